This design comes from an exercise in tuning for small area, a short achievable clock period and few clock cycles on the open sky130 flow, not from production work.
Where RTL was checked, it was by simulation tests only, not by an equivalence proof against the original.
Order is by start time. A run may have started before the one above it ended, and the first run may already hold edits.
Some runs may be left out. An edit can pass the tests and still lose a function that they never use.
For runs 3 to 8, 10, 13, 14, 17, 28, 29, 31 and 32, only the layout was checked, not whether the RTL still works.

<file path="design.v">
module SME(clk,reset,chardata,isstring,ispattern,valid,match,match_index);
  input clk;
  input reset;
  input [7:0] chardata;
  input isstring;
  input ispattern;
  output match;
  output [4:0] match_index;
  output valid;
  reg match;
  reg [4:0] match_index;
  reg valid;
  reg [7:0] string_data [31:0];
  reg [5:0] string_length;
  reg [7:0] pattern_data [7:0];
  reg [3:0] pattern_length;
  reg [1:0] state;
  reg [5:0] string_counter;
  reg [3:0] pattern_counter;
  reg fresh;             
  reg [5:0] head;        
  reg star_seen;         
  reg [3:0] star_pattern;  
  reg [5:0] star_string;   
  parameter DATA_READ   = 0;
  parameter FIND_HEAD   = 1;
  parameter CHECK_DATA  = 2;
  parameter DATA_OUT    = 3;
  always@(*) valid <= (state == DATA_OUT);
  wire anchored = (pattern_data[0] == "^");
  wire [7:0] pchar = pattern_data[pattern_counter[2:0]];
  wire [7:0] schar = string_data[string_counter[4:0]];
  wire [7:0] prev_char = string_data[head[4:0] - 5'd1];
  wire at_end = (string_counter >= string_length);
  always @(posedge clk or posedge reset) begin
    if(reset)begin
      state <= DATA_READ;
      string_length <= 0;
      pattern_length <= 0;
      match_index <= 0;
      match <= 0;
      fresh <= 1;
      head <= 0;
      star_seen <= 0;
    end
    else begin
      case(state)
        DATA_READ:begin
          if(isstring)begin
            if(fresh)begin
              string_length <= 1;
              string_data[0] <= chardata;
            end
            else begin
              string_length <= string_length + 1;
              string_data[string_length[4:0]] <= chardata;
            end
            pattern_length <= 0;
            fresh <= 0;
          end
          else if(ispattern)begin
            pattern_length <= pattern_length + 1;
            pattern_data[pattern_length[2:0]] <= chardata;
            fresh <= 0;
          end
          else if(pattern_length != 0)begin
            state <= FIND_HEAD;
            head <= 0;
          end
        end
        FIND_HEAD:begin
          if(head >= string_length)begin
            state <= DATA_OUT;
            match <= 0;
            match_index <= 0;
          end
          else if(anchored && head != 0 && prev_char != " ")begin
            head <= head + 1;
          end
          else begin
            state <= CHECK_DATA;
            string_counter <= head;
            pattern_counter <= anchored ? 4'd1 : 4'd0;
            star_seen <= 0;
          end
        end
        CHECK_DATA:begin
          if(pattern_counter >= pattern_length)begin  
            state <= DATA_OUT;
            match <= 1;
            match_index <= head[4:0];
          end
          else if(pchar == "*")begin
            star_seen <= 1;
            star_pattern <= pattern_counter + 1;
            star_string <= string_counter;
            pattern_counter <= pattern_counter + 1;
          end
          else if(pchar == "$" && at_end)begin
            pattern_counter <= pattern_counter + 1;
          end
          else if(!at_end && ( schar == pchar || pchar == "."
                              || (pchar == "$" && schar == " ") ))begin
            string_counter <= string_counter + 1;
            pattern_counter <= pattern_counter + 1;
          end
          else if(star_seen && star_string < string_length)begin
            star_string <= star_string + 1;
            string_counter <= star_string + 1;
            pattern_counter <= star_pattern;
          end
          else begin
            state <= FIND_HEAD;
            head <= head + 1;
          end
        end
        DATA_OUT:begin
          match <= 0;
          match_index <= 0;
          fresh <= 1;
          pattern_length <= 0;
          state <= DATA_READ;
          if(isstring)begin
            string_length <= 1;
            string_data[0] <= chardata;
            fresh <= 0;
          end
          else if(ispattern)begin
            pattern_length <= 1;
            pattern_data[0] <= chardata;
            fresh <= 0;
          end
        end
        default begin
          state <= DATA_READ;
        end
      endcase
    end
  end
endmodule
</file>
<file path="constraint.sdc">
create_clock -name core_clock -period 6.2 [get_ports {clk}]
set_input_delay 1.2400 -clock core_clock [delete_from_list [all_inputs] [get_ports {clk}]]
set_output_delay 1.2400 -clock core_clock [all_outputs]
set_load 0.01 [all_outputs]
</file>
<file path="config.mk">
export PLATFORM = sky130hd
export DESIGN_NAME = SME
export DESIGN_NICKNAME = SME
export VERILOG_FILES = /design/flow/design.v
export SDC_FILE = /design/flow/constraint.sdc
export NUM_CORES = 4
export LEC_CHECK = 0
export CAP_MARGIN = 20
export CORE_MARGIN = 2
export CORE_UTILIZATION = 40
export SLEW_MARGIN = 20
</file>
<file path="run.sh">
#!/bin/bash
# synth_recipe.tcl (not shown) runs the flow's synth.tcl, then flattens the netlist and writes it again
# the make line also repeats each setting of config.mk as NAME=value (left out here)
make -C /OpenROAD-flow-scripts/flow DESIGN_CONFIG=/design/flow/config.mk WORK_HOME=/design/flow/orfs CLKGATE_MAP_FILE= SYNTH_SCRIPT=/design/flow/synth_recipe.tcl finish
</file>
==> results.toml, run 1 <==
[detailed_routing]
drcViolationCount = 0
via_count = 14500
wl_per_cell_um = 35.7
ant_nets = 0
first_pass_iters = 8
routed.top_layer = "met4"
met3WireLength_mm = 6.40
vias_per_cell = 6.69
wirelength_mm = 77.1
m1WireLength_mm = 30.4
drt_iter0_drc = 2053
dr_wl_met2_mm = 34.3

[sta]
finalSetupViolCount = 0
rsz0062_at_grt = "no"
clock_skew_ns = 0.0156
timing.fmax_mhz = 180
min_period_over_period_pct = 89.6
period_needed_ns = 5.55
hold_violations = 0
worst_pin_slew_ns = 1.17
setup_ws_ns = 0.647
maxSlewViolCount = 0
tns_ns = 0
relSlewSlack_pct = 22.0

[synthesis]
syn_inst = 1499
netlist_area_sq_um = 18700
yosysSeqAreaShare_pct = 58.1
ys_seq_elements = 366
ys_types = 100
yosys.area_share.simple_pct = 13.9
synthTopCellsByArea = "edfxtp_1 (55%), ha_1 (3.8%), dfrtp_1 (3.3%), mux2i_1 (2.5%), nand3_1 (2.0%)"
yosys.area.top_type_share_pct = 54.6
synth_nets = 1568
synth_ff_type = "edfxtp_1"
syn_avg_cell_area_sq_um = 12.5
yosysWarnings = 3
synthAdderAreaFrac_pct = 3.81
async_flop_share_pct = 7.10
synth_compound_area_share_pct = 14.9
yosysTopAreaCell = "edfxtp_1"
synth_xor_area_share_pct = 0.883
post_synth_mux_area_share_pct = 4.91
synth_top_family_by_area = "compound AO/OA/AOI/OAI gates"
synth_edf_count = 340

[critical_path]
critical_path.max_fanout = 13
reg2reg_depth = 13
slowest_stage = "a22oi_1"
crit_required_ns = 6.43
crit_top_cell = "o21ai_1"
r2r_start = "string_counter[3]"
critPathKind = "flop to flop"
worstPathArrival_ns = 5.78
crit_path_start_kind = "flop"
slowest_delay_ns = 0.84
crit_chain = "and3_1 -> ha_1 -> a22oi_1 -> nand3_1 -> or4_1 -> o21ai_1 -> xor2_1 -> or4b_1 -> o21ai_1 -> o21ai_2 -> nor2b_1 -> o21a_1 -> nor2_1"
cp-end-kind = "flop"
endpoint = "string_counter[0]"
timing.rr.end = "string_counter[0]"
crit_path_start = "string_counter[3]"
r2r_slack_ns = 0.65

[floorplan]
start_util_pct = 40.3
dieArea_sq_um = 48500
core_area_sq_um = 46400
die_y_um = 220
ios = 19
die_w_um = 220
std_cell_rows = 79

[cts]
max-clock-path-buffers = 3
htree_levels = 2
cts_tree = "built"
post-cts-setup-buffers = 0
numCtsBuffers = 42
numClockSinks = 366
path_clk_slew_ns = 0.06
post_cts_resized = 0
clock-root-buffer = "clkbuf_16"
clock_latency_ns = 0.60
hold_buffers = 0

[placement]
hpwl_mm = 55.6
port-buffer-count = 18
place.gp.congestion = 1.04
place_ws_ns = 0.921
placedCellCount = 2083
dpl_cell_area_sq_um = 19500

[global_routing]
gr-total-overflow = 0
grt_max_degree = 85
grt_pass1_wl_mm = 108
grt_pass1_vias = 14000
antenna_found_initial = 0
grt.total_usage_pct = 32.0

[run]
drv_cap = 0

[cells_and_area]
area.growth.synth_to_final_pct = 11.7
nets = 1589
instances_no_fill = 2159
drive_gt1_share_pct = 12.2
n_fill_cell = 4148
final_area_sq_um = 20900
num_antenna_cells = 0

[outcome]
status = "complete, no violations"

[hold_path]
hold_class = "flop to flop"
[state kept, by name, indices dropped and copies added (netlist names)]
signal	count
fresh	1
star_pattern	4
star_string	6
string_data	256
string_length	6
string_counter	6
pattern_counter	4
match_index	5
match	1
pattern_data	64
state	2
head	6
star_seen	1
pattern_length	4
[how the worst min path moves through the flow]
| stage | slack (ns) | start | to | cells after the start |
|---|---|---|---|---|
| after global placement | 0.46 | match | match | 1 |
| after global routing | 0.52 | match | match | 1 |
| final | 0.48 | string_length[5] | string_length[5] | 1 |
| after floorplan | 0.45 | string_length[5] | string_length[5] | 1 |
| after detailed placement | 0.47 | match | match | 1 |
| after CTS | 0.48 | string_length[5] | string_length[5] | 1 |
[layer usage]
metal  global-route usage (%)  vias up
met5                        0        -
met3                     5.26      281
met1                     41.5     7198
li1                         -     6017
met2                     50.1      958
met4                     20.2        0
[synth_stat cells, types with 16 or more instances]
cell type,n
a21o_1,16
a21oi_1,33
a221oi_1,18
a22o_1,30
a22oi_1,40
a31oi_1,31
and2_1,18
and3_1,27
buf_2,28
clkbuf_1,33
dfrtp_1,25
edfxtp_1,340
ha_1,57
inv_1,35
mux2_2,30
mux2i_1,47
nand2_1,100
nand3_1,76
nand3b_1,17
nor2_1,67
nor3_1,35
nor4_1,19
o21ai_0,55
o22ai_1,20
[stage by stage]
stage               hold slack (ns)  util, %
floorplan                     0.448        -
global placement              0.463     42.1
detailed placement            0.471     42.1
CTS                           0.482     45.0
global route                  0.515     45.0
finish                        0.481     45.0
[cell families (layout without fill, tap and decap cells)]
group	count (synthesis)	count (layout)
mux	83	83
simple gates	475	475
xor+xnor	18	18
fa+ha+maj	57	57
buf+inv	125	178
compound gates	375	375
flops	366	366
[area by class of cell]
cell class              instances  area, sq um  share of cell area [%]
clock inverters                28          284                    1.36
repair buffers                 67          551                    2.64
flip-flops and latches        366        10900                    52.0
inverters                      35          131                   0.629
clock buffers                  48         1070                    5.14
multi-input cells            1008         7210                    34.6
well taps                     607          759                    3.64
[placed cells by master (no fill, tap or decap), types with 33 or more instances in the layout]
cell type and instances:
a21oi_1 33, a22oi_1 40, buf_4 46, clkbuf_16 42
edfxtp_1 340, ha_1 57, inv_1 34, mux2i_1 47
nand2_1 100, nand3_1 76, nor2_1 67, nor3_1 34
o21ai_0 55
[worst max-delay path: cells and delay by family (launching register included)]
family,cells,cell delay [ns]
xor gates and xnor gates,1,0.09
adders and majority gates,1,0.40
DFF,1,0.69
and+or+nand+nor,6,2.41
AOI/OAI and AO/OA,5,1.59
Testbench counts, summed over its fixed seeds: cycles 68,754.
Power of run 1 is not shown: the default activity estimate is doubtful for this run.
==> run 2: changes to the inputs <==
==> design.v (replaced) <==
module SME(clk,reset,chardata,isstring,ispattern,valid,match,match_index);
  input clk;
  input reset;
  input [7:0] chardata;
  input isstring;
  input ispattern;
  output match;
  output [4:0] match_index;
  output valid;
  reg match;
  reg [4:0] match_index;
  reg valid;
  reg [7:0] s [0:31];        
  reg [5:0] len;             
  reg       prev_str;        
  reg [31:0] eq_r;
  reg        v_r;            
  reg        first_r;        
  reg        lit_r, dot_r, dol_r, star_r, car_r;
  reg [32:0] D;              
  reg [4:0]  off;            
  reg        star_seen;
  reg [4:0]  start0;         
  integer k;
  wire newstr = isstring & ~prev_str;
  always @(posedge clk) begin
    if (isstring) begin
      for (k = 0; k < 31; k = k + 1) s[k] <= s[k+1];
      s[31] <= chardata;
      len <= newstr ? 6'd1 : len + 6'd1;
    end
  end
  always @(posedge clk) begin
    for (k = 0; k < 32; k = k + 1) eq_r[k] <= (s[k] == chardata);
    dot_r  <= (chardata == ".");
    dol_r  <= (chardata == "$");
    star_r <= (chardata == "*");
    car_r  <= (chardata == "^");
    lit_r  <= (chardata != ".") & (chardata != "$") & (chardata != "*") & (chardata != "^");
  end
  always @(posedge clk or posedge reset) begin
    if (reset) begin
      prev_str <= 1'b0;
      v_r <= 1'b0;
      first_r <= 1'b0;
      valid <= 1'b0;
    end else begin
      prev_str <= isstring;
      v_r <= ispattern;
      first_r <= ispattern & ~v_r;
      valid <= v_r & ~ispattern;
    end
  end
  reg [31:0] occ, sp;
  always @(*) begin
    for (k = 0; k < 32; k = k + 1) begin
      occ[k] = ({1'b0, k[5:0]} + {1'b0, len}) >= 7'd32;
      sp[k]  = (s[k] == 8'h20);
    end
  end
  wire [32:0] Dcur   = first_r ? {1'b0, occ} : D;
  wire [4:0]  offcur = first_r ? len[4:0] : off;
  reg [32:0] X, Dn, pre;
  reg [31:0] anch;
  always @(*) begin
    X = Dcur;
    if (lit_r)  X = {1'b0, Dcur[31:0] & eq_r};
    if (dot_r)  X = {1'b0, Dcur[31:0]};
    if (dol_r)  X = {Dcur[32], Dcur[31:0] & sp};
    pre[0] = X[0];
    for (k = 1; k < 33; k = k + 1) pre[k] = pre[k-1] | X[k];
    anch[0] = occ[0];
    for (k = 1; k < 32; k = k + 1) anch[k] = occ[k] & (~occ[k-1] | sp[k-1]);
    Dn = {X[31:0], 1'b0};
    if (dol_r)  Dn = X;
    if (star_r) Dn = pre;
    if (car_r)  Dn = {1'b0, anch};
  end
  reg [4:0] lo;
  always @(*) begin
    lo = 5'd0;
    for (k = 31; k >= 0; k = k - 1) if (X[k]) lo = k[4:0];
  end
  wire [4:0] idx_now = lo + offcur;
  always @(posedge clk) begin
    if (v_r) begin
      D <= Dn;
      off <= offcur - {4'd0, lit_r | dot_r};
      star_seen <= (star_seen & ~first_r) | star_r;
      if (star_r) start0 <= idx_now;
    end
    match <= |X;
    match_index <= (star_seen & ~first_r) ? start0 : idx_now;
  end
endmodule
==> results.toml, run 2 <==
[floorplan]
die_w_um = 215
die_y_um = 215
dieArea_sq_um = 46200
std_cell_rows = 77
ios = 19
start_util_pct = 40.4
core_area_sq_um = 44000

[placement]
hpwl_mm = 29.0
place.gp.congestion = 0.958
dpl_cell_area_sq_um = 18500
port-buffer-count = 18

[synthesis]
yosysMostFrequentCell = "edfxtp_1"
synthTopCellsByArea = "edfxtp_1 (52%), xnor2_1 (13%), dfxtp_1 (4.8%), nand4_1 (2.3%), nor2_1 (2.2%)"
yosysTopAreaCell = "edfxtp_1"
synth_ff_type = "edfxtp_1"
ys_types = 99
syn_inst = 1466
netlist_area_sq_um = 17800
ys_seq_elements = 353
yosysSeqAreaShare_pct = 57.0
synth_nets = 1488
yosys.area.top_type_share_pct = 51.6
yosysWarnings = 2
async_flop_share_pct = 1.13
synth_edf_count = 306
synthTopCellsByCount = "edfxtp_1 (306), xnor2_1 (262), nor2_1 (105)"
syn_avg_cell_area_sq_um = 12.1

[sta]
hold_violations = 0
rsz0062_at_grt = "no"
tns_ns = 0
finalSetupViolCount = 0
relSlewSlack_pct = 33.6
min_period_over_period_pct = 87.7
period_needed_ns = 5.44
worst_pin_slew_ns = 0.996
timing.fmax_mhz = 184
maxSlewViolCount = 0
clock_skew_ns = 0.0138

[cts]
max-clock-path-buffers = 3
numCtsBuffers = 38
cts_tree = "built"
post-cts-setup-buffers = 0
post_cts_resized = 0
htree_levels = 2
hold_buffers = 0
numClockSinks = 353
clock-root-buffer = "clkbuf_16"
clock_latency_ns = 0.54
path_clk_slew_ns = 0.06

[global_routing]
antenna_found_initial = 0
gr-total-overflow = 0
grt_max_degree = 149
grt.total_usage_pct = 19.0
grt_pass1_wl_mm = 70.0
grt_pass1_vias = 12200

[cells_and_area]
most-common-layout-cells = "edfxtp_1 (306), xnor2_1 (262), nor2_1 (105)"
drive_gt1_share_pct = 9.74
largest-register = "s"
final_area_sq_um = 19800
area.growth.synth_to_final_pct = 11.1
top_regs = "s: 256 flops, D: 33 flops, eq_r: 32 flops"
seq_area_sq_um = 10200
n_fill_cell = 4003
nets = 1491
multi_input_area_sq_um = 7120
num_antenna_cells = 0
largest_reg_flops = 256
final_common_cell = "edfxtp_1"

[hold_path]
hold_class = "flop to flop"
hp-start = "start0[3]"

[critical_path]
r2r_start = "len[5]"
slowest_delay_ns = 1.01
crit_path_start_kind = "flop"
worstPathArrival_ns = 5.73
critPathKind = "flop to flop"
cp-end-kind = "flop"
slowest_stage = "edfxtp_1"
critical_path.max_fanout = 30
crit_chain = "a211o_1 -> o311ai_1 -> a211oi_1 -> a21oi_1 -> a2111oi_0 -> a21oi_1 -> a211oi_1 -> ha_1 -> inv_1 -> fa_1 -> inv_1 -> a21o_1 -> a21oi_1 -> xnor2_1 -> or4_1 -> and2_1"
crit_path_start = "len[5]"
crit_required_ns = 6.50
crit_top_cell = "a21oi_1"

[detailed_routing]
drt_iter0_drc = 1135
wl_per_cell_um = 21.3
ant_nets = 0
first_pass_iters = 8
via_count = 12100
drcViolationCount = 0
vias_per_cell = 5.79
wirelength_mm = 44.6

[run]
drv_cap = 0

[outcome]
status = "complete, no violations"
==> run 2: critical path: cells and delay by family (launching register included) <==
| kind | cells | cell delay [ns] |
|---|---|---|
| adder cells (fa/ha/maj) | 2 | 0.63 |
| AND/OR/NAND/NOR | 2 | 0.66 |
| XOR/XNOR | 1 | 0.13 |
| buffers and inverters | 2 | 0.12 |
| AO/OA/AOI/OAI | 9 | 2.64 |
| flip-flops | 1 | 1.01 |
==> run 2: final timing paths <==
check,to,slack [ns],cells past startpoint
min in group asynchronous,valid,0.89,2
max,start0[4],0.76,16
max in group asynchronous,v_r,5.14,2
min,match_index[3],0.48,1
min reg2reg,match_index[3],0.48,1
max reg2reg,start0[4],0.76,16
==> run 2: logic make-up (layout without fill, tap and decap cells) <==
kind of cell               count (synthesis)  count (layout)  share of synthesized area (%)
adders and majority gates                 10              10                          0.745
DFF                                      353             353                           57.0
and+or+nand+nor                          430             430                           13.8
muxes                                     19              19                           1.13
xor gates and xnor gates                 264             264                           13.0
AOI/OAI and AO/OA                        277             277                           11.3
buffers and inverters                    113             146                           3.02
==> run 2: final cells by class <==
cell class / count / area share, %
timing repair buffer: 49 / 1.97
sequential: 353 / 51.3
clock buffer: 62 / 6.00
clock inverter: 8 / 0.449
inverter: 27 / 0.512
multi-input combinational: 1000 / 36.0
tap: 592 / 3.75
==> run 2: through the flow <==
stage	hold slack, ns	instances	worst slack [ns]	utilization [%]
after floorplan	0.449	1466	1.89	-
after global placement	0.458	2021	1.07	42.0
after detailed placement	0.459	2021	0.868	42.0
after CTS	0.479	2091	0.838	44.9
after global routing	0.490	2091	0.495	44.9
final	0.477	2091	0.765	44.9
==> run 2: metal layers <==
metal	share of wire, %	GRT usage, %	vias up
li1	-	-	5570
met1	45	26.0	6090
met2	47	31.4	362
met3	5.3	2.94	86
met4	2.4	5.39	0
met5	0	0	-
Testbench counts for the RTL of run 2, summed over its fixed seeds: cycles 16,721.
Power of run 2 is not shown: the default activity estimate is doubtful for this run.
==> run 3: changes to the inputs <==
==> design.v (replaced) <==
module SME(clk,reset,chardata,isstring,ispattern,valid,match,match_index);
  input clk;
  input reset;
  input [7:0] chardata;
  input isstring;
  input ispattern;
  output match;
  output [4:0] match_index;
  output valid;
  reg match;
  reg [4:0] match_index;
  reg valid;
  reg [7:0] s [0:31];        
  reg [5:0] len;             
  reg       prev_str;        
  reg [31:0] eq_r;
  reg        v_r;            
  reg        lit_r, dol_r, star_r, shift_r;
  reg [32:0] D;              
  reg [4:0]  off;            
  reg        star_seen;
  reg [4:0]  start0;         
  integer k, j;
  wire newstr = isstring & ~prev_str;
  always @(posedge clk) begin
    if (isstring) begin
      for (k = 0; k < 31; k = k + 1) s[k] <= s[k+1];
      s[31] <= chardata;
      len <= newstr ? 6'd1 : len + 6'd1;
    end
  end
  reg [31:0] occ, sp;
  always @(*)
    for (k = 0; k < 32; k = k + 1) begin
      occ[k] = ({1'b0, k[5:0]} + {1'b0, len}) >= 7'd32;
      sp[k]  = (s[k] == 8'h20);
    end
  reg [31:0] anch;
  always @(*) begin
    anch[0] = occ[0];
    for (k = 1; k < 32; k = k + 1) anch[k] = occ[k] & (~occ[k-1] | sp[k-1]);
  end
  wire is_dot  = (chardata == ".");
  wire is_dol  = (chardata == "$");
  wire is_star = (chardata == "*");
  wire is_car  = (chardata == "^");
  wire first = ispattern & ~v_r;    
  always @(posedge clk) begin
    for (k = 0; k < 32; k = k + 1) eq_r[k] <= (s[k] == chardata);
    dol_r   <= is_dol;
    star_r  <= is_star;
    lit_r   <= ~(is_dot | is_dol | is_star | is_car);
    shift_r <= ~(is_dol | is_star | is_car);
  end
  always @(posedge clk or posedge reset) begin
    if (reset) begin
      prev_str <= 1'b0;
      v_r <= 1'b0;
      valid <= 1'b0;
    end else begin
      prev_str <= isstring;
      v_r <= ispattern;
      valid <= v_r & ~ispattern;
    end
  end
  reg [32:0] X, Dn;
  reg [32:0] pre [0:6];
  always @(*) begin
    X[31:0] = D[31:0] & (eq_r | {32{~lit_r}}) & (sp | {32{~dol_r}});
    X[32]   = D[32] & ~shift_r;
    pre[0] = X;
    for (j = 0; j < 6; j = j + 1)
      for (k = 0; k < 33; k = k + 1)
        pre[j+1][k] = ((k >> j) & 1) ? (pre[j][k] | pre[j][((k >> j) << j) - 1]) : pre[j][k];
    Dn = X;
    if (shift_r) Dn = {X[31:0], 1'b0};
    if (star_r)  Dn = pre[6];
  end
  reg [31:0] a1; reg [15:0] a2; reg [7:0] a4; reg [3:0] a8; reg [1:0] a16;
  reg [0:0] i1 [0:15]; reg [1:0] i2 [0:7]; reg [2:0] i3 [0:3]; reg [3:0] i4 [0:1];
  reg [4:0] lo;
  always @(*) begin
    for (k = 0; k < 16; k = k + 1) begin
      a2[k] = X[2*k] | X[2*k+1];
      i1[k] = ~X[2*k];
    end
    for (k = 0; k < 8; k = k + 1) begin
      a4[k] = a2[2*k] | a2[2*k+1];
      i2[k] = a2[2*k] ? {1'b0, i1[2*k]} : {1'b1, i1[2*k+1]};
    end
    for (k = 0; k < 4; k = k + 1) begin
      a8[k] = a4[2*k] | a4[2*k+1];
      i3[k] = a4[2*k] ? {1'b0, i2[2*k]} : {1'b1, i2[2*k+1]};
    end
    for (k = 0; k < 2; k = k + 1) begin
      a16[k] = a8[2*k] | a8[2*k+1];
      i4[k] = a8[2*k] ? {1'b0, i3[2*k]} : {1'b1, i3[2*k+1]};
    end
    lo = a16[0] ? {1'b0, i4[0]} : (a16[1] ? {1'b1, i4[1]} : 5'd0);
  end
  wire [4:0] idx_now = lo + off;
  always @(posedge clk) begin
    D <= first ? {1'b0, is_car ? anch : occ} : Dn;
    off <= first ? len[4:0] : off - {4'd0, lit_r | (shift_r & ~lit_r)};
    star_seen <= ~first & (star_seen | star_r);
    if (star_r) start0 <= idx_now;
    match <= |X;
    match_index <= star_seen ? start0 : idx_now;
  end
endmodule
--- a/config.mk
+++ b/config.mk
@@ -7,2 +7,3 @@
 export LEC_CHECK = 0
+export ABC_CLOCK_PERIOD_IN_PS = 2800
 export CAP_MARGIN = 20
@@ -10,2 +11,3 @@
 export CORE_UTILIZATION = 40
+export SETUP_SLACK_MARGIN = 3.4
 export SLEW_MARGIN = 20
==> results.toml, run 3 <==
[sta]
finalSetupViolCount = 0
maxSlewViolCount = 0
hold_violations = 0
relSlewSlack_pct = 36.6
worst_pin_slew_ns = 0.951
period_needed_ns = 3.56
tns_ns = 0
clock_skew_ns = 0.0229
timing.fmax_mhz = 281
rsz0062_at_grt = "yes"
min_period_over_period_pct = 57.5

[synthesis]
synth_ff_type = "edfxtp_1"
async_flop_share_pct = 0.855
syn_avg_cell_area_sq_um = 11.7
yosysTopAreaCell = "edfxtp_1"
ys_seq_elements = 351
synth_nets = 1421
synth_edf_count = 267
synthTopCellsByCount = "edfxtp_1 (267), xnor2_1 (263), nor2_1 (112)"
yosysMostFrequentCell = "edfxtp_1"
netlist_area_sq_um = 16400
yosys.area.top_type_share_pct = 48.9
yosysSeqAreaShare_pct = 59.3
ys_types = 64
synthTopCellsByArea = "edfxtp_1 (49%), xnor2_1 (14%), dfxtp_1 (9.9%), nor2_1 (2.6%), nand4_1 (2.6%)"
syn_inst = 1399
yosysWarnings = 7

[cells_and_area]
top_regs = "s: 256 flops, D: 32 flops, eq_r: 32 flops"
num_antenna_cells = 0
finish.utilization_pct = 47.0
final_common_cell = "edfxtp_1"
largest_reg_flops = 256
largest-register = "s"
area.growth.synth_to_final_pct = 16.5
nets = 1446
most-common-layout-cells = "edfxtp_1 (267), xnor2_1 (263), nor2_1 (111)"
drive_gt1_share_pct = 15.6

[placement]
place.gp.congestion = 0.893
port-buffer-count = 18
hpwl_mm = 24.8

[global_routing]
grt_pass1_vias = 11000
grt_max_degree = 134
gr-total-overflow = 0
antenna_found_initial = 0
grt_pass1_wl_mm = 62.2
grt.total_usage_pct = 18.8

[hold_path]
hold_end = "match_index[1]"
hold_class = "flop to flop"
hp-start = "start0[1]"
min_path_cells = 2

[floorplan]
std_cell_rows = 74
core_area_sq_um = 40600
die_y_um = 206
die_w_um = 206
start_util_pct = 40.3
dieArea_sq_um = 42600
ios = 19

[critical_path]
critical_path.max_fanout = 3
cp-end-kind = "flop"
crit_required_ns = 6.61
critPathKind = "flop to flop"
reg2reg_depth = 16
r2r_start = "s[28][4]"
r2r_slack_ns = 2.64
timing.rr.end = "match_index[4]"
crit_path_start_kind = "flop"
worstPathArrival_ns = 3.97

[cts]
clock-root-buffer = "clkbuf_16"
max-clock-path-buffers = 3
hold_buffers = 0
numClockSinks = 351
cts_tree = "built"
path_clk_slew_ns = 0.06
clock_latency_ns = 0.53
htree_levels = 2
numCtsBuffers = 39

[detailed_routing]
wirelength_mm = 39.5
drt_iter0_drc = 855
via_count = 11000
vias_per_cell = 5.56
first_pass_iters = 5
wl_per_cell_um = 19.9
ant_nets = 0
drcViolationCount = 0

[run]
drv_cap = 0

[outcome]
status = "complete, no violations"
==> run 3: critical path, cell delays in order, from the launching register on <==
cell and delay [ns]:
edfxtp_1 0.45, nor4b_2 0.38, a21oi_1 0.17, o22a_1 0.28
and2_1 0.21, a211oi_2 0.21, o21ai_1 0.13, a211oi_2 0.27
ha_2 0.22, inv_2 0.04, fa_2 0.33, inv_1 0.06
a21o_1 0.12, a21oi_2 0.06, xnor2_1 0.13, xnor2_1 0.13
mux2_2 0.26
==> run 3: area by class of cell <==
| type | instances | area (sq um) |
|---|---|---|
| fillers | 3588 | 21600 |
| multi-input cells | 958 | 6950 |
| repair buffers | 59 | 498 |
| clock inverters | 12 | 87.6 |
| clock buffers | 57 | 1100 |
| well taps | 532 | 666 |
| flip-flops and latches | 351 | 9720 |
| inverters | 15 | 63.8 |
==> run 3: worst max path at each step <==
stage,startpoint,end,slack (ns)
after floorplan,s[18][5],match_index[4],2.95
after global placement,s[22][0],match_index[4],2.34
after detailed placement,s[22][0],match_index[4],2.33
after CTS,s[21][0],match_index[4],2.67
after global routing,s[21][3],match_index[4],2.45
final,s[28][4],match_index[4],2.64
==> run 3: metal layers <==
layer | global-route usage [%] | part of all wire, %
met1 | 26.4 | 45
met2 | 29.7 | 47
met3 | 3.19 | 5.6
met4 | 5.69 | 2.4
met5 | 0 | 0
==> run 3: cell families (layout without fill, tap and decap cells) <==
kind of cell,count (synthesis),in the layout,share of synthesized area [%]
adders and majority gates,10,10,0.809
buffers and inverters,91,143,2.21
and+or+nand+nor,408,409,13.1
xor gates and xnor gates,267,267,14.3
AOI/OAI and AO/OA,266,266,9.93
muxes,6,6,0.405
DFF,351,351,59.3
==> run 3: stage by stage <==
stage,instance area [sq um],instances,setup WS [ns],hold slack (ns)
final,19100,1984,2.64,0.466
after global routing,19100,1984,2.45,0.491
after floorplan,16700,1399,2.95,0.422
after global placement,17300,1891,2.34,0.448
after CTS,19000,1982,2.67,0.473
after detailed placement,17300,1891,2.33,0.453
==> run 3: what timing repair did <==
item                       CTS  global route
buffers inserted            21             2
resized for setup           52            13
cloned                       1             0
setup endpoints to repair   41            35
pin swaps                   11             3
Power of run 3 is not shown: the default activity estimate is doubtful for this run.
==> run 4: changes to the inputs <==
--- a/config.mk
+++ b/config.mk
@@ -7,3 +7,2 @@
 export LEC_CHECK = 0
-export ABC_CLOCK_PERIOD_IN_PS = 2800
 export CAP_MARGIN = 20
@@ -11,3 +10,2 @@
 export CORE_UTILIZATION = 40
-export SETUP_SLACK_MARGIN = 3.4
 export SLEW_MARGIN = 20
==> results.toml, run 4 <==
[synthesis]
netlist_area_sq_um = 16400
yosysTopAreaCell = "edfxtp_1"
async_flop_share_pct = 0.855
syn_avg_cell_area_sq_um = 11.7
synthTopCellsByCount = "edfxtp_1 (267), xnor2_1 (263), nor2_1 (112)"
ys_seq_elements = 351
synth_edf_count = 267
synth_nets = 1421
synth_ff_type = "edfxtp_1"
yosysWarnings = 7
syn_inst = 1399
ys_types = 64
yosys.area.top_type_share_pct = 48.9
synthTopCellsByArea = "edfxtp_1 (49%), xnor2_1 (14%), dfxtp_1 (9.9%), nor2_1 (2.6%), nand4_1 (2.6%)"
yosysMostFrequentCell = "edfxtp_1"
yosysSeqAreaShare_pct = 59.3

[critical_path]
critPathKind = "flop to flop"
worstPathArrival_ns = 4.57
slowest_stage = "o22ai_1"
critPathBufInv = 2
slowest_delay_ns = 0.61
crit_required_ns = 6.61
cpLargestDelayFamily = "compound AO/OA/AOI/OAI gates"
cp-end-kind = "flop"
critical_path.max_fanout = 14
crit_path_start_kind = "flop"
crit_chain = "nor4_1 -> a21oi_1 -> o22ai_1 -> nor4_4 -> nand2_2 -> nor2_1 -> a211oi_1 -> ha_1 -> inv_1 -> fa_1 -> inv_1 -> a21o_1 -> a21oi_1 -> xnor2_1 -> xnor2_1 -> mux2_2"

[cells_and_area]
largest_reg_flops = 256
seq_area_sq_um = 9710
instances_no_fill = 1953
largest-register = "s"
n_fill_cell = 3674
num_antenna_cells = 0
top_regs = "s: 256 flops, D: 32 flops, eq_r: 32 flops"
final_common_cell = "edfxtp_1"
area.growth.synth_to_final_pct = 10.9
most-common-layout-cells = "edfxtp_1 (267), xnor2_1 (263), nor2_1 (111)"
nets = 1416
multi_input_area_sq_um = 6320
drive_gt1_share_pct = 7.60

[floorplan]
die_y_um = 206
die_w_um = 206
ios = 19
std_cell_rows = 74
start_util_pct = 40.3
core_area_sq_um = 40600
dieArea_sq_um = 42600

[outcome]
status = "complete, no violations"

[global_routing]
gr-total-overflow = 0
antenna_found_initial = 0
grt_pass1_wl_mm = 60.2
grt_max_degree = 145
grt.total_usage_pct = 18.0
grt_pass1_vias = 10800

[sta]
clock_skew_ns = 0.0145
maxSlewViolCount = 0
min_period_over_period_pct = 67.0
relSlewSlack_pct = 36.0
finalSetupViolCount = 0
tns_ns = 0
hold_violations = 0
rsz0062_at_grt = "no"
worst_pin_slew_ns = 0.959
period_needed_ns = 4.16
timing.fmax_mhz = 241

[cts]
clock-root-buffer = "clkbuf_16"
post-cts-setup-buffers = 0
numClockSinks = 351
max-clock-path-buffers = 3
hold_buffers = 0
clock_latency_ns = 0.53
numCtsBuffers = 37
post_cts_resized = 0
path_clk_slew_ns = 0.06
cts_tree = "built"
htree_levels = 2

[detailed_routing]
via_count = 10900
first_pass_iters = 5
wirelength_mm = 37.9
vias_per_cell = 5.56
drcViolationCount = 0
wl_per_cell_um = 19.4
ant_nets = 0
drt_iter0_drc = 891

[placement]
place.gp.congestion = 0.884
port-buffer-count = 18
placedCellCount = 1887
hpwl_mm = 24.2

[hold_path]
hold_class = "flop to flop"

[run]
drv_cap = 0
run 4: kinds of logic (layout without fill, tap and decap cells):
| group | after synthesis | in the layout | share of synthesized area (%) |
|---|---|---|---|
| mux | 6 | 6 | 0.405 |
| flops | 351 | 351 | 59.3 |
| xor+xnor | 267 | 267 | 14.3 |
| compound gates | 266 | 266 | 9.93 |
| buf+inv | 91 | 113 | 2.21 |
| fa+ha+maj | 10 | 10 | 0.809 |
| simple gates | 408 | 408 | 13.1 |
run 4: through the flow:
step / setup slack (ns) / hold WS [ns] / area, sq um / util (%)
after CTS: 2.03 / 0.480 / 18200 / 44.7
final: 2.04 / 0.474 / 18200 / 44.7
after floorplan: 2.73 / 0.422 / 16400 / -
after detailed placement: 2.03 / 0.466 / 17000 / 41.9
after global routing: 1.62 / 0.493 / 18200 / 44.7
after global placement: 2.08 / 0.450 / 17000 / 41.9
run 4: final cells by class:
cell class | instances | area share (%)
Multi-Input combinational cell | 957 | 34.8
Timing Repair Buffer | 32 | 1.45
Sequential cell | 351 | 53.4
Clock buffer | 58 | 6.09
Inverter | 15 | 0.310
Clock inverter | 8 | 0.275
Tap cell | 532 | 3.66
run 4: tightest hold or removal path: cells and delay by family, from the launching register on:
kind            cells  cell delay (ns)
simple gates        1             0.05
compound gates      1             0.07
flops               1             0.33
run 4: worst paths after layout:
path / slack, ns / cells after the start / start / end
min: 0.47 / 2 / start0[1] / match_index[1]
min in group asynchronous: 0.88 / 2 / reset / prev_str
max reg2reg: 2.04 / 16 / s[0][0] / match_index[4]
max: 2.04 / 16 / s[0][0] / match_index[4]
min reg2reg: 0.47 / 2 / start0[1] / match_index[1]
max in group asynchronous: 5.19 / 2 / reset / valid
run 4: metal layers:
| metal | track usage (%) | vias up | routed length [um] |
|---|---|---|---|
| li1 | - | 5146 | - |
| met1 | 25.0 | 5380 | 17400 |
| met4 | 4.26 | 0 | 690 |
| met3 | 3.12 | 58 | 2120 |
| met5 | 0 | - | 0 |
| met2 | 29.2 | 272 | 17600 |
Power of run 4 is not shown: the default activity estimate is doubtful for this run.
==> run 5: changes to the inputs <==
--- a/design.v
+++ b/design.v
@@ -17,3 +17,3 @@
   reg        v_r;            
-  reg        lit_r, dol_r, star_r, shift_r;
+  reg        need_r, dol_r, star_r, shift_r, car_r;
   reg [32:0] D;              
@@ -31,13 +31,6 @@
   end
-  reg [31:0] occ, sp;
+  reg [31:0] occ;
   always @(*)
-    for (k = 0; k < 32; k = k + 1) begin
+    for (k = 0; k < 32; k = k + 1)
       occ[k] = ({1'b0, k[5:0]} + {1'b0, len}) >= 7'd32;
-      sp[k]  = (s[k] == 8'h20);
-    end
-  reg [31:0] anch;
-  always @(*) begin
-    anch[0] = occ[0];
-    for (k = 1; k < 32; k = k + 1) anch[k] = occ[k] & (~occ[k-1] | sp[k-1]);
-  end
   wire is_dot  = (chardata == ".");
@@ -47,7 +40,11 @@
   wire first = ispattern & ~v_r;    
+  wire [7:0] cmp = {chardata[7], chardata[6] & ~is_car, chardata[5] | is_car,
+                    chardata[4:3] & {2{~is_car}}, chardata[2] & ~(is_car | is_dol),
+                    chardata[1] & ~is_car, chardata[0]};
   always @(posedge clk) begin
-    for (k = 0; k < 32; k = k + 1) eq_r[k] <= (s[k] == chardata);
+    for (k = 0; k < 32; k = k + 1) eq_r[k] <= (s[k] == cmp);
     dol_r   <= is_dol;
     star_r  <= is_star;
-    lit_r   <= ~(is_dot | is_dol | is_star | is_car);
+    need_r  <= ~(is_dot | is_star | is_car);
+    car_r   <= is_car;
     shift_r <= ~(is_dol | is_star | is_car);
@@ -68,3 +65,3 @@
   always @(*) begin
-    X[31:0] = D[31:0] & (eq_r | {32{~lit_r}}) & (sp | {32{~dol_r}});
+    X[31:0] = D[31:0] & (eq_r | {32{~need_r}});
     X[32]   = D[32] & ~shift_r;
@@ -77,2 +74,4 @@
     if (star_r)  Dn = pre[6];
+    if (car_r)
+      for (k = 1; k < 33; k = k + 1) Dn[k] = X[k] & (~X[k-1] | eq_r[k-1]);
   end
@@ -100,6 +99,11 @@
   end
-  wire [4:0] idx_now = lo + off;
+  wire [4:0] g = lo & off, p = lo ^ off;
+  wire c1 = g[0];
+  wire c2 = g[1] | (p[1] & g[0]);
+  wire c3 = g[2] | (p[2] & g[1]) | (p[2] & p[1] & g[0]);
+  wire c4 = g[3] | (p[3] & g[2]) | (p[3] & p[2] & g[1]) | (p[3] & p[2] & p[1] & g[0]);
+  wire [4:0] idx_now = p ^ {c4, c3, c2, c1, 1'b0};
   always @(posedge clk) begin
-    D <= first ? {1'b0, is_car ? anch : occ} : Dn;
-    off <= first ? len[4:0] : off - {4'd0, lit_r | (shift_r & ~lit_r)};
+    D <= first ? {1'b0, occ} : Dn;
+    off <= first ? len[4:0] : off - {4'd0, shift_r};
     star_seen <= ~first & (star_seen | star_r);
--- a/config.mk
+++ b/config.mk
@@ -7,2 +7,3 @@
 export LEC_CHECK = 0
+export ABC_CLOCK_PERIOD_IN_PS = 2000
 export CAP_MARGIN = 20
@@ -10,2 +11,3 @@
 export CORE_UTILIZATION = 40
+export SETUP_SLACK_MARGIN = 3.6
 export SLEW_MARGIN = 20
==> results.toml, run 5 <==
[outcome]
status = "complete, no violations"

[detailed_routing]
wirelength_mm = 41.0
ant_nets = 0
drcViolationCount = 0
drt_iter0_drc = 1132
first_pass_iters = 7
vias_per_cell = 5.61
via_count = 10600
wl_per_cell_um = 21.7

[cts]
numClockSinks = 351
hold_buffers = 0
cts_tree = "built"
path_clk_slew_ns = 0.06
max-clock-path-buffers = 3
clock-root-buffer = "clkbuf_16"
clock_latency_ns = 0.55
htree_levels = 2
numCtsBuffers = 39

[sta]
setup_ws_ns = 3.02
holdWs_ns = 0.465
worst_pin_slew_ns = 1.04
timing.fmax_mhz = 314
period_needed_ns = 3.18
tns_ns = 0
maxSlewViolCount = 0
relSlewSlack_pct = 30.1
finalSetupViolCount = 0
rsz0062_at_grt = "yes"
min_period_over_period_pct = 51.3
clock_skew_ns = 0.0116
hold_violations = 0

[synthesis]
yosys.area.top_type_share_pct = 50.7
syn_avg_cell_area_sq_um = 12.6
synth_top_family_by_area = "XOR/XNOR gates"
async_flop_share_pct = 0.855
synthTopCellsByCount = "edfxtp_1 (267), xnor2_1 (196), dfxtp_1 (81)"
yosysWarnings = 7
yosysMostFrequentCell = "edfxtp_1"
synthTopCellsByArea = "edfxtp_1 (51%), xnor2_1 (11%), dfxtp_1 (10%), xor2_1 (3.9%), o21ai_0 (1.9%)"
synth_edf_count = 267
synth_xor_area_share_pct = 14.8
synthAdderAreaFrac_pct = 0.839
ys_seq_elements = 351
synth_ff_type = "edfxtp_1"
yosysTopAreaCell = "edfxtp_1"
synth_nets = 1278
syn_inst = 1256
netlist_area_sq_um = 15800
synth_compound_area_share_pct = 10.4
yosys.area_share.simple_pct = 9.19
yosysSeqAreaShare_pct = 61.4
ys_types = 79
post_synth_mux_area_share_pct = 0.483

[placement]
hpwl_mm = 23.0
place.gp.congestion = 0.908
dpl_cell_area_sq_um = 16700
place_ws_ns = 1.71
port-buffer-count = 18

[global_routing]
grt.total_usage_pct = 19.3
antenna_found_initial = 1
grt_pass1_wl_mm = 60.3
grt_max_degree = 116
gr-total-overflow = 0
grt_pass1_vias = 10100

[critical_path]
crit_path_start_kind = "flop"
critical_path.max_fanout = 5
crit_required_ns = 6.65
r2r_start = "need_r"
worstPathArrival_ns = 3.63
cp-end-kind = "flop"
critPathKind = "flop to flop"
crit_path_start = "need_r"

[hold_path]
hp-start = "s[17][4]"
hold_class = "flop to flop"

[cells_and_area]
area.growth.synth_to_final_pct = 21.6
num_antenna_cells = 0
largest-register = "s"
nets = 1360
largest_reg_flops = 256
most-common-layout-cells = "edfxtp_1 (267), xnor2_1 (169), dfxtp_1 (78)"
drive_gt1_share_pct = 19.6
final_area_sq_um = 19200
final_common_cell = "edfxtp_1"
top_regs = "s: 256 flops, D: 32 flops, eq_r: 32 flops"

[run]
drv_cap = 0

[floorplan]
die_w_um = 203
die_y_um = 203
std_cell_rows = 72
start_util_pct = 40.7
dieArea_sq_um = 41100
ios = 19
core_area_sq_um = 38800
==> run 5: cell types whose count changed after synthesis, sizes merged, moves of 18 or more <==
| cell | change |
|---|---|
| a21oi | -21 |
| a22oi | +21 |
| clkbuf | -21 |
| nand2 | -41 |
| nand3 | +27 |
| nand4 | -32 |
| nor2 | -60 |
| nor3 | +26 |
| nor4 | -34 |
| nor4b | -28 |
| o21ai | -31 |
| o22ai | -18 |
| xnor2 | -67 |
| xor2 | +67 |
==> run 5: worst max-delay path, cell delays in order (launching register included) <==
cell and delay (ns):
dfxtp_4 0.41, buf_12 0.15, o21bai_4 0.12, nand4_1 0.17, or2_4 0.28, or4_4 0.41, a22oi_2 0.25, ha_1 0.28
a21o_1 0.17, a21o_1 0.17, a21oi_2 0.12, xor2_1 0.17, xnor2_1 0.10, mux2_2 0.26
==> run 5: metal layers <==
metal / up-vias / wire length (um) / GRT usage [%]
met1: 5213 / 17600 / 26.6
met3: 98 / 2960 / 3.27
li1: 4794 / - / -
met4: 0 / 1300 / 7.85
met5: - / 0 / 0
met2: 468 / 19100 / 30.4
==> run 5: kinds of logic (layout without fill, tap and decap cells) <==
kind of cell,count (synthesis),in the layout
AO/OA/AOI/OAI,249,249
XOR/XNOR,267,267
adder cells (fa/ha/maj),10,10
buffers and inverters,95,199
flip-flops,351,351
multiplexers,7,7
AND/OR/NAND/NOR,277,284
==> run 5: area by class of cell <==
| cell class | instances | area [sq um] |
|---|---|---|
| clock inverters | 16 | 209 |
| clock buffers | 54 | 1100 |
| inverters | 26 | 101 |
| repair inverters | 1 | 7.51 |
| well taps | 518 | 648 |
| flip-flops and latches | 351 | 9720 |
| repair buffers | 102 | 1150 |
| multi-input cells | 817 | 6300 |
| fillers | 3331 | 19600 |
==> run 5: worst paths after layout <==
path | to | slack [ns] | cells past startpoint
hold reg to reg | s[16][4] | 0.47 | 0
max in group asynchronous | valid | 5.22 | 2
setup / recovery | match_index[4] | 3.02 | 13
hold / removal | s[16][4] | 0.47 | 0
min in group asynchronous | v_r | 0.85 | 2
setup reg to reg | match_index[4] | 3.02 | 13
==> run 5: through the flow <==
step,cells,utilization [%]
floorplan,1256,-
global placement,1737,42.8
detailed placement,1738,42.9
CTS,1858,48.4
global route,1885,49.5
finish,1885,49.5
==> run 5: timing repair <==
action | CTS | global route
gates cloned | 11 | 4
pin swaps | 26 | 22
setup buffers | 39 | 23
resized for setup | 119 | 45
hold endpoints to repair | 0 | 0
endpoints found under the setup margin | 68 | 43
Power of run 5 is not shown: the default activity estimate is doubtful for this run.
==> run 6: changes to the inputs <==
--- a/config.mk
+++ b/config.mk
@@ -7,3 +7,3 @@
 export LEC_CHECK = 0
-export ABC_CLOCK_PERIOD_IN_PS = 2000
+export ABC_CLOCK_PERIOD_IN_PS = 2800
 export CAP_MARGIN = 20
@@ -11,3 +11,3 @@
 export CORE_UTILIZATION = 40
-export SETUP_SLACK_MARGIN = 3.6
+export SETUP_SLACK_MARGIN = 3.4
 export SLEW_MARGIN = 20
==> results.toml, run 6 <==
[floorplan]
start_util_pct = 40.7
ios = 19
std_cell_rows = 72
core_area_sq_um = 38800
die_y_um = 203
dieArea_sq_um = 41100
die_w_um = 203

[detailed_routing]
vias_per_cell = 5.55
drt_iter0_drc = 1185
via_count = 10300
wl_per_cell_um = 20.9
ant_nets = 0
drcViolationCount = 0
wirelength_mm = 38.7
first_pass_iters = 6

[sta]
min_period_over_period_pct = 51.5
relSlewSlack_pct = 26.1
holdWs_ns = 0.464
hold_violations = 0
finalSetupViolCount = 0
rsz0062_at_grt = "yes"
tns_ns = 0
timing.fmax_mhz = 313
worst_pin_slew_ns = 1.10
maxSlewViolCount = 0
period_needed_ns = 3.19
clock_skew_ns = 0.0188

[synthesis]
syn_avg_cell_area_sq_um = 12.6
synth_nets = 1278
ys_types = 79
yosysWarnings = 7
yosys.area.top_type_share_pct = 50.7
synth_ff_type = "edfxtp_1"
synth_edf_count = 267
ys_seq_elements = 351
netlist_area_sq_um = 15800
synthTopCellsByArea = "edfxtp_1 (51%), xnor2_1 (11%), dfxtp_1 (10%), xor2_1 (3.9%), o21ai_0 (1.9%)"
yosysSeqAreaShare_pct = 61.4
synthTopCellsByCount = "edfxtp_1 (267), xnor2_1 (196), dfxtp_1 (81)"
yosysMostFrequentCell = "edfxtp_1"
syn_inst = 1256
async_flop_share_pct = 0.855
yosysTopAreaCell = "edfxtp_1"

[cts]
path_clk_slew_ns = 0.06
numClockSinks = 351
numCtsBuffers = 39
htree_levels = 2
cts_tree = "built"
max-clock-path-buffers = 3
clock-root-buffer = "clkbuf_16"
clock_latency_ns = 0.56

[cells_and_area]
num_antenna_cells = 0
largest-register = "s"
final_area_sq_um = 18500
final_common_cell = "edfxtp_1"
drive_gt1_share_pct = 16.6
nets = 1325
area.growth.synth_to_final_pct = 17.1
top_regs = "s: 256 flops, D: 32 flops, eq_r: 32 flops"
largest_reg_flops = 256
instances_no_fill = 1851
most-common-layout-cells = "edfxtp_1 (267), xnor2_1 (169), dfxtp_1 (72)"

[global_routing]
grt_pass1_vias = 10200
gr-total-overflow = 0
grt_max_degree = 150
grt.total_usage_pct = 18.4
use_met1_pct = 25.8
antenna_found_initial = 2
grt_pass1_wl_mm = 58.2
grt.busiest_layer = "met2"
grtUsageMet2_pct = 28.9
grt_use_met3_pct = 3.40

[outcome]
status = "complete, no violations"

[hold_path]
hold_class = "flop to flop"

[critical_path]
critPathKind = "flop to flop"
crit_required_ns = 6.63
worstPathArrival_ns = 3.63
crit_path_start_kind = "flop"
cp-end-kind = "flop"
critical_path.max_fanout = 3

[placement]
hpwl_mm = 23.0
dpl_cell_area_sq_um = 16700
placedCellCount = 1740
place.gp.congestion = 0.938
port-buffer-count = 18

[run]
drv_cap = 0
[run 6: worst paths after layout]
kind	slack (ns)	depth (start not counted)	start	end
worst max-delay path	3.01	12	D[2]	match_index[4]
worst min-delay path	0.46	0	s[27][5]	s[26][5]
worst max register to register	3.01	12	D[2]	match_index[4]
worst min register to register	0.46	0	s[27][5]	s[26][5]
max in group asynchronous	5.18	2	reset	valid
min in group asynchronous	0.89	2	reset	v_r
[run 6: cell families (layout without fill, tap and decap cells)]
kind of cell / Yosys count / in the layout / synth area share [%]
flops: 351 / 351 / 61.4
buf+inv: 95 / 166 / 2.92
compound gates: 249 / 249 / 10.4
simple gates: 277 / 283 / 9.19
xor+xnor: 267 / 267 / 14.8
fa+ha+maj: 10 / 10 / 0.839
mux: 7 / 7 / 0.483
[run 6: critical path: stages (launching register included)]
cell and delay, ns:
dfxtp_2 0.34, nor4_2 0.28, o211ai_1 0.22, or2_4 0.32
or4_4 0.43, a22oi_2 0.21, ha_1 0.26, a21o_1 0.17
a21o_1 0.17, a21oi_2 0.13, xor2_1 0.19, xnor2_1 0.09
mux2_2 0.26
[run 6: what timing repair did]
item / in CTS / in global routing
gates resized for setup: 64 / 45
buffers inserted: 21 / 12
endpoints found under the setup margin: 42 / 42
endpoints found under the hold margin: 0 / 0
gates cloned: 4 / 3
pin swaps: 20 / 13
hold buffers: 0 / 0
[run 6: layout make-up]
| cell class | instances | area [sq um] |
|---|---|---|
| clock inverters | 13 | 120 |
| fillers | 3383 | 20300 |
| multi-input cells | 816 | 6170 |
| flip-flops and latches | 351 | 9730 |
| well taps | 518 | 648 |
| repair buffers | 69 | 662 |
| inverters | 26 | 97.6 |
| clock buffers | 58 | 1100 |
[run 6: metrics by stage]
step	util (%)	setup slack (ns)
after floorplan	-	3.09
after global placement	42.9	1.88
after detailed placement	42.9	1.82
after CTS	47.0	3.04
after global routing	47.7	2.89
final	47.7	3.01
[run 6: metal layers]
metal	up-vias	wire [um]
li1	4719	-
met1	5057	17400
met2	391	17700
met5	-	0
met3	97	2540
met4	0	1040
Power of run 6 is not shown: the default activity estimate is doubtful for this run.
==> run 7: changes to the inputs <==
--- a/design.v
+++ b/design.v
@@ -77,30 +77,22 @@
   end
-  reg [31:0] a1; reg [15:0] a2; reg [7:0] a4; reg [3:0] a8; reg [1:0] a16;
-  reg [0:0] i1 [0:15]; reg [1:0] i2 [0:7]; reg [2:0] i3 [0:3]; reg [3:0] i4 [0:1];
-  reg [4:0] lo;
+  reg [3:0] any;
+  reg [2:0] loc [0:3];
+  reg [3:0] sum3 [0:3];
+  reg [1:0] hi [0:3];
+  reg [4:0] idxb [0:3];
+  reg [7:0] xb;
   always @(*) begin
-    for (k = 0; k < 16; k = k + 1) begin
-      a2[k] = X[2*k] | X[2*k+1];
-      i1[k] = ~X[2*k];
+    for (j = 0; j < 4; j = j + 1) begin
+      xb = X[8*j +: 8];
+      any[j] = |xb;
+      loc[j][2] = ~(|xb[3:0]);
+      loc[j][1] = loc[j][2] ? ~(|xb[5:4]) : ~(|xb[1:0]);
+      loc[j][0] = loc[j][2] ? (loc[j][1] ? ~xb[6] : ~xb[4]) : (loc[j][1] ? ~xb[2] : ~xb[0]);
+      sum3[j] = {1'b0, loc[j]} + {1'b0, off[2:0]};
+      hi[j] = off[4:3] + j[1:0] + {1'b0, sum3[j][3]};
+      idxb[j] = {hi[j], sum3[j][2:0]};
     end
-    for (k = 0; k < 8; k = k + 1) begin
-      a4[k] = a2[2*k] | a2[2*k+1];
-      i2[k] = a2[2*k] ? {1'b0, i1[2*k]} : {1'b1, i1[2*k+1]};
-    end
-    for (k = 0; k < 4; k = k + 1) begin
-      a8[k] = a4[2*k] | a4[2*k+1];
-      i3[k] = a4[2*k] ? {1'b0, i2[2*k]} : {1'b1, i2[2*k+1]};
-    end
-    for (k = 0; k < 2; k = k + 1) begin
-      a16[k] = a8[2*k] | a8[2*k+1];
-      i4[k] = a8[2*k] ? {1'b0, i3[2*k]} : {1'b1, i3[2*k+1]};
-    end
-    lo = a16[0] ? {1'b0, i4[0]} : (a16[1] ? {1'b1, i4[1]} : 5'd0);
   end
-  wire [4:0] g = lo & off, p = lo ^ off;
-  wire c1 = g[0];
-  wire c2 = g[1] | (p[1] & g[0]);
-  wire c3 = g[2] | (p[2] & g[1]) | (p[2] & p[1] & g[0]);
-  wire c4 = g[3] | (p[3] & g[2]) | (p[3] & p[2] & g[1]) | (p[3] & p[2] & p[1] & g[0]);
-  wire [4:0] idx_now = p ^ {c4, c3, c2, c1, 1'b0};
+  wire [4:0] idx_now = any[0] ? idxb[0] : any[1] ? idxb[1] : any[2] ? idxb[2] :
+                       any[3] ? idxb[3] : off;
   always @(posedge clk) begin
==> results.toml, run 7 <==
[detailed_routing]
drt_iter0_drc = 1002
first_pass_iters = 6
ant_nets = 0
vias_per_cell = 5.57
m1WireLength_mm = 18.5
wl_per_cell_um = 20.8
via_count = 11100
wirelength_mm = 41.5
drcViolationCount = 0
routed.top_layer = "met4"
met3WireLength_mm = 2.46
dr_wl_met2_mm = 19.2

[global_routing]
grt.total_usage_pct = 18.9
grt_pass1_vias = 11000
grt_pass1_wl_mm = 63.8
antenna_found_initial = 0
gr-total-overflow = 0
grt_max_degree = 125

[sta]
maxSlewViolCount = 0
hold_violations = 0
holdWs_ns = 0.460
worst_pin_slew_ns = 0.976
tns_ns = 0
setup_ws_ns = 3.18
relSlewSlack_pct = 34.9
timing.fmax_mhz = 331
finalSetupViolCount = 0
min_period_over_period_pct = 48.7
period_needed_ns = 3.02
clock_skew_ns = 0.0248
rsz0062_at_grt = "yes"

[cells_and_area]
finish.utilization_pct = 47.9
nets = 1470
area.growth.synth_to_final_pct = 18.2
largest_reg_flops = 256
num_antenna_cells = 0
most-common-layout-cells = "edfxtp_1 (267), xor2_1 (175), nor2_1 (86)"
final_common_cell = "edfxtp_1"
largest-register = "s"
drive_gt1_share_pct = 15.8
top_regs = "s: 256 flops, D: 32 flops, eq_r: 32 flops"

[cts]
cts_tree = "built"
htree_levels = 2
path_clk_slew_ns = 0.07
clock_latency_ns = 0.55
numClockSinks = 351
max-clock-path-buffers = 3
numCtsBuffers = 37
clock-root-buffer = "clkbuf_16"

[synthesis]
synth_nets = 1410
synthTopCellsByArea = "edfxtp_1 (49%), dfxtp_1 (9.8%), xor2_1 (9.3%), xnor2_1 (4.2%), o21ai_0 (2.3%)"
yosysTopAreaCell = "edfxtp_1"
async_flop_share_pct = 0.855
syn_avg_cell_area_sq_um = 12.0
yosysMostFrequentCell = "edfxtp_1"
syn_inst = 1373
yosys.area.top_type_share_pct = 48.6
synth_edf_count = 267
netlist_area_sq_um = 16500
ys_seq_elements = 351
yosysSeqAreaShare_pct = 58.9
ys_types = 71
synthTopCellsByCount = "edfxtp_1 (267), xor2_1 (175), nor2_1 (87)"
synth_ff_type = "edfxtp_1"
yosysWarnings = 7

[floorplan]
start_util_pct = 40.5
core_area_sq_um = 40700
dieArea_sq_um = 42900
die_w_um = 207
die_y_um = 207
ios = 19
std_cell_rows = 74

[hold_path]
hold_class = "flop to flop"
min_path_cells = 2

[critical_path]
critical_path.max_fanout = 7
crit_required_ns = 6.49
critPathKind = "flop to flop"
worstPathArrival_ns = 3.32
crit_path_start_kind = "flop"
reg2reg_depth = 14
cp-end-kind = "flop"

[run]
drv_cap = 0

[placement]
place_ws_ns = 1.88
port-buffer-count = 18
place.gp.congestion = 0.879
hpwl_mm = 25.4

[outcome]
status = "complete, no violations"
run 7: cell count changes in the layout (fill, tap and decap cells not counted), moves of 19 or more:
cell,before,now
xnor2_2,27,1
xnor2_1,169,78
buf_4,37,56
nand3_1,51,26
xor2_1,71,175
nor2_1,50,86
nor3_1,29,50
run 7: kinds of logic after synthesis:
family / after synthesis / synth area share (%)
compound gates: 306 / 12.5
xor+xnor: 254 / 13.5
fa+ha+maj: 25 / 2.08
buf+inv: 113 / 2.75
flops: 351 / 58.9
mux: 21 / 1.29
simple gates: 303 / 8.98
run 7: critical path: stages (launching register included):
cell	delay (ns)
dfxtp_4	0.36
buf_12	0.14
clkinvlp_4	0.17
buf_12	0.19
o21a_4	0.20
inv_2	0.05
o21ai_2	0.05
a221oi_2	0.31
ha_2	0.25
inv_2	0.04
fa_2	0.34
xnor2_2	0.14
mux2i_1	0.16
o21ai_2	0.11
a31o_2	0.25
run 7: metrics by stage:
stage	std cells	cell area (sq um)
finish	1994	19500
global route	1994	19500
global placement	1873	17300
CTS	1976	19100
detailed placement	1873	17300
floorplan	1373	16600
run 7: path summary, 6_finish.rpt:
kind / end / slack [ns] / from
worst max-delay path: start0[2] / 3.18 / need_r
min in group asynchronous: v_r / 0.88 / reset
max in group asynchronous: prev_str / 5.19 / reset
worst max register to register: start0[2] / 3.18 / need_r
worst min register to register: match_index[4] / 0.46 / start0[4]
worst min-delay path: match_index[4] / 0.46 / start0[4]
run 7: layout make-up:
cell class              instances  area, sq um
fillers                      3584        21200
flip-flops and latches        351         9720
multi-input cells             911         6770
clock buffers                  51         1030
repair buffers                 93         1000
well taps                     532          666
clock inverters                17          169
inverters                      39          150
run 7: routing by layer:
layer / vias to the layer above / global-route usage (%)
met5: - / 0
met4: 0 / 6.26
met3: 89 / 2.61
met2: 377 / 30.7
met1: 5460 / 26.0
li1: 5177 / -
run 7: what timing repair did:
action,4_1_cts,5_1_grt
gates resized for setup,95,59
setup endpoints to repair,52,48
pin swaps,23,14
setup buffers,29,16
cloned,6,2
hold buffers,0,0
endpoints found under the hold margin,0,0
Power of run 7 is not shown: the default activity estimate is doubtful for this run.
==> run 8: changes to the inputs <==
--- a/config.mk
+++ b/config.mk
@@ -7,3 +7,3 @@
 export LEC_CHECK = 0
-export ABC_CLOCK_PERIOD_IN_PS = 2800
+export ABC_CLOCK_PERIOD_IN_PS = 2400
 export CAP_MARGIN = 20
@@ -11,3 +11,3 @@
 export CORE_UTILIZATION = 40
-export SETUP_SLACK_MARGIN = 3.4
+export SETUP_SLACK_MARGIN = 3.8
 export SLEW_MARGIN = 20
==> results.toml, run 8 <==
[detailed_routing]
drcViolationCount = 0
via_count = 11500
vias_per_cell = 5.66
wl_per_cell_um = 21.9
drt_iter0_drc = 1240
wirelength_mm = 44.6
ant_nets = 0
first_pass_iters = 7

[cts]
max-clock-path-buffers = 3
cts_tree = "built"
hold_buffers = 0
clock_latency_ns = 0.56
path_clk_slew_ns = 0.06
numClockSinks = 351
htree_levels = 2
clock-root-buffer = "clkbuf_16"
numCtsBuffers = 38

[cells_and_area]
instances_no_fill = 2038
area.growth.synth_to_final_pct = 25.5
num_antenna_cells = 0
final_area_sq_um = 20700
n_fill_cell = 3456
final_common_cell = "edfxtp_1"
nets = 1514
largest_reg_flops = 256
top_regs = "s: 256 flops, D: 32 flops, eq_r: 32 flops"
largest-register = "s"
most-common-layout-cells = "edfxtp_1 (267), xor2_1 (146), nor2_1 (84)"
drive_gt1_share_pct = 23.3

[synthesis]
yosysWarnings = 7
synth_compound_area_share_pct = 12.5
ys_types = 71
ys_seq_elements = 351
synth_nets = 1410
async_flop_share_pct = 0.855
netlist_area_sq_um = 16500
synthTopCellsByCount = "edfxtp_1 (267), xor2_1 (175), nor2_1 (87)"
yosysMostFrequentCell = "edfxtp_1"
yosys.area_share.simple_pct = 8.98
synthAdderAreaFrac_pct = 2.08
synth_edf_count = 267
syn_avg_cell_area_sq_um = 12.0
post_synth_mux_area_share_pct = 1.29
yosysTopAreaCell = "edfxtp_1"
yosysSeqAreaShare_pct = 58.9
synth_ff_type = "edfxtp_1"
synth_top_family_by_area = "XOR/XNOR gates"
syn_inst = 1373
yosys.area.top_type_share_pct = 48.6
synth_xor_area_share_pct = 13.5
synthTopCellsByArea = "edfxtp_1 (49%), dfxtp_1 (9.8%), xor2_1 (9.3%), xnor2_1 (4.2%), o21ai_0 (2.3%)"

[sta]
tns_ns = 0
period_needed_ns = 3.01
finalSetupViolCount = 0
setup_ws_ns = 3.19
rsz0062_at_grt = "yes"
worst_pin_slew_ns = 0.899
hold_violations = 0
clock_skew_ns = 0.0209
relSlewSlack_pct = 39.8
maxSlewViolCount = 0
timing.fmax_mhz = 333
min_period_over_period_pct = 48.5

[floorplan]
start_util_pct = 40.5
std_cell_rows = 74
dieArea_sq_um = 42900
ios = 19
die_w_um = 207
core_area_sq_um = 40700
die_y_um = 207

[critical_path]
crit_chain = "buf_12 -> buf_4 -> o21ai_4 -> or2_2 -> inv_2 -> o211ai_1 -> o21ai_2 -> ha_2 -> inv_1 -> fa_1 -> xor2_1 -> nor2_1 -> a31o_2"
crit_cells = 13
reg2reg_depth = 13
critical_path.max_fanout = 16
critPathKind = "flop to flop"
r2r_slack_ns = 3.19
crit_path_start = "need_r"
endpoint = "start0[2]"
critPathBufInv = 4
crit_path_start_kind = "flop"
worstPathArrival_ns = 3.30
timing.rr.end = "start0[2]"
cp-end-kind = "flop"
crit_required_ns = 6.50
slowest_delay_ns = 0.39
slowest_stage = "dfxtp_4"
r2r_start = "need_r"
cpLargestDelayFamily = "adder cells"

[placement]
place.gp.congestion = 0.844
port-buffer-count = 18
placedCellCount = 1869
place_ws_ns = 1.89
hpwl_mm = 25.1
dpl_cell_area_sq_um = 17300

[global_routing]
gr-total-overflow = 0
grt_pass1_wl_mm = 67.0
grt_pass1_vias = 11300
antenna_found_initial = 0
grt.total_usage_pct = 20.2
grt_max_degree = 126

[outcome]
status = "complete, no violations"

[run]
drv_cap = 0

[hold_path]
hold_class = "flop to flop"
[run 8: cell counts after synthesis]
No cell type changed its count.
[run 8: layout make-up]
| type | count | area (sq um) | share of cell area, % |
|---|---|---|---|
| clock buffers | 52 | 1000 | 4.85 |
| clock inverters | 17 | 115 | 0.556 |
| inverters | 39 | 154 | 0.743 |
| multi-input cells | 918 | 7480 | 36.1 |
| flip-flops and latches | 351 | 9720 | 46.9 |
| well taps | 532 | 666 | 3.21 |
| repair buffers | 128 | 1570 | 7.58 |
| repair inverters | 1 | 5.00 | 0.0242 |
[run 8: logic make-up (layout without fill, tap and decap cells)]
kind of cell	count (synthesis)	count (layout)
AOI/OAI and AO/OA	306	306
xor gates and xnor gates	254	254
adders and majority gates	25	25
buffers and inverters	113	237
DFF	351	351
muxes	21	21
and+or+nand+nor	303	312
[run 8: stage by stage]
step	hold WS [ns]	util [%]
after floorplan	0.421	-
after global placement	0.440	42.4
after detailed placement	0.448	42.4
after CTS	0.463	49.2
after global routing	0.471	50.8
final	0.454	50.8
[run 8: worst min-delay path by stage]
| stage | endpoint | slack, ns | start | depth (start not counted) |
|---|---|---|---|---|
| 6_report | match_index[4] | 0.45 | start0[4] | 2 |
| 5_1_grt | s[11][0] | 0.47 | s[12][0] | 0 |
| 4_1_cts | match_index[4] | 0.46 | start0[4] | 2 |
| 3_5_place_dp | match_index[4] | 0.45 | start0[4] | 2 |
| 3_3_place_gp | match_index[4] | 0.44 | start0[4] | 2 |
| 2_1_floorplan | match_index[4] | 0.42 | start0[4] | 2 |
[run 8: what timing repair did]
action	in CTS	in global routing
gates resized for setup	197	98
setup endpoints to repair	75	64
pin swaps	60	63
gates cloned	18	1
setup buffers	65	16
[run 8: worst min-delay path: stages, from the launching register on]
cell	delay, ns
edfxtp_1	0.32
nand2_1	0.05
o31ai_1	0.05
[run 8: metal layers]
layer,global-route usage [%],up-vias,wire (um)
met5,0,-,0
met4,6.33,0,1470
met3,4.18,89,3040
met2,32.4,431,20900
met1,27.5,5750,19100
li1,-,5265,-
Power of run 8 is not shown: the default activity estimate is doubtful for this run.
==> run 9: changes to the inputs <==
--- a/design.v
+++ b/design.v
@@ -15,5 +15,5 @@
   reg       prev_str;        
-  reg [31:0] eq_r;
+  reg [31:0] eq_r;           
   reg        v_r;            
-  reg        need_r, dol_r, star_r, shift_r, car_r;
+  reg        dol_r, star_r, shift_r, car_r;
   reg [32:0] D;              
@@ -40,2 +40,3 @@
   wire first = ispattern & ~v_r;    
+  wire need = ~(is_dot | is_star);    
   wire [7:0] cmp = {chardata[7], chardata[6] & ~is_car, chardata[5] | is_car,
@@ -44,6 +45,5 @@
   always @(posedge clk) begin
-    for (k = 0; k < 32; k = k + 1) eq_r[k] <= (s[k] == cmp);
+    for (k = 0; k < 32; k = k + 1) eq_r[k] <= (s[k] == cmp) | ~need;
     dol_r   <= is_dol;
     star_r  <= is_star;
-    need_r  <= ~(is_dot | is_star | is_car);
     car_r   <= is_car;
@@ -65,3 +65,3 @@
   always @(*) begin
-    X[31:0] = D[31:0] & (eq_r | {32{~need_r}});
+    X[31:0] = D[31:0] & eq_r;
     X[32]   = D[32] & ~shift_r;
@@ -75,24 +75,32 @@
     if (car_r)
-      for (k = 1; k < 33; k = k + 1) Dn[k] = X[k] & (~X[k-1] | eq_r[k-1]);
+      begin Dn[0] = D[0]; for (k = 1; k < 33; k = k + 1) Dn[k] = D[k] & (~D[k-1] | eq_r[k-1]); end
   end
-  reg [3:0] any;
-  reg [2:0] loc [0:3];
-  reg [3:0] sum3 [0:3];
-  reg [1:0] hi [0:3];
-  reg [4:0] idxb [0:3];
-  reg [7:0] xb;
+  reg [31:0] a1; reg [15:0] a2; reg [7:0] a4; reg [3:0] a8; reg [1:0] a16;
+  reg [0:0] i1 [0:15]; reg [1:0] i2 [0:7]; reg [2:0] i3 [0:3]; reg [3:0] i4 [0:1];
+  reg [4:0] lo;
   always @(*) begin
-    for (j = 0; j < 4; j = j + 1) begin
-      xb = X[8*j +: 8];
-      any[j] = |xb;
-      loc[j][2] = ~(|xb[3:0]);
-      loc[j][1] = loc[j][2] ? ~(|xb[5:4]) : ~(|xb[1:0]);
-      loc[j][0] = loc[j][2] ? (loc[j][1] ? ~xb[6] : ~xb[4]) : (loc[j][1] ? ~xb[2] : ~xb[0]);
-      sum3[j] = {1'b0, loc[j]} + {1'b0, off[2:0]};
-      hi[j] = off[4:3] + j[1:0] + {1'b0, sum3[j][3]};
-      idxb[j] = {hi[j], sum3[j][2:0]};
+    for (k = 0; k < 16; k = k + 1) begin
+      a2[k] = X[2*k] | X[2*k+1];
+      i1[k] = ~X[2*k];
     end
+    for (k = 0; k < 8; k = k + 1) begin
+      a4[k] = a2[2*k] | a2[2*k+1];
+      i2[k] = a2[2*k] ? {1'b0, i1[2*k]} : {1'b1, i1[2*k+1]};
+    end
+    for (k = 0; k < 4; k = k + 1) begin
+      a8[k] = a4[2*k] | a4[2*k+1];
+      i3[k] = a4[2*k] ? {1'b0, i2[2*k]} : {1'b1, i2[2*k+1]};
+    end
+    for (k = 0; k < 2; k = k + 1) begin
+      a16[k] = a8[2*k] | a8[2*k+1];
+      i4[k] = a8[2*k] ? {1'b0, i3[2*k]} : {1'b1, i3[2*k+1]};
+    end
+    lo = a16[0] ? {1'b0, i4[0]} : (a16[1] ? {1'b1, i4[1]} : 5'd0);
   end
-  wire [4:0] idx_now = any[0] ? idxb[0] : any[1] ? idxb[1] : any[2] ? idxb[2] :
-                       any[3] ? idxb[3] : off;
+  wire [4:0] g = lo & off, p = lo ^ off;
+  wire c1 = g[0];
+  wire c2 = g[1] | (p[1] & g[0]);
+  wire c3 = g[2] | (p[2] & g[1]) | (p[2] & p[1] & g[0]);
+  wire c4 = g[3] | (p[3] & g[2]) | (p[3] & p[2] & g[1]) | (p[3] & p[2] & p[1] & g[0]);
+  wire [4:0] idx_now = p ^ {c4, c3, c2, c1, 1'b0};
   always @(posedge clk) begin
--- a/config.mk
+++ b/config.mk
@@ -7,3 +7,3 @@
 export LEC_CHECK = 0
-export ABC_CLOCK_PERIOD_IN_PS = 2400
+export ABC_CLOCK_PERIOD_IN_PS = 2800
 export CAP_MARGIN = 20
@@ -11,3 +11,3 @@
 export CORE_UTILIZATION = 40
-export SETUP_SLACK_MARGIN = 3.8
+export SETUP_SLACK_MARGIN = 3.4
 export SLEW_MARGIN = 20
==> results.toml, run 9 <==
[cells_and_area]
top_regs = "s: 256 flops, D: 32 flops, eq_r: 32 flops"
instances_no_fill = 1901
final_common_cell = "edfxtp_1"
most-common-layout-cells = "edfxtp_1 (268), xor2_1 (158), xnor2_1 (85)"
drive_gt1_share_pct = 15.9
largest-register = "s"
area.growth.synth_to_final_pct = 16.7
largest_reg_flops = 256
final_area_sq_um = 18800
n_fill_cell = 3606
num_antenna_cells = 0
nets = 1367

[floorplan]
die_w_um = 205
std_cell_rows = 73
ios = 19
start_util_pct = 40.5
core_area_sq_um = 39800
die_y_um = 205
dieArea_sq_um = 42000

[run]
drv_cap = 0

[synthesis]
synth_ff_type = "edfxtp_1"
yosysTopAreaCell = "edfxtp_1"
yosys.area.top_type_share_pct = 49.8
ys_seq_elements = 350
synth_edf_count = 268
yosysWarnings = 7
netlist_area_sq_um = 16100
ys_types = 69
syn_avg_cell_area_sq_um = 12.5
synthTopCellsByCount = "edfxtp_1 (268), xor2_1 (160), xnor2_1 (86)"
syn_inst = 1295
yosysMostFrequentCell = "edfxtp_1"
async_flop_share_pct = 0.857
yosysSeqAreaShare_pct = 60.1
synth_nets = 1317
synthTopCellsByArea = "edfxtp_1 (50%), dfxtp_1 (9.8%), xor2_1 (8.7%), xnor2_1 (4.7%), nand3_1 (2.4%)"

[critical_path]
critPathBufInv = 1
slowest_delay_ns = 0.41
cpLargestDelayFamily = "compound AO/OA/AOI/OAI gates"
crit_chain = "a22oi_2 -> nand4_1 -> buf_4 -> nor2_4 -> nand3_2 -> o31ai_4 -> ha_1 -> a21o_1 -> a21o_1 -> a21oi_2 -> xor2_1 -> xnor2_1 -> mux2_2"
slowest_stage = "dfxtp_1"
worstPathArrival_ns = 3.33
critical_path.max_fanout = 6
crit_path_start_kind = "flop"
critPathKind = "flop to flop"
crit_top_cell = "a21o_1"
cp-end-kind = "flop"
crit_required_ns = 6.63

[detailed_routing]
drcViolationCount = 0
via_count = 10700
ant_nets = 0
drt_iter0_drc = 1134
vias_per_cell = 5.61
wl_per_cell_um = 21.7
first_pass_iters = 5
wirelength_mm = 41.3

[cts]
path_clk_slew_ns = 0.06
htree_levels = 2
numCtsBuffers = 40
max-clock-path-buffers = 3
clock_latency_ns = 0.55
numClockSinks = 350
hold_buffers = 0
cts_tree = "built"
clock-root-buffer = "clkbuf_16"

[hold_path]
hold_class = "flop to flop"

[sta]
rsz0062_at_grt = "yes"
tns_ns = 0
period_needed_ns = 2.90
holdWs_ns = 0.459
min_period_over_period_pct = 46.8
finalSetupViolCount = 0
clock_skew_ns = 0.0179
worst_pin_slew_ns = 0.988
timing.fmax_mhz = 345
maxSlewViolCount = 0
hold_violations = 0
relSlewSlack_pct = 34.1

[global_routing]
grt_pass1_vias = 10300
antenna_found_initial = 0
grt_max_degree = 148
grt.total_usage_pct = 19.5
gr-total-overflow = 0
grt_pass1_wl_mm = 61.9

[outcome]
status = "complete, no violations"

[placement]
dpl_cell_area_sq_um = 16800
port-buffer-count = 18
place.gp.congestion = 0.882
hpwl_mm = 24.8
placedCellCount = 1778
==> run 9: cell count changes after synthesis, sizes merged, moves of 19 or more <==
cell,change
inv,-19
nand4,-33
o41ai,+23
nor2,-19
a21oi,+24
o21ai,-33
nor3,-44
nand2b,+23
nand3,+52
==> run 9: final timing paths <==
path                                  end  depth (start not counted)  slack (ns)  startpoint
max                        match_index[4]                         13        3.30     eq_r[6]
min                        match_index[1]                          1        0.46   start0[1]
max reg2reg                match_index[4]                         13        3.30     eq_r[6]
min reg2reg                match_index[1]                          1        0.46   start0[1]
max in group asynchronous        prev_str                          2        5.19       reset
min in group asynchronous           valid                          2        0.87       reset
==> run 9: kinds of logic after synthesis <==
| logic type | Yosys count | synth area share (%) |
|---|---|---|
| DFF | 350 | 60.1 |
| and+or+nand+nor | 304 | 9.46 |
| AOI/OAI and AO/OA | 283 | 12.9 |
| xor gates and xnor gates | 246 | 13.3 |
| buffers and inverters | 93 | 2.81 |
| adders and majority gates | 10 | 0.822 |
| muxes | 9 | 0.597 |
==> run 9: metrics by stage <==
step,worst slack [ns],util [%]
finish,3.30,47.3
CTS,3.28,46.8
global route,3.15,47.3
global placement,1.61,42.2
floorplan,3.16,-
detailed placement,1.49,42.2
==> run 9: cell type report <==
type,count,area [sq um],share of cell area [%]
flip-flops and latches,350,9720,51.6
clock buffers,60,1110,5.87
inverters,20,75.1,0.398
clock inverters,13,78.8,0.418
multi-input cells,860,6470,34.4
well taps,525,657,3.49
repair buffers,73,732,3.88
==> run 9: metal layers <==
metal | vias up | wire (um) | global-route usage [%]
met5 | - | 0 | 0
met4 | 0 | 1220 | 7.09
met1 | 5295 | 18500 | 27.2
met3 | 80 | 2640 | 3.66
met2 | 363 | 18900 | 30.5
li1 | 4920 | - | -
==> run 9: what timing repair did <==
action	4_1_cts	5_1_grt
setup buffers	31	8
gates cloned	9	2
setup endpoints to repair	50	33
pin swaps	27	15
resized for setup	86	25
==> run 9: worst register-to-register path: stages (launching register included) <==
cell and delay [ns]:
dfxtp_1 0.41, a22oi_2 0.31, nand4_1 0.12, buf_4 0.18, nor2_4 0.09, nand3_2 0.11, o31ai_4 0.26, ha_1 0.29
a21o_1 0.17, a21o_1 0.18, a21oi_2 0.14, xor2_1 0.17, xnor2_1 0.09, mux2_2 0.26
Testbench counts for the RTL of run 9, summed over its fixed seeds: cycles 16,721.
Power of run 9 is not shown: the default activity estimate is doubtful for this run.
==> run 10: changes to the inputs <==
==> design.v (replaced) <==
module SME(clk,reset,chardata,isstring,ispattern,valid,match,match_index);
  input clk;
  input reset;
  input [7:0] chardata;
  input isstring;
  input ispattern;
  output match;
  output [4:0] match_index;
  output valid;
  reg match;
  reg [4:0] match_index;
  reg valid;
  reg [7:0] s [0:31];        
  reg [5:0] len;             
  reg       prev_str;        
  reg [32:-1] X;             
  reg        v_r;            
  reg        sh_r, st_r;     
  reg [4:0]  off;            
  reg        star_seen;      
  reg [4:0]  start0;         
  integer k, j;
  wire newstr = isstring & ~prev_str;
  always @(posedge clk) begin
    if (isstring) begin
      for (k = 0; k < 31; k = k + 1) s[k] <= s[k+1];
      s[31] <= chardata;
      len <= newstr ? 6'd1 : len + 6'd1;
    end
  end
  reg [31:0] occ;
  always @(*)
    for (k = 0; k < 32; k = k + 1)
      occ[k] = ({1'b0, k[5:0]} + {1'b0, len}) >= 7'd32;
  always @(posedge clk or posedge reset) begin
    if (reset) begin
      prev_str <= 1'b0;
      v_r <= 1'b0;
      valid <= 1'b0;
    end else begin
      prev_str <= isstring;
      v_r <= ispattern;
      valid <= v_r & ~ispattern;
    end
  end
  wire first = ispattern & ~v_r;    
  wire is_dot  = (chardata == ".");
  wire is_dol  = (chardata == "$");
  wire is_star = (chardata == "*");
  wire is_car  = (chardata == "^");
  wire pass = is_dot | is_star;
  reg [32:0] Dp;
  reg [32:-1] D;
  reg [32:0] pre [0:6];
  always @(*) begin
    pre[0] = X[32:0];
    for (j = 0; j < 6; j = j + 1)
      for (k = 0; k < 33; k = k + 1)
        pre[j+1][k] = ((k >> j) & 1) ? (pre[j][k] | pre[j][((k >> j) << j) - 1]) : pre[j][k];
    Dp = X[32:0];
    if (sh_r) Dp = X[31:-1];
    if (st_r) Dp = pre[6];
    D = first ? (is_car ? {2'b0, occ} : {1'b0, occ, 1'b0}) : {Dp, 1'b0};
  end
  wire [7:0] cmp = {chardata[7], chardata[6] & ~is_car, chardata[5] | is_car,
                    chardata[4:3] & {2{~is_car}}, chardata[2] & ~(is_car | is_dol),
                    chardata[1] & ~is_car, chardata[0]};
  reg [31:0] eq;
  reg [32:-1] Xn;
  always @(*) begin
    for (k = 0; k < 32; k = k + 1) eq[k] = (s[k] == cmp);
    Xn[-1] = D[-1];
    for (k = 0; k < 32; k = k + 1)
      Xn[k] = D[k] & (eq[k] | pass | ~occ[k]);
    Xn[32] = D[32] & (is_dol | is_star);
  end
  reg [15:0] a2; reg [7:0] a4; reg [3:0] a8; reg [1:0] a16;
  reg [0:0] i1 [0:15]; reg [1:0] i2 [0:7]; reg [2:0] i3 [0:3]; reg [3:0] i4 [0:1];
  reg [4:0] lo;
  always @(*) begin
    for (k = 0; k < 16; k = k + 1) begin
      a2[k] = X[2*k] | X[2*k+1];
      i1[k] = ~X[2*k];
    end
    for (k = 0; k < 8; k = k + 1) begin
      a4[k] = a2[2*k] | a2[2*k+1];
      i2[k] = a2[2*k] ? {1'b0, i1[2*k]} : {1'b1, i1[2*k+1]};
    end
    for (k = 0; k < 4; k = k + 1) begin
      a8[k] = a4[2*k] | a4[2*k+1];
      i3[k] = a4[2*k] ? {1'b0, i2[2*k]} : {1'b1, i2[2*k+1]};
    end
    for (k = 0; k < 2; k = k + 1) begin
      a16[k] = a8[2*k] | a8[2*k+1];
      i4[k] = a8[2*k] ? {1'b0, i3[2*k]} : {1'b1, i3[2*k+1]};
    end
    lo = a16[0] ? {1'b0, i4[0]} : (a16[1] ? {1'b1, i4[1]} : 5'd0);
  end
  wire [4:0] idx_now = lo + off;
  always @(posedge clk) begin
    X <= Xn;
    sh_r <= ~(is_dol | is_star);
    st_r <= is_star;
    off <= first ? len[4:0] + {4'd0, is_car} : off - {4'd0, sh_r};
    star_seen <= ~first & (star_seen | (v_r & st_r));
    if (st_r) start0 <= idx_now;
    match <= |X[32:0];
    match_index <= star_seen ? start0 : idx_now;
  end
endmodule
==> results.toml, run 10 <==
[outcome]
status = "complete, no violations"

[synthesis]
yosysSeqAreaShare_pct = 54.5
synth_edf_count = 267
synth_compound_area_share_pct = 18.4
yosys.area.top_type_share_pct = 48.2
ys_seq_elements = 318
netlist_area_sq_um = 16600
synth_nets = 1523
synth_ff_type = "edfxtp_1"
post_synth_mux_area_share_pct = 1.21
synth_xor_area_share_pct = 8.17
syn_avg_cell_area_sq_um = 11.1
ys_types = 94
synthTopCellsByCount = "edfxtp_1 (267), nor2_1 (116), a21oi_1 (99)"
yosysMostFrequentCell = "edfxtp_1"
async_flop_share_pct = 0.943
syn_inst = 1499
synthTopCellsByArea = "edfxtp_1 (48%), dfxtp_1 (5.8%), xnor2_1 (4.6%), xor2_1 (3.5%), a21oi_1 (3.0%)"
synth_top_family_by_area = "compound AO/OA/AOI/OAI gates"
yosysTopAreaCell = "edfxtp_1"
yosys.area_share.simple_pct = 13.0
yosysWarnings = 7
synthAdderAreaFrac_pct = 0.949

[global_routing]
grt_pass1_wl_mm = 81.9
grt.total_usage_pct = 24.9
antenna_found_initial = 2
grt_pass1_vias = 12800
grt_max_degree = 136
gr-total-overflow = 0

[cts]
cts_tree = "built"
max-clock-path-buffers = 3
clock_latency_ns = 0.55
path_clk_slew_ns = 0.06
numCtsBuffers = 36
numClockSinks = 318
clock-root-buffer = "clkbuf_16"
htree_levels = 2

[detailed_routing]
routed.top_layer = "met5"
met3WireLength_mm = 7.04
ant_nets = 0
wl_per_cell_um = 26.4
dr_wl_met2_mm = 24.8
vias_per_cell = 6.48
wirelength_mm = 57.6
first_pass_iters = 6
m1WireLength_mm = 22.4
via_count = 14100
drt_iter0_drc = 2245
drcViolationCount = 0

[cells_and_area]
nets = 1650
largest-register = "s"
top_regs = "s: 256 flops, X: 33 flops, len: 6 flops"
drive_gt1_share_pct = 22.0
final_common_cell = "edfxtp_1"
largest_reg_flops = 256
n_fill_cell = 3509
area.growth.synth_to_final_pct = 24.3
finish.utilization_pct = 50.5
most-common-layout-cells = "edfxtp_1 (267), buf_4 (134), nor2_1 (112)"
final_area_sq_um = 20700

[critical_path]
critPathBufInv = 0
critical_path.max_fanout = 5
cp-end-kind = "flop"
crit_required_ns = 6.63
crit_chain = "or4_4 -> or2_4 -> a221oi_4 -> o31a_1 -> a21oi_2 -> ha_2 -> fa_2 -> a21o_1 -> a21oi_2 -> xnor2_1 -> xnor2_1 -> mux2_2"
critPathKind = "flop to flop"
worstPathArrival_ns = 3.56
crit_path_start_kind = "flop"
slowest_delay_ns = 0.54
slowest_stage = "or4_4"
cpLargestDelayFamily = "simple AND/OR/NAND/NOR gates"

[sta]
clock_skew_ns = 0.0193
relSlewSlack_pct = 34.0
maxSlewViolCount = 0
hold_violations = 0
rsz0062_at_grt = "yes"
period_needed_ns = 3.13
worst_pin_slew_ns = 0.990
tns_ns = 0
finalSetupViolCount = 0
min_period_over_period_pct = 50.5
timing.fmax_mhz = 319

[placement]
port-buffer-count = 18
hpwl_mm = 33.9
dpl_cell_area_sq_um = 17300
place.gp.congestion = 0.905

[floorplan]
core_area_sq_um = 40900
die_y_um = 208
start_util_pct = 40.6
die_w_um = 208
dieArea_sq_um = 43200
ios = 19
std_cell_rows = 74

[hold_path]
hold_class = "flop to flop"

[run]
drv_cap = 0
run 10: cell types whose count changed after synthesis, sizes merged, moves of 14 or more:
cell,change
nand3,-44
nor3,+40
a21oi,+30
o21ai,+34
nand2b,-24
o41ai,-26
o22ai,+17
buf,+18
nor2,+49
inv,+21
xor2,-93
o211ai,+14
dfxtp,-31
nor4,+17
run 10: final cells by class:
type | instances | area [sq um] | area share [%]
timing repair inverter | 1 | 16.3 | 0.0787
clock inverter | 12 | 158 | 0.763
timing repair buffer | 187 | 1980 | 9.60
tap | 532 | 666 | 3.22
antenna | 1 | 2.50 | 0.0121
clock buffer | 46 | 960 | 4.65
sequential | 318 | 9070 | 43.9
multi-input combinational | 1039 | 7590 | 36.8
inverter | 43 | 208 | 1.01
run 10: final timing paths:
check                        start        endpoint  slack, ns  cells past startpoint
setup reg to reg             X[21]  match_index[4]       3.07                     12
max in group asynchronous    reset           valid       5.11                      2
hold / removal             s[7][7]         s[6][7]       0.46                      0
min in group asynchronous    reset        prev_str       0.91                      2
hold reg to reg            s[7][7]         s[6][7]       0.46                      0
setup / recovery             X[21]  match_index[4]       3.07                     12
run 10: per-stage QoR:
step / setup WS [ns] / hold WS (ns) / instances
after global routing: 2.91 / 0.471 / 2178
after CTS: 2.99 / 0.459 / 2108
after detailed placement: 1.97 / 0.445 / 1971
final: 3.07 / 0.457 / 2179
after floorplan: 3.17 / 0.426 / 1499
after global placement: 2.04 / 0.445 / 1971
run 10: cells by family (layout without fill, tap and decap cells):
group,Yosys count,after routing
AOI/OAI and AO/OA,444,444
xor gates and xnor gates,155,155
adders and majority gates,12,12
buffers and inverters,144,289
DFF,318,318
muxes,19,19
other,0,1
and+or+nand+nor,407,409
run 10: repair_timing:
action                                  CTS  global route
endpoints found under the hold margin     0             0
pin swaps                                21            47
hold buffers                              0             0
cloned                                    8             5
buffers inserted                         71            65
endpoints found under the setup margin   49            38
gates resized for setup                 111            73
run 10: metal layers:
layer / vias up / track usage, %
met4: 2 / 11.6
met1: 6816 / 34.3
met3: 218 / 5.67
li1: 6020 / -
met2: 1054 / 37.4
met5: - / 0
Power of run 10 is not shown: the default activity estimate is doubtful for this run.
==> run 11: changes to the inputs <==
==> design.v: back to that of run 9 <==
--- a/config.mk
+++ b/config.mk
@@ -11,2 +11,5 @@
 export CORE_UTILIZATION = 40
+export CTS_BUF_LIST = sky130_fd_sc_hd__clkbuf_8
+export CTS_CLUSTER_DIAMETER = 60
+export CTS_CLUSTER_SIZE = 16
 export SETUP_SLACK_MARGIN = 3.4
==> results.toml, run 11 <==
[floorplan]
start_util_pct = 40.5
core_area_sq_um = 39800
std_cell_rows = 73
ios = 19
dieArea_sq_um = 42000
die_y_um = 205
die_w_um = 205

[global_routing]
gr-total-overflow = 0
grt_pass1_vias = 10200
grt_pass1_wl_mm = 61.4
grt.total_usage_pct = 19.1
grt_max_degree = 148
antenna_found_initial = 0

[sta]
min_period_over_period_pct = 47.5
period_needed_ns = 2.94
clock_skew_ns = 0.0509
worst_pin_slew_ns = 1.15
relSlewSlack_pct = 23.4
hold_violations = 0
maxSlewViolCount = 0
timing.fmax_mhz = 340
rsz0062_at_grt = "yes"
finalSetupViolCount = 0
tns_ns = 0

[run]
drv_cap = 0

[detailed_routing]
drt_iter0_drc = 1127
ant_nets = 0
drcViolationCount = 0
wirelength_mm = 40.8
first_pass_iters = 5
via_count = 10700
wl_per_cell_um = 21.6
vias_per_cell = 5.64

[cells_and_area]
multi_input_area_sq_um = 6440
final_common_cell = "edfxtp_1"
top_regs = "s: 256 flops, D: 32 flops, eq_r: 32 flops"
largest-register = "s"
nets = 1364
largest_reg_flops = 256
area.growth.synth_to_final_pct = 13.4
finish.utilization_pct = 46.0
num_antenna_cells = 0
n_fill_cell = 3677
seq_area_sq_um = 9750
drive_gt1_share_pct = 16.8
most-common-layout-cells = "edfxtp_1 (268), xor2_1 (160), xnor2_1 (85)"

[synthesis]
yosysTopAreaCell = "edfxtp_1"
synthTopCellsByCount = "edfxtp_1 (268), xor2_1 (160), xnor2_1 (86)"
yosys.area.top_type_share_pct = 49.8
yosysMostFrequentCell = "edfxtp_1"
async_flop_share_pct = 0.857
synth_ff_type = "edfxtp_1"
yosysWarnings = 7
syn_avg_cell_area_sq_um = 12.5
netlist_area_sq_um = 16100
ys_types = 69
yosysSeqAreaShare_pct = 60.1
synthTopCellsByArea = "edfxtp_1 (50%), dfxtp_1 (9.8%), xor2_1 (8.7%), xnor2_1 (4.7%), nand3_1 (2.4%)"
ys_seq_elements = 350
synth_nets = 1317
synth_edf_count = 268
syn_inst = 1295

[cts]
htree_levels = 1
cts_tree = "built"
max-clock-path-buffers = 3
clock-root-buffer = "clkbuf_8"
clock_latency_ns = 0.68
numClockSinks = 350
numCtsBuffers = 31
path_clk_slew_ns = 0.09

[hold_path]
hold_class = "flop to flop"

[critical_path]
cp-end-kind = "flop"
crit_path_start_kind = "flop"
worstPathArrival_ns = 3.48
critical_path.max_fanout = 4
critPathKind = "flop to flop"
crit_required_ns = 6.73

[placement]
port-buffer-count = 18
hpwl_mm = 24.8
place.gp.congestion = 0.882

[outcome]
status = "complete, no violations"
run 11: changes by cell type after synthesis, moves of 18 or more:
cell / before / now
nor2_1: 116 / 68
o21ai_0: 71 / 44
nand3_1: 32 / 78
buf_2: 30 / 10
nand2b_1: 8 / 32
dfxtp_1: 48 / 79
xor2_1: 67 / 160
a21oi_1: 99 / 70
o41ai_2: 0 / 22
inv_1: 38 / 20
nor3_1: 48 / 9
run 11: final timing paths:
check	startpoint	to	slack [ns]	cells after the start
worst max-delay path	D[0]	match_index[4]	3.26	13
worst min-delay path	s[11][7]	s[10][7]	0.46	0
worst max register to register	D[0]	match_index[4]	3.26	13
worst min register to register	s[11][7]	s[10][7]	0.46	0
max in group asynchronous	reset	prev_str	5.29	2
min in group asynchronous	reset	valid	0.77	2
run 11: kinds of logic after synthesis:
group | synth area share [%]
DFF | 60.1
and+or+nand+nor | 9.46
adders and majority gates | 0.822
buffers and inverters | 2.81
xor gates and xnor gates | 13.3
AOI/OAI and AO/OA | 12.9
muxes | 0.597
run 11: critical path: stages, from the launching register on:
cell	delay, ns
edfxtp_1	0.42
a22oi_2	0.29
nand4_1	0.14
buf_6	0.16
nor2_4	0.09
nand3_2	0.11
o31ai_4	0.32
ha_1	0.29
a21o_1	0.18
a21o_1	0.18
a21oi_2	0.13
xor2_1	0.18
xnor2_1	0.09
mux2_2	0.26
run 11: metrics by stage:
step	instances	setup WS [ns]	hold WS, ns	area (sq um)
2_1_floorplan	1295	3.16	0.442	16300
3_3_place_gp	1778	1.61	0.449	16800
3_5_place_dp	1778	1.49	0.456	16800
4_1_cts	1875	3.30	0.463	18100
5_1_grt	1890	3.11	0.469	18300
6_report	1890	3.26	0.464	18300
run 11: area by class of cell:
class / count / share of cell area (%)
multi-input cells: 859 / 35.2
inverters: 20 / 0.410
well taps: 525 / 3.59
clock inverters: 24 / 0.944
repair buffers: 80 / 4.18
clock buffers: 32 / 2.41
flip-flops and latches: 350 / 53.3
run 11: layer usage:
metal | track usage [%] | wire (um) | vias to the layer above
met3 | 2.72 | 2520 | 87
met2 | 30.3 | 18600 | 400
met1 | 27.6 | 18500 | 5277
met4 | 5.14 | 1110 | 0
met5 | 0 | 0 | -
li1 | - | - | 4901
run 11: what timing repair did:
| action | CTS | global route |
|---|---|---|
| pin swaps | 35 | 15 |
| resized for setup | 96 | 32 |
| cloned | 7 | 1 |
| endpoints found under the setup margin | 48 | 29 |
| hold buffers | 0 | 0 |
| setup buffers | 34 | 14 |
Testbench counts for the RTL of run 11, summed over its fixed seeds: cycles 16,721.
Power of run 11 is not shown: the default activity estimate is doubtful for this run.
==> run 12: changes to the inputs <==
--- a/config.mk
+++ b/config.mk
@@ -11,5 +11,5 @@
 export CORE_UTILIZATION = 40
-export CTS_BUF_LIST = sky130_fd_sc_hd__clkbuf_8
-export CTS_CLUSTER_DIAMETER = 60
-export CTS_CLUSTER_SIZE = 16
+export CTS_BUF_LIST = sky130_fd_sc_hd__clkbuf_16
+export CTS_CLUSTER_DIAMETER = 80
+export CTS_CLUSTER_SIZE = 25
 export SETUP_SLACK_MARGIN = 3.4
==> results.toml, run 12 <==
[detailed_routing]
vias_per_cell = 5.62
wirelength_mm = 40.2
first_pass_iters = 5
wl_per_cell_um = 21.5
drcViolationCount = 0
ant_nets = 0
via_count = 10500
drt_iter0_drc = 1134

[cells_and_area]
most-common-layout-cells = "edfxtp_1 (268), xor2_1 (160), xnor2_1 (85)"
nets = 1349
drive_gt1_share_pct = 15.2
top_regs = "s: 256 flops, D: 32 flops, eq_r: 32 flops"
instances_no_fill = 1871
largest_reg_flops = 256
num_antenna_cells = 0
final_common_cell = "edfxtp_1"
area.growth.synth_to_final_pct = 14.3
finish.utilization_pct = 46.3
largest-register = "s"

[global_routing]
grt_pass1_wl_mm = 61.0
grt_max_degree = 148
grt_pass1_vias = 10100
gr-total-overflow = 0
grt.total_usage_pct = 19.1
antenna_found_initial = 0

[sta]
relSlewSlack_pct = 35.9
tns_ns = 0
min_period_over_period_pct = 47.1
hold_violations = 0
maxSlewViolCount = 0
timing.fmax_mhz = 342
rsz0062_at_grt = "yes"
clock_skew_ns = 0.0341
finalSetupViolCount = 0
period_needed_ns = 2.92
worst_pin_slew_ns = 0.960

[synthesis]
synth_nets = 1317
netlist_area_sq_um = 16100
yosysWarnings = 7
synth_edf_count = 268
ys_seq_elements = 350
ys_types = 69
synth_ff_type = "edfxtp_1"
syn_inst = 1295
synthTopCellsByCount = "edfxtp_1 (268), xor2_1 (160), xnor2_1 (86)"
yosysMostFrequentCell = "edfxtp_1"
yosys.area.top_type_share_pct = 49.8
async_flop_share_pct = 0.857
syn_avg_cell_area_sq_um = 12.5
synthTopCellsByArea = "edfxtp_1 (50%), dfxtp_1 (9.8%), xor2_1 (8.7%), xnor2_1 (4.7%), nand3_1 (2.4%)"
yosysSeqAreaShare_pct = 60.1
yosysTopAreaCell = "edfxtp_1"

[hold_path]
hold_class = "flop to flop"

[floorplan]
ios = 19
die_y_um = 205
die_w_um = 205
dieArea_sq_um = 42000
core_area_sq_um = 39800
std_cell_rows = 73
start_util_pct = 40.5

[cts]
path_clk_slew_ns = 0.09
cts_tree = "built"
numClockSinks = 350
numCtsBuffers = 25
clock_latency_ns = 0.59
max-clock-path-buffers = 3
hold_buffers = 0
htree_levels = 1
clock-root-buffer = "clkbuf_16"

[placement]
placedCellCount = 1778
port-buffer-count = 18
place.gp.congestion = 0.882
hpwl_mm = 24.8

[critical_path]
crit_required_ns = 6.67
critPathKind = "flop to flop"
critical_path.max_fanout = 6
worstPathArrival_ns = 3.40
cp-end-kind = "flop"
crit_path_start_kind = "flop"

[run]
drv_cap = 0

[outcome]
status = "complete, no violations"
-- run 12: cell types whose count changed in the layout (fill, tap and decap cells not counted), moves of 3 or more --
| cell | previous run | this run |
|---|---|---|
| a22o_4 | 3 | 0 |
| buf_4 | 53 | 43 |
| clkbuf_16 | 0 | 25 |
| clkbuf_8 | 32 | 0 |
| clkinv_4 | 0 | 3 |
| dfxtp_1 | 57 | 67 |
| dfxtp_4 | 8 | 0 |
| inv_1 | 30 | 21 |
| inv_16 | 0 | 3 |
| nand2_4 | 5 | 1 |
| nand2_8 | 7 | 10 |
-- run 12: metrics by stage --
step                worst slack [ns]  cell area (sq um)  hold WS (ns)
CTS                             3.29              18300         0.465
detailed placement              1.49              16800         0.456
global route                    3.16              18500         0.476
finish                          3.28              18500         0.460
floorplan                       3.16              16300         0.442
global placement                1.61              16800         0.449
-- run 12: layout make-up --
| class | instances | area [sq um] |
|---|---|---|
| Tap cell | 525 | 657 |
| Clock buffer | 25 | 626 |
| Sequential cell | 350 | 9720 |
| Multi-Input combinational cell | 859 | 6400 |
| Inverter | 20 | 75.1 |
| Timing Repair Buffer | 71 | 693 |
| Fill cell | 3657 | 21400 |
| Clock inverter | 21 | 277 |
-- run 12: logic make-up after synthesis --
family | count (synthesis) | share of synthesized area, %
AND/OR/NAND/NOR | 304 | 9.46
adder cells (fa/ha/maj) | 10 | 0.822
XOR/XNOR | 246 | 13.3
buffers and inverters | 93 | 2.81
flip-flops | 350 | 60.1
multiplexers | 9 | 0.597
AO/OA/AOI/OAI | 283 | 12.9
-- run 12: worst paths after layout --
path	startpoint	endpoint	slack [ns]	depth (start not counted)
min reg2reg	start0[4]	match_index[4]	0.46	1
max in group asynchronous	reset	prev_str	5.23	2
min in group asynchronous	reset	valid	0.83	2
min	start0[4]	match_index[4]	0.46	1
max reg2reg	eq_r[12]	match_index[4]	3.28	13
max	eq_r[12]	match_index[4]	3.28	13
-- run 12: timing repair --
| action | 4_1_cts | 5_1_grt |
|---|---|---|
| setup endpoints to repair | 49 | 31 |
| gates resized for setup | 80 | 25 |
| pin swaps | 24 | 11 |
| gates cloned | 8 | 0 |
| setup buffers | 30 | 9 |
-- run 12: critical path, cell delays in order, from the launching register on --
cell and delay, ns:
dfxtp_1 0.41, a22oi_2 0.26, nand4_1 0.13, buf_4 0.19, nor2_4 0.12, nand3_2 0.11, o31ai_4 0.27, ha_1 0.29
a21o_1 0.17, a21o_1 0.18, a21oi_2 0.14, xor2_1 0.18, xnor2_1 0.09, mux2_2 0.26
-- run 12: routing by layer --
layer  global-route usage [%]  vias to the layer above  wire [um]
li1                         -                     4872          -
met5                        0                        -          0
met3                     2.75                       51       2300
met2                     30.6                      330      18700
met4                     4.96                        0        927
met1                     27.2                     5264      18300
Power of run 12 is not shown: the default activity estimate is doubtful for this run.
==> run 13: changes to the inputs <==
==> design.v (replaced) <==
module SME(clk,reset,chardata,isstring,ispattern,valid,match,match_index);
  input clk;
  input reset;
  input [7:0] chardata;
  input isstring;
  input ispattern;
  output match;
  output [4:0] match_index;
  output valid;
  reg match;
  reg [4:0] match_index;
  reg valid;
  reg [7:0] s [0:31];        
  reg [5:0] len;             
  reg       prev_str;        
  reg        v_r;            
  reg [32:-1] D;             
  reg [4:0]  off;            
  reg        star_seen;      
  reg [4:0]  start0;         
  integer k, j;
  wire newstr = isstring & ~prev_str;
  always @(posedge clk) begin
    if (isstring) begin
      for (k = 0; k < 31; k = k + 1) s[k] <= s[k+1];
      s[31] <= chardata;
      len <= newstr ? 6'd1 : len + 6'd1;
    end
  end
  reg [31:0] occ, spo;
  always @(*)
    for (k = 0; k < 32; k = k + 1) begin
      occ[k] = ({1'b0, k[5:0]} + {1'b0, len}) >= 7'd32;
      spo[k] = (s[k] == 8'h20) | ~occ[k];
    end
  always @(posedge clk or posedge reset) begin
    if (reset) begin
      prev_str <= 1'b0;
      v_r <= 1'b0;
      valid <= 1'b0;
    end else begin
      prev_str <= isstring;
      v_r <= ispattern;
      valid <= v_r & ~ispattern;
    end
  end
  reg [15:0] a2; reg [7:0] a4; reg [3:0] a8; reg [1:0] a16;
  reg [0:0] i1 [0:15]; reg [1:0] i2 [0:7]; reg [2:0] i3 [0:3]; reg [3:0] i4 [0:1];
  reg [4:0] lo;
  always @(*) begin
    for (k = 0; k < 16; k = k + 1) begin
      a2[k] = D[2*k] | D[2*k+1];
      i1[k] = ~D[2*k];
    end
    for (k = 0; k < 8; k = k + 1) begin
      a4[k] = a2[2*k] | a2[2*k+1];
      i2[k] = a2[2*k] ? {1'b0, i1[2*k]} : {1'b1, i1[2*k+1]};
    end
    for (k = 0; k < 4; k = k + 1) begin
      a8[k] = a4[2*k] | a4[2*k+1];
      i3[k] = a4[2*k] ? {1'b0, i2[2*k]} : {1'b1, i2[2*k+1]};
    end
    for (k = 0; k < 2; k = k + 1) begin
      a16[k] = a8[2*k] | a8[2*k+1];
      i4[k] = a8[2*k] ? {1'b0, i3[2*k]} : {1'b1, i3[2*k+1]};
    end
    lo = a16[0] ? {1'b0, i4[0]} : (a16[1] ? {1'b1, i4[1]} : 5'd0);
  end
  wire [4:0] idx_now = lo + off;    
  wire is_dot  = (chardata == ".");
  wire is_dol  = (chardata == "$");
  wire is_star = (chardata == "*");
  wire is_car  = (chardata == "^");
  wire lit   = ~(is_dot | is_dol | is_star | is_car);
  wire spc   = is_dol | is_car;           
  wire shift = ~(is_dol | is_star);       
  wire first = ispattern & ~v_r;          
  reg [32:-1] Dc, Dn;
  reg [32:0] pre [0:6];
  reg [31:0] eq, X;
  always @(*) begin
    if (first) Dc = is_car ? {2'b0, occ} : {1'b0, occ, 1'b0};
    else       Dc = D;
    for (k = 0; k < 32; k = k + 1) eq[k] = (s[k] == chardata);
    pre[0] = Dc[32:0];
    for (j = 0; j < 6; j = j + 1)
      for (k = 0; k < 33; k = k + 1)
        pre[j+1][k] = ((k >> j) & 1) ? (pre[j][k] | pre[j][((k >> j) << j) - 1]) : pre[j][k];
    for (k = 0; k < 32; k = k + 1)
      X[k] = Dc[k] & ((eq[k] & lit) | is_dot | (spc & spo[k]));
    if (is_star)    Dn = {pre[6], 1'b0};
    else if (shift) Dn = {X, Dc[-1], 1'b0};
    else            Dn = {Dc[32], X, 1'b0};
  end
  always @(posedge clk) begin
    D <= Dn;
    off <= (first ? len[4:0] + {4'd0, is_car} : off) - {4'd0, shift};
    star_seen <= (star_seen & ~first) | is_star;
    if (is_star) start0 <= first ? 5'd0 : idx_now;
    match <= |D[32:0];
    match_index <= star_seen ? start0 : idx_now;
  end
endmodule
==> results.toml, run 13 <==
[outcome]
status = "complete, no violations"

[sta]
maxSlewViolCount = 0
relSlewSlack_pct = 29.8
tns_ns = 0
rsz0062_at_grt = "yes"
clock_skew_ns = 0.0210
finalSetupViolCount = 0
period_needed_ns = 3.19
hold_violations = 0
worst_pin_slew_ns = 1.03
timing.fmax_mhz = 313
min_period_over_period_pct = 51.5

[synthesis]
synthTopCellsByCount = "edfxtp_1 (267), xnor2_1 (152), xor2_1 (118)"
syn_avg_cell_area_sq_um = 11.5
ys_seq_elements = 315
synth_edf_count = 267
yosysWarnings = 7
yosys.area.top_type_share_pct = 49.7
synthTopCellsByArea = "edfxtp_1 (50%), xnor2_1 (8.3%), xor2_1 (6.4%), dfxtp_1 (5.6%), nor4_1 (2.9%)"
yosysMostFrequentCell = "edfxtp_1"
synth_ff_type = "edfxtp_1"
yosysTopAreaCell = "edfxtp_1"
synth_nets = 1421
yosysSeqAreaShare_pct = 55.8
ys_types = 79
async_flop_share_pct = 0.952
syn_inst = 1398
netlist_area_sq_um = 16100

[global_routing]
grt_max_degree = 136
grt.total_usage_pct = 22.6
antenna_found_initial = 0
gr-total-overflow = 0
grt_pass1_wl_mm = 71.6
grt_pass1_vias = 11800

[floorplan]
start_util_pct = 40.6
std_cell_rows = 73
die_w_um = 205
dieArea_sq_um = 41900
die_y_um = 205
core_area_sq_um = 39700
ios = 19

[cts]
path_clk_slew_ns = 0.09
numClockSinks = 315
clock_latency_ns = 0.54
max-clock-path-buffers = 3
numCtsBuffers = 19
cts_tree = "built"
clock-root-buffer = "clkbuf_16"
hold_buffers = 0
htree_levels = 1

[hold_path]
min_path_cells = 2
hold_end = "match_index[3]"
hold_class = "flop to flop"
hp-start = "start0[3]"

[run]
drv_cap = 0

[cells_and_area]
area.growth.synth_to_final_pct = 19.8
n_fill_cell = 3446
largest_reg_flops = 256
top_regs = "s: 256 flops, D: 33 flops, len: 6 flops"
drive_gt1_share_pct = 18.0
instances_no_fill = 2004
nets = 1489
num_antenna_cells = 0
largest-register = "s"
final_common_cell = "edfxtp_1"
most-common-layout-cells = "edfxtp_1 (267), xnor2_1 (152), xor2_1 (118)"

[detailed_routing]
wirelength_mm = 48.7
drcViolationCount = 0
first_pass_iters = 8
via_count = 12200
vias_per_cell = 6.09
drt_iter0_drc = 1677
ant_nets = 0
wl_per_cell_um = 24.3

[placement]
port-buffer-count = 18
hpwl_mm = 26.2
place.gp.congestion = 0.888
placedCellCount = 1873

[critical_path]
crit_required_ns = 6.61
reg2reg_depth = 13
critical_path.max_fanout = 5
r2r_slack_ns = 3.04
critPathKind = "primary input to flop"
timing.rr.end = "D[19]"
crit_path_start_kind = "primary input"
cp-end-kind = "flop"
r2r_start = "len[1]"
worstPathArrival_ns = 3.61
run 13: cell families after synthesis:
logic type | Yosys count | synth area share (%)
simple gates | 413 | 14.4
mux | 13 | 0.854
xor+xnor | 270 | 14.7
flops | 315 | 55.8
fa+ha+maj | 11 | 0.900
compound gates | 269 | 10.7
buf+inv | 107 | 2.69
run 13: area by class of cell:
type | count | area (sq um) | share of cell area, %
Sequential cell | 315 | 9000 | 46.6
Multi-Input combinational cell | 980 | 7370 | 38.2
Clock inverter | 15 | 151 | 0.784
Inverter | 19 | 108 | 0.557
Timing Repair Buffer | 128 | 1510 | 7.83
Tap cell | 525 | 657 | 3.40
Timing Repair inverter | 3 | 41.3 | 0.214
Clock buffer | 19 | 475 | 2.46
run 13: worst max path at each step:
| stage | from | end | depth (start not counted) | slack [ns] |
|---|---|---|---|---|
| after global placement | ispattern | D[16] | 9 | 1.38 |
| final | chardata[1] | D[19] | 12 | 3.01 |
| after global routing | D[24] | match_index[4] | 14 | 2.89 |
| after CTS | chardata[5] | D[16] | 11 | 2.89 |
| after detailed placement | ispattern | D[21] | 9 | 1.38 |
| after floorplan | chardata[0] | D[16] | 9 | 2.78 |
run 13: repair_timing:
item,CTS,global route
gates resized for setup,108,71
endpoints found under the hold margin,0,0
gates cloned,12,3
buffers inserted,54,28
pin swaps,29,29
endpoints found under the setup margin,51,48
run 13: metal layers:
metal	part of all wire [%]	track usage, %	vias to the layer above
met5	0	0	-
met4	4.1	8.46	0
met3	9.7	5.11	127
met2	45	35.3	649
met1	42	30.6	6027
li1	-	-	5409
run 13: per-stage QoR:
step,area [sq um],hold WS (ns),util (%),worst slack (ns)
CTS,18700,0.479,47.2,2.89
detailed placement,16900,0.448,42.5,1.38
global placement,16900,0.437,42.5,1.38
finish,19300,0.476,48.6,3.01
floorplan,16400,0.415,-,2.78
global route,19300,0.500,48.6,2.89
run 13: worst max-delay path, cell delays in order:
cell and delay [ns]:
clkbuf_4 0.17, buf_12 0.14, nand4b_1 0.13, or4_4 0.53, a211oi_4 0.26, a2bb2o_4 0.25, nor4_4 0.14, buf_6 0.17
nand2_8 0.08, buf_12 0.13, a211oi_4 0.25, o22ai_1 0.11
Power of run 13 is not shown: the default activity estimate is doubtful for this run.
==> run 14: changes to the inputs <==
==> flow/run.sh (new file) <==
#!/bin/bash
# The standard layout (standard.sh, unchanged synthesis and steps), with the
# port buffers made of buf_4 cells instead of the slow delay buffers that
# buffer_ports picks on its own.
set -euo pipefail
echo 'export BUFFER_PORTS_ARGS = -buffer_cell sky130_fd_sc_hd__buf_4' >> config.mk
bash standard.sh > standard.log 2>&1
==> standard.sh (new file) <==
#!/bin/bash
# synth_recipe.tcl (not shown) runs the flow's synth.tcl, then flattens the netlist and writes it again
# the make line also repeats each setting of config.mk as NAME=value (left out here)
make -C /OpenROAD-flow-scripts/flow DESIGN_CONFIG=/design/flow/config.mk WORK_HOME=/design/flow/orfs CLKGATE_MAP_FILE= SYNTH_SCRIPT=/design/flow/synth_recipe.tcl "${@:-finish}"
--- a/config.mk
+++ b/config.mk
@@ -16 +16,2 @@
 export SLEW_MARGIN = 20
+export BUFFER_PORTS_ARGS = -buffer_cell sky130_fd_sc_hd__buf_4
removed: run.sh
==> results.toml, run 14 <==
[outcome]
status = "complete, no violations"

[detailed_routing]
drcViolationCount = 0
drt_iter0_drc = 1479
ant_nets = 0
via_count = 12300
vias_per_cell = 6.13
wl_per_cell_um = 24.2
first_pass_iters = 6
wirelength_mm = 48.4

[cts]
clock-root-buffer = "clkbuf_16"
clock_latency_ns = 0.52
htree_levels = 1
path_clk_slew_ns = 0.10
numClockSinks = 315
max-clock-path-buffers = 3
hold_buffers = 0
numCtsBuffers = 17
cts_tree = "built"

[sta]
hold_violations = 0
min_period_over_period_pct = 52.6
setup_ws_ns = 2.94
timing.fmax_mhz = 307
period_needed_ns = 3.26
finalSetupViolCount = 0
worst_pin_slew_ns = 1.14
clock_skew_ns = 0.0143
maxSlewViolCount = 0
relSlewSlack_pct = 23.7
tns_ns = 0
rsz0062_at_grt = "yes"

[synthesis]
syn_inst = 1398
synth_ff_type = "edfxtp_1"
ys_types = 79
async_flop_share_pct = 0.952
yosysTopAreaCell = "edfxtp_1"
synth_edf_count = 267
netlist_area_sq_um = 16100
synth_nets = 1421
yosysSeqAreaShare_pct = 55.8
yosysWarnings = 7
synthTopCellsByArea = "edfxtp_1 (50%), xnor2_1 (8.3%), xor2_1 (6.4%), dfxtp_1 (5.6%), nor4_1 (2.9%)"
ys_seq_elements = 315
syn_avg_cell_area_sq_um = 11.5
yosysMostFrequentCell = "edfxtp_1"
yosys.area.top_type_share_pct = 49.7
synthTopCellsByCount = "edfxtp_1 (267), xnor2_1 (152), xor2_1 (118)"

[critical_path]
cp-end-kind = "flop"
critical_path.max_fanout = 5
reg2reg_depth = 14
crit_required_ns = 6.59
crit_path_start_kind = "primary input"
timing.rr.end = "start0[4]"
slowest_delay_ns = 0.52
endpoint = "D[21]"
r2r_start = "D[24]"
crit_path_start = "chardata[5]"
critPathKind = "primary input to flop"
r2r_slack_ns = 3.00
slowest_stage = "or4_4"
worstPathArrival_ns = 3.65
crit_chain = "buf_16 -> buf_16 -> nand4bb_4 -> or4_4 -> a211oi_4 -> a2bb2o_4 -> nor4_4 -> nand2_2 -> buf_6 -> a211oi_4 -> o211ai_1"

[global_routing]
grt_max_degree = 119
antenna_found_initial = 0
grt_pass1_vias = 11500
grt.total_usage_pct = 22.3
grt_pass1_wl_mm = 71.1
gr-total-overflow = 0

[cells_and_area]
largest-register = "s"
finish.utilization_pct = 48.3
final_common_cell = "edfxtp_1"
nets = 1486
largest_reg_flops = 256
most-common-layout-cells = "edfxtp_1 (267), xnor2_1 (152), xor2_1 (118)"
n_fill_cell = 3477
drive_gt1_share_pct = 19.1
num_antenna_cells = 0
area.growth.synth_to_final_pct = 19.1
top_regs = "s: 256 flops, D: 33 flops, len: 6 flops"

[floorplan]
std_cell_rows = 73
die_w_um = 205
dieArea_sq_um = 41900
start_util_pct = 40.6
die_y_um = 205
core_area_sq_um = 39700
ios = 19

[hold_path]
hold_class = "flop to flop"
min_path_cells = 2

[run]
drv_cap = 0

[placement]
place.gp.congestion = 0.874
hpwl_mm = 27.1
place_ws_ns = 1.32
port-buffer-count = 18
[run 14: cell families (layout without fill, tap and decap cells)]
kind of cell,Yosys count,in the layout,synth area share (%)
simple gates,413,415,14.4
compound gates,269,269,10.7
xor+xnor,270,270,14.7
mux,13,13,0.854
buf+inv,107,180,2.69
fa+ha+maj,11,11,0.900
flops,315,315,55.8
[run 14: how the worst min path moves through the flow]
stage / slack [ns] / to / from
floorplan: 0.41 / match / D[32]
global placement: 0.43 / match_index[3] / start0[3]
detailed placement: 0.43 / match_index[3] / start0[3]
CTS: 0.46 / match_index[3] / start0[3]
global route: 0.50 / match_index[1] / start0[1]
finish: 0.46 / match_index[3] / start0[3]
[run 14: metrics by stage]
step	hold WS (ns)	area, sq um	cells
after global routing	0.497	19200	1998
final	0.463	19200	1998
after floorplan	0.415	16400	1398
after detailed placement	0.435	16800	1867
after CTS	0.458	18500	1961
after global placement	0.431	16800	1867
[run 14: cell type report]
class,count,area (sq um),area share [%]
clock buffer,17,425,2.22
clock inverter,12,63.8,0.332
inverter,19,104,0.541
multi-input combinational,978,7400,38.6
sequential,315,9000,46.9
tap,525,657,3.42
timing repair buffer,130,1520,7.91
timing repair inverter,2,25.0,0.130
[run 14: per-layer routing]
| layer | wire length, um | GRT usage (%) | up-vias |
|---|---|---|---|
| met5 | 36 | 0.714 | - |
| met4 | 1950 | 8.41 | 2 |
| met3 | 4130 | 3.34 | 101 |
| met2 | 21400 | 34.3 | 619 |
| met1 | 20900 | 31.8 | 6123 |
| li1 | - | - | 5412 |
[run 14: critical path, delay by kind of cell]
| family | cells | cell delay, ns |
|---|---|---|
| AND/OR/NAND/NOR | 4 | 1.11 |
| AO/OA/AOI/OAI | 4 | 0.88 |
| buffers and inverters | 3 | 0.41 |
[run 14: timing repair]
action                                  4_1_cts  5_1_grt
pin swaps                                    16       57
resized for setup                           102       80
cloned                                       10        3
setup buffers                                55       34
endpoints found under the setup margin       51       44
Power of run 14 is not shown: the default activity estimate is doubtful for this run.
==> run 15: changes to the inputs <==
==> design.v: back to that of run 9 <==
--- a/config.mk
+++ b/config.mk
@@ -14,3 +14,3 @@
 export CTS_CLUSTER_SIZE = 25
-export SETUP_SLACK_MARGIN = 3.4
+export SETUP_SLACK_MARGIN = 3.7
 export SLEW_MARGIN = 20
==> results.toml, run 15 <==
[floorplan]
die_w_um = 205
die_y_um = 205
core_area_sq_um = 39800
ios = 19
start_util_pct = 40.5
dieArea_sq_um = 42000
std_cell_rows = 73

[cts]
numCtsBuffers = 23
htree_levels = 1
cts_tree = "built"
max-clock-path-buffers = 3
path_clk_slew_ns = 0.10
clock-root-buffer = "clkbuf_16"
clock_latency_ns = 0.56
numClockSinks = 350

[synthesis]
synth_nets = 1317
synthTopCellsByCount = "edfxtp_1 (268), xor2_1 (160), xnor2_1 (86)"
post_synth_mux_area_share_pct = 0.597
syn_inst = 1295
yosys.area.top_type_share_pct = 49.8
syn_avg_cell_area_sq_um = 12.5
yosysWarnings = 7
yosysTopAreaCell = "edfxtp_1"
synthTopCellsByArea = "edfxtp_1 (50%), dfxtp_1 (9.8%), xor2_1 (8.7%), xnor2_1 (4.7%), nand3_1 (2.4%)"
yosysSeqAreaShare_pct = 60.1
yosys.area_share.simple_pct = 9.46
synth_compound_area_share_pct = 12.9
async_flop_share_pct = 0.857
synth_edf_count = 268
synth_xor_area_share_pct = 13.3
yosysMostFrequentCell = "edfxtp_1"
ys_seq_elements = 350
ys_types = 69
synth_top_family_by_area = "XOR/XNOR gates"
netlist_area_sq_um = 16100
synthAdderAreaFrac_pct = 0.822
synth_ff_type = "edfxtp_1"

[critical_path]
crit_cells = 11
critPathBufInv = 0
crit_path_start_kind = "flop"
critical_path.max_fanout = 5
crit_chain = "a22o_1 -> or2_2 -> nor2_2 -> o211ai_1 -> a31oi_2 -> ha_1 -> a21o_1 -> a21oi_2 -> xor2_1 -> xnor2_1 -> mux2_2"
reg2reg_depth = 11
crit_required_ns = 6.61
worstPathArrival_ns = 3.38
slowest_delay_ns = 0.40
slowest_stage = "dfxtp_1"
cpLargestDelayFamily = "compound AO/OA/AOI/OAI gates"
cp-end-kind = "flop"
critPathKind = "flop to flop"

[detailed_routing]
wirelength_mm = 42.3
drt_iter0_drc = 1032
first_pass_iters = 5
wl_per_cell_um = 22.0
vias_per_cell = 5.70
via_count = 11000
drcViolationCount = 0
ant_nets = 0

[sta]
maxSlewViolCount = 0
hold_violations = 0
worst_pin_slew_ns = 0.852
rsz0062_at_grt = "yes"
min_period_over_period_pct = 47.9
timing.fmax_mhz = 337
finalSetupViolCount = 0
tns_ns = 0
period_needed_ns = 2.97
clock_skew_ns = 0.0469
relSlewSlack_pct = 43.0

[global_routing]
grt_pass1_vias = 10700
grt_max_degree = 131
antenna_found_initial = 0
grt_pass1_wl_mm = 64.2
gr-total-overflow = 0
grt.total_usage_pct = 20.2

[cells_and_area]
drive_gt1_share_pct = 23.0
largest_reg_flops = 256
largest-register = "s"
num_antenna_cells = 0
top_regs = "s: 256 flops, D: 32 flops, eq_r: 32 flops"
nets = 1402
area.growth.synth_to_final_pct = 21.0
most-common-layout-cells = "edfxtp_1 (268), xor2_1 (135), xnor2_1 (77)"
final_common_cell = "edfxtp_1"

[hold_path]
hold_class = "flop to flop"
min_path_cells = 0

[run]
drv_cap = 0

[outcome]
status = "complete, no violations"

[placement]
port-buffer-count = 18
hpwl_mm = 24.3
place.gp.congestion = 0.872
-- run 15: kinds of logic (layout without fill, tap and decap cells) --
family                   after synthesis  in the layout
adder cells (fa/ha/maj)               10             10
flip-flops                           350            350
buffers and inverters                 93            179
multiplexers                           9              9
AO/OA/AOI/OAI                        283            286
XOR/XNOR                             246            246
AND/OR/NAND/NOR                      304            316
-- run 15: cell type report --
| type | count | area [sq um] |
|---|---|---|
| fillers | 3470 | 20300 |
| clock inverters | 17 | 149 |
| inverters | 20 | 78.8 |
| clock buffers | 24 | 601 |
| repair buffers | 118 | 1300 |
| flip-flops and latches | 350 | 9730 |
| well taps | 525 | 657 |
| multi-input cells | 867 | 7020 |
-- run 15: metrics by stage --
| step | util (%) | setup slack (ns) | hold WS [ns] | area [sq um] | instances |
|---|---|---|---|---|---|
| 6_report | 49.0 | 3.23 | 0.461 | 19500 | 1921 |
| 5_1_grt | 49.0 | 3.03 | 0.461 | 19500 | 1921 |
| 4_1_cts | 47.9 | 3.25 | 0.464 | 19100 | 1897 |
| 3_5_place_dp | 42.1 | 2.10 | 0.455 | 16700 | 1775 |
| 3_3_place_gp | 42.1 | 2.22 | 0.448 | 16700 | 1775 |
| 2_1_floorplan | - | 3.16 | 0.442 | 16300 | 1295 |
-- run 15: path summary, 6_finish.rpt --
path,startpoint,to,slack [ns]
worst max register to register,eq_r[18],match_index[4],3.23
worst min-delay path,s[21][2],s[20][2],0.46
max in group asynchronous,reset,prev_str,5.49
worst max-delay path,eq_r[18],match_index[4],3.23
min in group asynchronous,reset,valid,0.58
worst min register to register,s[21][2],s[20][2],0.46
-- run 15: metal layers --
metal	routed length (um)	up-vias	global-route usage [%]
li1	-	4963	-
met1	18400	5449	28.3
met2	19900	467	32.5
met3	2820	77	2.69
met4	1250	0	6.22
met5	0	-	0
-- run 15: timing repair --
item / CTS / global route
cloned: 17 / 0
pin swaps: 90 / 40
setup endpoints to repair: 45 / 40
hold buffers: 0 / 0
buffers inserted: 64 / 24
gates resized for setup: 140 / 44
Testbench counts for the RTL of run 15, summed over its fixed seeds: cycles 16,721.
Power of run 15 is not shown: the default activity estimate is doubtful for this run.
==> run 16: changes to the inputs <==
--- a/config.mk
+++ b/config.mk
@@ -14,3 +14,3 @@
 export CTS_CLUSTER_SIZE = 25
-export SETUP_SLACK_MARGIN = 3.7
+export SETUP_SLACK_MARGIN = 3.4
 export SLEW_MARGIN = 20
==> results.toml, run 16 <==
[outcome]
status = "complete, no violations"

[floorplan]
dieArea_sq_um = 42000
start_util_pct = 40.5
ios = 19
std_cell_rows = 73
core_area_sq_um = 39800
die_y_um = 205
die_w_um = 205

[detailed_routing]
ant_nets = 0
wl_per_cell_um = 21.6
wirelength_mm = 40.5
drcViolationCount = 0
first_pass_iters = 7
drt_iter0_drc = 1098
via_count = 10600
vias_per_cell = 5.64

[synthesis]
ys_types = 69
synth_edf_count = 268
yosys.area_share.simple_pct = 9.46
syn_avg_cell_area_sq_um = 12.5
yosysSeqAreaShare_pct = 60.1
yosys.area.top_type_share_pct = 49.8
yosysMostFrequentCell = "edfxtp_1"
post_synth_mux_area_share_pct = 0.597
synth_ff_type = "edfxtp_1"
synth_top_family_by_area = "XOR/XNOR gates"
async_flop_share_pct = 0.857
synthTopCellsByArea = "edfxtp_1 (50%), dfxtp_1 (9.8%), xor2_1 (8.7%), xnor2_1 (4.7%), nand3_1 (2.4%)"
synth_xor_area_share_pct = 13.3
ys_seq_elements = 350
netlist_area_sq_um = 16100
syn_inst = 1295
yosysTopAreaCell = "edfxtp_1"
synth_nets = 1317
yosysWarnings = 7
synthTopCellsByCount = "edfxtp_1 (268), xor2_1 (160), xnor2_1 (86)"
synthAdderAreaFrac_pct = 0.822
synth_compound_area_share_pct = 12.9

[run]
drv_cap = 0

[cts]
cts_tree = "built"
path_clk_slew_ns = 0.10
htree_levels = 1
numClockSinks = 350
clock_latency_ns = 0.56
numCtsBuffers = 21
clock-root-buffer = "clkbuf_16"
max-clock-path-buffers = 3
hold_buffers = 0

[placement]
hpwl_mm = 24.7
place.gp.congestion = 0.889
port-buffer-count = 18
dpl_cell_area_sq_um = 16700

[sta]
relSlewSlack_pct = 29.0
tns_ns = 0
period_needed_ns = 2.91
maxSlewViolCount = 0
clock_skew_ns = 0.0256
worst_pin_slew_ns = 1.06
hold_violations = 0
timing.fmax_mhz = 344
finalSetupViolCount = 0
min_period_over_period_pct = 46.9
rsz0062_at_grt = "yes"

[critical_path]
crit_top_cell = "a21o_1"
critical_path.max_fanout = 5
cp-end-kind = "flop"
slowest_stage = "edfxtp_1"
critPathKind = "flop to flop"
crit_chain = "a22oi_2 -> and4_4 -> nand3b_1 -> a31oi_4 -> a2111oi_4 -> ha_2 -> a21o_1 -> a21o_1 -> a21oi_2 -> xor2_1 -> xnor2_1 -> mux2_2"
crit_required_ns = 6.64
slowest_delay_ns = 0.44
crit_path_start_kind = "flop"
worstPathArrival_ns = 3.35

[global_routing]
antenna_found_initial = 0
grt_pass1_vias = 10300
grt_max_degree = 116
gr-total-overflow = 0
grt_pass1_wl_mm = 61.0
grt.total_usage_pct = 19.0

[cells_and_area]
largest_reg_flops = 256
top_regs = "s: 256 flops, D: 32 flops, eq_r: 32 flops"
largest-register = "s"
final_common_cell = "edfxtp_1"
most-common-layout-cells = "edfxtp_1 (268), xor2_1 (159), xnor2_1 (85)"
area.growth.synth_to_final_pct = 14.3
num_antenna_cells = 0
nets = 1360
drive_gt1_share_pct = 16.1
final_area_sq_um = 18500

[hold_path]
hold_class = "flop to flop"
## run 16: cell counts after synthesis
Identical to the previous run, type by type.
## run 16: layout make-up
class | instances | area (sq um)
fillers | 3585 | 21400
flip-flops and latches | 350 | 9720
multi-input cells | 859 | 6400
repair buffers | 86 | 850
well taps | 525 | 657
clock buffers | 21 | 526
clock inverters | 16 | 224
inverters | 20 | 75.1
## run 16: kinds of logic (layout without fill, tap and decap cells)
kind of cell,after synthesis,in the layout
DFF,350,350
and+or+nand+nor,304,311
AOI/OAI and AO/OA,283,283
xor gates and xnor gates,246,246
buffers and inverters,93,143
adders and majority gates,10,10
muxes,9,9
## run 16: repair_timing
action | in CTS | in global routing
pin swaps | 30 | 17
gates resized for setup | 53 | 26
setup endpoints to repair | 40 | 32
gates cloned | 6 | 2
setup buffers | 28 | 28
## run 16: final timing paths
kind | start | end | slack [ns] | depth (start not counted)
setup reg to reg | D[0] | match_index[4] | 3.29 | 12
setup / recovery | D[0] | match_index[4] | 3.29 | 12
min in group asynchronous | reset | valid | 0.56 | 2
max in group asynchronous | reset | prev_str | 5.50 | 2
hold / removal | s[25][4] | s[24][4] | 0.47 | 0
hold reg to reg | s[25][4] | s[24][4] | 0.47 | 0
## run 16: worst max-delay path: cells and delay by family, from the launching register on
kind / cells / cell delay (ns)
xor gates and xnor gates: 2 / 0.27
AOI/OAI and AO/OA: 6 / 1.12
muxes: 1 / 0.26
adders and majority gates: 1 / 0.22
and+or+nand+nor: 2 / 0.50
DFF: 1 / 0.44
## run 16: through the flow
stage	cells	worst slack, ns	utilization [%]	hold WS [ns]
after global placement	1776	2.21	42.1	0.451
after detailed placement	1776	2.09	42.1	0.455
after CTS	1847	3.33	45.3	0.477
after floorplan	1295	3.16	-	0.442
after global routing	1877	3.15	46.3	0.489
final	1877	3.29	46.3	0.472
## run 16: metal layers
| layer | vias to the layer above | GRT usage, % | share of wire, % |
|---|---|---|---|
| li1 | 4875 | - | - |
| met1 | 5295 | 27.0 | 46 |
| met2 | 351 | 30.1 | 46 |
| met3 | 60 | 3.04 | 5.3 |
| met4 | 0 | 5.24 | 2.6 |
| met5 | - | 0 | 0 |
Power of run 16 is not shown: the default activity estimate is doubtful for this run.
==> run 17: changes to the inputs <==
--- a/design.v
+++ b/design.v
@@ -67,3 +67,3 @@
     X[32]   = D[32] & ~shift_r;
-    pre[0] = X;
+    pre[0] = D;                   
     for (j = 0; j < 6; j = j + 1)
@@ -77,30 +77,46 @@
   end
-  reg [31:0] a1; reg [15:0] a2; reg [7:0] a4; reg [3:0] a8; reg [1:0] a16;
-  reg [0:0] i1 [0:15]; reg [1:0] i2 [0:7]; reg [2:0] i3 [0:3]; reg [3:0] i4 [0:1];
-  reg [4:0] lo;
+  function [3:0] vtab(input [2:0] p, input [2:0] o);
+    case (o)
+      3'd0: vtab = {1'b0, p};
+      3'd1: vtab = {1'b0, p} + 4'd1;
+      3'd2: vtab = {1'b0, p} + 4'd2;
+      3'd3: vtab = {1'b0, p} + 4'd3;
+      3'd4: vtab = {1'b0, p} + 4'd4;
+      3'd5: vtab = {1'b0, p} + 4'd5;
+      3'd6: vtab = {1'b0, p} + 4'd6;
+      default: vtab = {1'b0, p} + 4'd7;
+    endcase
+  endfunction
+  function [1:0] htab(input [1:0] p, input [1:0] o);
+    case (o)
+      2'd0: htab = p;
+      2'd1: htab = p + 2'd1;
+      2'd2: htab = p + 2'd2;
+      default: htab = p + 2'd3;
+    endcase
+  endfunction
+  reg [3:0] V [0:7];
+  reg [1:0] h0 [0:3], h1 [0:3];
+  reg [7:0] xb, H;
+  reg [3:0] any;
+  reg [3:0] sb;
+  reg [4:0] idxb [0:3];
   always @(*) begin
-    for (k = 0; k < 16; k = k + 1) begin
-      a2[k] = X[2*k] | X[2*k+1];
-      i1[k] = ~X[2*k];
+    for (k = 0; k < 8; k = k + 1) V[k] = vtab(k[2:0], off[2:0]);
+    for (j = 0; j < 4; j = j + 1) begin
+      h0[j] = htab(j[1:0], off[4:3]);
+      h1[j] = htab(j[1:0] + 2'd1, off[4:3]);
     end
-    for (k = 0; k < 8; k = k + 1) begin
-      a4[k] = a2[2*k] | a2[2*k+1];
-      i2[k] = a2[2*k] ? {1'b0, i1[2*k]} : {1'b1, i1[2*k+1]};
+    for (j = 0; j < 4; j = j + 1) begin
+      xb = X[8*j +: 8];
+      any[j] = |xb;
+      H = xb & ~{xb[6:0] | {xb[5:0], 1'b0} | {xb[4:0], 2'b0} | {xb[3:0], 3'b0} |
+                 {xb[2:0], 4'b0} | {xb[1:0], 5'b0} | {xb[0], 6'b0}, 1'b0};
+      sb = ({4{H[0]}} & V[0]) | ({4{H[1]}} & V[1]) | ({4{H[2]}} & V[2]) | ({4{H[3]}} & V[3]) |
+           ({4{H[4]}} & V[4]) | ({4{H[5]}} & V[5]) | ({4{H[6]}} & V[6]) | ({4{H[7]}} & V[7]);
+      idxb[j] = {sb[3] ? h1[j] : h0[j], sb[2:0]};
     end
-    for (k = 0; k < 4; k = k + 1) begin
-      a8[k] = a4[2*k] | a4[2*k+1];
-      i3[k] = a4[2*k] ? {1'b0, i2[2*k]} : {1'b1, i2[2*k+1]};
-    end
-    for (k = 0; k < 2; k = k + 1) begin
-      a16[k] = a8[2*k] | a8[2*k+1];
-      i4[k] = a8[2*k] ? {1'b0, i3[2*k]} : {1'b1, i3[2*k+1]};
-    end
-    lo = a16[0] ? {1'b0, i4[0]} : (a16[1] ? {1'b1, i4[1]} : 5'd0);
   end
-  wire [4:0] g = lo & off, p = lo ^ off;
-  wire c1 = g[0];
-  wire c2 = g[1] | (p[1] & g[0]);
-  wire c3 = g[2] | (p[2] & g[1]) | (p[2] & p[1] & g[0]);
-  wire c4 = g[3] | (p[3] & g[2]) | (p[3] & p[2] & g[1]) | (p[3] & p[2] & p[1] & g[0]);
-  wire [4:0] idx_now = p ^ {c4, c3, c2, c1, 1'b0};
+  wire [4:0] idx_now = any[0] ? idxb[0] : any[1] ? idxb[1] : any[2] ? idxb[2] :
+                       any[3] ? idxb[3] : off;
   always @(posedge clk) begin
--- a/config.mk
+++ b/config.mk
@@ -14,3 +14,3 @@
 export CTS_CLUSTER_SIZE = 25
-export SETUP_SLACK_MARGIN = 3.4
+export SETUP_SLACK_MARGIN = 3.8
 export SLEW_MARGIN = 20
==> results.toml, run 17 <==
[synthesis]
yosysWarnings = 7
yosysMostFrequentCell = "edfxtp_1"
synthTopCellsByArea = "edfxtp_1 (48%), dfxtp_1 (9.4%), xor2_1 (8.4%), xnor2_1 (5.4%), o21ai_0 (3.2%)"
yosysSeqAreaShare_pct = 57.4
synthTopCellsByCount = "edfxtp_1 (268), xor2_1 (163), o21ai_0 (109)"
syn_avg_cell_area_sq_um = 11.5
ys_seq_elements = 350
async_flop_share_pct = 0.857
synth_ff_type = "edfxtp_1"
yosys.area.top_type_share_pct = 47.6
synth_edf_count = 268
yosysTopAreaCell = "edfxtp_1"
netlist_area_sq_um = 16900
synth_nets = 1496
ys_types = 69
syn_inst = 1475

[placement]
port-buffer-count = 18
place.gp.congestion = 0.906
hpwl_mm = 28.7

[critical_path]
crit_path_start_kind = "flop"
r2r_slack_ns = 3.33
cp-end-kind = "flop"
critPathKind = "flop to flop"
crit_required_ns = 6.59
worstPathArrival_ns = 3.26
crit_chain = "or4_4 -> or3_4 -> or3_4 -> or4_4 -> o31a_1 -> nor3_4 -> a222oi_1"
slowest_stage = "or4_4"
slowest_delay_ns = 0.54
critical_path.max_fanout = 5

[global_routing]
grt.total_usage_pct = 21.1
use_met1_pct = 29.3
grt_pass1_wl_mm = 71.4
grt_max_degree = 105
grt_use_met3_pct = 2.50
gr-total-overflow = 0
grt_pass1_vias = 11700
antenna_found_initial = 0
grtUsageMet2_pct = 34.6
grt.busiest_layer = "met2"

[cells_and_area]
area.growth.synth_to_final_pct = 17.4
nets = 1521
top_regs = "s: 256 flops, D: 32 flops, eq_r: 32 flops"
largest-register = "s"
final_common_cell = "edfxtp_1"
largest_reg_flops = 256
drive_gt1_share_pct = 17.1
most-common-layout-cells = "edfxtp_1 (268), xor2_1 (160), a21oi_1 (81)"

[sta]
clock_skew_ns = 0.0328
worst_pin_slew_ns = 1.03
finalSetupViolCount = 0
rsz0062_at_grt = "yes"
tns_ns = 0
relSlewSlack_pct = 31.3
maxSlewViolCount = 0
hold_violations = 0
timing.fmax_mhz = 349
min_period_over_period_pct = 46.3
period_needed_ns = 2.87

[floorplan]
core_area_sq_um = 41900
ios = 19
die_y_um = 210
std_cell_rows = 75
start_util_pct = 40.4
die_w_um = 210
dieArea_sq_um = 43900

[cts]
hold_buffers = 0
numClockSinks = 350
max-clock-path-buffers = 3
cts_tree = "built"
path_clk_slew_ns = 0.08
clock-root-buffer = "clkbuf_16"
numCtsBuffers = 21
clock_latency_ns = 0.56
htree_levels = 1

[detailed_routing]
via_count = 12200
wirelength_mm = 47.2
ant_nets = 0
vias_per_cell = 5.92
first_pass_iters = 5
wl_per_cell_um = 23.0
drcViolationCount = 0
drt_iter0_drc = 1249

[outcome]
status = "complete, no violations"

[hold_path]
hold_class = "flop to flop"

[run]
drv_cap = 0
==> run 17: changes by cell type after synthesis, moves of 18 or more <==
cell	change
xnor2_1	+18
o41ai_2	-22
nand4_1	+74
clkbuf_1	+21
nand3_1	-49
o21ai_0	+65
nand2_1	+25
==> run 17: layer usage <==
metal / routed length (um) / part of all wire, %
met5: 0 / 0
met4: 1480 / 3.1
met3: 2670 / 5.7
met2: 22500 / 48
met1: 20500 / 43
==> run 17: area by class of cell <==
| class | count | area, sq um |
|---|---|---|
| fillers | 3744 | 22000 |
| flip-flops and latches | 350 | 9750 |
| multi-input cells | 1009 | 7490 |
| repair buffers | 87 | 1150 |
| well taps | 539 | 674 |
| clock buffers | 21 | 526 |
| clock inverters | 17 | 128 |
| inverters | 31 | 125 |
| diodes | 2 | 5.00 |
==> run 17: logic make-up after synthesis <==
family | synth area share [%]
buf+inv | 2.61
mux | 0.992
xor+xnor | 13.8
fa+ha+maj | 0.666
flops | 57.4
compound gates | 13.4
simple gates | 11.1
==> run 17: worst max-delay path: cells and delay by family, from the launching register on <==
kind	cells	cell delay (ns)
flip-flops	1	0.35
AND/OR/NAND/NOR	5	1.89
AO/OA/AOI/OAI	2	0.48
==> run 17: path summary, 6_finish.rpt <==
kind | depth (start not counted) | endpoint | from
min in group asynchronous | 2 | valid | reset
setup reg to reg | 7 | D[27] | D[17]
hold reg to reg | 2 | match_index[3] | start0[3]
hold / removal | 2 | match_index[3] | start0[3]
max in group asynchronous | 2 | prev_str | reset
setup / recovery | 7 | D[27] | D[17]
==> run 17: timing repair <==
| item | in CTS | in global routing |
|---|---|---|
| endpoints found under the setup margin | 64 | 64 |
| gates resized for setup | 92 | 79 |
| setup buffers | 31 | 10 |
| cloned | 11 | 2 |
| pin swaps | 21 | 41 |
==> run 17: through the flow <==
| stage | std cells | utilization, % | instance area [sq um] | hold WS [ns] | worst slack (ns) |
|---|---|---|---|---|---|
| 2_1_floorplan | 1475 | - | 17300 | 0.412 | 3.43 |
| 3_3_place_gp | 1961 | 42.6 | 17800 | 0.440 | 2.49 |
| 3_5_place_dp | 1962 | 42.6 | 17800 | 0.439 | 2.39 |
| 4_1_cts | 2042 | 46.4 | 19400 | 0.463 | 3.28 |
| 5_1_grt | 2054 | 47.4 | 19800 | 0.480 | 3.27 |
| 6_report | 2056 | 47.4 | 19900 | 0.465 | 3.33 |
Power of run 17 is not shown: the default activity estimate is doubtful for this run.
==> run 18: changes to the inputs <==
--- a/design.v
+++ b/design.v
@@ -67,3 +67,3 @@
     X[32]   = D[32] & ~shift_r;
-    pre[0] = D;                   
+    pre[0] = X;
     for (j = 0; j < 6; j = j + 1)
@@ -77,22 +77,2 @@
   end
-  function [3:0] vtab(input [2:0] p, input [2:0] o);
-    case (o)
-      3'd0: vtab = {1'b0, p};
-      3'd1: vtab = {1'b0, p} + 4'd1;
-      3'd2: vtab = {1'b0, p} + 4'd2;
-      3'd3: vtab = {1'b0, p} + 4'd3;
-      3'd4: vtab = {1'b0, p} + 4'd4;
-      3'd5: vtab = {1'b0, p} + 4'd5;
-      3'd6: vtab = {1'b0, p} + 4'd6;
-      default: vtab = {1'b0, p} + 4'd7;
-    endcase
-  endfunction
-  function [1:0] htab(input [1:0] p, input [1:0] o);
-    case (o)
-      2'd0: htab = p;
-      2'd1: htab = p + 2'd1;
-      2'd2: htab = p + 2'd2;
-      default: htab = p + 2'd3;
-    endcase
-  endfunction
   reg [3:0] V [0:7];
@@ -104,6 +84,6 @@
   always @(*) begin
-    for (k = 0; k < 8; k = k + 1) V[k] = vtab(k[2:0], off[2:0]);
+    for (k = 0; k < 8; k = k + 1) V[k] = k[3:0] + {1'b0, off[2:0]};
     for (j = 0; j < 4; j = j + 1) begin
-      h0[j] = htab(j[1:0], off[4:3]);
-      h1[j] = htab(j[1:0] + 2'd1, off[4:3]);
+      h0[j] = off[4:3] + j[1:0];
+      h1[j] = off[4:3] + j[1:0] + 2'd1;
     end
==> results.toml, run 18 <==
[cells_and_area]
n_fill_cell = 3608
area.growth.synth_to_final_pct = 18.3
final_common_cell = "edfxtp_1"
largest-register = "s"
top_regs = "s: 256 flops, D: 32 flops, eq_r: 32 flops"
largest_reg_flops = 256
nets = 1489
finish.utilization_pct = 48.3
most-common-layout-cells = "edfxtp_1 (268), xnor2_1 (108), xor2_1 (93)"
drive_gt1_share_pct = 19.1
num_antenna_cells = 0

[critical_path]
timing.rr.end = "match_index[4]"
worstPathArrival_ns = 2.94
critPathKind = "flop to flop"
r2r_slack_ns = 3.70
cp-end-kind = "flop"
reg2reg_depth = 10
crit_path_start_kind = "flop"
r2r_start = "D[20]"
critical_path.max_fanout = 8
crit_required_ns = 6.64

[floorplan]
ios = 19
die_w_um = 208
std_cell_rows = 74
die_y_um = 208
core_area_sq_um = 41000
start_util_pct = 40.8
dieArea_sq_um = 43500

[placement]
place.gp.congestion = 0.912
port-buffer-count = 18
hpwl_mm = 28.7

[synthesis]
synth_ff_type = "edfxtp_1"
synthTopCellsByArea = "edfxtp_1 (48%), dfxtp_1 (9.5%), xnor2_1 (8.7%), xor2_1 (5.3%), nand4_1 (2.8%)"
async_flop_share_pct = 0.857
yosys.area.top_type_share_pct = 48.1
ys_types = 73
synth_edf_count = 268
yosysSeqAreaShare_pct = 58.0
yosysTopAreaCell = "edfxtp_1"
syn_avg_cell_area_sq_um = 11.7
ys_seq_elements = 350
yosysMostFrequentCell = "edfxtp_1"
synthTopCellsByCount = "edfxtp_1 (268), xnor2_1 (167), xor2_1 (101)"
yosysWarnings = 7
netlist_area_sq_um = 16700
syn_inst = 1429
synth_nets = 1452

[detailed_routing]
drt_iter0_drc = 1593
routed.top_layer = "met4"
via_count = 11900
first_pass_iters = 7
wirelength_mm = 46.2
wl_per_cell_um = 22.9
vias_per_cell = 5.90
ant_nets = 0
m1WireLength_mm = 20.8
met3WireLength_mm = 3.69
drcViolationCount = 0
dr_wl_met2_mm = 20.0

[sta]
timing.fmax_mhz = 400
min_period_over_period_pct = 40.3
worst_pin_slew_ns = 0.890
holdWs_ns = 0.478
relSlewSlack_pct = 40.7
period_needed_ns = 2.50
tns_ns = 0
maxSlewViolCount = 0
hold_violations = 0
rsz0062_at_grt = "yes"
finalSetupViolCount = 0
clock_skew_ns = 0.0285

[global_routing]
antenna_found_initial = 0
grt.total_usage_pct = 20.4
gr-total-overflow = 0
grt_pass1_vias = 11300
grt_pass1_wl_mm = 68.9
grt_max_degree = 112

[outcome]
status = "complete, no violations"

[cts]
numClockSinks = 350
htree_levels = 1
max-clock-path-buffers = 3
numCtsBuffers = 20
clock_latency_ns = 0.56
clock-root-buffer = "clkbuf_16"
hold_buffers = 0
path_clk_slew_ns = 0.10
cts_tree = "built"

[run]
drv_cap = 0

[hold_path]
hp-start = "s[22][2]"
min_path_cells = 0
hold_end = "s[21][2]"
hold_class = "flop to flop"
run 18: changes by cell type after synthesis, moves of 11 or more:
cell / delta
xor2_1: -62
buf_2: +18
xnor2_1: +63
a311oi_1: +21
and2_1: +15
a21oi_1: -13
nand2_1: -22
buf_1: -11
a31oi_1: +12
o21ai_0: -31
run 18: repair_timing:
action | CTS | global route
endpoints found under the setup margin | 60 | 111
cloned | 9 | 4
gates resized for setup | 84 | 47
pin swaps | 32 | 31
buffers inserted | 43 | 18
endpoints found under the hold margin | 0 | 0
run 18: stage by stage:
| stage | setup WS, ns | instance area (sq um) | instances |
|---|---|---|---|
| final | 3.70 | 19800 | 2012 |
| after global routing | 3.65 | 19800 | 2012 |
| after CTS | 3.73 | 19300 | 1989 |
| after detailed placement | 2.47 | 17800 | 1901 |
| after global placement | 2.52 | 17800 | 1901 |
| after floorplan | 3.61 | 17400 | 1429 |
run 18: area by class of cell:
class,instances,area [sq um],area share [%]
multi-input cells,964,7390,37.3
clock buffers,21,526,2.65
well taps,532,666,3.36
flip-flops and latches,350,9730,49.2
clock inverters,15,131,0.664
inverters,27,123,0.619
repair buffers,103,1230,6.20
run 18: worst max-delay path by stage:
stage                 from              to  slack (ns)  cells after the start
2_1_floorplan  chardata[7]        eq_r[20]        3.61                     10
3_3_place_gp   chardata[0]        eq_r[12]        2.52                     10
3_5_place_dp   chardata[7]        eq_r[12]        2.47                     10
4_1_cts             off[0]       start0[2]        3.73                      8
5_1_grt             off[1]       start0[2]        3.65                     10
6_report             D[20]  match_index[4]        3.70                     10
run 18: logic make-up after synthesis:
kind of cell	after synthesis	share of synthesized area [%]
fa+ha+maj	11	0.823
flops	350	58.0
mux	10	0.673
xor+xnor	268	14.0
compound gates	332	13.1
buf+inv	120	2.86
simple gates	338	10.5
run 18: layer usage:
metal  vias to the layer above  GRT usage [%]
li1                       5406              -
met1                      5826           30.7
met2                       536           30.4
met3                        97           2.58
met4                         0           6.92
met5                         -              0
run 18: worst max-delay path, cell delays in order, from the launching register on:
cell and delay [ns]:
dfxtp_2 0.37, a222oi_1 0.41, buf_4 0.19, buf_4 0.12, and4_1 0.24, a32oi_1 0.09
a311oi_2 0.32, nor4_2 0.09, xor2_1 0.17, buf_4 0.16, mux2_4 0.25
Testbench counts for the RTL of run 18, summed over its fixed seeds: cycles 16,721.
Power of run 18 is not shown: the default activity estimate is doubtful for this run.
==> run 19: changes to the inputs <==
--- a/config.mk
+++ b/config.mk
@@ -14,3 +14,3 @@
 export CTS_CLUSTER_SIZE = 25
-export SETUP_SLACK_MARGIN = 3.8
+export SETUP_SLACK_MARGIN = 3.6
 export SLEW_MARGIN = 20
==> results.toml, run 19 <==
[synthesis]
ys_types = 73
netlist_area_sq_um = 16700
synthTopCellsByArea = "edfxtp_1 (48%), dfxtp_1 (9.5%), xnor2_1 (8.7%), xor2_1 (5.3%), nand4_1 (2.8%)"
synth_nets = 1452
synth_ff_type = "edfxtp_1"
async_flop_share_pct = 0.857
yosys.area.top_type_share_pct = 48.1
syn_avg_cell_area_sq_um = 11.7
yosysSeqAreaShare_pct = 58.0
yosysTopAreaCell = "edfxtp_1"
ys_seq_elements = 350
yosysMostFrequentCell = "edfxtp_1"
synthTopCellsByCount = "edfxtp_1 (268), xnor2_1 (167), xor2_1 (101)"
synth_edf_count = 268
syn_inst = 1429
yosysWarnings = 7

[placement]
port-buffer-count = 18
hpwl_mm = 30.2
place.gp.congestion = 0.904
dpl_cell_area_sq_um = 17300

[critical_path]
r2r_start = "eq_r[9]"
timing.rr.end = "start0[3]"
critPathKind = "primary input to flop"
crit_path_start_kind = "primary input"
cp-end-kind = "flop"
critical_path.max_fanout = 8
worstPathArrival_ns = 3.01
critPathBufInv = 3
slowest_delay_ns = 0.24
crit_required_ns = 6.68
cpLargestDelayFamily = "simple AND/OR/NAND/NOR gates"
crit_chain = "buf_4 -> and3b_1 -> and4_4 -> nand2_4 -> inv_2 -> nor2_4 -> clkbuf_16 -> xor2_1 -> nand4_1 -> o21ai_1"
slowest_stage = "clkbuf_16"
reg2reg_depth = 8
r2r_slack_ns = 3.69

[global_routing]
gr-total-overflow = 0
grt_pass1_vias = 10900
grt.total_usage_pct = 20.3
grt_pass1_wl_mm = 67.8
grt_max_degree = 144
antenna_found_initial = 0

[outcome]
status = "complete, no violations"

[cts]
htree_levels = 1
cts_tree = "built"
path_clk_slew_ns = 0.08
numCtsBuffers = 22
hold_buffers = 0
numClockSinks = 350
clock-root-buffer = "clkbuf_16"
max-clock-path-buffers = 3
clock_latency_ns = 0.56

[detailed_routing]
wirelength_mm = 45.7
via_count = 11500
wl_per_cell_um = 23.3
ant_nets = 0
first_pass_iters = 6
drt_iter0_drc = 1329
drcViolationCount = 0
vias_per_cell = 5.86

[sta]
hold_violations = 0
min_period_over_period_pct = 40.8
finalSetupViolCount = 0
relSlewSlack_pct = 19.8
rsz0062_at_grt = "no"
worst_pin_slew_ns = 1.20
maxSlewViolCount = 0
clock_skew_ns = 0.0179
timing.fmax_mhz = 395
period_needed_ns = 2.53
tns_ns = 0

[cells_and_area]
drive_gt1_share_pct = 10.4
most-common-layout-cells = "edfxtp_1 (268), xnor2_1 (167), xor2_1 (100)"
nets = 1442
num_antenna_cells = 0
area.growth.synth_to_final_pct = 11.0
top_regs = "s: 256 flops, D: 32 flops, eq_r: 32 flops"
final_common_cell = "edfxtp_1"
largest-register = "s"
final_area_sq_um = 18600
n_fill_cell = 3739
largest_reg_flops = 256

[hold_path]
hold_class = "flop to flop"
hp-start = "start0[2]"
min_path_cells = 2
hold_end = "match_index[2]"

[floorplan]
die_w_um = 208
ios = 19
start_util_pct = 40.8
std_cell_rows = 74
core_area_sq_um = 41000
die_y_um = 208
dieArea_sq_um = 43500

[run]
drv_cap = 0
-- run 19: changes by cell type in the layout (fill, tap and decap cells not counted), sizes merged --
cell | previous run | this run
and2 | 34 | 33
buf | 98 | 52
bufbuf | 2 | 0
clkbuf | 24 | 25
clkinv | 3 | 8
inv | 38 | 35
-- run 19: worst max-delay path by stage --
stage	to	startpoint	slack (ns)	depth (start not counted)
after floorplan	eq_r[10]	chardata[0]	3.59	10
after global placement	eq_r[0]	chardata[7]	2.39	8
after detailed placement	eq_r[6]	chardata[7]	2.36	8
after CTS	start0[3]	off[1]	3.61	9
after global routing	eq_r[30]	chardata[2]	3.60	11
final	eq_r[21]	chardata[2]	3.67	10
-- run 19: tightest hold or removal path: cells and delay by family, from the launching register on --
family / cells / cell delay [ns]
simple gates: 1 / 0.05
compound gates: 1 / 0.05
flops: 1 / 0.33
-- run 19: through the flow --
stage / hold slack (ns) / util [%] / cells / worst slack, ns
4_1_cts: 0.465 / 44.6 / 1949 / 3.61
3_3_place_gp: 0.441 / 42.2 / 1898 / 2.39
2_1_floorplan: 0.421 / - / 1429 / 3.59
5_1_grt: 0.481 / 45.2 / 1966 / 3.60
3_5_place_dp: 0.443 / 42.2 / 1898 / 2.36
6_report: 0.458 / 45.2 / 1966 / 3.67
-- run 19: what timing repair did --
item	in CTS	in global routing
resized for setup	37	28
setup endpoints to repair	69	43
pin swaps	8	8
gates cloned	4	4
buffers inserted	8	13
-- run 19: final cells by class --
cell class                      count  area [sq um]  area share (%)
Clock buffer                       22           551            2.97
Clock inverter                     17           183           0.984
Inverter                           27           113           0.607
Multi-Input combinational cell    963          6750            36.4
Sequential cell                   350          9720            52.4
Tap cell                          532           666            3.59
Timing Repair Buffer               55           576            3.10
-- run 19: cells by family after synthesis --
kind of cell / share of synthesized area (%)
flip-flops: 58.0
AO/OA/AOI/OAI: 13.1
multiplexers: 0.673
buffers and inverters: 2.86
XOR/XNOR: 14.0
AND/OR/NAND/NOR: 10.5
adder cells (fa/ha/maj): 0.823
-- run 19: per-layer routing --
layer / vias up / track usage [%] / part of all wire, %
met3: 87 / 2.28 / 4.7
li1: 5307 / - / -
met2: 367 / 34.7 / 48
met1: 5763 / 25.9 / 42
met4: 0 / 9.25 / 4.9
met5: - / 0 / 0
Power of run 19 is not shown: the default activity estimate is doubtful for this run.
==> run 20: changes to the inputs <==
==> run.sh (new file) <==
#!/bin/bash
# synth_recipe.tcl (not shown) runs the flow's synth.tcl, then flattens the netlist and writes it again
# the make line also repeats each setting of config.mk as NAME=value (left out here)
make -C /OpenROAD-flow-scripts/flow DESIGN_CONFIG=/design/flow/config.mk WORK_HOME=/design/flow/orfs CLKGATE_MAP_FILE= SYNTH_SCRIPT=/design/flow/synth_recipe.tcl finish
--- a/config.mk
+++ b/config.mk
@@ -7,3 +7,3 @@
 export LEC_CHECK = 0
-export ABC_CLOCK_PERIOD_IN_PS = 2800
+export ABC_CLOCK_PERIOD_IN_PS = 2000
 export CAP_MARGIN = 20
@@ -16,2 +16 @@
 export SLEW_MARGIN = 20
-export BUFFER_PORTS_ARGS = -buffer_cell sky130_fd_sc_hd__buf_4
removed: flow/run.sh
removed: standard.sh
==> results.toml, run 20 <==
[critical_path]
r2r_slack_ns = 3.69
crit_required_ns = 6.64
worstPathArrival_ns = 2.96
critical_path.max_fanout = 8
cp-end-kind = "flop"
crit_path_start_kind = "flop"
critPathKind = "flop to flop"

[cts]
clock_latency_ns = 0.58
htree_levels = 1
cts_tree = "built"
max-clock-path-buffers = 3
numClockSinks = 350
numCtsBuffers = 23
path_clk_slew_ns = 0.10
hold_buffers = 0
clock-root-buffer = "clkbuf_16"

[sta]
relSlewSlack_pct = 38.4
rsz0062_at_grt = "yes"
maxSlewViolCount = 0
clock_skew_ns = 0.0328
setup_ws_ns = 3.69
timing.fmax_mhz = 398
tns_ns = 0
period_needed_ns = 2.51
finalSetupViolCount = 0
worst_pin_slew_ns = 0.924
min_period_over_period_pct = 40.5
hold_violations = 0

[floorplan]
core_area_sq_um = 41000
std_cell_rows = 74
dieArea_sq_um = 43500
die_y_um = 208
ios = 19
die_w_um = 208
start_util_pct = 40.8

[synthesis]
synth_nets = 1452
yosys.area.top_type_share_pct = 48.1
async_flop_share_pct = 0.857
netlist_area_sq_um = 16700
synth_xor_area_share_pct = 14.0
synthTopCellsByCount = "edfxtp_1 (268), xnor2_1 (167), xor2_1 (101)"
synth_edf_count = 268
synth_ff_type = "edfxtp_1"
ys_types = 73
yosysTopAreaCell = "edfxtp_1"
yosys.area_share.simple_pct = 10.5
synthAdderAreaFrac_pct = 0.823
ys_seq_elements = 350
synth_compound_area_share_pct = 13.1
yosysSeqAreaShare_pct = 58.0
post_synth_mux_area_share_pct = 0.673
yosysMostFrequentCell = "edfxtp_1"
syn_inst = 1429
yosysWarnings = 7
syn_avg_cell_area_sq_um = 11.7
synthTopCellsByArea = "edfxtp_1 (48%), dfxtp_1 (9.5%), xnor2_1 (8.7%), xor2_1 (5.3%), nand4_1 (2.8%)"
synth_top_family_by_area = "XOR/XNOR gates"

[cells_and_area]
largest-register = "s"
area.growth.synth_to_final_pct = 11.6
most-common-layout-cells = "edfxtp_1 (268), xnor2_1 (167), xor2_1 (99)"
nets = 1451
instances_no_fill = 1977
num_antenna_cells = 0
n_fill_cell = 3750
largest_reg_flops = 256
finish.utilization_pct = 45.5
multi_input_area_sq_um = 6730
seq_area_sq_um = 9720
top_regs = "s: 256 flops, D: 32 flops, eq_r: 32 flops"
final_common_cell = "edfxtp_1"
drive_gt1_share_pct = 10.0

[detailed_routing]
met3WireLength_mm = 2.43
m1WireLength_mm = 19.6
wl_per_cell_um = 22.6
wirelength_mm = 44.6
ant_nets = 0
first_pass_iters = 6
drt_iter0_drc = 1220
vias_per_cell = 5.84
routed.top_layer = "met4"
via_count = 11500
dr_wl_met2_mm = 21.4
drcViolationCount = 0

[placement]
place_ws_ns = 2.17
port-buffer-count = 18
placedCellCount = 1904
place.gp.congestion = 0.921
hpwl_mm = 28.1

[global_routing]
gr-total-overflow = 0
grt_pass1_vias = 11100
grt_pass1_wl_mm = 67.3
grt_max_degree = 95
antenna_found_initial = 2
grt.total_usage_pct = 20.0

[run]
drv_cap = 0

[hold_path]
hold_class = "flop to flop"

[outcome]
status = "complete, no violations"
-- run 20: metal layers --
layer	GRT usage (%)	vias up
li1	-	5309
met5	0	-
met2	33.4	411
met4	5.48	0
met3	2.29	53
met1	27.5	5773
-- run 20: cells by family (layout without fill, tap and decap cells) --
family                     Yosys count  count (layout)
buffers and inverters              120             132
xor gates and xnor gates           268             268
and+or+nand+nor                    338             342
muxes                               10              10
AOI/OAI and AO/OA                  332             332
adders and majority gates           11              11
DFF                                350             350
-- run 20: worst max-delay path, stage by stage (launching register included) --
cell and delay (ns):
dfxtp_1 0.39, a222oi_1 0.42, buf_4 0.20, and4_2 0.37, nand2_2 0.14, a211oi_1 0.33, nor4_2 0.10, xor2_1 0.16
mux2_4 0.27
-- run 20: path summary, 6_finish.rpt --
path                           from             end  depth (start not counted)
max reg2reg                eq_r[12]  match_index[4]                          8
min in group asynchronous     reset           valid                          2
max in group asynchronous     reset        prev_str                          2
max                        eq_r[12]  match_index[4]                          8
min reg2reg                s[24][3]        s[23][3]                          0
min                        s[24][3]        s[23][3]                          0
-- run 20: cell type report --
type	instances	share of cell area (%)
Tap cell	532	3.57
Sequential cell	350	52.1
Inverter	27	0.603
Multi-Input combinational cell	963	36.1
Clock inverter	19	1.01
Timing Repair Buffer	63	3.57
Clock buffer	23	3.08
-- run 20: timing repair --
action                                  CTS  global route
pin swaps                                 9             6
gates cloned                              7             2
buffers inserted                          9            13
gates resized for setup                  65            23
endpoints found under the setup margin   77            38
-- run 20: per-stage QoR --
stage                     hold slack, ns  cell area, sq um
after floorplan                    0.421             17000
after global placement             0.434             17400
after detailed placement           0.443             17400
after CTS                          0.458             18500
after global routing               0.468             18700
final                              0.458             18700
Power of run 20 is not shown: the default activity estimate is doubtful for this run.
==> run 21: changes to the inputs <==
--- a/config.mk
+++ b/config.mk
@@ -7,3 +7,3 @@
 export LEC_CHECK = 0
-export ABC_CLOCK_PERIOD_IN_PS = 2000
+export ABC_CLOCK_PERIOD_IN_PS = 2800
 export CAP_MARGIN = 20
@@ -14,3 +14,3 @@
 export CTS_CLUSTER_SIZE = 25
-export SETUP_SLACK_MARGIN = 3.6
+export SETUP_SLACK_MARGIN = 3.5
 export SLEW_MARGIN = 20
==> results.toml, run 21 <==
[hold_path]
min_path_cells = 0
hold_end = "s[16][7]"
hold_class = "flop to flop"
hp-start = "s[17][7]"

[detailed_routing]
wl_per_cell_um = 22.2
vias_per_cell = 5.87
wirelength_mm = 43.9
via_count = 11600
ant_nets = 0
drcViolationCount = 0
drt_iter0_drc = 1357
first_pass_iters = 5

[cells_and_area]
drive_gt1_share_pct = 9.44
num_antenna_cells = 0
area.growth.synth_to_final_pct = 11.6
nets = 1448
top_regs = "s: 256 flops, D: 32 flops, eq_r: 32 flops"
most-common-layout-cells = "edfxtp_1 (268), xnor2_1 (167), xor2_1 (98)"
final_common_cell = "edfxtp_1"
largest_reg_flops = 256
largest-register = "s"
final_area_sq_um = 18700
n_fill_cell = 3744

[synthesis]
synth_nets = 1452
synth_ff_type = "edfxtp_1"
ys_types = 73
yosysWarnings = 7
synth_compound_area_share_pct = 13.1
synthAdderAreaFrac_pct = 0.823
yosys.area_share.simple_pct = 10.5
synth_xor_area_share_pct = 14.0
yosysSeqAreaShare_pct = 58.0
synthTopCellsByArea = "edfxtp_1 (48%), dfxtp_1 (9.5%), xnor2_1 (8.7%), xor2_1 (5.3%), nand4_1 (2.8%)"
synthTopCellsByCount = "edfxtp_1 (268), xnor2_1 (167), xor2_1 (101)"
netlist_area_sq_um = 16700
synth_edf_count = 268
ys_seq_elements = 350
syn_avg_cell_area_sq_um = 11.7
async_flop_share_pct = 0.857
yosysMostFrequentCell = "edfxtp_1"
yosys.area.top_type_share_pct = 48.1
syn_inst = 1429
post_synth_mux_area_share_pct = 0.673
synth_top_family_by_area = "XOR/XNOR gates"
yosysTopAreaCell = "edfxtp_1"

[cts]
htree_levels = 1
numClockSinks = 350
max-clock-path-buffers = 3
hold_buffers = 0
cts_tree = "built"
numCtsBuffers = 21
clock-root-buffer = "clkbuf_16"
clock_latency_ns = 0.55
path_clk_slew_ns = 0.10

[floorplan]
die_y_um = 208
std_cell_rows = 74
core_area_sq_um = 41000
start_util_pct = 40.8
die_w_um = 208
ios = 19
dieArea_sq_um = 43500

[sta]
period_needed_ns = 2.65
relSlewSlack_pct = 27.7
rsz0062_at_grt = "no"
tns_ns = 0
timing.fmax_mhz = 377
maxSlewViolCount = 0
finalSetupViolCount = 0
min_period_over_period_pct = 42.8
hold_violations = 0
worst_pin_slew_ns = 1.08
clock_skew_ns = 0.0201

[critical_path]
crit_path_start_kind = "primary input"
critPathKind = "primary input to flop"
reg2reg_depth = 9
r2r_slack_ns = 3.57
cp-end-kind = "flop"
timing.rr.end = "start0[2]"
critical_path.max_fanout = 5
crit_required_ns = 6.67
worstPathArrival_ns = 3.12
r2r_start = "off[2]"

[global_routing]
grt_max_degree = 117
antenna_found_initial = 1
gr-total-overflow = 0
grt_pass1_wl_mm = 66.7
grt_pass1_vias = 11000
grt.total_usage_pct = 19.6

[placement]
hpwl_mm = 26.8
dpl_cell_area_sq_um = 17400
place.gp.congestion = 0.920
port-buffer-count = 18

[run]
drv_cap = 0

[outcome]
status = "complete, no violations"
run 21: cell counts after synthesis:
No cell type changed its count.
run 21: how the worst max path moves through the flow:
stage,start,to
finish,chardata[4],eq_r[21]
global placement,chardata[7],eq_r[21]
detailed placement,chardata[7],eq_r[21]
CTS,chardata[5],eq_r[21]
floorplan,chardata[7],eq_r[0]
global route,off[2],start0[2]
run 21: layer usage:
layer	track usage, %	up-vias	part of all wire [%]
li1	-	5307	-
met1	28.1	5747	45
met2	31.0	457	46
met3	2.85	66	6.8
met4	5.58	0	2.5
met5	0	-	0
run 21: cells by family after synthesis:
family,after synthesis
mux,10
buf+inv,120
xor+xnor,268
fa+ha+maj,11
flops,350
compound gates,332
simple gates,338
run 21: critical path: stages:
cell             delay [ns]
clkdlybuf4s15_2        0.27
and3b_1                0.18
and4_4                 0.25
nand2_4                0.05
buf_4                  0.17
o311ai_4               0.09
buf_6                  0.17
buf_4                  0.14
xor2_1                 0.15
nand4_1                0.16
o21ai_2                0.24
run 21: layout make-up:
| cell class | instances | area, sq um | area share, % |
|---|---|---|---|
| Tap cell | 532 | 666 | 3.57 |
| Timing Repair Buffer | 60 | 741 | 3.97 |
| Inverter | 27 | 103 | 0.550 |
| Multi-Input combinational cell | 965 | 6760 | 36.2 |
| Clock buffer | 21 | 526 | 2.81 |
| Clock inverter | 17 | 161 | 0.864 |
| Sequential cell | 350 | 9720 | 52.0 |
run 21: through the flow:
| step | hold slack [ns] | util (%) | std cells | setup slack (ns) |
|---|---|---|---|---|
| final | 0.470 | 45.5 | 1972 | 3.55 |
| after global routing | 0.482 | 45.5 | 1972 | 3.49 |
| after CTS | 0.472 | 45.0 | 1961 | 3.42 |
| after detailed placement | 0.455 | 42.3 | 1902 | 2.02 |
| after global placement | 0.442 | 42.3 | 1902 | 1.78 |
| after floorplan | 0.421 | - | 1429 | 3.51 |
run 21: timing repair:
item,CTS,global route
setup endpoints to repair,55,46
gates cloned,6,3
pin swaps,4,5
resized for setup,55,25
setup buffers,15,7
Power of run 21 is not shown: the default activity estimate is doubtful for this run.
==> run 22: changes to the inputs <==
--- a/config.mk
+++ b/config.mk
@@ -10,3 +10,3 @@
 export CORE_MARGIN = 2
-export CORE_UTILIZATION = 40
+export CORE_UTILIZATION = 60
 export CTS_BUF_LIST = sky130_fd_sc_hd__clkbuf_16
@@ -14,3 +14,3 @@
 export CTS_CLUSTER_SIZE = 25
-export SETUP_SLACK_MARGIN = 3.5
+export SETUP_SLACK_MARGIN = 3.6
 export SLEW_MARGIN = 20
==> results.toml, run 22 <==
[cts]
path_clk_slew_ns = 0.10
cts_tree = "built"
clock_latency_ns = 0.54
numClockSinks = 350
max-clock-path-buffers = 3
numCtsBuffers = 19
clock-root-buffer = "clkbuf_16"
htree_levels = 1
hold_buffers = 0

[global_routing]
grt.total_usage_pct = 28.9
grt.busiest_layer = "met2"
grt_max_degree = 157
grt_use_met3_pct = 4.79
grt_pass1_wl_mm = 63.7
antenna_found_initial = 0
use_met1_pct = 39.2
grt_pass1_vias = 11000
grtUsageMet2_pct = 47.3
gr-total-overflow = 0

[critical_path]
slowest_delay_ns = 0.75
crit_cells = 4
crit_path_start_kind = "primary input"
reg2reg_depth = 8
crit_required_ns = 6.61
slowest_stage = "clkdlybuf4s50_1"
worstPathArrival_ns = 2.99
cp-end-kind = "flop"
critPathKind = "primary input to flop"
critical_path.max_fanout = 21
critPathBufInv = 1
cpLargestDelayFamily = "simple AND/OR/NAND/NOR gates"
crit_chain = "clkdlybuf4s50_1 -> nand2b_2 -> nor2_1 -> a31oi_1"

[floorplan]
die_w_um = 171
std_cell_rows = 61
die_y_um = 171
ios = 19
dieArea_sq_um = 29200
start_util_pct = 60.5
core_area_sq_um = 27600

[cells_and_area]
largest_reg_flops = 256
area.growth.synth_to_final_pct = 9.61
num_antenna_cells = 0
most-common-layout-cells = "edfxtp_1 (268), xnor2_1 (167), xor2_1 (99)"
final_common_cell = "edfxtp_1"
largest-register = "s"
drive_gt1_share_pct = 8.83
final_area_sq_um = 18300
top_regs = "s: 256 flops, D: 32 flops, eq_r: 32 flops"
nets = 1437

[synthesis]
yosysWarnings = 7
syn_inst = 1429
yosysTopAreaCell = "edfxtp_1"
synth_ff_type = "edfxtp_1"
syn_avg_cell_area_sq_um = 11.7
synth_edf_count = 268
yosysMostFrequentCell = "edfxtp_1"
synthTopCellsByCount = "edfxtp_1 (268), xnor2_1 (167), xor2_1 (101)"
ys_types = 73
synth_nets = 1452
netlist_area_sq_um = 16700
yosysSeqAreaShare_pct = 58.0
async_flop_share_pct = 0.857
ys_seq_elements = 350
synthTopCellsByArea = "edfxtp_1 (48%), dfxtp_1 (9.5%), xnor2_1 (8.7%), xor2_1 (5.3%), nand4_1 (2.8%)"
yosys.area.top_type_share_pct = 48.1

[run]
drv_cap = 0

[hold_path]
min_path_cells = 0
hold_class = "flop to flop"

[placement]
hpwl_mm = 25.9
dpl_cell_area_sq_um = 17200
port-buffer-count = 18
place.gp.congestion = 0.935

[detailed_routing]
wirelength_mm = 42.6
wl_per_cell_um = 23.6
vias_per_cell = 6.41
ant_nets = 0
first_pass_iters = 10
drt_iter0_drc = 1379
via_count = 11600
drcViolationCount = 0

[sta]
clock_skew_ns = 0.0200
finalSetupViolCount = 0
maxSlewViolCount = 0
hold_violations = 0
tns_ns = 0
worst_pin_slew_ns = 1.04
timing.fmax_mhz = 387
relSlewSlack_pct = 30.2
rsz0062_at_grt = "yes"
min_period_over_period_pct = 41.7
period_needed_ns = 2.59

[outcome]
status = "complete, no violations"
[run 22: cell types whose count changed in the layout (fill, tap and decap cells not counted), sizes merged, moves of 3 or more]
cell           change
clkdlybuf4s50      -6
clkinv             -3
buf                -9
dlygate4sd2        +6
inv                +3
[run 22: cell type report]
cell class | instances | area, sq um
clock buffer | 19 | 475
clock inverter | 15 | 134
fill | 2115 | 9290
inverter | 27 | 109
multi-input combinational | 964 | 6790
sequential | 350 | 9720
tap | 378 | 473
timing repair buffer | 52 | 632
[run 22: path summary, 6_finish.rpt]
path / startpoint / slack [ns] / end
worst max-delay path: ispattern / 3.61 / D[30]
worst min-delay path: s[16][6] / 0.47 / s[15][6]
worst max register to register: eq_r[20] / 3.63 / start0[3]
worst min register to register: s[16][6] / 0.47 / s[15][6]
max in group asynchronous: reset / 5.16 / valid
min in group asynchronous: reset / 0.90 / prev_str
[run 22: per-stage QoR]
| step | std cells | setup WS, ns | util [%] | hold WS [ns] |
|---|---|---|---|---|
| 5_1_grt | 1805 | 3.56 | 66.4 | 0.483 |
| 2_1_floorplan | 1429 | 3.59 | - | 0.421 |
| 3_3_place_gp | 1747 | 2.48 | 62.2 | 0.438 |
| 4_1_cts | 1799 | 3.61 | 65.7 | 0.471 |
| 3_5_place_dp | 1747 | 2.36 | 62.2 | 0.454 |
| 6_report | 1805 | 3.61 | 66.4 | 0.471 |
[run 22: worst reg2reg max path: stages, from the launching register on]
cell      delay (ns)
dfxtp_1         0.43
a222oi_1        0.40
buf_4           0.19
nand3_1         0.13
nor2_1          0.36
nand3_1         0.22
a311oi_4        0.38
nor3_1          0.10
xnor2_1         0.13
[run 22: timing repair]
action | 4_1_cts | 5_1_grt
gates resized for setup | 69 | 31
setup buffers | 11 | 3
gates cloned | 7 | 3
pin swaps | 7 | 7
endpoints found under the setup margin | 81 | 46
[run 22: cell families (layout without fill, tap and decap cells)]
| logic type | after synthesis | after routing | share of synthesized area, % |
|---|---|---|---|
| adder cells (fa/ha/maj) | 11 | 11 | 0.823 |
| XOR/XNOR | 268 | 268 | 14.0 |
| AO/OA/AOI/OAI | 332 | 332 | 13.1 |
| buffers and inverters | 120 | 113 | 2.86 |
| flip-flops | 350 | 350 | 58.0 |
| AND/OR/NAND/NOR | 338 | 343 | 10.5 |
| multiplexers | 10 | 10 | 0.673 |
[run 22: layer usage]
layer / share of wire (%) / vias up
li1: - / 5296
met2: 48 / 503
met3: 7.4 / 90
met4: 3.1 / 0
met1: 41 / 5685
met5: 0 / -
Power of run 22 is not shown: the default activity estimate is doubtful for this run.
==> run 23: changes to the inputs <==
--- a/config.mk
+++ b/config.mk
@@ -10,3 +10,3 @@
 export CORE_MARGIN = 2
-export CORE_UTILIZATION = 60
+export CORE_UTILIZATION = 40
 export CTS_BUF_LIST = sky130_fd_sc_hd__clkbuf_16
@@ -14,3 +14,3 @@
 export CTS_CLUSTER_SIZE = 25
-export SETUP_SLACK_MARGIN = 3.6
+export SETUP_SLACK_MARGIN = 3.7
 export SLEW_MARGIN = 20
==> results.toml, run 23 <==
[outcome]
status = "complete, no violations"

[floorplan]
die_y_um = 208
std_cell_rows = 74
dieArea_sq_um = 43500
start_util_pct = 40.8
die_w_um = 208
ios = 19
core_area_sq_um = 41000

[sta]
maxSlewViolCount = 0
worst_pin_slew_ns = 0.845
finalSetupViolCount = 0
hold_violations = 0
rsz0062_at_grt = "yes"
min_period_over_period_pct = 40.7
clock_skew_ns = 0.0198
timing.fmax_mhz = 396
period_needed_ns = 2.52
tns_ns = 0
relSlewSlack_pct = 43.6

[cts]
clock-root-buffer = "clkbuf_16"
path_clk_slew_ns = 0.10
numClockSinks = 350
numCtsBuffers = 20
max-clock-path-buffers = 3
hold_buffers = 0
cts_tree = "built"
htree_levels = 1
clock_latency_ns = 0.56

[synthesis]
yosysMostFrequentCell = "edfxtp_1"
syn_avg_cell_area_sq_um = 11.7
netlist_area_sq_um = 16700
synth_nets = 1452
ys_types = 73
yosysWarnings = 7
syn_inst = 1429
async_flop_share_pct = 0.857
yosysSeqAreaShare_pct = 58.0
synthTopCellsByArea = "edfxtp_1 (48%), dfxtp_1 (9.5%), xnor2_1 (8.7%), xor2_1 (5.3%), nand4_1 (2.8%)"
ys_seq_elements = 350
yosys.area.top_type_share_pct = 48.1
synth_edf_count = 268
yosysTopAreaCell = "edfxtp_1"
synthTopCellsByCount = "edfxtp_1 (268), xnor2_1 (167), xor2_1 (101)"
synth_ff_type = "edfxtp_1"

[detailed_routing]
via_count = 11700
wirelength_mm = 46.0
first_pass_iters = 5
wl_per_cell_um = 23.3
drcViolationCount = 0
drt_iter0_drc = 1275
vias_per_cell = 5.93
ant_nets = 0

[cells_and_area]
nets = 1454
num_antenna_cells = 0
multi_input_area_sq_um = 6880
drive_gt1_share_pct = 11.3
instances_no_fill = 1976
finish.utilization_pct = 46.0
area.growth.synth_to_final_pct = 12.8
seq_area_sq_um = 9720
n_fill_cell = 3761
largest-register = "s"
final_area_sq_um = 18900
top_regs = "s: 256 flops, D: 32 flops, eq_r: 32 flops"
most-common-layout-cells = "edfxtp_1 (268), xnor2_1 (158), xor2_1 (97)"
final_common_cell = "edfxtp_1"
largest_reg_flops = 256

[global_routing]
grt_pass1_wl_mm = 68.6
gr-total-overflow = 0
antenna_found_initial = 0
grt.total_usage_pct = 20.6
grt_pass1_vias = 11000
grt_max_degree = 111

[critical_path]
worstPathArrival_ns = 2.96
critPathKind = "flop to flop"
crit_chain = "a222oi_1 -> and4_2 -> nand2_2 -> a211oi_1 -> nor4_2 -> xor2_1 -> mux2_4"
cp-end-kind = "flop"
critical_path.max_fanout = 8
reg2reg_depth = 7
crit_path_start_kind = "flop"
slowest_stage = "a222oi_1"
slowest_delay_ns = 0.50
crit_required_ns = 6.64

[run]
drv_cap = 0

[placement]
place.gp.congestion = 0.914
placedCellCount = 1902
dpl_cell_area_sq_um = 17400
hpwl_mm = 27.4
port-buffer-count = 18

[hold_path]
min_path_cells = 2
hold_class = "flop to flop"
-- run 23: cell counts after synthesis --
Identical to the previous run, type by type.
-- run 23: cell families after synthesis --
kind of cell	share of synthesized area [%]
DFF	58.0
and+or+nand+nor	10.5
AOI/OAI and AO/OA	13.1
xor gates and xnor gates	14.0
buffers and inverters	2.86
adders and majority gates	0.823
muxes	0.673
-- run 23: per-layer routing --
metal	global-route usage [%]	up-vias	part of all wire [%]
met3	2.54	81	5.8
met1	29.7	5856	45
met4	7.42	0	3.5
met5	0	-	0
li1	-	5328	-
met2	31.8	457	45
-- run 23: cell type report --
type,count,area share (%)
Clock buffer,20,2.65
Clock inverter,15,0.835
Inverter,27,0.636
Multi-Input combinational cell,965,36.4
Sequential cell,350,51.5
Tap cell,532,3.53
Timing Repair Buffer,67,4.40
-- run 23: repair_timing --
item,CTS,global route
setup endpoints to repair,83,91
cloned,11,2
hold endpoints to repair,0,0
setup buffers,15,11
pin swaps,12,12
gates resized for setup,81,33
-- run 23: stage by stage --
stage,setup slack [ns],hold WS [ns]
2_1_floorplan,3.60,0.421
3_3_place_gp,2.38,0.434
3_5_place_dp,2.29,0.436
4_1_cts,3.65,0.457
5_1_grt,3.61,0.467
6_report,3.68,0.460
-- run 23: path summary, 6_finish.rpt --
check / end / start / slack, ns
max: match_index[4] / eq_r[12] / 3.68
min: match_index[2] / start0[2] / 0.46
max reg2reg: match_index[4] / eq_r[12] / 3.68
min reg2reg: match_index[2] / start0[2] / 0.46
max in group asynchronous: valid / reset / 5.15
min in group asynchronous: v_r / reset / 0.89
-- run 23: worst max-delay path, delay by kind of cell (launching register included) --
family	cells	cell delay [ns]
AO/OA/AOI/OAI	2	0.85
XOR/XNOR	1	0.16
flip-flops	1	0.41
multiplexers	1	0.27
AND/OR/NAND/NOR	3	0.69
Power of run 23 is not shown: the default activity estimate is doubtful for this run.
==> run 24: changes to the inputs <==
--- a/config.mk
+++ b/config.mk
@@ -11,6 +11,6 @@
 export CORE_UTILIZATION = 40
-export CTS_BUF_LIST = sky130_fd_sc_hd__clkbuf_16
-export CTS_CLUSTER_DIAMETER = 80
-export CTS_CLUSTER_SIZE = 25
-export SETUP_SLACK_MARGIN = 3.7
+export CTS_BUF_LIST = sky130_fd_sc_hd__clkbuf_8
+export CTS_CLUSTER_DIAMETER = 60
+export CTS_CLUSTER_SIZE = 16
+export SETUP_SLACK_MARGIN = 3.6
 export SLEW_MARGIN = 20
==> results.toml, run 24 <==
[cts]
htree_levels = 2
numClockSinks = 350
path_clk_slew_ns = 0.10
cts_tree = "built"
clock-root-buffer = "clkbuf_8"
numCtsBuffers = 34
clock_latency_ns = 0.63
max-clock-path-buffers = 3

[sta]
min_period_over_period_pct = 41.3
period_needed_ns = 2.56
maxSlewViolCount = 0
worst_pin_slew_ns = 0.940
rsz0062_at_grt = "yes"
clock_skew_ns = 0.0512
finalSetupViolCount = 0
tns_ns = 0
hold_violations = 0
relSlewSlack_pct = 37.3
timing.fmax_mhz = 391

[synthesis]
yosysSeqAreaShare_pct = 58.0
yosysWarnings = 7
synthTopCellsByArea = "edfxtp_1 (48%), dfxtp_1 (9.5%), xnor2_1 (8.7%), xor2_1 (5.3%), nand4_1 (2.8%)"
async_flop_share_pct = 0.857
yosys.area.top_type_share_pct = 48.1
synth_edf_count = 268
synth_nets = 1452
yosysMostFrequentCell = "edfxtp_1"
syn_avg_cell_area_sq_um = 11.7
yosysTopAreaCell = "edfxtp_1"
ys_types = 73
synthTopCellsByCount = "edfxtp_1 (268), xnor2_1 (167), xor2_1 (101)"
netlist_area_sq_um = 16700
synth_ff_type = "edfxtp_1"
ys_seq_elements = 350
syn_inst = 1429

[detailed_routing]
drcViolationCount = 0
first_pass_iters = 8
wl_per_cell_um = 22.3
ant_nets = 0
wirelength_mm = 44.6
drt_iter0_drc = 1323
vias_per_cell = 5.80
via_count = 11600

[critical_path]
r2r_start = "eq_r[24]"
cp-end-kind = "flop"
crit_top_cell = "buf_12"
critPathKind = "primary input to flop"
crit_chain = "buf_2 -> buf_12 -> nor2_4 -> and4_4 -> nand2_8 -> o311ai_4 -> buf_6 -> buf_12 -> buf_16 -> buf_12 -> xor2_1 -> nand4_1 -> o21ai_1"
slowest_stage = "and4_4"
worstPathArrival_ns = 3.13
crit_required_ns = 6.77
critical_path.max_fanout = 8
cpLargestDelayFamily = "buffers and inverters"
r2r_slack_ns = 3.70
critPathBufInv = 6
slowest_delay_ns = 0.26
reg2reg_depth = 7
timing.rr.end = "match_index[1]"
crit_path_start_kind = "primary input"

[cells_and_area]
drive_gt1_share_pct = 11.1
most-common-layout-cells = "edfxtp_1 (268), xnor2_1 (167), xor2_1 (100)"
n_fill_cell = 3788
final_common_cell = "edfxtp_1"
top_regs = "s: 256 flops, D: 32 flops, eq_r: 32 flops"
nets = 1466
largest_reg_flops = 256
num_antenna_cells = 0
area.growth.synth_to_final_pct = 11.3
largest-register = "s"

[global_routing]
grt.total_usage_pct = 19.9
grt_max_degree = 95
grt_pass1_wl_mm = 66.7
gr-total-overflow = 0
antenna_found_initial = 1
grt_pass1_vias = 11100

[floorplan]
die_w_um = 208
core_area_sq_um = 41000
die_y_um = 208
std_cell_rows = 74
start_util_pct = 40.8
dieArea_sq_um = 43500
ios = 19

[placement]
port-buffer-count = 18
place.gp.congestion = 0.921
hpwl_mm = 28.1

[hold_path]
hold_class = "flop to flop"
min_path_cells = 0
hold_end = "s[6][3]"
hp-start = "s[7][3]"

[outcome]
status = "complete, no violations"

[run]
drv_cap = 0
==> run 24: cell counts after synthesis <==
No cell type changed its count.
==> run 24: kinds of logic (layout without fill, tap and decap cells) <==
group | count (synthesis) | in the layout | share of synthesized area (%)
simple gates | 338 | 341 | 10.5
compound gates | 332 | 332 | 13.1
mux | 10 | 10 | 0.673
fa+ha+maj | 11 | 11 | 0.823
flops | 350 | 350 | 58.0
xor+xnor | 268 | 268 | 14.0
buf+inv | 120 | 156 | 2.86
==> run 24: repair_timing <==
item | CTS | global route
cloned | 4 | 2
pin swaps | 6 | 4
endpoints found under the setup margin | 76 | 51
gates resized for setup | 50 | 38
hold buffers | 0 | 0
endpoints found under the hold margin | 0 | 0
buffers inserted | 8 | 20
==> run 24: metrics by stage <==
step           instances  hold slack (ns)  worst slack (ns)  utilization, %  cell area (sq um)
2_1_floorplan       1429            0.421              3.59               -              17000
3_3_place_gp        1904            0.434              2.30            42.4              17400
3_5_place_dp        1904            0.443              2.17            42.4              17400
4_1_cts             1977            0.440              3.60            44.6              18300
5_1_grt             2000            0.457              3.59            45.4              18600
6_report            2000            0.450              3.64            45.4              18600
==> run 24: metal layers <==
layer | track usage, % | wire length, um
met5 | 0 | 0
met4 | 7.02 | 1320
met3 | 2.84 | 2520
met2 | 32.4 | 21300
met1 | 27.2 | 19500
==> run 24: worst max path at each step <==
| stage | start | endpoint | slack [ns] | depth (start not counted) |
|---|---|---|---|---|
| floorplan | chardata[0] | eq_r[10] | 3.59 | 10 |
| global placement | chardata[7] | eq_r[12] | 2.30 | 10 |
| detailed placement | chardata[7] | eq_r[0] | 2.17 | 10 |
| CTS | off[0] | match_index[1] | 3.60 | 8 |
| global route | eq_r[26] | match_index[4] | 3.59 | 7 |
| finish | chardata[0] | eq_r[19] | 3.64 | 13 |
==> run 24: final cells by class <==
cell class,instances,area (sq um),share of cell area [%]
clock inverters,23,173,0.927
repair buffers,68,707,3.80
clock buffers,38,523,2.81
inverters,27,113,0.605
multi-input cells,962,6720,36.1
well taps,532,666,3.57
flip-flops and latches,350,9720,52.2
Power of run 24 is not shown: the default activity estimate is doubtful for this run.
==> run 25: changes to the inputs <==
--- a/config.mk
+++ b/config.mk
@@ -11,5 +11,5 @@
 export CORE_UTILIZATION = 40
-export CTS_BUF_LIST = sky130_fd_sc_hd__clkbuf_8
-export CTS_CLUSTER_DIAMETER = 60
-export CTS_CLUSTER_SIZE = 16
+export CTS_BUF_LIST = sky130_fd_sc_hd__clkbuf_16
+export CTS_CLUSTER_DIAMETER = 80
+export CTS_CLUSTER_SIZE = 25
 export SETUP_SLACK_MARGIN = 3.6
==> results.toml, run 25 <==
[floorplan]
ios = 19
std_cell_rows = 74
core_area_sq_um = 41000
die_w_um = 208
die_y_um = 208
dieArea_sq_um = 43500
start_util_pct = 40.8

[synthesis]
yosys.area.top_type_share_pct = 48.1
ys_seq_elements = 350
ys_types = 73
synth_ff_type = "edfxtp_1"
synthTopCellsByCount = "edfxtp_1 (268), xnor2_1 (167), xor2_1 (101)"
synth_edf_count = 268
syn_avg_cell_area_sq_um = 11.7
syn_inst = 1429
synth_nets = 1452
netlist_area_sq_um = 16700
synthTopCellsByArea = "edfxtp_1 (48%), dfxtp_1 (9.5%), xnor2_1 (8.7%), xor2_1 (5.3%), nand4_1 (2.8%)"
yosysWarnings = 7
yosysTopAreaCell = "edfxtp_1"
yosysMostFrequentCell = "edfxtp_1"
yosysSeqAreaShare_pct = 58.0
async_flop_share_pct = 0.857

[detailed_routing]
wirelength_mm = 44.6
first_pass_iters = 6
drt_iter0_drc = 1220
drcViolationCount = 0
wl_per_cell_um = 22.6
via_count = 11500
ant_nets = 0
vias_per_cell = 5.84

[sta]
tns_ns = 0
rsz0062_at_grt = "yes"
relSlewSlack_pct = 38.4
maxSlewViolCount = 0
min_period_over_period_pct = 40.5
finalSetupViolCount = 0
period_needed_ns = 2.51
clock_skew_ns = 0.0328
hold_violations = 0
worst_pin_slew_ns = 0.924
timing.fmax_mhz = 398

[placement]
port-buffer-count = 18
place.gp.congestion = 0.921
hpwl_mm = 28.1
placedCellCount = 1904
dpl_cell_area_sq_um = 17400

[cells_and_area]
final_common_cell = "edfxtp_1"
most-common-layout-cells = "edfxtp_1 (268), xnor2_1 (167), xor2_1 (99)"
largest-register = "s"
drive_gt1_share_pct = 10.0
nets = 1451
final_area_sq_um = 18700
num_antenna_cells = 0
top_regs = "s: 256 flops, D: 32 flops, eq_r: 32 flops"
n_fill_cell = 3750
area.growth.synth_to_final_pct = 11.6
instances_no_fill = 1977
largest_reg_flops = 256

[critical_path]
reg2reg_depth = 8
r2r_slack_ns = 3.69
crit_cells = 8
slowest_delay_ns = 0.42
endpoint = "match_index[4]"
slowest_stage = "a222oi_1"
timing.rr.end = "match_index[4]"
cp-end-kind = "flop"
crit_required_ns = 6.64
worstPathArrival_ns = 2.96
critPathBufInv = 1
r2r_start = "eq_r[12]"
cpLargestDelayFamily = "compound AO/OA/AOI/OAI gates"
critPathKind = "flop to flop"
crit_path_start_kind = "flop"
crit_chain = "a222oi_1 -> buf_4 -> and4_2 -> nand2_2 -> a211oi_1 -> nor4_2 -> xor2_1 -> mux2_4"
critical_path.max_fanout = 8
crit_path_start = "eq_r[12]"

[cts]
clock-root-buffer = "clkbuf_16"
htree_levels = 1
hold_buffers = 0
cts_tree = "built"
clock_latency_ns = 0.58
numCtsBuffers = 23
max-clock-path-buffers = 3
numClockSinks = 350
path_clk_slew_ns = 0.10

[global_routing]
gr-total-overflow = 0
grt_max_degree = 95
grt_pass1_wl_mm = 67.3
antenna_found_initial = 2
grt_pass1_vias = 11100
grt.total_usage_pct = 20.0

[hold_path]
hold_class = "flop to flop"

[run]
drv_cap = 0

[outcome]
status = "complete, no violations"
-- run 25: stage by stage --
| step | util (%) | hold slack (ns) | worst slack (ns) |
|---|---|---|---|
| global route | 45.5 | 0.468 | 3.52 |
| CTS | 45.1 | 0.458 | 3.60 |
| detailed placement | 42.4 | 0.443 | 2.17 |
| floorplan | - | 0.421 | 3.59 |
| finish | 45.5 | 0.458 | 3.69 |
| global placement | 42.4 | 0.434 | 2.30 |
-- run 25: how the worst min path moves through the flow --
stage	start	end	slack, ns	cells after the start
finish	s[24][3]	s[23][3]	0.46	0
global route	s[2][7]	s[1][7]	0.47	0
CTS	s[2][7]	s[1][7]	0.46	0
detailed placement	start0[2]	match_index[2]	0.44	2
global placement	start0[2]	match_index[2]	0.43	2
floorplan	start0[2]	match_index[2]	0.42	2
-- run 25: timing repair --
item                       in CTS  in global routing
setup endpoints to repair      77                 38
buffers inserted                9                 13
gates resized for setup        65                 23
pin swaps                       9                  6
cloned                          7                  2
-- run 25: cells by family after synthesis --
logic type,Yosys count,synth area share (%)
AOI/OAI and AO/OA,332,13.1
adders and majority gates,11,0.823
buffers and inverters,120,2.86
muxes,10,0.673
and+or+nand+nor,338,10.5
DFF,350,58.0
xor gates and xnor gates,268,14.0
-- run 25: area by class of cell --
type	count	area, sq um	area share [%]
Clock buffer	23	576	3.08
Clock inverter	19	189	1.01
Inverter	27	113	0.603
Multi-Input combinational cell	963	6730	36.1
Sequential cell	350	9720	52.1
Tap cell	532	666	3.57
Timing Repair Buffer	63	666	3.57
-- run 25: per-layer routing --
layer | wire [um] | vias to the layer above | share of wire, % | GRT usage [%]
met4 | 1140 | 0 | 2.6 | 5.48
met2 | 21400 | 411 | 48 | 33.4
li1 | - | 5309 | - | -
met3 | 2430 | 53 | 5.4 | 2.29
met1 | 19600 | 5773 | 44 | 27.5
met5 | 0 | - | 0 | 0
Power of run 25 is not shown: the default activity estimate is doubtful for this run.
==> run 26: changes to the inputs <==
--- a/config.mk
+++ b/config.mk
@@ -12,4 +12,4 @@
 export CTS_BUF_LIST = sky130_fd_sc_hd__clkbuf_16
-export CTS_CLUSTER_DIAMETER = 80
-export CTS_CLUSTER_SIZE = 25
+export CTS_CLUSTER_DIAMETER = 100
+export CTS_CLUSTER_SIZE = 32
 export SETUP_SLACK_MARGIN = 3.6
==> results.toml, run 26 <==
[outcome]
status = "complete, no violations"

[sta]
setup_ws_ns = 3.63
rsz0062_at_grt = "yes"
min_period_over_period_pct = 41.4
clock_skew_ns = 0.0311
relSlewSlack_pct = 37.5
worst_pin_slew_ns = 0.937
hold_violations = 0
finalSetupViolCount = 0
maxSlewViolCount = 0
period_needed_ns = 2.57
tns_ns = 0
timing.fmax_mhz = 389

[synthesis]
synth_nets = 1452
synth_edf_count = 268
syn_avg_cell_area_sq_um = 11.7
async_flop_share_pct = 0.857
syn_inst = 1429
netlist_area_sq_um = 16700
ys_types = 73
yosys.area.top_type_share_pct = 48.1
ys_seq_elements = 350
yosysMostFrequentCell = "edfxtp_1"
synth_ff_type = "edfxtp_1"
yosysSeqAreaShare_pct = 58.0
yosysWarnings = 7
synthTopCellsByArea = "edfxtp_1 (48%), dfxtp_1 (9.5%), xnor2_1 (8.7%), xor2_1 (5.3%), nand4_1 (2.8%)"
synthTopCellsByCount = "edfxtp_1 (268), xnor2_1 (167), xor2_1 (101)"
yosysTopAreaCell = "edfxtp_1"

[critical_path]
slowest_stage = "dfxtp_2"
r2r_start = "off[2]"
cp-end-kind = "flop"
crit_required_ns = 6.49
crit_chain = "buf_12 -> clkinv_4 -> ha_1 -> a21o_2 -> nand3_1 -> a21oi_1 -> or3_1 -> a311oi_2 -> nor3_1 -> xnor2_1"
critical_path.max_fanout = 11
timing.rr.end = "start0[3]"
crit_cells = 10
cpLargestDelayFamily = "compound AO/OA/AOI/OAI gates"
critPathKind = "flop to flop"
critPathBufInv = 2
slowest_delay_ns = 0.40
crit_path_start_kind = "flop"
crit_path_start = "off[2]"
worstPathArrival_ns = 2.86
reg2reg_depth = 10
endpoint = "start0[3]"
r2r_slack_ns = 3.63

[hold_path]
hold_class = "flop to flop"

[detailed_routing]
first_pass_iters = 7
via_count = 11500
vias_per_cell = 5.86
ant_nets = 0
drcViolationCount = 0
wirelength_mm = 44.3
drt_iter0_drc = 1240
wl_per_cell_um = 22.5

[placement]
place_ws_ns = 2.17
dpl_cell_area_sq_um = 17400
place.gp.congestion = 0.921
port-buffer-count = 18
hpwl_mm = 28.1

[cts]
numCtsBuffers = 16
path_clk_slew_ns = 0.12
clock-root-buffer = "clkbuf_16"
htree_levels = 1
numClockSinks = 350
clock_latency_ns = 0.54
cts_tree = "built"
max-clock-path-buffers = 3

[cells_and_area]
largest-register = "s"
final_common_cell = "edfxtp_1"
final_area_sq_um = 18500
most-common-layout-cells = "edfxtp_1 (268), xnor2_1 (167), xor2_1 (99)"
nets = 1454
largest_reg_flops = 256
top_regs = "s: 256 flops, D: 32 flops, eq_r: 32 flops"
num_antenna_cells = 0
drive_gt1_share_pct = 9.73
area.growth.synth_to_final_pct = 10.7
n_fill_cell = 3757

[global_routing]
gr-total-overflow = 0
grt.total_usage_pct = 19.8
antenna_found_initial = 0
grt_pass1_vias = 11000
grt_max_degree = 95
grt_pass1_wl_mm = 66.8

[floorplan]
start_util_pct = 40.8
std_cell_rows = 74
ios = 19
die_y_um = 208
dieArea_sq_um = 43500
die_w_um = 208
core_area_sq_um = 41000

[run]
drv_cap = 0
-- run 26: cell counts after synthesis --
No cell type changed its count.
-- run 26: worst register-to-register path: stages (launching register included) --
cell and delay (ns):
dfxtp_2 0.40, buf_12 0.16, clkinv_4 0.12, ha_1 0.20
a21o_2 0.28, nand3_1 0.09, a21oi_1 0.09, or3_1 0.40
a311oi_2 0.37, nor3_1 0.10, xnor2_1 0.14
-- run 26: worst min path at each step --
stage	from	end	slack, ns	cells after the start
2_1_floorplan	start0[2]	match_index[2]	0.42	2
3_3_place_gp	start0[2]	match_index[2]	0.43	2
3_5_place_dp	start0[2]	match_index[2]	0.44	2
4_1_cts	s[6][2]	s[5][2]	0.47	0
5_1_grt	s[6][2]	s[5][2]	0.49	0
6_report	start0[2]	match_index[2]	0.47	2
-- run 26: final cells by class --
type                       instances  area [sq um]  area share (%)
timing repair buffer              73           773            4.18
multi-input combinational        963          6720            36.3
tap                              532           666            3.59
clock inverter                    10           130           0.703
sequential                       350          9720            52.5
inverter                          27           110           0.595
clock buffer                      16           400            2.16
-- run 26: repair_timing --
action / 4_1_cts / 5_1_grt
setup endpoints to repair: 77 / 40
cloned: 7 / 2
pin swaps: 10 / 7
resized for setup: 69 / 25
buffers inserted: 14 / 18
hold buffers: 0 / 0
-- run 26: cells by family (layout without fill, tap and decap cells) --
kind of cell	after synthesis	after routing	share of synthesized area, %
XOR/XNOR	268	268	14.0
buffers and inverters	120	126	2.86
flip-flops	350	350	58.0
multiplexers	10	10	0.673
AND/OR/NAND/NOR	338	342	10.5
AO/OA/AOI/OAI	332	332	13.1
adder cells (fa/ha/maj)	11	11	0.823
-- run 26: per-stage QoR --
stage	instances	util (%)	hold WS (ns)
after CTS	1951	44.6	0.468
after global routing	1971	45.2	0.492
final	1971	45.2	0.466
after global placement	1904	42.4	0.434
after detailed placement	1904	42.4	0.443
after floorplan	1429	-	0.421
-- run 26: layer usage --
metal,wire length (um),track usage (%),vias to the layer above
li1,-,-,5310
met1,19700,27.6,5792
met2,21200,33.0,375
met3,2250,2.01,70
met4,1240,5.01,0
met5,0,0,-
Power of run 26 is not shown: the default activity estimate is doubtful for this run.
==> run 27: changes to the inputs <==
--- a/config.mk
+++ b/config.mk
@@ -7,3 +7,2 @@
 export LEC_CHECK = 0
-export ABC_CLOCK_PERIOD_IN_PS = 2800
 export CAP_MARGIN = 20
@@ -12,5 +11,5 @@
 export CTS_BUF_LIST = sky130_fd_sc_hd__clkbuf_16
-export CTS_CLUSTER_DIAMETER = 100
-export CTS_CLUSTER_SIZE = 32
-export SETUP_SLACK_MARGIN = 3.6
+export CTS_CLUSTER_DIAMETER = 80
+export CTS_CLUSTER_SIZE = 25
+export SETUP_SLACK_MARGIN = 0
 export SLEW_MARGIN = 20
==> results.toml, run 27 <==
[outcome]
status = "complete, no violations"

[detailed_routing]
drcViolationCount = 0
ant_nets = 0
drt_iter0_drc = 995
wl_per_cell_um = 20.9
first_pass_iters = 6
wirelength_mm = 40.5
via_count = 11200
vias_per_cell = 5.76

[run]
drv_cap = 0

[critical_path]
crit_required_ns = 6.67
worstPathArrival_ns = 3.92
crit_path_start_kind = "primary input"
r2r_slack_ns = 2.83
cpLargestDelayFamily = "buffers and inverters"
slowest_stage = "clkdlybuf4s50_1"
critPathBufInv = 3
critPathKind = "primary input to flop"
cp-end-kind = "flop"
crit_chain = "clkdlybuf4s50_1 -> and3b_1 -> and4_1 -> nand2_1 -> inv_1 -> nor2_4 -> buf_4 -> xor2_1 -> nand4_1 -> o21ai_0"
critical_path.max_fanout = 17
slowest_delay_ns = 0.62

[sta]
worst_pin_slew_ns = 1.11
tns_ns = 0
period_needed_ns = 3.45
maxSlewViolCount = 0
relSlewSlack_pct = 26.2
hold_violations = 0
finalSetupViolCount = 0
min_period_over_period_pct = 55.7
timing.fmax_mhz = 290
clock_skew_ns = 0.0249
rsz0062_at_grt = "no"

[cts]
clock_latency_ns = 0.55
post-cts-setup-buffers = 0
clock-root-buffer = "clkbuf_16"
path_clk_slew_ns = 0.09
htree_levels = 1
numClockSinks = 350
cts_tree = "built"
post_cts_resized = 0
max-clock-path-buffers = 3
hold_buffers = 0
numCtsBuffers = 21

[synthesis]
ys_seq_elements = 350
yosysMostFrequentCell = "edfxtp_1"
netlist_area_sq_um = 16700
synth_nets = 1452
synthTopCellsByCount = "edfxtp_1 (268), xnor2_1 (167), xor2_1 (101)"
syn_avg_cell_area_sq_um = 11.7
yosysTopAreaCell = "edfxtp_1"
synth_ff_type = "edfxtp_1"
syn_inst = 1429
yosysSeqAreaShare_pct = 58.0
async_flop_share_pct = 0.857
synthTopCellsByArea = "edfxtp_1 (48%), dfxtp_1 (9.5%), xnor2_1 (8.7%), xor2_1 (5.3%), nand4_1 (2.8%)"
yosys.area.top_type_share_pct = 48.1
ys_types = 73
yosysWarnings = 7
synth_edf_count = 268

[floorplan]
std_cell_rows = 74
core_area_sq_um = 41000
dieArea_sq_um = 43500
ios = 19
die_y_um = 208
start_util_pct = 40.8
die_w_um = 208

[cells_and_area]
drive_gt1_share_pct = 5.47
area.growth.synth_to_final_pct = 8.16
final_common_cell = "edfxtp_1"
nets = 1417
top_regs = "s: 256 flops, D: 32 flops, eq_r: 32 flops"
multi_input_area_sq_um = 6580
seq_area_sq_um = 9710
most-common-layout-cells = "edfxtp_1 (268), xnor2_1 (167), xor2_1 (101)"
largest_reg_flops = 256
largest-register = "s"
num_antenna_cells = 0
n_fill_cell = 3829

[global_routing]
grt_max_degree = 148
grt_pass1_wl_mm = 63.6
grt.total_usage_pct = 18.4
grt_pass1_vias = 10800
antenna_found_initial = 0
gr-total-overflow = 0

[placement]
hpwl_mm = 26.7
place.gp.congestion = 0.943
port-buffer-count = 18

[hold_path]
hold_class = "flop to flop"
==> run 27: layer usage <==
layer	global-route usage [%]	routed length, um	vias to the layer above	part of all wire (%)
met5	0	0	-	0
met4	4.99	1050	0	2.6
met3	2.08	2270	61	5.6
met2	28.1	17800	380	44
met1	27.7	19400	5497	48
li1	-	-	5243	-
==> run 27: logic make-up (layout without fill, tap and decap cells) <==
group                      Yosys count  in the layout  synth area share (%)
AOI/OAI and AO/OA                  332            332                  13.1
xor gates and xnor gates           268            268                  14.0
adders and majority gates           11             11                 0.823
buffers and inverters              120             99                  2.86
DFF                                350            350                  58.0
muxes                               10             10                 0.673
and+or+nand+nor                    338            338                  10.5
==> run 27: through the flow <==
stage / cell area (sq um) / hold slack (ns) / utilization (%) / setup WS, ns / cells
3_3_place_gp: 17400 / 0.438 / 42.3 / 2.25 / 1902
6_report: 18100 / 0.476 / 44.1 / 2.75 / 1940
2_1_floorplan: 16700 / 0.421 / - / 3.28 / 1429
3_5_place_dp: 17400 / 0.456 / 42.3 / 2.17 / 1902
5_1_grt: 18100 / 0.486 / 44.1 / 2.52 / 1940
4_1_cts: 18100 / 0.476 / 44.0 / 2.74 / 1939
==> run 27: path summary, 6_finish.rpt <==
path                             start        endpoint  depth (start not counted)
max                        chardata[5]        eq_r[16]                         10
min                          start0[2]  match_index[2]                          2
max in group asynchronous        reset             v_r                          2
max reg2reg                     off[0]       start0[2]                          9
min reg2reg                  start0[2]  match_index[2]                          2
min in group asynchronous        reset        prev_str                          2
==> run 27: cell type report <==
type	count	share of cell area, %
Clock buffer	21	2.90
Clock inverter	16	0.961
Timing Repair Buffer	35	1.85
Sequential cell	350	53.7
Tap cell	532	3.68
Multi-Input combinational cell	959	36.4
Inverter	27	0.560
==> run 27: tightest hold or removal path, delay by kind of cell, from the launching register on <==
family	cells	cell delay, ns
flops	1	0.35
simple gates	1	0.05
compound gates	1	0.05
Power of run 27 is not shown: the default activity estimate is doubtful for this run.
==> run 28: changes to the inputs <==
--- a/design.v
+++ b/design.v
@@ -19,6 +19,7 @@
   reg [32:0] D;              
-  reg [4:0]  off;            
+  reg [7:0]  ol;             
+  reg [3:0]  oh;             
   reg        star_seen;
   reg [4:0]  start0;         
-  integer k, j;
+  integer k, j, b;
   wire newstr = isstring & ~prev_str;
@@ -77,2 +78,5 @@
   end
+  wire [4:0] off = {oh[3] | oh[2], oh[3] | oh[1],
+                    ol[7] | ol[6] | ol[5] | ol[4], ol[7] | ol[6] | ol[3] | ol[2],
+                    ol[7] | ol[5] | ol[3] | ol[1]};
   reg [3:0] V [0:7];
@@ -84,6 +88,13 @@
   always @(*) begin
-    for (k = 0; k < 8; k = k + 1) V[k] = k[3:0] + {1'b0, off[2:0]};
+    for (k = 0; k < 8; k = k + 1) begin
+      V[k] = 4'd0;
+      for (b = 0; b < 8; b = b + 1) V[k] = V[k] | ({4{ol[b]}} & (k[3:0] + b[3:0]));
+    end
     for (j = 0; j < 4; j = j + 1) begin
-      h0[j] = off[4:3] + j[1:0];
-      h1[j] = off[4:3] + j[1:0] + 2'd1;
+      h0[j] = 2'd0;
+      h1[j] = 2'd0;
+      for (b = 0; b < 4; b = b + 1) begin
+        h0[j] = h0[j] | ({2{oh[b]}} & (j[1:0] + b[1:0]));
+        h1[j] = h1[j] | ({2{oh[b]}} & (j[1:0] + b[1:0] + 2'd1));
+      end
     end
@@ -103,3 +114,9 @@
     D <= first ? {1'b0, occ} : Dn;
-    off <= first ? len[4:0] : off - {4'd0, shift_r};
+    if (first) begin
+      ol <= 8'd1 << len[2:0];
+      oh <= 4'd1 << len[4:3];
+    end else if (shift_r) begin
+      ol <= {ol[0], ol[7:1]};
+      if (ol[0]) oh <= {oh[0], oh[3:1]};
+    end
     star_seen <= ~first & (star_seen | star_r);
--- a/config.mk
+++ b/config.mk
@@ -7,2 +7,3 @@
 export LEC_CHECK = 0
+export ABC_CLOCK_PERIOD_IN_PS = 2800
 export CAP_MARGIN = 20
@@ -13,3 +14,3 @@
 export CTS_CLUSTER_SIZE = 25
-export SETUP_SLACK_MARGIN = 0
+export SETUP_SLACK_MARGIN = 3.6
 export SLEW_MARGIN = 20
==> results.toml, run 28 <==
[outcome]
status = "complete, no violations"

[synthesis]
ys_types = 74
synth_ff_type = "edfxtp_1"
syn_inst = 1456
ys_seq_elements = 357
synthTopCellsByArea = "edfxtp_1 (49%), dfxtp_1 (8.7%), xnor2_1 (8.3%), xor2_1 (5.1%), nand4_1 (2.7%)"
yosysMostFrequentCell = "edfxtp_1"
yosys.area.top_type_share_pct = 49.4
synthTopCellsByCount = "edfxtp_1 (280), xnor2_1 (161), xor2_1 (99)"
yosysWarnings = 7
synth_edf_count = 280
async_flop_share_pct = 0.840
synth_nets = 1475
yosysTopAreaCell = "edfxtp_1"
netlist_area_sq_um = 17000
yosysSeqAreaShare_pct = 58.5
syn_avg_cell_area_sq_um = 11.7

[cells_and_area]
n_fill_cell = 3786
top_regs = "s: 256 flops, D: 32 flops, eq_r: 32 flops"
multi_input_area_sq_um = 7090
finish.utilization_pct = 46.3
largest-register = "s"
num_antenna_cells = 0
most-common-layout-cells = "edfxtp_1 (280), xnor2_1 (151), xor2_1 (97)"
drive_gt1_share_pct = 12.3
seq_area_sq_um = 9970
largest_reg_flops = 256
final_common_cell = "edfxtp_1"
final_area_sq_um = 19400
area.growth.synth_to_final_pct = 14.0
nets = 1510

[hold_path]
min_path_cells = 0
hold_class = "flop to flop"

[sta]
hold_violations = 0
min_period_over_period_pct = 40.9
finalSetupViolCount = 0
tns_ns = 0
clock_skew_ns = 0.0311
period_needed_ns = 2.54
timing.fmax_mhz = 394
rsz0062_at_grt = "yes"
maxSlewViolCount = 0
relSlewSlack_pct = 33.4
worst_pin_slew_ns = 0.995

[critical_path]
slowest_delay_ns = 0.40
r2r_start = "eq_r[28]"
crit_path_start_kind = "flop"
timing.rr.end = "start0[0]"
slowest_stage = "dfxtp_1"
critPathKind = "flop to flop"
crit_chain = "a22oi_2 -> a41oi_1 -> or2_2 -> a31oi_1 -> mux2_2 -> a21oi_1 -> nor2_1"
endpoint = "start0[0]"
crit_path_start = "eq_r[28]"
worstPathArrival_ns = 2.84
reg2reg_depth = 7
critPathBufInv = 0
crit_cells = 7
r2r_slack_ns = 3.66
crit_required_ns = 6.51
cp-end-kind = "flop"
cpLargestDelayFamily = "compound AO/OA/AOI/OAI gates"
critical_path.max_fanout = 6

[detailed_routing]
first_pass_iters = 6
drcViolationCount = 0
wirelength_mm = 47.4
via_count = 12000
wl_per_cell_um = 23.1
drt_iter0_drc = 1338
vias_per_cell = 5.85
ant_nets = 0

[cts]
clock-root-buffer = "clkbuf_16"
cts_tree = "built"
path_clk_slew_ns = 0.09
clock_latency_ns = 0.59
hold_buffers = 0
numCtsBuffers = 22
max-clock-path-buffers = 3
numClockSinks = 357
htree_levels = 1

[global_routing]
antenna_found_initial = 1
grt_pass1_wl_mm = 71.6
gr-total-overflow = 0
grt_max_degree = 123
grt.total_usage_pct = 21.1
grt_pass1_vias = 11700

[floorplan]
std_cell_rows = 75
ios = 19
die_w_um = 210
dieArea_sq_um = 44200
start_util_pct = 40.6
core_area_sq_um = 41900
die_y_um = 210

[run]
drv_cap = 0

[placement]
hpwl_mm = 29.4
dpl_cell_area_sq_um = 17800
port-buffer-count = 18
place.gp.congestion = 0.936
==> run 28: worst register-to-register path: stages (launching register included) <==
cell and delay, ns:
dfxtp_1 0.40, a22oi_2 0.29, a41oi_1 0.23, or2_2 0.34, a31oi_1 0.25, mux2_2 0.36, a21oi_1 0.31, nor2_1 0.09
==> run 28: worst min path at each step <==
| stage | start | end |
|---|---|---|
| finish | s[8][6] | s[7][6] |
| global route | s[26][6] | s[25][6] |
| CTS | s[8][6] | s[7][6] |
| detailed placement | start0[1] | match_index[1] |
| global placement | start0[1] | match_index[1] |
| floorplan | start0[0] | match_index[0] |
==> run 28: kinds of logic after synthesis <==
kind of cell	synth area share [%]
AND/OR/NAND/NOR	11.9
AO/OA/AOI/OAI	12.5
adder cells (fa/ha/maj)	0.514
flip-flops	58.5
buffers and inverters	2.46
multiplexers	0.786
XOR/XNOR	13.4
==> run 28: area by class of cell <==
type | instances | share of cell area, %
repair buffers | 90 | 4.45
flip-flops and latches | 357 | 51.3
well taps | 539 | 3.47
clock buffers | 22 | 2.84
clock inverters | 18 | 1.03
inverters | 19 | 0.367
multi-input cells | 1001 | 36.5
==> run 28: routing by layer <==
layer  wire length (um)  up-vias  global-route usage (%)
li1                   -     5499                       -
met1              21400     5937                    30.2
met2              21700      450                    33.6
met3               2920       73                    3.13
met4               1330        0                    5.97
met5                  0        -                       0
==> run 28: through the flow <==
stage / instances / hold slack [ns] / worst slack, ns
3_5_place_dp: 1949 / 0.453 / 2.11
4_1_cts: 2035 / 0.466 / 3.55
6_report: 2046 / 0.464 / 3.66
3_3_place_gp: 1949 / 0.444 / 2.23
5_1_grt: 2046 / 0.470 / 3.55
2_1_floorplan: 1456 / 0.421 / 3.60
==> run 28: repair_timing <==
action	in CTS	in global routing
buffers inserted	40	10
endpoints found under the setup margin	75	53
hold endpoints to repair	0	0
gates cloned	6	1
pin swaps	12	14
gates resized for setup	59	42
Power of run 28 is not shown: the default activity estimate is doubtful for this run.
==> run 29: changes to the inputs <==
==> flow/run.sh (new file) <==
#!/bin/bash
# The standard layout (standard.sh, unchanged synthesis and steps), with the
# port buffers made of buf_4 cells instead of the slow delay buffers that
# buffer_ports picks on its own.
set -euo pipefail
echo 'export BUFFER_PORTS_ARGS = -buffer_cell sky130_fd_sc_hd__buf_4' >> config.mk
bash standard.sh > standard.log 2>&1
==> standard.sh (new file) <==
#!/bin/bash
# synth_recipe.tcl (not shown) runs the flow's synth.tcl, then flattens the netlist and writes it again
# the make line also repeats each setting of config.mk as NAME=value (left out here)
make -C /OpenROAD-flow-scripts/flow DESIGN_CONFIG=/design/flow/config.mk WORK_HOME=/design/flow/orfs CLKGATE_MAP_FILE= SYNTH_SCRIPT=/design/flow/synth_recipe.tcl "${@:-finish}"
--- a/config.mk
+++ b/config.mk
@@ -16 +16,2 @@
 export SLEW_MARGIN = 20
+export BUFFER_PORTS_ARGS = -buffer_cell sky130_fd_sc_hd__buf_4
removed: run.sh
==> results.toml, run 29 <==
[outcome]
status = "complete, no violations"

[sta]
rsz0062_at_grt = "yes"
finalSetupViolCount = 0
relSlewSlack_pct = 40.2
min_period_over_period_pct = 41.5
period_needed_ns = 2.57
timing.fmax_mhz = 388
clock_skew_ns = 0.0460
hold_violations = 0
tns_ns = 0
worst_pin_slew_ns = 0.897
maxSlewViolCount = 0

[global_routing]
gr-total-overflow = 0
grt.total_usage_pct = 20.6
grt_pass1_wl_mm = 70.2
antenna_found_initial = 1
grt_pass1_vias = 11500
grt_max_degree = 156

[placement]
placedCellCount = 1952
hpwl_mm = 29.6
dpl_cell_area_sq_um = 17800
place.gp.congestion = 0.919
port-buffer-count = 18

[synthesis]
yosysSeqAreaShare_pct = 58.5
ys_seq_elements = 357
syn_avg_cell_area_sq_um = 11.7
synthTopCellsByCount = "edfxtp_1 (280), xnor2_1 (161), xor2_1 (99)"
yosysTopAreaCell = "edfxtp_1"
netlist_area_sq_um = 17000
synth_nets = 1475
yosys.area.top_type_share_pct = 49.4
synth_edf_count = 280
ys_types = 74
synth_ff_type = "edfxtp_1"
synthTopCellsByArea = "edfxtp_1 (49%), dfxtp_1 (8.7%), xnor2_1 (8.3%), xor2_1 (5.1%), nand4_1 (2.7%)"
yosysWarnings = 7
async_flop_share_pct = 0.840
syn_inst = 1456
yosysMostFrequentCell = "edfxtp_1"

[critical_path]
critical_path.max_fanout = 6
r2r_start = "ol[7]"
endpoint = "start0[1]"
r2r_slack_ns = 3.63
worstPathArrival_ns = 2.89
timing.rr.end = "start0[1]"
crit_chain = "buf_4 -> nor4_2 -> nor3_1 -> nor4_1 -> o31ai_2 -> a21boi_2 -> nor2_1"
cp-end-kind = "flop"
reg2reg_depth = 7
critPathKind = "flop to flop"
slowest_stage = "nor4_2"
crit_required_ns = 6.51
slowest_delay_ns = 0.60
critPathBufInv = 1
crit_path_start_kind = "flop"
crit_cells = 7
crit_path_start = "ol[7]"
cpLargestDelayFamily = "simple AND/OR/NAND/NOR gates"

[detailed_routing]
wl_per_cell_um = 23.0
m1WireLength_mm = 21.7
wirelength_mm = 46.7
met3WireLength_mm = 3.16
ant_nets = 0
routed.top_layer = "met4"
first_pass_iters = 6
drt_iter0_drc = 1342
vias_per_cell = 5.89
dr_wl_met2_mm = 20.4
via_count = 12000
drcViolationCount = 0

[cells_and_area]
finish.utilization_pct = 45.8
area.growth.synth_to_final_pct = 12.8
num_antenna_cells = 0
drive_gt1_share_pct = 12.5
n_fill_cell = 3810
nets = 1501
final_area_sq_um = 19200
top_regs = "s: 256 flops, D: 32 flops, eq_r: 32 flops"
most-common-layout-cells = "edfxtp_1 (280), xnor2_1 (151), xor2_1 (99)"
instances_no_fill = 2035
largest-register = "s"
largest_reg_flops = 256
final_common_cell = "edfxtp_1"

[cts]
clock-root-buffer = "clkbuf_16"
clock_latency_ns = 0.59
numCtsBuffers = 22
htree_levels = 1
path_clk_slew_ns = 0.09
max-clock-path-buffers = 3
hold_buffers = 0
numClockSinks = 357
cts_tree = "built"

[floorplan]
std_cell_rows = 75
die_y_um = 210
dieArea_sq_um = 44200
core_area_sq_um = 41900
start_util_pct = 40.6
ios = 19
die_w_um = 210

[hold_path]
hold_class = "flop to flop"

[run]
drv_cap = 0
## run 29: changes by cell type in the layout (fill, tap and decap cells not counted), moves of 4 or more
cell           before  now
buf_12             10    6
clkbuf_2            4    0
dlygate4sd2_1       7    0
buf_4              56   69
buf_2               4    0
## run 29: repair_timing
action | 4_1_cts | 5_1_grt
cloned | 3 | 2
setup buffers | 31 | 9
endpoints found under the setup margin | 58 | 51
pin swaps | 11 | 22
hold endpoints to repair | 0 | 0
gates resized for setup | 38 | 36
## run 29: worst register-to-register path, cell delays in order (launching register included)
cell	delay, ns
edfxtp_1	0.54
buf_4	0.20
nor4_2	0.60
nor3_1	0.11
nor4_1	0.41
o31ai_2	0.17
a21boi_2	0.23
nor2_1	0.06
## run 29: final cells by class
| class | count | area [sq um] | share of cell area (%) |
|---|---|---|---|
| Multi-Input combinational cell | 1000 | 7030 | 36.6 |
| Clock inverter | 16 | 168 | 0.873 |
| Timing Repair Buffer | 82 | 734 | 3.83 |
| Sequential cell | 357 | 9970 | 51.9 |
| Clock buffer | 22 | 551 | 2.87 |
| Tap cell | 539 | 674 | 3.51 |
| Inverter | 19 | 71.3 | 0.371 |
## run 29: metrics by stage
stage | hold WS (ns) | worst slack [ns]
after floorplan | 0.421 | 3.60
after global placement | 0.443 | 2.52
after detailed placement | 0.454 | 2.48
after CTS | 0.464 | 3.58
after global routing | 0.474 | 3.54
final | 0.470 | 3.63
## run 29: how the worst min path moves through the flow
| stage | from | end | slack, ns | cells past startpoint |
|---|---|---|---|---|
| final | start0[1] | match_index[1] | 0.47 | 2 |
| after CTS | s[17][5] | s[16][5] | 0.46 | 0 |
| after global routing | s[5][5] | s[4][5] | 0.47 | 0 |
| after detailed placement | s[23][5] | s[22][5] | 0.45 | 0 |
| after global placement | start0[1] | match_index[1] | 0.44 | 2 |
| after floorplan | start0[0] | match_index[0] | 0.42 | 2 |
## run 29: routing by layer
layer | track usage (%) | up-vias
met5 | 0 | -
met2 | 30.9 | 475
li1 | - | 5490
met4 | 6.16 | 0
met3 | 2.83 | 99
met1 | 31.1 | 5931
## run 29: cell families after synthesis
logic type / synth area share, %
and+or+nand+nor: 11.9
DFF: 58.5
AOI/OAI and AO/OA: 12.5
xor gates and xnor gates: 13.4
buffers and inverters: 2.46
muxes: 0.786
adders and majority gates: 0.514
Power of run 29 is not shown: the default activity estimate is doubtful for this run.
==> run 30: changes to the inputs <==
--- a/design.v
+++ b/design.v
@@ -19,7 +19,6 @@
   reg [32:0] D;              
-  reg [7:0]  ol;             
-  reg [3:0]  oh;             
+  reg [4:0]  off;            
   reg        star_seen;
   reg [4:0]  start0;         
-  integer k, j, b;
+  integer k, j;
   wire newstr = isstring & ~prev_str;
@@ -78,5 +77,2 @@
   end
-  wire [4:0] off = {oh[3] | oh[2], oh[3] | oh[1],
-                    ol[7] | ol[6] | ol[5] | ol[4], ol[7] | ol[6] | ol[3] | ol[2],
-                    ol[7] | ol[5] | ol[3] | ol[1]};
   reg [3:0] V [0:7];
@@ -88,13 +84,6 @@
   always @(*) begin
-    for (k = 0; k < 8; k = k + 1) begin
-      V[k] = 4'd0;
-      for (b = 0; b < 8; b = b + 1) V[k] = V[k] | ({4{ol[b]}} & (k[3:0] + b[3:0]));
-    end
+    for (k = 0; k < 8; k = k + 1) V[k] = k[3:0] + {1'b0, off[2:0]};
     for (j = 0; j < 4; j = j + 1) begin
-      h0[j] = 2'd0;
-      h1[j] = 2'd0;
-      for (b = 0; b < 4; b = b + 1) begin
-        h0[j] = h0[j] | ({2{oh[b]}} & (j[1:0] + b[1:0]));
-        h1[j] = h1[j] | ({2{oh[b]}} & (j[1:0] + b[1:0] + 2'd1));
-      end
+      h0[j] = off[4:3] + j[1:0];
+      h1[j] = off[4:3] + j[1:0] + 2'd1;
     end
@@ -114,9 +103,3 @@
     D <= first ? {1'b0, occ} : Dn;
-    if (first) begin
-      ol <= 8'd1 << len[2:0];
-      oh <= 4'd1 << len[4:3];
-    end else if (shift_r) begin
-      ol <= {ol[0], ol[7:1]};
-      if (ol[0]) oh <= {oh[0], oh[3:1]};
-    end
+    off <= first ? len[4:0] : off - {4'd0, shift_r};
     star_seen <= ~first & (star_seen | star_r);
==> run.sh (new file) <==
#!/bin/bash
# synth_recipe.tcl (not shown) runs the flow's synth.tcl, then flattens the netlist and writes it again
# the make line also repeats each setting of config.mk as NAME=value (left out here)
make -C /OpenROAD-flow-scripts/flow DESIGN_CONFIG=/design/flow/config.mk WORK_HOME=/design/flow/orfs CLKGATE_MAP_FILE= SYNTH_SCRIPT=/design/flow/synth_recipe.tcl finish
--- a/config.mk
+++ b/config.mk
@@ -8,3 +8,3 @@
 export ABC_CLOCK_PERIOD_IN_PS = 2800
-export CAP_MARGIN = 20
+export CAP_MARGIN = 0
 export CORE_MARGIN = 2
@@ -15,3 +15,2 @@
 export SETUP_SLACK_MARGIN = 3.6
-export SLEW_MARGIN = 20
-export BUFFER_PORTS_ARGS = -buffer_cell sky130_fd_sc_hd__buf_4
+export SLEW_MARGIN = 0
removed: flow/run.sh
removed: standard.sh
==> results.toml, run 30 <==
[detailed_routing]
drcViolationCount = 0
ant_nets = 0
first_pass_iters = 6
wirelength_mm = 44.6
vias_per_cell = 5.84
wl_per_cell_um = 22.6
via_count = 11500
drt_iter0_drc = 1220

[global_routing]
antenna_found_initial = 2
grt_pass1_wl_mm = 67.3
grt_max_degree = 95
grt.total_usage_pct = 20.0
grt_pass1_vias = 11100
gr-total-overflow = 0

[critical_path]
timing.rr.end = "match_index[4]"
cp-end-kind = "flop"
r2r_start = "eq_r[12]"
slowest_delay_ns = 0.42
r2r_slack_ns = 3.69
critPathKind = "flop to flop"
reg2reg_depth = 8
crit_chain = "a222oi_1 -> buf_4 -> and4_2 -> nand2_2 -> a211oi_1 -> nor4_2 -> xor2_1 -> mux2_4"
crit_path_start_kind = "flop"
crit_cells = 8
worstPathArrival_ns = 2.96
critical_path.max_fanout = 8
slowest_stage = "a222oi_1"
cpLargestDelayFamily = "compound AO/OA/AOI/OAI gates"
crit_required_ns = 6.64
critPathBufInv = 1

[sta]
timing.fmax_mhz = 398
finalSetupViolCount = 0
period_needed_ns = 2.51
maxSlewViolCount = 0
relSlewSlack_pct = 38.4
clock_skew_ns = 0.0328
min_period_over_period_pct = 40.5
tns_ns = 0
hold_violations = 0
worst_pin_slew_ns = 0.924
rsz0062_at_grt = "yes"

[floorplan]
die_y_um = 208
std_cell_rows = 74
core_area_sq_um = 41000
start_util_pct = 40.8
ios = 19
dieArea_sq_um = 43500
die_w_um = 208

[cts]
numClockSinks = 350
cts_tree = "built"
numCtsBuffers = 23
htree_levels = 1
max-clock-path-buffers = 3
clock_latency_ns = 0.58
clock-root-buffer = "clkbuf_16"
path_clk_slew_ns = 0.10

[cells_and_area]
largest-register = "s"
largest_reg_flops = 256
final_common_cell = "edfxtp_1"
most-common-layout-cells = "edfxtp_1 (268), xnor2_1 (167), xor2_1 (99)"
drive_gt1_share_pct = 10.0
top_regs = "s: 256 flops, D: 32 flops, eq_r: 32 flops"
nets = 1451
num_antenna_cells = 0
area.growth.synth_to_final_pct = 11.6

[synthesis]
yosysSeqAreaShare_pct = 58.0
synth_nets = 1452
yosysMostFrequentCell = "edfxtp_1"
ys_types = 73
yosys.area.top_type_share_pct = 48.1
yosysTopAreaCell = "edfxtp_1"
syn_inst = 1429
async_flop_share_pct = 0.857
synthTopCellsByArea = "edfxtp_1 (48%), dfxtp_1 (9.5%), xnor2_1 (8.7%), xor2_1 (5.3%), nand4_1 (2.8%)"
synth_ff_type = "edfxtp_1"
syn_avg_cell_area_sq_um = 11.7
synth_edf_count = 268
synthTopCellsByCount = "edfxtp_1 (268), xnor2_1 (167), xor2_1 (101)"
ys_seq_elements = 350
netlist_area_sq_um = 16700
yosysWarnings = 7

[placement]
place.gp.congestion = 0.921
hpwl_mm = 28.1
port-buffer-count = 18

[run]
drv_cap = 0

[hold_path]
min_path_cells = 0
hp-start = "s[24][3]"
hold_end = "s[23][3]"
hold_class = "flop to flop"

[outcome]
status = "complete, no violations"
## run 30: changes by cell type in the layout (fill, tap and decap cells not counted), moves of 7 or more
| cell | previous run | this run |
|---|---|---|
| mux2i_1 | 10 | 3 |
| nand2_1 | 96 | 68 |
| xnor2_2 | 10 | 0 |
| a21oi_1 | 60 | 69 |
| nor3_1 | 21 | 14 |
| a31oi_1 | 19 | 30 |
| dlygate4sd2_1 | 0 | 7 |
| inv_1 | 22 | 32 |
| xnor2_1 | 151 | 167 |
| edfxtp_1 | 280 | 268 |
| buf_4 | 69 | 32 |
## run 30: area by class of cell
| type | count | area (sq um) |
|---|---|---|
| repair buffers | 63 | 666 |
| flip-flops and latches | 350 | 9720 |
| clock inverters | 19 | 189 |
| clock buffers | 23 | 576 |
| well taps | 532 | 666 |
| fillers | 3750 | 22400 |
| multi-input cells | 963 | 6730 |
| inverters | 27 | 113 |
## run 30: per-stage QoR
stage,hold WS [ns],worst slack [ns],cells,area (sq um),util [%]
6_report,0.458,3.69,1977,18700,45.5
5_1_grt,0.468,3.52,1977,18700,45.5
4_1_cts,0.458,3.60,1962,18500,45.1
3_5_place_dp,0.443,2.17,1904,17400,42.4
3_3_place_gp,0.434,2.30,1904,17400,42.4
2_1_floorplan,0.421,3.59,1429,17000,-
## run 30: logic make-up after synthesis
group | Yosys count | synth area share, %
AO/OA/AOI/OAI | 332 | 13.1
XOR/XNOR | 268 | 14.0
adder cells (fa/ha/maj) | 11 | 0.823
buffers and inverters | 120 | 2.86
flip-flops | 350 | 58.0
multiplexers | 10 | 0.673
AND/OR/NAND/NOR | 338 | 10.5
## run 30: how the worst max path moves through the flow
stage	startpoint	end	slack [ns]
floorplan	chardata[0]	eq_r[10]	3.59
global placement	chardata[7]	eq_r[12]	2.30
global route	eq_r[12]	match_index[4]	3.52
finish	eq_r[12]	match_index[4]	3.69
CTS	off[2]	start0[3]	3.60
detailed placement	chardata[7]	eq_r[0]	2.17
## run 30: layer usage
metal / track usage, % / wire length, um / vias up
met5: 0 / 0 / -
met4: 5.48 / 1140 / 0
met3: 2.29 / 2430 / 53
met2: 33.4 / 21400 / 411
met1: 27.5 / 19600 / 5773
li1: - / - / 5309
## run 30: what timing repair did
action,CTS,global route
endpoints found under the setup margin,77,38
gates resized for setup,65,23
setup buffers,9,13
hold buffers,0,0
gates cloned,7,2
pin swaps,9,6
Testbench counts for the RTL of run 30, summed over its fixed seeds: cycles 16,721.
Power of run 30 is not shown: the default activity estimate is doubtful for this run.
==> run 31: changes to the inputs <==
--- a/design.v
+++ b/design.v
@@ -17,3 +17,3 @@
   reg        v_r;            
-  reg        dol_r, star_r, shift_r, car_r;
+  reg        star_r, shift_r, car_r;
   reg [32:0] D;              
@@ -46,3 +46,2 @@
     for (k = 0; k < 32; k = k + 1) eq_r[k] <= (s[k] == cmp) | ~need;
-    dol_r   <= is_dol;
     star_r  <= is_star;
@@ -62,4 +61,6 @@
   end
-  reg [32:0] X, Dn;
-  reg [32:0] pre [0:6];
+  reg [32:0] X, Dn, pre;
+  reg [31:0] lp;             
+  reg [3:0]  any;            
+  reg [7:0]  xb;
   always @(*) begin
@@ -67,9 +68,16 @@
     X[32]   = D[32] & ~shift_r;
-    pre[0] = X;
-    for (j = 0; j < 6; j = j + 1)
-      for (k = 0; k < 33; k = k + 1)
-        pre[j+1][k] = ((k >> j) & 1) ? (pre[j][k] | pre[j][((k >> j) << j) - 1]) : pre[j][k];
+    for (j = 0; j < 4; j = j + 1) begin
+      xb = X[8*j +: 8];
+      lp[8*j +: 8] = xb | {xb[6:0], 1'b0} | {xb[5:0], 2'b0} | {xb[4:0], 3'b0} |
+                     {xb[3:0], 4'b0} | {xb[2:0], 5'b0} | {xb[1:0], 6'b0} | {xb[0], 7'b0};
+      any[j] = lp[8*j + 7];
+    end
+    pre[7:0]   = lp[7:0];
+    pre[15:8]  = lp[15:8]  | {8{any[0]}};
+    pre[23:16] = lp[23:16] | {8{any[0] | any[1]}};
+    pre[31:24] = lp[31:24] | {8{any[0] | any[1] | any[2]}};
+    pre[32]    = X[32] | (|any);
     Dn = X;
     if (shift_r) Dn = {X[31:0], 1'b0};
-    if (star_r)  Dn = pre[6];
+    if (star_r)  Dn = pre;
     if (car_r)
@@ -79,4 +87,3 @@
   reg [1:0] h0 [0:3], h1 [0:3];
-  reg [7:0] xb, H;
-  reg [3:0] any;
+  reg [7:0] H;
   reg [3:0] sb;
@@ -90,6 +97,3 @@
     for (j = 0; j < 4; j = j + 1) begin
-      xb = X[8*j +: 8];
-      any[j] = |xb;
-      H = xb & ~{xb[6:0] | {xb[5:0], 1'b0} | {xb[4:0], 2'b0} | {xb[3:0], 3'b0} |
-                 {xb[2:0], 4'b0} | {xb[1:0], 5'b0} | {xb[0], 6'b0}, 1'b0};
+      H = X[8*j +: 8] & ~{lp[8*j +: 7], 1'b0};    
       sb = ({4{H[0]}} & V[0]) | ({4{H[1]}} & V[1]) | ({4{H[2]}} & V[2]) | ({4{H[3]}} & V[3]) |
--- a/config.mk
+++ b/config.mk
@@ -8,3 +8,3 @@
 export ABC_CLOCK_PERIOD_IN_PS = 2800
-export CAP_MARGIN = 0
+export CAP_MARGIN = 20
 export CORE_MARGIN = 2
@@ -15,2 +15,2 @@
 export SETUP_SLACK_MARGIN = 3.6
-export SLEW_MARGIN = 0
+export SLEW_MARGIN = 20
==> results.toml, run 31 <==
[outcome]
status = "complete, no violations"

[cells_and_area]
largest-register = "s"
final_common_cell = "edfxtp_1"
multi_input_area_sq_um = 7220
finish.utilization_pct = 46.7
n_fill_cell = 3675
most-common-layout-cells = "edfxtp_1 (268), xor2_1 (162), nand2_1 (81)"
drive_gt1_share_pct = 12.8
area.growth.synth_to_final_pct = 14.7
largest_reg_flops = 256
top_regs = "s: 256 flops, D: 32 flops, eq_r: 32 flops"
num_antenna_cells = 0
seq_area_sq_um = 9720
nets = 1476

[synthesis]
synthTopCellsByCount = "edfxtp_1 (268), xor2_1 (163), xnor2_1 (104)"
synth_xor_area_share_pct = 14.0
yosys.area.top_type_share_pct = 48.2
yosysSeqAreaShare_pct = 58.1
synth_nets = 1447
yosysMostFrequentCell = "edfxtp_1"
synth_top_family_by_area = "XOR/XNOR gates"
netlist_area_sq_um = 16700
ys_seq_elements = 350
async_flop_share_pct = 0.857
synth_ff_type = "edfxtp_1"
syn_inst = 1424
yosysTopAreaCell = "edfxtp_1"
synthAdderAreaFrac_pct = 0.824
yosys.area_share.simple_pct = 11.4
yosysWarnings = 6
post_synth_mux_area_share_pct = 0.562
synthTopCellsByArea = "edfxtp_1 (48%), dfxtp_1 (9.5%), xor2_1 (8.5%), xnor2_1 (5.5%), o21ai_0 (2.8%)"
ys_types = 74
synth_compound_area_share_pct = 12.6
syn_avg_cell_area_sq_um = 11.7
synth_edf_count = 268

[placement]
port-buffer-count = 18
place.gp.congestion = 0.940
hpwl_mm = 28.1

[sta]
rsz0062_at_grt = "yes"
finalSetupViolCount = 0
relSlewSlack_pct = 40.9
clock_skew_ns = 0.0186
worst_pin_slew_ns = 0.886
tns_ns = 0
period_needed_ns = 2.61
timing.fmax_mhz = 384
hold_violations = 0
maxSlewViolCount = 0
min_period_over_period_pct = 42.0

[critical_path]
slowest_stage = "ha_2"
crit_chain = "clkinvlp_4 -> ha_2 -> nor3_1 -> nor3_1 -> o211ai_1 -> a2111oi_4 -> a211oi_2 -> mux2_2"
crit_path_start = "off[1]"
critPathKind = "flop to flop"
endpoint = "match_index[2]"
r2r_start = "off[1]"
crit_path_start_kind = "flop"
r2r_slack_ns = 3.59
reg2reg_depth = 8
critical_path.max_fanout = 12
worstPathArrival_ns = 3.04
crit_required_ns = 6.63
cp-end-kind = "flop"
timing.rr.end = "match_index[2]"
cpLargestDelayFamily = "compound AO/OA/AOI/OAI gates"
slowest_delay_ns = 0.51
crit_cells = 8
crit_top_cell = "nor3_1"
critPathBufInv = 1

[cts]
numClockSinks = 350
max-clock-path-buffers = 3
hold_buffers = 0
htree_levels = 1
cts_tree = "built"
numCtsBuffers = 21
clock_latency_ns = 0.56
clock-root-buffer = "clkbuf_16"
path_clk_slew_ns = 0.10

[run]
drv_cap = 0

[detailed_routing]
met3WireLength_mm = 2.28
via_count = 11800
wirelength_mm = 46.6
drt_iter0_drc = 1042
ant_nets = 0
m1WireLength_mm = 20.7
dr_wl_met2_mm = 22.1
drcViolationCount = 0
vias_per_cell = 5.89
first_pass_iters = 6
routed.top_layer = "met4"
wl_per_cell_um = 23.3

[hold_path]
hold_class = "flop to flop"

[global_routing]
grt_max_degree = 99
grt_pass1_wl_mm = 69.9
antenna_found_initial = 0
grt.total_usage_pct = 20.8
grt_pass1_vias = 11500
gr-total-overflow = 0

[floorplan]
start_util_pct = 40.7
dieArea_sq_um = 43400
ios = 19
core_area_sq_um = 41000
die_w_um = 208
std_cell_rows = 74
die_y_um = 208
[run 31: timing repair]
item                                    4_1_cts  5_1_grt
buffers inserted                             31        8
endpoints found under the setup margin       77       50
pin swaps                                    10       10
cloned                                       10        2
gates resized for setup                      80       31
[run 31: per-layer routing]
| metal | track usage [%] | up-vias |
|---|---|---|
| met4 | 6.90 | 0 |
| met1 | 28.5 | 5908 |
| met3 | 2.26 | 75 |
| met5 | 0 | - |
| met2 | 34.6 | 400 |
| li1 | - | 5387 |
[run 31: cell type report]
type	count	area share, %
clock buffers	21	2.74
flip-flops and latches	350	50.7
multi-input cells	982	37.7
inverters	25	0.542
repair buffers	73	3.86
clock inverters	17	0.928
well taps	532	3.48
[run 31: worst min path at each step]
| stage | from | slack [ns] | to | depth (start not counted) |
|---|---|---|---|---|
| after floorplan | start0[0] | 0.42 | match_index[0] | 2 |
| after global placement | s[1][5] | 0.45 | s[0][5] | 0 |
| after detailed placement | s[2][5] | 0.45 | s[1][5] | 0 |
| after CTS | s[17][5] | 0.47 | s[16][5] | 0 |
| after global routing | s[17][5] | 0.48 | s[16][5] | 0 |
| final | s[17][5] | 0.47 | s[16][5] | 0 |
[run 31: cell families (layout without fill, tap and decap cells)]
| family | Yosys count | after routing |
|---|---|---|
| multiplexers | 9 | 9 |
| XOR/XNOR | 267 | 267 |
| AO/OA/AOI/OAI | 318 | 318 |
| AND/OR/NAND/NOR | 366 | 377 |
| flip-flops | 350 | 350 |
| adder cells (fa/ha/maj) | 11 | 11 |
| buffers and inverters | 103 | 136 |
[run 31: stage by stage]
step | instances | setup WS [ns] | instance area [sq um] | hold slack, ns
floorplan | 1424 | 3.45 | 17000 | 0.421
global placement | 1910 | 2.08 | 17600 | 0.450
detailed placement | 1911 | 2.03 | 17600 | 0.455
CTS | 1990 | 3.55 | 19000 | 0.469
global route | 2000 | 3.55 | 19200 | 0.480
finish | 2000 | 3.59 | 19200 | 0.470
[run 31: worst reg2reg max path, delay by kind of cell, from the launching register on]
| family | cells | cell delay (ns) |
|---|---|---|
| simple gates | 2 | 0.27 |
| mux | 1 | 0.32 |
| flops | 1 | 0.46 |
| compound gates | 3 | 0.71 |
| fa+ha+maj | 1 | 0.51 |
| buf+inv | 1 | 0.22 |
Power of run 31 is not shown: the default activity estimate is doubtful for this run.
==> run 32: changes to the inputs <==
--- a/design.v
+++ b/design.v
@@ -39,3 +39,2 @@
   wire is_car  = (chardata == "^");
-  wire first = ispattern & ~v_r;    
   wire need = ~(is_dot | is_star);    
@@ -106,5 +105,5 @@
   always @(posedge clk) begin
-    D <= first ? {1'b0, occ} : Dn;
-    off <= first ? len[4:0] : off - {4'd0, shift_r};
-    star_seen <= ~first & (star_seen | star_r);
+    D <= v_r ? Dn : {1'b0, occ};
+    off <= v_r ? off - {4'd0, shift_r} : len[4:0];
+    star_seen <= v_r & (star_seen | star_r);
     if (star_r) start0 <= idx_now;
==> results.toml, run 32 <==
[synthesis]
synth_ff_type = "edfxtp_1"
yosys.area.top_type_share_pct = 48.3
syn_inst = 1437
syn_avg_cell_area_sq_um = 11.6
async_flop_share_pct = 0.857
yosysMostFrequentCell = "edfxtp_1"
yosysWarnings = 6
netlist_area_sq_um = 16700
synth_edf_count = 268
ys_seq_elements = 350
synth_nets = 1460
synthTopCellsByArea = "edfxtp_1 (48%), dfxtp_1 (9.5%), xor2_1 (8.6%), xnor2_1 (5.4%), nand4_1 (3.1%)"
synthTopCellsByCount = "edfxtp_1 (268), xor2_1 (163), xnor2_1 (102)"
yosysSeqAreaShare_pct = 58.2
yosysTopAreaCell = "edfxtp_1"
ys_types = 75

[cts]
numClockSinks = 350
numCtsBuffers = 20
cts_tree = "built"
hold_buffers = 0
max-clock-path-buffers = 3
htree_levels = 1
path_clk_slew_ns = 0.09
clock-root-buffer = "clkbuf_16"
clock_latency_ns = 0.57

[sta]
clock_skew_ns = 0.0384
min_period_over_period_pct = 40.8
hold_violations = 0
finalSetupViolCount = 0
relSlewSlack_pct = 29.1
rsz0062_at_grt = "yes"
setup_ws_ns = 3.67
maxSlewViolCount = 0
period_needed_ns = 2.53
worst_pin_slew_ns = 1.06
timing.fmax_mhz = 395
tns_ns = 0

[global_routing]
use_met1_pct = 29.2
gr-total-overflow = 0
grtUsageMet2_pct = 34.1
antenna_found_initial = 1
grt.total_usage_pct = 21.3
grt_use_met3_pct = 3.43
grt.busiest_layer = "met2"
grt_max_degree = 135
grt_pass1_vias = 11400
grt_pass1_wl_mm = 70.5

[cells_and_area]
nets = 1503
largest-register = "s"
drive_gt1_share_pct = 13.5
area.growth.synth_to_final_pct = 15.6
largest_reg_flops = 256
top_regs = "s: 256 flops, D: 32 flops, eq_r: 32 flops"
most-common-layout-cells = "edfxtp_1 (268), xor2_1 (162), nand2_1 (96)"
final_common_cell = "edfxtp_1"

[placement]
place_ws_ns = 1.88
place.gp.congestion = 0.885
port-buffer-count = 18
hpwl_mm = 27.8

[run]
drv_cap = 0

[floorplan]
dieArea_sq_um = 43300
die_y_um = 208
start_util_pct = 40.6
die_w_um = 208
std_cell_rows = 74
ios = 19
core_area_sq_um = 41000

[critical_path]
crit_required_ns = 6.70
crit_path_start_kind = "primary input"
critPathKind = "primary input to flop"
worstPathArrival_ns = 3.03
cp-end-kind = "flop"
critical_path.max_fanout = 35

[hold_path]
hold_class = "flop to flop"

[outcome]
status = "complete, no violations"

[detailed_routing]
first_pass_iters = 5
wirelength_mm = 46.8
wl_per_cell_um = 23.1
vias_per_cell = 5.88
drcViolationCount = 0
drt_iter0_drc = 1206
via_count = 11900
ant_nets = 0
[run 32: changes by cell type after synthesis, moves of 6 or more]
cell	previous run	this run
a22oi_1	11	20
nand4_1	74	82
o211ai_1	6	12
o21ai_0	93	54
a311oi_1	23	16
nand2_1	86	101
o21ai_1	1	45
nor2_1	68	80
a31oi_1	21	27
[run 32: routing by layer]
metal	part of all wire, %	vias to the layer above
met3	6.0	86
met5	0	-
li1	-	5431
met2	46	429
met1	44	5971
met4	3.9	0
[run 32: final timing paths]
path / slack (ns) / from / cells past startpoint / endpoint
setup reg to reg: 3.69 / eq_r[30] / 7 / start0[1]
setup / recovery: 3.67 / chardata[7] / 10 / eq_r[20]
min in group asynchronous: 0.84 / reset / 2 / valid
hold reg to reg: 0.46 / start0[1] / 2 / match_index[1]
max in group asynchronous: 5.22 / reset / 2 / v_r
hold / removal: 0.46 / start0[1] / 2 / match_index[1]
[run 32: metrics by stage]
| stage | area (sq um) | utilization, % | std cells | hold slack [ns] |
|---|---|---|---|---|
| after global routing | 19300 | 47.0 | 2024 | 0.488 |
| after detailed placement | 17600 | 42.9 | 1927 | 0.448 |
| after CTS | 19000 | 46.4 | 2008 | 0.467 |
| final | 19300 | 47.0 | 2025 | 0.460 |
| after floorplan | 17000 | - | 1437 | 0.421 |
| after global placement | 17600 | 42.9 | 1927 | 0.437 |
[run 32: cell families (layout without fill, tap and decap cells)]
kind of cell	count (synthesis)	count (layout)	share of synthesized area (%)
and+or+nand+nor	378	385	11.5
buffers and inverters	105	153	2.51
xor gates and xnor gates	265	265	13.9
adders and majority gates	11	11	0.826
AOI/OAI and AO/OA	321	321	12.5
muxes	7	7	0.458
DFF	350	350	58.2
other	0	1	0
[run 32: timing repair]
action	CTS	global route
pin swaps	12	22
setup buffers	35	16
cloned	12	0
endpoints found under the setup margin	50	52
gates resized for setup	87	29
[run 32: layout make-up]
type,instances,area [sq um]
timing repair buffer,91,1030
multi-input combinational,989,7110
clock buffer,20,500
clock inverter,14,128
fill,3721,21700
sequential,350,9720
antenna,1,2.50
inverter,28,114
tap,532,666
[run 32: critical path, cell delays in order]
cell and delay (ns):
buf_2 0.11, buf_12 0.19, or3_4 0.45, buf_6 0.19, nand2_8 0.09, buf_8 0.17, buf_4 0.13, xor2_1 0.14
nand4_1 0.13, o21ai_2 0.16
Power of run 32 is not shown: the default activity estimate is doubtful for this run.

==> what the ideal ports hide <==
The results above use ideal ports. As a check the final layouts listed here were re-extracted and re-timed, cells and wires unchanged.
Step 1 assumes that a clkbuf_16 drives the clock port and a buf_2 every other input.
Step 2 adds t to the input delays and takes it off the output delays; t is the mean of the earliest and latest rising clock arrival at the registers after step 1. Input paths then give back, and output paths get back, about the clock's delay inside the block.
Three values: ideal, step 1, step 2; two values: the first two.
| run | shift t [ns] | setup slack, ns | worst register clock-pin slew, ns |
|---|---|---|---|
| run 1 | 0.643 | 0.647 / 0.647 / 0.647 | 0.07 / 0.07 |
| run 2 | 0.583 | 0.765 / 0.765 / 0.765 | 0.06 / 0.06 |
| run 3 | 0.577 | 2.638 / 2.638 / 2.638 | 0.06 / 0.06 |
| run 4 | 0.575 | 2.043 / 2.043 / 2.043 | 0.06 / 0.06 |
| run 5 | 0.605 | 3.018 / 3.018 / 3.011 | 0.06 / 0.06 |
| run 6 | 0.603 | 3.007 / 3.007 / 2.909 | 0.06 / 0.06 |
| run 7 | 0.589 | 3.179 / 3.179 / 2.917 | 0.07 / 0.07 |
| run 8 | 0.601 | 3.195 / 3.195 / 2.792 | 0.06 / 0.06 |
| run 9 | 0.601 | 3.299 / 3.299 / 2.865 | 0.06 / 0.06 |
| run 10 | 0.600 | 3.070 / 3.070 / 2.771 | 0.06 / 0.06 |
| run 11 | 0.701 | 3.258 / 3.258 / 2.718 | 0.11 / 0.11 |
| run 12 | 0.633 | 3.277 / 3.277 / 2.886 | 0.09 / 0.09 |
| run 13 | 0.587 | 3.007 / 3.022 / 2.435 | 0.10 / 0.10 |
| run 14 | 0.571 | 2.941 / 2.918 / 2.347 | 0.10 / 0.10 |
| run 15 | 0.591 | 3.230 / 3.230 / 2.862 | 0.10 / 0.10 |
| run 16 | 0.605 | 3.290 / 3.290 / 2.797 | 0.10 / 0.10 |
| run 17 | 0.601 | 3.332 / 3.332 / 3.086 | 0.10 / 0.10 |
| run 18 | 0.602 | 3.702 / 3.702 / 3.155 | 0.10 / 0.10 |
| run 19 | 0.606 | 3.670 / 3.688 / 3.095 | 0.10 / 0.10 |
| run 20 | 0.621 | 3.686 / 3.686 / 3.105 | 0.10 / 0.10 |
| run 21 | 0.595 | 3.548 / 3.494 / 2.982 | 0.10 / 0.10 |
| run 22 | 0.583 | 3.613 / 3.628 / 3.061 | 0.10 / 0.10 |
| run 23 | 0.603 | 3.676 / 3.676 / 3.133 | 0.10 / 0.10 |
| run 24 | 0.656 | 3.642 / 3.657 / 3.017 | 0.10 / 0.10 |
| run 25 | 0.621 | 3.686 / 3.686 / 3.105 | 0.10 / 0.10 |
| run 26 | 0.586 | 3.631 / 3.631 / 3.082 | 0.12 / 0.12 |
| run 27 | 0.591 | 2.746 / 2.772 / 2.181 | 0.10 / 0.10 |
| run 28 | 0.623 | 3.664 / 3.664 / 3.095 | 0.10 / 0.10 |
| run 29 | 0.617 | 3.625 / 3.625 / 3.092 | 0.10 / 0.10 |
| run 30 | 0.621 | 3.686 / 3.686 / 3.105 | 0.10 / 0.10 |
| run 31 | 0.607 | 3.594 / 3.594 / 3.063 | 0.10 / 0.10 |
| run 32 | 0.605 | 3.671 / 3.692 / 3.095 | 0.10 / 0.10 |
After both steps every run listed still meets setup and hold. For run 24, which loses most, drivers alone change the setup slack by +0.015 ns; drivers and shift together by -0.625 ns.
